What follows belongs to an exercise in optimizing a design on an open flow for small area; a production flow would make more cautious choices. RTL that was checked went through simulation tests only; none was proved equivalent to the original. Order is by start time. A run may have started before the one above it ended, and the first run may already hold edits. Some runs may be left out. An edit can pass the tests and still lose a function that they never use. The RTL of runs 10, 18 and 19 was laid out without a check of its function. In runs 13 to 22 the design's own scripts or RTL, not TritonCTS, make the clock network. The clock port is modelled as an ideal driver, which makes a skipped or thinned clock tree look cheaper than it is; a real chip needs a root buffer or a tree.

--- config.mk ---
export PLATFORM = sky130hd
export DESIGN_NAME = checkers_top
export DESIGN_NICKNAME = checkers_top
export VERILOG_FILES = /design/flow/design.v
export SDC_FILE = /design/flow/constraint.sdc
export NUM_CORES = 4
export LEC_CHECK = 0
export CAP_MARGIN = 20
export CORE_MARGIN = 2
export CORE_UTILIZATION = 40
export PLACE_DENSITY = 0.6
export SLEW_MARGIN = 20
--- constraint.sdc ---
create_clock -name core_clock -period 10.0 [get_ports {clk}]
set_input_delay 2.0000 -clock core_clock [delete_from_list [all_inputs] [get_ports {clk}]]
set_output_delay 2.0000 -clock core_clock [all_outputs]
set_load 0.01 [all_outputs]
--- design.v ---
module getStatus(
    input [3:0] x_location,       
    input [3:0] y_location,       
    input [191:0] BoardState,     
    output reg [2:0] status       
);
    reg [5:0] index;   
		reg [2:0] result;
always @(*) begin
	index = (y_location) * 8 + (x_location);
	result = BoardState[index*3 +: 3];  
	status = result;
	end	
endmodule
module seven_segment (
input [3:0]i,
output reg [6:0]o
);
always@(*)
begin
   case (i)
     4'd0: o = 7'b1000000;
     4'd1: o = 7'b1111001;
     4'd2: o = 7'b0100100;
     4'd3: o = 7'b0110000;
     4'd4: o = 7'b0011001;
     4'd5: o = 7'b0010010;
     4'd6: o = 7'b0000010;
     4'd7: o = 7'b1111000;
     4'd8: o = 7'b0000000;
     4'd9: o = 7'b0010000;
     default: o = 7'b0000000;
   endcase
end
endmodule
module seven_segment_negative(i,o);
input i;
output reg [6:0]o;  
always@(*)
begin
   case (i)
    1'b1 : o = 7'b0111111;
    1'b0 : o = 7'b1111111;
   endcase
end
endmodule
module three_decimal_vals_w_neg (
input [3:0]val,
output [6:0]seg7_neg_sign,
output [6:0]seg7_dig0,
output [6:0]seg7_dig1,
output [6:0]seg7_dig2
);
reg [3:0] result_one_digit;
reg [3:0] result_ten_digit;
reg [3:0] result_hundred_digit;
reg result_is_negative;
always @(*) begin
	result_ten_digit = val[1];
	result_one_digit = val[0];
	result_hundred_digit = val[2];
	result_is_negative = 1'b0;
end
seven_segment dig2(result_hundred_digit,seg7_dig2);
seven_segment dig1(result_ten_digit,seg7_dig1);
seven_segment dig0(result_one_digit,seg7_dig0);
seven_segment_negative neg(result_is_negative,seg7_neg_sign);
endmodule
module selector (
    input clk,
    input rst,
    input s_rst,
    input submit,
    input [3:0] num,
    output reg [3:0] x1,
    output reg [3:0] y1,
    output reg [3:0] x2,
    output reg [3:0] y2,
    output reg done
);
reg [3:0] S;
reg [3:0] NS;
parameter START = 4'b0000,
    SET_x1 = 4'b0001,
    Debounce_1 = 4'b0010,
    SET_y1 = 4'b0011,
    Debounce_2 = 4'b0100,
    SET_x2 = 4'b0101,
    Debounce_3 = 4'b0110,
    SET_y2 = 4'b0111, 
    Debounce_4 = 4'b1000,
    DONE = 4'b1001;
always @(posedge clk or negedge rst) begin
    if (rst == 0)
        S <= START;
    else if (s_rst == 0)
        S <= START;
    else 
        S <= NS;
end
always @(*) begin
    case (S)
        START : begin
            if (submit == 0)  
                NS = SET_x1;
            else
                NS = START;
        end
        SET_x1 : begin
            if (submit == 1)
                NS = Debounce_1;
            else
                NS = SET_x1;
        end
        Debounce_1 : begin
            if (submit == 0)
                NS = SET_y1;
            else
                NS = Debounce_1; 
        end
        SET_y1 : begin
            if (submit == 1)
                NS = Debounce_2;
            else
                NS = SET_y1;
        end
        Debounce_2 : begin
            if (submit == 0)
                NS = SET_x2;
            else
                NS = Debounce_2;
        end
        SET_x2 : begin
            if (submit == 1)
                NS = Debounce_3;
            else
                NS = SET_x2;
        end
        Debounce_3 : begin
            if (submit == 0)
                NS = SET_y2;
            else
                NS = Debounce_3;
        end
        SET_y2 : begin
            if (submit == 1)
                NS = Debounce_4;
            else
                NS = SET_y2;
        end
        Debounce_4 : begin
            if (submit == 0)
                NS = DONE;
            else
                NS = Debounce_4; 
        end
        DONE : NS = DONE;
		  default : NS = START;
    endcase
end
always @(posedge clk or negedge rst) begin
    if (rst == 0) begin
        done <= 0;
        x1 <= 0;
        y1 <= 0;
        x2 <= 0;
        y2 <= 0;
    end
    else if (s_rst == 0) begin
        done <= 0;
        x1 <= 0;
        y1 <= 0;
        x2 <= 0;
        y2 <= 0;
    end
    else begin
        case (S)
            START : done <=0;
            SET_x1 : x1 <= num;
            Debounce_1 : done <= 0;
            SET_y1 : y1 <= num;
            Debounce_2 : done <= 0;
            SET_x2 : x2 <= num;
            Debounce_3 : done <= 0;
            SET_y2 : y2 <= num;
            Debounce_4 : done <= 0;
            DONE : done <= 1;
            default: done <= 0; 
        endcase
    end
end
endmodule
module PIECE_MOVER(
    input clk,
    input rst,
    input enable,
    input [191:0] BOARD,
    input Curr_Player_Turn,
    input [4:0] x_Selected,
    input [4:0] y_Selected,
    input [4:0] x_Target,
    input [4:0] y_Target,
    output reg [191:0] updated_board,
    output reg updated_Player_turn,  
    output reg done
);
    reg [7:0] S;
    reg [7:0] NS;
    wire [2:0] Select_Status;
    wire [2:0] Target_Status;
    parameter START = 8'd0,
              CHECK_PLAYER = 8'd1,
              CHECK_TARGET = 8'd2,
              CHECK_DISTANCE = 8'd3,
              REMOVE_SELECTED = 8'd4,
              PLACE_TARGET = 8'd5,
              REMOVE_CAPTURED = 8'd6,
              DONE = 8'd7,
              FAIL = 8'd8;
    localparam [191:0] INIT_BOARD = 192'b000010000010000010000010010000010000010000010000000010000010000010000010111000111000111000111000000111000111000111000111001000001000001000001000000001000001000001000001001000001000001000001000;
    reg [2:0] board_mem [0:63];
    always @(posedge clk or negedge rst) begin
        if (rst == 1'b0)
            S <= START;
        else
            S <= NS;
    end
    reg [5:0] distance;
    reg [5:0] x_distance, y_distance;
    always @(*) begin
        x_distance = 6'd0;
        y_distance = 6'd0;
        case (S)
            START: begin
                if (enable)
                    NS = CHECK_TARGET;
                else
                    NS = START;
            end
            CHECK_TARGET: begin
                if ((Select_Status != 3'b000) && (Select_Status != 3'b111) && (Target_Status == 3'b111))  
                    NS = CHECK_PLAYER;
                else
                    NS = FAIL;
            end
            CHECK_PLAYER: begin
                if (Curr_Player_Turn == 1) begin
                    if ((Select_Status == 3'b001) || (Select_Status == 3'b101))  
                        NS = CHECK_DISTANCE;
                    else
                        NS = FAIL;
                end else begin
                    if ((Select_Status == 3'b010) || (Select_Status == 3'b110))  
                        NS = CHECK_DISTANCE;
                    else
                        NS = FAIL;
                end
            end
            CHECK_DISTANCE: begin
                x_distance = (x_Selected > x_Target) ? (x_Selected - x_Target) : (x_Target - x_Selected);
                y_distance = (y_Selected > y_Target) ? (y_Selected - y_Target) : (y_Target - y_Selected);
                if (x_distance == 1 && y_distance == 1)
                    NS = REMOVE_SELECTED;  
                else if (x_distance == 2 && y_distance == 2)
                    NS = REMOVE_CAPTURED;  
                else
                    NS = FAIL;  
            end
            REMOVE_SELECTED: begin
                NS = PLACE_TARGET;
            end
            PLACE_TARGET: begin
                NS = DONE;
            end
            REMOVE_CAPTURED: begin
                NS = REMOVE_SELECTED;
            end
            DONE: begin
                NS = START;
            end
            FAIL: begin
                NS = START;
            end
            default: NS = START;
        endcase    
    end
    reg [191:0] next_board;
    reg [5:0] index_Target;
    reg [5:0] index_Selected;
    reg [5:0] removal_Index;
    reg [5:0] x_middle;
    reg [5:0] y_middle;
    always @(posedge clk or negedge rst) begin
        if (rst == 1'b0) begin
				updated_board <= INIT_BOARD;
            x_middle <=0;
            y_middle <=0;
            removal_Index <=0;
            board_mem[0] <= INIT_BOARD[2:0];
            board_mem[1] <= INIT_BOARD[5:3];
            board_mem[2] <= INIT_BOARD[8:6];
            board_mem[3] <= INIT_BOARD[11:9];
            board_mem[4] <= INIT_BOARD[14:12];
            board_mem[5] <= INIT_BOARD[17:15];
            board_mem[6] <= INIT_BOARD[20:18];
            board_mem[7] <= INIT_BOARD[23:21];
            board_mem[8] <= INIT_BOARD[26:24];
            board_mem[9] <= INIT_BOARD[29:27];
            board_mem[10] <= INIT_BOARD[32:30];
            board_mem[11] <= INIT_BOARD[35:33];
            board_mem[12] <= INIT_BOARD[38:36];
            board_mem[13] <= INIT_BOARD[41:39];
            board_mem[14] <= INIT_BOARD[44:42];
            board_mem[15] <= INIT_BOARD[47:45];
            board_mem[16] <= INIT_BOARD[50:48];
            board_mem[17] <= INIT_BOARD[53:51];
            board_mem[18] <= INIT_BOARD[56:54];
            board_mem[19] <= INIT_BOARD[59:57];
            board_mem[20] <= INIT_BOARD[62:60];
            board_mem[21] <= INIT_BOARD[65:63];
            board_mem[22] <= INIT_BOARD[68:66];
            board_mem[23] <= INIT_BOARD[71:69];
            board_mem[24] <= INIT_BOARD[74:72];
            board_mem[25] <= INIT_BOARD[77:75];
            board_mem[26] <= INIT_BOARD[80:78];
            board_mem[27] <= INIT_BOARD[83:81];
            board_mem[28] <= INIT_BOARD[86:84];
            board_mem[29] <= INIT_BOARD[89:87];
            board_mem[30] <= INIT_BOARD[92:90];
            board_mem[31] <= INIT_BOARD[95:93];
            board_mem[32] <= INIT_BOARD[98:96];
            board_mem[33] <= INIT_BOARD[101:99];
            board_mem[34] <= INIT_BOARD[104:102];
            board_mem[35] <= INIT_BOARD[107:105];
            board_mem[36] <= INIT_BOARD[110:108];
            board_mem[37] <= INIT_BOARD[113:111];
            board_mem[38] <= INIT_BOARD[116:114];
            board_mem[39] <= INIT_BOARD[119:117];
            board_mem[40] <= INIT_BOARD[122:120];
            board_mem[41] <= INIT_BOARD[125:123];
            board_mem[42] <= INIT_BOARD[128:126];
            board_mem[43] <= INIT_BOARD[131:129];
            board_mem[44] <= INIT_BOARD[134:132];
            board_mem[45] <= INIT_BOARD[137:135];
            board_mem[46] <= INIT_BOARD[140:138];
            board_mem[47] <= INIT_BOARD[143:141];
            board_mem[48] <= INIT_BOARD[146:144];
            board_mem[49] <= INIT_BOARD[149:147];
            board_mem[50] <= INIT_BOARD[152:150];
            board_mem[51] <= INIT_BOARD[155:153];
            board_mem[52] <= INIT_BOARD[158:156];
            board_mem[53] <= INIT_BOARD[161:159];
            board_mem[54] <= INIT_BOARD[164:162];
            board_mem[55] <= INIT_BOARD[167:165];
            board_mem[56] <= INIT_BOARD[170:168];
            board_mem[57] <= INIT_BOARD[173:171];
            board_mem[58] <= INIT_BOARD[176:174];
            board_mem[59] <= INIT_BOARD[179:177];
            board_mem[60] <= INIT_BOARD[182:180];
            board_mem[61] <= INIT_BOARD[185:183];
            board_mem[62] <= INIT_BOARD[188:186];
            board_mem[63] <= INIT_BOARD[191:189];
            updated_Player_turn <= 1'b1;  
            done <= 0;
        end else begin
            case (S)
                START: begin
                    index_Selected <= ((y_Selected) * 8 + x_Selected);  
                    index_Target <= ((y_Target) * 8 + x_Target);      
                    board_mem[0] <= BOARD[2:0];
                    board_mem[1] <= BOARD[5:3];
                    board_mem[2] <= BOARD[8:6];
                    board_mem[3] <= BOARD[11:9];
                    board_mem[4] <= BOARD[14:12];
                    board_mem[5] <= BOARD[17:15];
                    board_mem[6] <= BOARD[20:18];
                    board_mem[7] <= BOARD[23:21];
                    board_mem[8] <= BOARD[26:24];
                    board_mem[9] <= BOARD[29:27];
                    board_mem[10] <= BOARD[32:30];
                    board_mem[11] <= BOARD[35:33];
                    board_mem[12] <= BOARD[38:36];
                    board_mem[13] <= BOARD[41:39];
                    board_mem[14] <= BOARD[44:42];
                    board_mem[15] <= BOARD[47:45];
                    board_mem[16] <= BOARD[50:48];
                    board_mem[17] <= BOARD[53:51];
                    board_mem[18] <= BOARD[56:54];
                    board_mem[19] <= BOARD[59:57];
                    board_mem[20] <= BOARD[62:60];
                    board_mem[21] <= BOARD[65:63];
                    board_mem[22] <= BOARD[68:66];
                    board_mem[23] <= BOARD[71:69];
                    board_mem[24] <= BOARD[74:72];
                    board_mem[25] <= BOARD[77:75];
                    board_mem[26] <= BOARD[80:78];
                    board_mem[27] <= BOARD[83:81];
                    board_mem[28] <= BOARD[86:84];
                    board_mem[29] <= BOARD[89:87];
                    board_mem[30] <= BOARD[92:90];
                    board_mem[31] <= BOARD[95:93];
                    board_mem[32] <= BOARD[98:96];
                    board_mem[33] <= BOARD[101:99];
                    board_mem[34] <= BOARD[104:102];
                    board_mem[35] <= BOARD[107:105];
                    board_mem[36] <= BOARD[110:108];
                    board_mem[37] <= BOARD[113:111];
                    board_mem[38] <= BOARD[116:114];
                    board_mem[39] <= BOARD[119:117];
                    board_mem[40] <= BOARD[122:120];
                    board_mem[41] <= BOARD[125:123];
                    board_mem[42] <= BOARD[128:126];
                    board_mem[43] <= BOARD[131:129];
                    board_mem[44] <= BOARD[134:132];
                    board_mem[45] <= BOARD[137:135];
                    board_mem[46] <= BOARD[140:138];
                    board_mem[47] <= BOARD[143:141];
                    board_mem[48] <= BOARD[146:144];
                    board_mem[49] <= BOARD[149:147];
                    board_mem[50] <= BOARD[152:150];
                    board_mem[51] <= BOARD[155:153];
                    board_mem[52] <= BOARD[158:156];
                    board_mem[53] <= BOARD[161:159];
                    board_mem[54] <= BOARD[164:162];
                    board_mem[55] <= BOARD[167:165];
                    board_mem[56] <= BOARD[170:168];
                    board_mem[57] <= BOARD[173:171];
                    board_mem[58] <= BOARD[176:174];
                    board_mem[59] <= BOARD[179:177];
                    board_mem[60] <= BOARD[182:180];
                    board_mem[61] <= BOARD[185:183];
                    board_mem[62] <= BOARD[188:186];
                    board_mem[63] <= BOARD[191:189];
                    done <= 0;
                end
                CHECK_PLAYER : begin
                    x_middle <= (x_Target + x_Selected) >> 1;
                    y_middle <= (y_Target + y_Selected) >> 1;
                end
                CHECK_DISTANCE : begin
                    removal_Index <= y_middle * 8 + x_middle;
                end
                REMOVE_SELECTED: begin
                    board_mem[index_Selected] <= 3'b111;  
                end
                PLACE_TARGET: begin
                    if ((index_Target == 0) || (index_Target == 1) || (index_Target == 2) || (index_Target == 3) || (index_Target == 4) || (index_Target == 5) || (index_Target == 6) || (index_Target == 7) || (index_Target == 57) || (index_Target == 58) || (index_Target == 59) || (index_Target == 60) || (index_Target == 61) || (index_Target == 62) || (index_Target == 63))  
                        begin
                            if (Select_Status[1] == 1)  
                                begin
                                    board_mem[index_Target] <= 3'b110;    
                                end
                            else  
                                begin
                                    board_mem[index_Target] <= 3'b101;
                                end
                            end
                    else 
                        begin
                            board_mem[index_Target] <= Select_Status;  
                        end                            
                end
                REMOVE_CAPTURED: begin
                        if (board_mem[removal_Index] != 3'b000) begin
                            board_mem[removal_Index] <= 3'b111;  
                        end
                end
                DONE: begin
                    done <= 1;
                    updated_Player_turn <= !Curr_Player_Turn;  
                    updated_board[2:0]     <= board_mem[0];
                    updated_board[5:3]     <= board_mem[1];
                    updated_board[8:6]     <= board_mem[2];
                    updated_board[11:9]    <= board_mem[3];
                    updated_board[14:12]   <= board_mem[4];
                    updated_board[17:15]   <= board_mem[5];
                    updated_board[20:18]   <= board_mem[6];
                    updated_board[23:21]   <= board_mem[7];
                    updated_board[26:24]   <= board_mem[8];
                    updated_board[29:27]   <= board_mem[9];
                    updated_board[32:30]   <= board_mem[10];
                    updated_board[35:33]   <= board_mem[11];
                    updated_board[38:36]   <= board_mem[12];
                    updated_board[41:39]   <= board_mem[13];
                    updated_board[44:42]   <= board_mem[14];
                    updated_board[47:45]   <= board_mem[15];
                    updated_board[50:48]   <= board_mem[16];
                    updated_board[53:51]   <= board_mem[17];
                    updated_board[56:54]   <= board_mem[18];
                    updated_board[59:57]   <= board_mem[19];
                    updated_board[62:60]   <= board_mem[20];
                    updated_board[65:63]   <= board_mem[21];
                    updated_board[68:66]   <= board_mem[22];
                    updated_board[71:69]   <= board_mem[23];
                    updated_board[74:72]   <= board_mem[24];
                    updated_board[77:75]   <= board_mem[25];
                    updated_board[80:78]   <= board_mem[26];
                    updated_board[83:81]   <= board_mem[27];
                    updated_board[86:84]   <= board_mem[28];
                    updated_board[89:87]   <= board_mem[29];
                    updated_board[92:90]   <= board_mem[30];
                    updated_board[95:93]   <= board_mem[31];
                    updated_board[98:96]   <= board_mem[32];
                    updated_board[101:99]  <= board_mem[33];
                    updated_board[104:102] <= board_mem[34];
                    updated_board[107:105] <= board_mem[35];
                    updated_board[110:108] <= board_mem[36];
                    updated_board[113:111] <= board_mem[37];
                    updated_board[116:114] <= board_mem[38];
                    updated_board[119:117] <= board_mem[39];
                    updated_board[122:120] <= board_mem[40];
                    updated_board[125:123] <= board_mem[41];
                    updated_board[128:126] <= board_mem[42];
                    updated_board[131:129] <= board_mem[43];
                    updated_board[134:132] <= board_mem[44];
                    updated_board[137:135] <= board_mem[45];
                    updated_board[140:138] <= board_mem[46];
                    updated_board[143:141] <= board_mem[47];
                    updated_board[146:144] <= board_mem[48];
                    updated_board[149:147] <= board_mem[49];
                    updated_board[152:150] <= board_mem[50];
                    updated_board[155:153] <= board_mem[51];
                    updated_board[158:156] <= board_mem[52];
                    updated_board[161:159] <= board_mem[53];
                    updated_board[164:162] <= board_mem[54];
                    updated_board[167:165] <= board_mem[55];
                    updated_board[170:168] <= board_mem[56];
                    updated_board[173:171] <= board_mem[57];
                    updated_board[176:174] <= board_mem[58];
                    updated_board[179:177] <= board_mem[59];
                    updated_board[182:180] <= board_mem[60];
                    updated_board[185:183] <= board_mem[61];
                    updated_board[188:186] <= board_mem[62];
                    updated_board[191:189] <= board_mem[63];
                end
                FAIL: begin
                    done <= 1;
                    updated_Player_turn <= Curr_Player_Turn;
                    updated_board <= BOARD;  
                end
                default: ;
            endcase
        end
    end
    getStatus Select_Get(
        x_Selected,
        y_Selected,
        BOARD,
        Select_Status
    );
    getStatus Target_Get(
        x_Target,
        y_Target,
        BOARD,
        Target_Status
    );
endmodule
module BOARD_DRAWER (
    input clk,
    input rst,
    input [191:0]Board,
    output reg [14:0]the_vga_draw_frame_write_mem_address,  
    output reg [23:0]the_vga_draw_frame_write_mem_data,  
    output reg the_vga_draw_frame_write_a_pixel,  
    input enabled
);
reg [3:0]S;
reg [3:0]NS;
reg [14:0]IDX;  
reg [23:0] color;
wire [2:0] status;
reg [3:0] X;  
reg [3:0] Y;  
reg [14:0] counter;
parameter START = 4'd0,
    SET_ADDRESS = 4'd1,
    CONVERT_IDX = 4'd2,
    SET_COLOR = 4'd3,
    ENABLE_WRITE = 4'd4,
    DISABLE_WRITE = 4'd5,
    IDX_UP = 4'd6,
    CHECK_COLOR = 4'd7,
	 WAIT = 4'd8;
always @(posedge clk or negedge rst)
begin
	if (rst == 1'b0)
		S <= START;
	else
			S <= NS;
end
always @(*) begin
    case (S)
        START : NS = SET_ADDRESS;
		  SET_ADDRESS : NS = CONVERT_IDX;
        CONVERT_IDX : NS = CHECK_COLOR;
        CHECK_COLOR : NS = SET_COLOR;
        SET_COLOR : begin
            if ((enabled))  
                NS = ENABLE_WRITE;
            else begin
                if (enabled)  
                    NS = SET_COLOR;  
                else
                    NS = IDX_UP;  
            end
                end
        ENABLE_WRITE : NS = WAIT;
        WAIT : begin
		  if (counter >= 2)
			NS = DISABLE_WRITE;
		  else
			NS = WAIT;
		  end
		  DISABLE_WRITE : NS = IDX_UP;
        IDX_UP : NS = SET_ADDRESS;
        default : NS = START;
    endcase
end
getStatus g1 (
	.x_location(X),
	.y_location(Y),
   .BoardState(Board),
   .status(status)
);
reg [10:0] Y_step;
always @(posedge clk or negedge rst) begin
    if (rst == 1'b0) begin
		IDX <= 15'd0;  
        color <= 24'h000000;  
        the_vga_draw_frame_write_mem_address <= 15'd0;  
		the_vga_draw_frame_write_mem_data <= 24'd0;  
		the_vga_draw_frame_write_a_pixel <= 1'b0;  
		counter <= 6'd0;
		X <= 7;
		Y <= 7;
	end
    else begin
        case (S)
            START : begin
                the_vga_draw_frame_write_a_pixel <= 1'b0;
                IDX <= 15'd0;  
            end
            SET_ADDRESS : begin
                the_vga_draw_frame_write_mem_address <= IDX;
					 Y_step <= IDX % 120;
            end
            CONVERT_IDX : begin  
					if (Y_step < 15) begin
						Y <= 0;
						end
					else 
						if (Y_step > 14 && Y_step < 30) begin
							Y <= 1;
							end
						else
							if (Y_step > 29 && Y_step < 45) begin
								Y <= 2;
								end
							else
								if (Y_step > 44 && Y_step < 60) begin
									Y <= 3;
									end
								else
									if (Y_step > 59 && Y_step < 75) begin
										Y <= 4;
										end
									else
										if (Y_step > 74 && Y_step < 90) begin
											Y <= 5;
											end
										else
											if (Y_step > 89 && Y_step < 105) begin
												Y <= 6;
												end
											else begin
												Y <= 7;
												end
					if (IDX < 1801) begin
						X <= 0;
						end
					else 
						if (IDX > 1800 && IDX < 3601) begin
							X <= 1;
							end
						else
							if (IDX > 3600 && IDX < 5401) begin
								X <= 2;
								end
							else
								if (IDX > 5400 && IDX < 7201) begin
									X <= 3;
									end
								else
									if (IDX > 7200 && IDX < 9001) begin
										X <= 4;
										end
									else
										if (IDX > 9000 && IDX < 10801) begin
											X<= 5;
											end
										else
											if (IDX > 10800 && IDX < 12601) begin
												X<= 6;
												end
											else begin
												X<= 7;
												end 
            end
            SET_COLOR : begin
					case (status)
					  3'b000: color <= 24'hFFFFFF;  
					  3'b001: color <= 24'h98f5f9;  
					  3'b010: color <= 24'hfe5c5e;  
					  3'b101: color <= 24'h3f97fc;  
					  3'b110: color <= 24'hd80305;  
					  3'b111: color <= 24'h000000;  
					  default : color <= 24'h123123;  
				 endcase
			end
            CHECK_COLOR : begin
                the_vga_draw_frame_write_mem_data <= color;
            end
            ENABLE_WRITE : begin
					the_vga_draw_frame_write_a_pixel <= 1'b1;
                    counter <= 6'd0;
            end
            WAIT : counter <= counter + 6'd1;
            DISABLE_WRITE : begin
                the_vga_draw_frame_write_a_pixel <= 1'b0;
            end
            IDX_UP : begin
                if (IDX > 15'd14400)  
                    IDX <= 15'd0;
                else
                    IDX <= IDX + 15'd1 ;
            end
        endcase
    end
end
endmodule
module checkers_top (
    input             clk,            
    input             rst_n,          
    input             draw_n,         
    input             submit_n,       
    input      [3:0]  sw,             
    output     [6:0]  hex0,           
    output     [6:0]  hex1,           
    output     [6:0]  hex2,           
    output     [6:0]  hex3,           
    output     [9:0]  ledr,           
    output     [14:0] fb_addr,        
    output     [23:0] fb_data,        
    output            fb_we           
);
reg [191:0] BOARD;
wire rst;
assign rst = rst_n;
wire [14:0] adrr;
wire [23:0] framedraw;
wire en;
reg up;
wire enabled;
assign enabled = !draw_n || up;
assign ledr = adrr;
assign fb_addr = adrr;
assign fb_data = framedraw;
assign fb_we = en;
BOARD_DRAWER b1(
    clk,
    rst,
    BOARD,
    adrr,
    framedraw,
    en,
    enabled
	);
reg Curr_Player_Turn;
three_decimal_vals_w_neg display(
    {3'b000, Curr_Player_Turn},
    hex3,
    hex0,
    hex1,
    hex2
);
reg start_move;
wire move_done;
wire [191:0] updated_board;
wire corrected_Player_Turn;
wire [3:0] x1;
wire [3:0] y1;
wire [3:0] x2;
wire [3:0] y2;
wire Selector_done;
PIECE_MOVER p1(
    clk,
    rst,                      
    start_move,               
    BOARD,       
	Curr_Player_Turn,  
	{1'b0, x1},        
    {1'b0, y1},        
    {1'b0, x2},        
    {1'b0, y2},        
    updated_board,  
	corrected_Player_Turn,  
    move_done                
);
wire [3:0] num;
assign num = sw;
reg s_rst;
wire submit;
assign submit = !submit_n;
selector s1(
    clk,  
    rst,  
    s_rst,  
    submit,  
    num,  
    x1, 
    y1,
    x2,
    y2,
    Selector_done
);
reg [3:0] S;
reg [3:0] NS;
parameter StartState = 4'b0000 ,
	RUN_SELECTOR = 4'b0001,
	WAIT_SELECTOR = 4'b0011,
	RUN_PIECE_MOVER = 4'b0100,
	WAIT_MOVE = 4'b0101,
	UPDATE_BOARD = 4'b0110,
	DRAW_BOARD = 4'b0111,
	WAIT_DRAW = 4'b1000,
	DRAW_DONE = 4'b1001;
always @(posedge clk or negedge rst) begin
	if (rst == 0)
		S <= StartState;
	else
		S <= NS;
end
reg [20:0] wait_Counter;
always @(*) begin
	case (S)
		StartState : NS = RUN_SELECTOR;
		RUN_SELECTOR : NS = WAIT_SELECTOR;
		WAIT_SELECTOR : begin
			if (Selector_done)
				NS = RUN_PIECE_MOVER;
			else
				NS = WAIT_SELECTOR;
		end
		RUN_PIECE_MOVER : NS = WAIT_MOVE;
		WAIT_MOVE : begin
			if (move_done)
				NS = UPDATE_BOARD;
			else
				NS = WAIT_MOVE;
		end
		UPDATE_BOARD : NS = DRAW_BOARD;
		DRAW_BOARD : NS = WAIT_DRAW;
		WAIT_DRAW : begin
			if (wait_Counter > 20'd150000)
				NS = DRAW_DONE;
			else
				NS = WAIT_DRAW;
		end
		DRAW_DONE : NS = StartState;
		default: NS = StartState;
	endcase
end
always @(posedge clk or negedge rst) begin
	if (rst == 1'b0) begin
		s_rst <= 0;  
		start_move <= 0;  
		up <= 0;
		Curr_Player_Turn <= 1;  
		BOARD <= 192'b000010000010000010000010010000010000010000010000000010000010000010000010111000111000111000111000000111000111000111000111001000001000001000001000000001000001000001000001001000001000001000001000;
	end
	else begin
		case (S)
			StartState : begin
				s_rst <= 0;  
			end
			RUN_SELECTOR : begin
				s_rst <= 1;  
			end
			WAIT_SELECTOR : start_move <= 0;  
			RUN_PIECE_MOVER : start_move <= 1;  
			WAIT_MOVE : start_move <= 0;  
			UPDATE_BOARD : begin
				BOARD <= updated_board;
				Curr_Player_Turn <= corrected_Player_Turn;
			end
			DRAW_BOARD :begin
				up <= 1;  
				wait_Counter <= 0;
			end
			WAIT_DRAW : wait_Counter <= wait_Counter +1;
			DRAW_DONE : up <= 0;  
			default: up <= 0;
		endcase
	end
end
endmodule
--- run.sh ---
#!/bin/bash
# synth_recipe.tcl (not shown) runs the flow's synth.tcl, then flattens the netlist and writes it again
# the make line also repeats each setting of config.mk as NAME=value (left out here)
make -C /OpenROAD-flow-scripts/flow DESIGN_CONFIG=/design/flow/config.mk WORK_HOME=/design/flow/orfs CLKGATE_MAP_FILE= SYNTH_SCRIPT=/design/flow/synth_recipe.tcl finish
==> summary.txt, run 1 <==
The run finished with no timing, DRC or antenna violations. The count of buffers inserted at the top-level ports was 61; the slew at the pin with the worst max-slew slack was 1.20 ns. In the final layout, the share of cells above drive strength 1 is 21.4%. The number of antenna violations at the first check in global routing came out at 4. The root buffer selected by CTS was sky130_fd_sc_hd__clkbuf_16. 86 I/O pins were placed. Summing the areas of all fa, ha and maj instances in the mapped netlist gives 1.40% of the synthesized area. The hold buffer count at cts was 0; the via density per instance was 6.18. After layout, the minimum clock period comes to 5.82 ns.

The number of CTS-inserted buffers is 85, and the number of filler cells placed in the layout is 9,790. Counting distinct cell types in the post-synthesis netlist gives 111. The class of the most critical hold timing path was register to register. The worst path arrival time came out at 6.34 ns.

TritonCTS built the clock tree. Sequential elements use 46.1% of the synthesized area. The number of hold-slack violations in the final timing report came out at 0.

The first routing iteration left 4,624 violations. In the post-synthesis netlist, the cell with the most instances is sky130_fd_sc_hd__nand2_1. The proportion of register bits with asynchronous set or reset after synthesis came out at 94.2%. The reg-to-reg critical path endpoint is b1.Y_step[10].

For this run, the number of Yosys warnings is 13. Headroom to the max-slew limit came out at 19.0%. The tools report the synthesized instance count as 4,166. The die is 329 um tall. For the number of H-tree branching levels, the log shows 3.

The total number of vias is 34,300, and the clock transition at the register clock pins on the worst setup and hold paths after CTS is 0.06 ns. The setup fix buffers added after clock tree synthesis was 0; the number of enable flip-flop cells after synthesis was 44. The maximum clock frequency is 0.172 GHz, and the data required time of the worst path is 10.52 ns. The largest total area in the synthesized netlist belongs to sky130_fd_sc_hd__dfrtp_1. The max-capacitance violation count is 0. By area, the combinational part of the netlist is dominated by multiplexers. The origin of the worst setup path was b1.IDX[11]. Summed over all nets, the half-perimeter wirelength after detailed placement is 88,900 um. For this design, the sink count on the clock tree is 762.

Entering global routing, the biggest net connects 158 pins. The number of cells on the worst reg-to-reg path is 18. The count of nets left with antenna violations once routing finished came out at 0.

Worst setup path endpoint: b1.Y_step[10]. Aggregate global-route resource usage: 25.0%. Launching element type of the critical path: a register.

The worst register-to-register path begins at b1.IDX[11]. The share of synthesized area in the top cell type comes to 33.5%. Final RePlAce weighted congestion: 0.940.

Final-stage net count: 4,127. STA classifies the critical path endpoint as a register. After detailed routing, the number of remaining DRC violations is 0. The smallest hold slack is 0.454 ns. The run gives 0 as the total setup violations reported at the end of the flow.

The clock passes through at most 3 buffers. The wire length of the first global-routing pass is 210,000 um. Of the post-synthesis cell area, the part taken by muxes is 18.4%. The average cell area after synthesis is 10.1 um2, and the total negative setup slack is 0 ns. The starting utilization of the core area is 40.2%.

The run gives 42,200 um2 as the post-synthesis instance area. The run gives 32,900 as the number of global-route vias before repair. Number of detailed-routing iterations run before antenna repair: 10.

For this run, the leading register cell type out of synthesis is sky130_fd_sc_hd__dfrtp_1. The flop and latch count out of synthesis came out at 762. Across the routed clock network, the largest skew measured is 0.0299 ns. Sorting the synthesized cells by area gives the leading types as sky130_fd_sc_hd__dfrtp_1 34%, sky130_fd_sc_hd__dfstp_2 9.5%, sky130_fd_sc_hd__mux2_2 8.0%. The final wirelength was 137,000 um.

The run gives 0 as the number of pins with negative max-slew slack in the final report. The minimum setup slack among reg-to-reg paths is 4.18 ns, and the wire length per cell after detailed routing is 24.7 um. Summing the areas of all compound-gate instances in the mapped netlist gives 14.8% of the synthesized area.

The later pin in the worst-skew pair is clocked with a latency of 0.67 ns. Global routing finished with a remaining overflow of 0. The floorplan step defined a die boundary enclosing 108,000 um2. Summing the areas of all xor and xnor instances in the mapped netlist gives 0.788% of the synthesized area. The placeable core region is 105,000 um2, and the maximum fanout along the worst path is 25. The relative area change from synthesis to final layout was 11.5%; the number of core rows was 119.

Class of the most critical setup path: register to register. Ranked by instance count, the synthesized netlist is headed by 674 x sky130_fd_sc_hd__nand2_1, 566 x sky130_fd_sc_hd__dfrtp_1, 393 x sky130_fd_sc_hd__a21oi_1. The post-synthesis simple-gate area fraction was 13.5%; the die span in x was 329 um.

The post-route fraction of the period consumed by the critical path was 58.2%. Setup repair after global routing left no endpoint under its margin. The count of cells resized by post-cts repair came out at 0.
[kinds of logic after synthesis]
logic type	Yosys count
and+or+nand+nor	1249
AOI/OAI and AO/OA	985
DFF	762
xor gates and xnor gates	38
buffers and inverters	513
muxes	573
other	2
adders and majority gates	44
[sequential cells by signal, summed over array words and instances (netlist names), 6 cells and up]
register / count
b1.the_vga_draw_frame_write_mem_address: 15
b1.the_vga_draw_frame_write_mem_data: 19
p1.updated_board: 192
p1.removal_Index: 6
p1.board_mem: 192
wait_Counter: 21
p1.index_Selected: 6
b1.color: 19
b1.Y_step: 11
b1.IDX: 15
b1.counter: 15
BOARD: 192
p1.index_Target: 6
[routing by layer]
metal  GRT usage (%)  share of wire [%]
met5               0              0.029
met4            12.0                5.2
met3            5.88                9.5
met2            36.8                 44
met1            34.8                 41
[worst min-delay path by stage]
stage,startpoint,to,slack (ns),cells after the start
floorplan,b1.color[22],b1.color[22],0.43,2
global placement,p1.updated_board[181],p1.updated_board[181],0.45,2
detailed placement,p1.updated_board[107],p1.updated_board[107],0.45,2
CTS,p1.updated_board[9],p1.updated_board[9],0.46,2
global route,p1.updated_board[92],p1.updated_board[92],0.47,2
finish,p1.updated_board[101],p1.updated_board[101],0.45,2
[area by class of cell]
| class | instances | area [um2] | area share, % |
|---|---|---|---|
| diodes | 1 | 2.50 | 0.00531 |
| well taps | 1391 | 1740 | 3.70 |
| repair buffers | 142 | 1280 | 2.73 |
| inverters | 173 | 649 | 1.38 |
| multi-input cells | 2913 | 21000 | 44.5 |
| flip-flops and latches | 762 | 19500 | 41.4 |
| clock inverters | 30 | 367 | 0.778 |
| clock buffers | 128 | 2590 | 5.50 |
[placed cells by master (no fill, tap or decap), drive strengths merged, types with 143 or more instances in the layout]
cell type,count
dfstp,152
a21oi,395
o21ai,161
dfrtp,566
nor2,152
mux2i,143
a22oi,209
nand2,674
inv,177
mux2,299
[through the flow]
step	worst slack [ns]	instances	util, %	area [um2]
2_1_floorplan	5.30	4188	-	42300
3_3_place_gp	4.27	5379	41.9	44000
3_5_place_dp	4.23	5380	42.0	44100
4_1_cts	4.20	5538	44.8	47000
5_1_grt	3.79	5539	44.9	47100
6_report	4.18	5540	44.9	47100
[worst max-delay path: stages (launching register included)]
cell and delay, ns:
sky130_fd_sc_hd__dfrtp_1 0.85, sky130_fd_sc_hd__nand3_2 0.38, sky130_fd_sc_hd__inv_1 0.13, sky130_fd_sc_hd__ha_1 0.24, sky130_fd_sc_hd__nand3b_1 0.22, sky130_fd_sc_hd__o221a_4 0.31
sky130_fd_sc_hd__or2_4 0.28, sky130_fd_sc_hd__a311oi_1 0.36, sky130_fd_sc_hd__o2bb2ai_2 0.29, sky130_fd_sc_hd__and3b_1 0.26, sky130_fd_sc_hd__mux2i_4 0.30, sky130_fd_sc_hd__and2_1 0.38
sky130_fd_sc_hd__a32o_1 0.22, sky130_fd_sc_hd__o21ai_1 0.18, sky130_fd_sc_hd__o31ai_4 0.40, sky130_fd_sc_hd__o22ai_2 0.14, sky130_fd_sc_hd__a21o_2 0.29, sky130_fd_sc_hd__or3b_1 0.37
sky130_fd_sc_hd__nand3_1 0.09
Power of run 1 is not shown: the default activity estimate is doubtful for this run.
==> run 2, diff against run 1 <==
==> design.v (replaced) <==
module checkers_top (
    input             clk,
    input             rst_n,
    input             draw_n,
    input             submit_n,
    input      [3:0]  sw,
    output     [6:0]  hex0,
    output     [6:0]  hex1,
    output     [6:0]  hex2,
    output     [6:0]  hex3,
    output     [9:0]  ledr,
    output     [14:0] fb_addr,
    output     [23:0] fb_data,
    output            fb_we
);
reg [31:0] be;    
reg [31:0] bp;    
reg [31:0] bk;    
reg turn;         
assign hex0 = {1'b1, turn, turn, turn, 2'b00, turn};
assign hex1 = 7'b1000000;
assign hex2 = 7'b1000000;
assign hex3 = 7'b1111111;
reg [17:0] c;
reg [3:0] x1, y1, x2, y2;
wire pressed = !submit_n;
wire [2:0] sr = y1[2:0] + {2'b00, x1[3]};
wire [4:0] sb = {sr, x1[2:1]};
wire sdark = x1[0] ^ sr[0];
wire [2:0] tr = y2[2:0] + {2'b00, x2[3]};
wire [4:0] tb = {tr, x2[2:1]};
wire tdark = x2[0] ^ tr[0];
wire s_e = be[sb];
wire s_p = bp[sb];
wire s_k = bk[sb];
wire t_e = be[tb];
wire ok1 = sdark & ~s_e & tdark & t_e;
wire mine = s_p ^ turn;
wire [3:0] dx = (x1 > x2) ? x1 - x2 : x2 - x1;
wire [3:0] dy = (y1 > y2) ? y1 - y2 : y2 - y1;
wire d1 = (dx == 4'd1) && (dy == 4'd1);
wire d2 = (dx == 4'd2) && (dy == 4'd2);
wire [4:0] xsum = x1 + x2;
wire [4:0] ysum = y1 + y2;
wire [3:0] xm = xsum[4:1];
wire [3:0] ym = ysum[4:1];
wire [2:0] mr = ym[2:0] + {2'b00, xm[3]};
wire [4:0] mb = {mr, xm[2:1]};
wire mdark = xm[0] ^ mr[0];
wire king = (tr == 3'd0) | ((tr == 3'd7) & (x2[2:0] != 3'd0));
wire valid = ok1 & mine & (d1 | d2);
wire lowc = ~|c[17:4];
wire c_sel = lowc & (c[3:0] >= 4'd2) & (c[3:0] <= 4'd10);
wire c_done = lowc & (c[3:0] == 4'd11);
wire c_end = &{c[17], c[14], c[11], c[9], c[3], c[1], c[0]};    
wire upd = (c == 18'd23);
wire up = (|c[17:5]) | (c[4] & c[3] & (|c[2:0]));               
wire [4:0] off = !ok1 ? 5'd17 : !mine ? 5'd16 : d1 ? 5'd13 : d2 ? 5'd12 : 5'd15;
always @(posedge clk or negedge rst_n) begin
    if (!rst_n)
        c <= 18'd0;
    else if (c_end)
        c <= 18'd0;
    else if (c_done)
        c <= {13'd0, off};
    else if (!c_sel || (c[0] == pressed))
        c <= c + 18'd1;
end
always @(posedge clk) begin
    if (lowc && c[3:0] == 4'd3) x1 <= sw;
    if (lowc && c[3:0] == 4'd5) y1 <= sw;
    if (lowc && c[3:0] == 4'd7) x2 <= sw;
    if (lowc && c[3:0] == 4'd9) y2 <= sw;
end
integer i;
always @(posedge clk or negedge rst_n) begin
    if (!rst_n) begin
        be <= 32'h000FF000;
        bp <= 32'hFFF00000;
        bk <= 32'h00000000;
        turn <= 1'b1;
    end else if (upd && valid) begin
        turn <= ~turn;
        for (i = 0; i < 32; i = i + 1) begin
            if (i == tb) begin
                be[i] <= 1'b0;
                bp[i] <= s_p;
                bk[i] <= s_k | king;
            end else if (i == sb || (d2 && mdark && i == mb)) begin
                be[i] <= 1'b1;
            end
        end
    end
end
localparam [3:0] D_SA = 4'd0, D_CI = 4'd1, D_CC = 4'd2, D_SC = 4'd3,
                 D_EW = 4'd4, D_W1 = 4'd5, D_W2 = 4'd6, D_W3 = 4'd7,
                 D_DW = 4'd8, D_IU = 4'd9, D_ST = 4'd10, D_S0 = 4'd11;
localparam [2:0] K_P1 = 3'd0, K_K1 = 3'd1, K_P2 = 3'd2, K_K2 = 3'd3,
                 K_E = 3'd4, K_W = 3'd7;
reg [3:0] ds;
reg [14:0] addr;
reg [3:0] s15;    
reg [2:0] yc;     
reg [3:0] m15;    
reg [2:0] xc;     
reg [2:0] colr;
reg [2:0] dat;
wire en = ~draw_n | up;
wire wrap = &{addr[13], addr[12], addr[11], addr[6], addr[0]};   
wire [4:0] rb = {yc, xc[2:1]};
wire light = ~(xc[0] ^ yc[0]);
wire [2:0] cls = light ? K_W : be[rb] ? K_E : {1'b0, bp[rb], bk[rb]};
always @(posedge clk or negedge rst_n) begin
    if (!rst_n) begin
        ds <= D_ST;
        addr <= 15'd0;
        s15 <= 4'd0;
        yc <= 3'd0;
        m15 <= 4'd15;
        xc <= 3'd0;
        colr <= K_E;
    end else begin
        case (ds)
            D_ST: ds <= D_S0;
            D_S0: ds <= D_CI;
            D_SA: ds <= D_CI;
            D_CI: ds <= D_CC;
            D_CC: ds <= D_SC;
            D_SC: ds <= en ? D_EW : D_IU;
            D_EW: ds <= D_W1;
            D_W1: ds <= D_W2;
            D_W2: ds <= D_W3;
            D_W3: ds <= D_DW;
            D_DW: ds <= D_IU;
            D_IU: ds <= D_SA;
            default: ds <= D_ST;
        endcase
        if (ds == D_SA) begin
            if (wrap) begin
                addr <= 15'd0;
                s15 <= 4'd0;
                yc <= 3'd0;
                m15 <= 4'd15;
                xc <= 3'd0;
            end else begin
                addr <= addr + 15'd1;
                s15 <= (s15 == 4'd14) ? 4'd0 : s15 + 4'd1;
                if (s15 == 4'd14) yc <= yc + 3'd1;
                if (s15 == 4'd0 && yc == 3'd0) begin
                    m15 <= (m15 == 4'd14) ? 4'd0 : m15 + 4'd1;
                    if (m15 == 4'd14 && xc != 3'd7) xc <= xc + 3'd1;
                end
            end
        end
        if (ds == D_SC) colr <= cls;
    end
end
always @(posedge clk) begin
    if (ds == D_CC) dat <= colr;
end
reg [23:0] rgb;
always @(*) begin
    case (dat)
        K_P1: rgb = 24'h98f5f9;
        K_K1: rgb = 24'h3f97fc;
        K_P2: rgb = 24'hfe5c5e;
        K_K2: rgb = 24'hd80305;
        K_E:  rgb = 24'h000000;
        default: rgb = 24'hffffff;
    endcase
end
assign fb_addr = addr;
assign ledr = addr[9:0];
assign fb_data = rgb;
assign fb_we = (ds == D_W1) | (ds == D_W2) | (ds == D_W3) | (ds == D_DW);
endmodule
==> run 2 against run 1 <==
Sequential share of layout area is 8.4 points lower. Non-clock buffer count is 68 lower. Register-to-register slack better by 0.66 ns. Synthesized area is 71% lower. Cell area is 72% lower. Die area is 71% lower. Critical path depth is 8 lower.
==> summary.txt, run 2 <==
The run finished with no timing, DRC or antenna violations. The number of antenna diodes in the final layout is 0. Adding up every negative setup slack in the final design gives 0 ns.

After detailed routing, the number of vias per cell comes to 5.83. The later pin in the worst-skew pair is clocked with a latency of 0.44 ns. The number of placed instances, taps included, is 1,553. The wire length of the first global-routing pass is 50,600 um.

In this run the clock root is driven by a sky130_fd_sc_hd__clkbuf_16. The startpoint identified for the worst hold timing path is colr[1]. The DRC violation total after the first TritonRoute iteration came out at 955. Setup violations remaining at the end of the flow were counted as 0. The worst setup path is launched from a register.

The run gives 40.7% as the starting utilization of the core area. Leaving out fill and tap cells, the most frequent cell in the layout is sky130_fd_sc_hd__dfrtp_1. The maximum fanout along the worst path was 47.

The maximum number of buffers from clock root to sink was 2; the total number of vias was 9,246. At the end of the flow, the number of nets in the layout was 1,236. The wire-length estimate of the detail-placed layout is 23,000 um. The hold buffer count at cts is 0. STA classifies the critical path endpoint as a register.

The critical path starts at x1[2]. In the synthesized netlist the dominant register cell turns out to be sky130_fd_sc_hd__dfrtp_1. The data required time of the worst path is 10.33 ns. For the final wirelength, the log shows 32,100 um. Across the run, the number of max-cap violations was 0. Ranked by instance count, the synthesized netlist is headed by 123 x sky130_fd_sc_hd__dfrtp_1, 79 x sky130_fd_sc_hd__nor2_1, 67 x sky130_fd_sc_hd__nand2_1, 67 x sky130_fd_sc_hd__nand3_1, 54 x sky130_fd_sc_hd__buf_4. The portion of the post-synthesis area used by sequential elements was 36.2%; the placeable core region was 29,700 um2. The number of nets with antenna violations after routing came out at 0. After synthesis, the cell types taking the most area are sky130_fd_sc_hd__dfrtp_1 25%, sky130_fd_sc_hd__mux4_2 9.1%, sky130_fd_sc_hd__dfstp_2 6.1%. TritonCTS built the clock tree.

Once layout is complete, the cells apart from fillers number 1,586. In this run the number of H-tree levels came out at 4. The number of hold-slack violations in the final timing report is 0, and the number of distinct library cell variants in the gate-level netlist after synthesis is 71.

The run gives 8,756 as the number of global-route vias before repair. Port buffering added 61 buffers. The number of pins with negative max-slew slack in the final report was 0; the shortest clock period the worst path allows after layout was 5.16 ns. The number of primary I/O pins was 86; the aggregate global routing overflow was 0. The class of the most critical hold timing path was register to register. On the final layout, the worst hold slack is 0.450 ns.

In this run the horizontal extent of the chip is 178 um. The proportion of register bits with asynchronous set or reset after synthesis was 88.8%; the setup fix buffers added after clock tree synthesis was 0. The average instance in the mapped netlist occupies 10.1 um2. The logs give 31,700 um2 for the die footprint and 17 for the number of CTS-inserted buffers. The largest registers in the layout are be: 32 flops, bk: 32 flops, bp: 32 flops. The post-route DRC violation count came out at 0.

Yosys mapped a number of flops with a built-in enable equal to 19. The cell area that synthesis handed to floorplanning was 12,100 um2. The synthesized instance count is 1,195.

Clock skew on the completed layout was measured at 0.0154 ns. Number of antenna violations at the first check in global routing: 1. The startpoint of the worst register-to-register path was x1[2]. After clock tree synthesis, the repair step resized 0 gates.

The run gives 63 as the number of core rows. At the pin with the least slew margin, the transition time is 1.15 ns. Setup repair after global routing left no endpoint under its margin. Of the post-synthesis cell area, the dominant cell type holds 25.4%. Of the available clock period, the critical path in the final layout requires 51.6%.

Entering global routing, the biggest net connects 85 pins. Timing would allow up to 0.194 GHz. In this run the tightest slew margin relative to its limit is 22.8%.

The die is 178 um tall. The tools report the total of warnings raised by yosys as 1. Clock tree synthesis found a total of 170 sinks. Global routing used 20.9% of the available tracks across all layers.

The largest total area in the synthesized netlist belongs to sky130_fd_sc_hd__dfrtp_1. The worst path arrival time is 5.49 ns. The share of layout cells above drive strength 1 is 20.3%.

The critical path is of the register to register type. sky130_fd_sc_hd__dfrtp_1 is the most common cell in the netlist. After detailed routing, the average wire length per cell comes to 20.3 um.

At the end of routability-driven placement, the weighted congestion stood at 0.891. The clock transition at the register clock pins on the worst setup and hold paths after CTS was 0.08 ns. Counting flops and latches in the post-synthesis netlist gives 170. The number of detailed-routing iterations run before antenna repair was 5. Relative to the synthesized area, the layout overhead comes to 9.80%.

In the layout the commonest cells are 123 x sky130_fd_sc_hd__dfrtp_1, 78 x sky130_fd_sc_hd__nor2_1, 67 x sky130_fd_sc_hd__nand3_1, 66 x sky130_fd_sc_hd__nand2_1, 60 x sky130_fd_sc_hd__clkdlybuf4s50_1.
==> run 2: through the flow <==
| step | util (%) | setup slack, ns | instance area, um2 |
|---|---|---|---|
| floorplan | - | 5.59 | 12200 |
| global placement | 42.6 | 4.69 | 12700 |
| detailed placement | 42.7 | 4.76 | 12700 |
| CTS | 44.6 | 4.76 | 13300 |
| global route | 44.7 | 4.60 | 13300 |
| finish | 44.7 | 4.84 | 13300 |
==> run 2: worst paths after layout <==
| path | end | slack (ns) | cells past startpoint |
|---|---|---|---|
| worst max-delay path | bp[0] | 4.84 | 10 |
| worst min-delay path | dat[1] | 0.45 | 0 |
| max in group asynchronous | bk[16] | 6.96 | 2 |
| worst min register to register | dat[1] | 0.45 | 0 |
| min in group asynchronous | ds[0] | 1.63 | 1 |
| worst max register to register | bp[0] | 4.84 | 10 |
==> run 2: critical path: stages (launching register included) <==
cell and delay, ns:
sky130_fd_sc_hd__edfxtp_1 0.32, sky130_fd_sc_hd__buf_4 0.50, sky130_fd_sc_hd__inv_1 0.14, sky130_fd_sc_hd__ha_1 0.46
sky130_fd_sc_hd__or3b_1 0.41, sky130_fd_sc_hd__a211o_1 0.32, sky130_fd_sc_hd__a221oi_2 0.26, sky130_fd_sc_hd__nand4_2 0.74
sky130_fd_sc_hd__or3b_4 0.96, sky130_fd_sc_hd__nor3_1 0.52, sky130_fd_sc_hd__mux2_2 0.39
==> run 2: final cells by class <==
type / count / area, um2
fill: 2781 / 16400
multi-input combinational: 868 / 6930
sequential: 170 / 4380
timing repair buffer: 74 / 711
tap: 390 / 488
clock buffer: 19 / 464
inverter: 52 / 195
clock inverter: 13 / 125
==> run 2: cells by family (layout without fill, tap and decap cells) <==
family | count (synthesis) | in the layout | synth area share [%]
other | 2 | 24 | 0.0620
buffers and inverters | 179 | 158 | 7.53
muxes | 139 | 139 | 18.0
adders and majority gates | 45 | 45 | 5.02
DFF | 170 | 170 | 36.2
and+or+nand+nor | 410 | 410 | 18.2
AOI/OAI and AO/OA | 207 | 207 | 11.8
xor gates and xnor gates | 43 | 43 | 3.22
==> run 2: metal layers <==
metal	up-vias	share of wire [%]	global-route usage, %
li1	4277	-	-
met1	4594	45	29.2
met2	320	46	32.5
met3	53	6.8	4.09
met4	2	2.2	7.10
met5	-	0.040	0
Power of run 2 is not shown: the default activity estimate is doubtful for this run.
==> run 3, diff against run 2 <==
--- a/design.v
+++ b/design.v
@@ -23,5 +23,12 @@
 assign hex3 = 7'b1111111;
-reg [17:0] c;
-reg [3:0] x1, y1, x2, y2;
+reg F;
+reg [4:0] cl;
+reg [12:0] ch;
+reg [2:0] y2h;
 wire pressed = !submit_n;
+wire [3:0] x1 = ch[3:0];
+wire [3:0] y1 = ch[7:4];
+wire [3:0] x2 = ch[11:8];
+wire [3:0] y2 = {y2h, ch[12]};
+reg s_e, s_p, s_k, t_e;
 wire [2:0] sr = y1[2:0] + {2'b00, x1[3]};
@@ -32,12 +39,8 @@
 wire tdark = x2[0] ^ tr[0];
-wire s_e = be[sb];
-wire s_p = bp[sb];
-wire s_k = bk[sb];
-wire t_e = be[tb];
 wire ok1 = sdark & ~s_e & tdark & t_e;
 wire mine = s_p ^ turn;
-wire [3:0] dx = (x1 > x2) ? x1 - x2 : x2 - x1;
-wire [3:0] dy = (y1 > y2) ? y1 - y2 : y2 - y1;
-wire d1 = (dx == 4'd1) && (dy == 4'd1);
-wire d2 = (dx == 4'd2) && (dy == 4'd2);
+wire [4:0] dx = {1'b0, x1} - {1'b0, x2};
+wire [4:0] dy = {1'b0, y1} - {1'b0, y2};
+wire d1 = ((dx == 5'd1) | (dx == 5'd31)) & ((dy == 5'd1) | (dy == 5'd31));
+wire d2 = ((dx == 5'd2) | (dx == 5'd30)) & ((dy == 5'd2) | (dy == 5'd30));
 wire [4:0] xsum = x1 + x2;
@@ -51,28 +54,63 @@
 wire valid = ok1 & mine & (d1 | d2);
-wire lowc = ~|c[17:4];
-wire c_sel = lowc & (c[3:0] >= 4'd2) & (c[3:0] <= 4'd10);
-wire c_done = lowc & (c[3:0] == 4'd11);
-wire c_end = &{c[17], c[14], c[11], c[9], c[3], c[1], c[0]};    
-wire upd = (c == 18'd23);
-wire up = (|c[17:5]) | (c[4] & c[3] & (|c[2:0]));               
-wire [4:0] off = !ok1 ? 5'd17 : !mine ? 5'd16 : d1 ? 5'd13 : d2 ? 5'd12 : 5'd15;
+wire c_sel = (cl >= 5'd2) & (cl <= 5'd10);
+wire c_end = &{ch[12], ch[9], ch[6], ch[4], cl[3], cl[1], cl[0]};    
+wire upd = !F & (cl == 5'd23);
+wire up = F;
+wire [4:0] off = !ok1 ? 5'd20 : !mine ? 5'd19 : d1 ? 5'd16 : d2 ? 5'd15 : 5'd18;
+always @(posedge clk or negedge rst_n) begin
+    if (!rst_n) begin
+        F <= 1'b0;
+        cl <= 5'd31;
+    end else if (F) begin
+        if (c_end) begin
+            F <= 1'b0;
+            cl <= 5'd0;
+        end else
+            cl <= cl + 5'd1;
+    end else if (cl == 5'd24) begin
+        F <= 1'b1;
+        cl <= 5'd25;
+    end else if (cl == 5'd14)
+        cl <= off;
+    else if (cl == 5'd31)
+        cl <= 5'd1;
+    else if (!c_sel || (cl[0] == pressed))
+        cl <= cl + 5'd1;
+end
+always @(posedge clk) begin
+    if (F) begin
+        if (&cl) ch <= ch + 13'd1;
+    end else begin
+        if (cl == 5'd24) ch <= 13'd0;
+        if (cl == 5'd3) ch[3:0] <= sw;
+        if (cl == 5'd5) ch[7:4] <= sw;
+        if (cl == 5'd7) ch[11:8] <= sw;
+        if (cl == 5'd9) {y2h, ch[12]} <= sw;
+    end
+end
+wire dsc;
+wire [4:0] rb;
+wire [4:0] ra = dsc ? rb : (cl >= 5'd10) ? tb : sb;
+wire r_e = be[ra];
+wire r_p = bp[ra];
+wire r_k = bk[ra];
+always @(posedge clk) begin
+    if (!F && !dsc && cl >= 5'd6 && cl <= 5'd9) begin
+        s_e <= r_e;
+        s_p <= r_p;
+        s_k <= r_k;
+    end
+    if (!F && !dsc && cl >= 5'd10 && cl <= 5'd13)
+        t_e <= r_e;
+end
+wire binit = !F & (cl == 5'd31);
 always @(posedge clk or negedge rst_n) begin
     if (!rst_n)
-        c <= 18'd0;
-    else if (c_end)
-        c <= 18'd0;
-    else if (c_done)
-        c <= {13'd0, off};
-    else if (!c_sel || (c[0] == pressed))
-        c <= c + 18'd1;
-end
-always @(posedge clk) begin
-    if (lowc && c[3:0] == 4'd3) x1 <= sw;
-    if (lowc && c[3:0] == 4'd5) y1 <= sw;
-    if (lowc && c[3:0] == 4'd7) x2 <= sw;
-    if (lowc && c[3:0] == 4'd9) y2 <= sw;
+        turn <= 1'b1;
+    else if (upd && valid)
+        turn <= ~turn;
 end
 integer i;
-always @(posedge clk or negedge rst_n) begin
-    if (!rst_n) begin
+always @(posedge clk) begin
+    if (binit) begin
         be <= 32'h000FF000;
@@ -80,5 +118,3 @@
         bk <= 32'h00000000;
-        turn <= 1'b1;
     end else if (upd && valid) begin
-        turn <= ~turn;
         for (i = 0; i < 32; i = i + 1) begin
@@ -109,5 +145,6 @@
 wire wrap = &{addr[13], addr[12], addr[11], addr[6], addr[0]};   
-wire [4:0] rb = {yc, xc[2:1]};
+assign rb = {yc, xc[2:1]};
+assign dsc = (ds == D_SC);
 wire light = ~(xc[0] ^ yc[0]);
-wire [2:0] cls = light ? K_W : be[rb] ? K_E : {1'b0, bp[rb], bk[rb]};
+wire [2:0] cls = light ? K_W : r_e ? K_E : {1'b0, r_p, r_k};
 always @(posedge clk or negedge rst_n) begin
@@ -116,7 +153,2 @@
         addr <= 15'd0;
-        s15 <= 4'd0;
-        yc <= 3'd0;
-        m15 <= 4'd15;
-        xc <= 3'd0;
-        colr <= K_E;
     end else begin
@@ -138,4 +170,11 @@
         if (ds == D_SA) begin
-            if (wrap) begin
+            if (wrap)
                 addr <= 15'd0;
+            else
+                addr <= addr + 15'd1;
+        end
+    end
+end
+always @(posedge clk) begin
+        if (ds == D_ST || (ds == D_SA && wrap)) begin
                 s15 <= 4'd0;
@@ -144,4 +183,4 @@
                 xc <= 3'd0;
-            end else begin
-                addr <= addr + 15'd1;
+        end else if (ds == D_SA) begin
+            begin
                 s15 <= (s15 == 4'd14) ? 4'd0 : s15 + 4'd1;
@@ -154,4 +193,4 @@
         end
+        if (ds == D_ST) colr <= K_E;
         if (ds == D_SC) colr <= cls;
-    end
 end
--- a/config.mk
+++ b/config.mk
@@ -7,2 +7,3 @@
 export LEC_CHECK = 0
+export ABC_AREA = 1
 export CAP_MARGIN = 20
==> run 3 against run 2 <==
Cell count up 26%. Count of clock-buffer cells in the layout is the same. Still clean. Synthesized area is 10% lower. Largest cell class unchanged. Via count up 12%. Critical path depth is 4 lower. Register-to-register slack better by 1.5 ns. Sequential cell count decreased by 8. Synthesized cell count up 38%. Utilization about the same. First-iteration DRC count down 21%. Non-clock buffer count down 1. Setup slack improved by 0.93 ns.
==> summary.txt, run 3 <==
Global routing consumed, over all layers together, 21.9% of the routing resources. Counting distinct cell types in the post-synthesis netlist gives 57. Summed over its instances, the top area cell type makes up 20.2% of the synthesized netlist area. After routing the design area is 12,000 um2. The total of warnings raised by yosys is 1, and the number of hold-slack violations in the final timing report is 0. The final-stage net count is 1,695. The cell area that synthesis handed to floorplanning was 10,900 um2. Summing all placed instances gives a cell area of 11,400 um2.

The min-delay analysis places its worst path in the category register to register. Stage delay of the slowest cell on the critical path: 0.48 ns. The repair_antennas step left the layout with diodes totalling 0. The tool flagged a number of max-cap violations equal to 0. Most common flop cell mapped by yosys: sky130_fd_sc_hd__dfxtp_1.

The area share of xor/xnor cells in the synthesized design was 1.53%. For the number of core rows, the log shows 60. The critical path contains buffers and inverters numbering 2 combined. The run gives 162 as the clock net sink count. The die span in x is 169 um. The flow ran to the end and the layout has no timing, DRC or antenna violations. For the number of global-route vias before repair, the log shows 9,899.

Traced cell by cell, the critical path runs through nor2_1 -> inv_1 -> nand2_1 -> a21oi_1 -> or2_2 -> clkdlybuf4s50_1. After synthesis, the share of cell area in mux cells is 0%. The post-synthesis simple-gate area fraction is 38.0%. Gates resized during post-CTS repair numbered 0. The DRC violation total after the first TritonRoute iteration was 751; the height of the die was 169 um. The run gives 0 as the number of antenna violations at the first check in global routing.

STA puts the critical path data arrival time at 2.23 ns. The critical path is of the register to output pin type. Ranked by instance count, the synthesized netlist is headed by 413 x sky130_fd_sc_hd__nand2_1, 249 x sky130_fd_sc_hd__nor2_1, 220 x sky130_fd_sc_hd__inv_1. The smallest clock period supported by the final layout is computed as 4.23 ns. The HPWL after detailed placement is 21,600 um.

The tools report the synthesized instance count as 1,648. On the final layout, the worst hold slack is 0.438 ns. STA classifies the critical path startpoint as a register.

The kind of end point of the critical path is an output pin. The worst path uses 42.3% of the clock period. The run gives 0.236 GHz as the maximum clock frequency.

The congestion estimate from routability-driven global placement came to 0.928. sky130_fd_sc_hd__nand2_1 is the most common cell in the netlist. The run gives 0 as the number of pins with negative max-slew slack in the final report. Counting flops and latches in the post-synthesis netlist gives 162. Port buffering added 61 buffers. Largest family of logic cells by synthesized area: simple AND/OR/NAND/NOR gates. TritonCTS built the clock tree. Clock tree synthesis inserted a total of 17 buffers. Setup repair after global routing left no endpoint under its margin.

The run gives 30,500 um as the final wirelength. The logs give 0.0135 ns for the final worst clock skew and 3640 um2 for the register area. The average cell area after synthesis works out to 6.61 um2. After clock tree synthesis, the flow added hold-fix buffers numbering 0. The largest registers in the layout are be: 32 flops, bk: 32 flops, bp: 32 flops. STA puts the critical path data required time at 8.00 ns. CTS built an H-tree with a depth of 4. Entering global routing, the biggest net connects 86 pins. The worst pin sits at a relative slew slack of 35.8%. In the final layout, the multi-input gates occupy 5810 um2. Root buffer selected by CTS: sky130_fd_sc_hd__clkbuf_16. The run gives 33.4% as the portion of the post-synthesis area used by sequential elements. At the pin with the least slew margin, the transition time is 0.963 ns.

Counting the fill cells in the layout gives 2,816. The synthesized netlist devotes 8.41% of its cell area to compound gates. The number of detailed-routing iterations run before antenna repair came out at 5. The wire length of the first global-routing pass is 50,400 um.

Library cell occupying the most area in the post-synthesis netlist: sky130_fd_sc_hd__dfxtp_1. Once detail routing completed, the nets flagged for antenna violations numbered 0. The aggregate global routing overflow came out at 0. Yosys mapped a number of flops with a built-in enable equal to 26. The total number of vias was 10,400; the die footprint was 28,600 um2.

The floorplan step defined a core boundary enclosing 26,900 um2. Before CTS, the worst setup slack after placement is 5.89 ns. In the routed design, unresolved DRC markers number 0. The post-route netlist has 5.53% of its cells at a drive strength greater than 1. For the post-route worst setup slack, the log shows 5.77 ns. The clock transition at the register clock pins on the worst setup and hold paths after CTS was 0.07 ns; the adder and majority gate portion of the synthesized area was 4.41%. The run gives 0.44 ns as the insertion delay to the later sink of the worst-skew pair. For the final routed database, the setup TNS stands at 0 ns. After clock tree synthesis, the setup repair step added 0 buffers. Once the floorplan was initialized, standard cells occupied 40.5% of the core.

On the critical path, the stage with the largest delay is an instance of sky130_fd_sc_hd__clkdlybuf4s50_1. The clock passes through at most 2 buffers. On the critical path the largest part of the delay comes from simple AND/OR/NAND/NOR gates. The via density per instance works out to 5.17.

The maximum fanout along the worst path was 6; the proportion of register bits with asynchronous set or reset after synthesis was 16.0%. The wire length per cell after detailed routing works out to 15.2 um. In this run the count of I/O pins placed on the die edge is 86. In the post-synthesis netlist, the biggest area contributors are sky130_fd_sc_hd__dfxtp_1 20%, sky130_fd_sc_hd__nand2_1 14%, sky130_fd_sc_hd__nor2_1 8.6%.

For the total setup violations reported at the end of the flow, the log shows 0. In the layout the commonest cells are 413 x sky130_fd_sc_hd__nand2_1, 249 x sky130_fd_sc_hd__nor2_1, 220 x sky130_fd_sc_hd__inv_1, 174 x sky130_fd_sc_hd__nand3_1, 110 x sky130_fd_sc_hd__dfxtp_1. The library cell used most frequently in the layout, excluding fill and tap cells, is sky130_fd_sc_hd__nand2_1. The relative area change from synthesis to final layout came out at 10.3%.
## run 3: per-layer routing
layer / GRT usage (%) / routed length [um] / vias to the layer above
met5: 0 / 0 / -
met4: 6.50 / 682 / 0
met3: 3.60 / 1930 / 44
met2: 37.1 / 14400 / 345
met1: 28.7 / 13400 / 4798
li1: - / - / 5184
## run 3: path summary, 6_finish.rpt
| check | startpoint | end | slack, ns | depth (start not counted) |
|---|---|---|---|---|
| setup / recovery | dat[0] | fb_data[8] | 5.77 | 6 |
| hold / removal | colr[1] | dat[1] | 0.44 | 0 |
| setup reg to reg | ch[0] | be[21] | 6.31 | 16 |
| hold reg to reg | colr[1] | dat[1] | 0.44 | 0 |
| max in group asynchronous | rst_n | turn | 7.75 | 2 |
| min in group asynchronous | rst_n | addr[9] | 1.92 | 2 |
## run 3: per-stage QoR
step	instances	util [%]
after floorplan	1670	-
after global placement	1973	42.5
after detailed placement	1973	42.5
after CTS	2005	44.7
after global routing	2005	44.7
final	2005	44.7
## run 3: kinds of logic (layout without fill, tap and decap cells)
logic type / Yosys count / in the layout
adder cells (fa/ha/maj): 36 / 36
other: 2 / 24
buffers and inverters: 337 / 331
XOR/XNOR: 19 / 19
AO/OA/AOI/OAI: 164 / 164
flip-flops: 162 / 162
AND/OR/NAND/NOR: 928 / 928
## run 3: final cells by class
type / count / area share, %
multi-input combinational: 1171 / 48.4
inverter: 226 / 7.07
clock buffer: 19 / 3.69
clock inverter: 13 / 1.16
timing repair buffer: 73 / 5.83
sequential: 162 / 30.3
tap: 341 / 3.55
## run 3: worst register-to-register path, delay by kind of cell (launching register included)
kind,cells,cell delay [ns]
adders and majority gates,2,0.56
AOI/OAI and AO/OA,2,0.36
and+or+nand+nor,6,0.89
DFF,1,0.49
xor gates and xnor gates,1,0.17
buffers and inverters,5,1.15
Power of run 3 is not shown: the default activity estimate is doubtful for this run.
==> run 4, diff against run 3 <==
--- a/design.v
+++ b/design.v
@@ -15,5 +15,2 @@
 );
-reg [31:0] be;    
-reg [31:0] bp;    
-reg [31:0] bk;    
 reg turn;         
@@ -27,2 +24,4 @@
 reg [2:0] y2h;
+reg win;          
+reg pw;           
 wire pressed = !submit_n;
@@ -52,6 +51,9 @@
 wire mdark = xm[0] ^ mr[0];
+wire mclr = d2 & mdark;
 wire king = (tr == 3'd0) | ((tr == 3'd7) & (x2[2:0] != 3'd0));
 wire valid = ok1 & mine & (d1 | d2);
+wire P = s_p;
+wire K = s_k | king;
 wire c_sel = (cl >= 5'd2) & (cl <= 5'd10);
-wire c_end = &{ch[12], ch[9], ch[6], ch[4], cl[3], cl[1], cl[0]};    
+wire c_end = F & (&{ch[12], ch[9], ch[6], ch[4], ~cl[4], cl[3], cl[1], cl[0]});   
 wire upd = !F & (cl == 5'd23);
@@ -62,18 +64,30 @@
         F <= 1'b0;
-        cl <= 5'd31;
-    end else if (F) begin
-        if (c_end) begin
-            F <= 1'b0;
-            cl <= 5'd0;
-        end else
+        cl <= 5'd0;
+        win <= 1'b0;
+        pw <= 1'b0;
+        turn <= 1'b1;
+    end else begin
+        if (F) begin
+            if (c_end) begin
+                F <= 1'b0;
+                cl <= 5'd0;
+            end else
+                cl <= cl + 5'd1;
+            if (&cl) begin
+                win <= 1'b0;
+                pw <= 1'b0;
+            end
+        end else if (cl == 5'd24) begin
+            F <= 1'b1;
+            cl <= 5'd25;
+        end else if (cl == 5'd14)
+            cl <= off;
+        else if (!c_sel || (cl[0] == pressed))
             cl <= cl + 5'd1;
-    end else if (cl == 5'd24) begin
-        F <= 1'b1;
-        cl <= 5'd25;
-    end else if (cl == 5'd14)
-        cl <= off;
-    else if (cl == 5'd31)
-        cl <= 5'd1;
-    else if (!c_sel || (cl[0] == pressed))
-        cl <= cl + 5'd1;
+        if (upd) begin
+            win <= 1'b1;
+            pw <= valid;
+            if (valid) turn <= ~turn;
+        end
+    end
 end
@@ -81,5 +95,4 @@
     if (F) begin
-        if (&cl) ch <= ch + 13'd1;
-    end else begin
-        if (cl == 5'd24) ch <= 13'd0;
+        if (&cl) ch <= win ? 13'd1 : ch + 13'd1;
+    end else begin
         if (cl == 5'd3) ch[3:0] <= sw;
@@ -90,2 +103,23 @@
 end
+reg [95:0] ring;
+reg [2:0] ph;
+reg ini;
+always @(posedge clk or negedge rst_n) begin
+    if (!rst_n) begin
+        ph <= 3'd0;
+        ini <= 1'b1;
+    end else begin
+        ph <= ph + 3'd1;
+        if (ph == 3'd7) ini <= 1'b0;
+    end
+end
+wire [11:0] r0 = ring[11:0];
+wire [3:0] tdec = (pw && tr == ph) ? (4'b0001 << x2[2:1]) : 4'b0000;
+wire [3:0] sdec = (pw && sr == ph) ? (4'b0001 << x1[2:1]) : 4'b0000;
+wire [3:0] mdec = (pw && mclr && mr == ph) ? (4'b0001 << xm[2:1]) : 4'b0000;
+wire [3:0] ie = ini ? {4{ph == 3'd3 || ph == 3'd4}} : (r0[3:0] & ~tdec) | sdec | mdec;
+wire [3:0] ip = ini ? {4{ph >= 3'd5}} : (r0[7:4] & ~tdec) | (tdec & {4{P}});
+wire [3:0] ik = ini ? 4'b0000 : (r0[11:8] & ~tdec) | (tdec & {4{K}});
+always @(posedge clk)
+    ring <= {ik, ip, ie, ring[95:12]};
 wire dsc;
@@ -93,5 +127,9 @@
 wire [4:0] ra = dsc ? rb : (cl >= 5'd10) ? tb : sb;
-wire r_e = be[ra];
-wire r_p = bp[ra];
-wire r_k = bk[ra];
+wire [2:0] rpos = ra[4:2] - ph;
+wire [11:0] rw = ring[rpos * 12 +: 12];
+wire f_t = pw & (ra == tb);
+wire f_s = pw & ((ra == sb) | (mclr & (ra == mb)));
+wire r_e = ini ? (ra[4:2] == 3'd3 || ra[4:2] == 3'd4) : f_t ? 1'b0 : f_s ? 1'b1 : rw[ra[1:0]];
+wire r_p = ini ? (ra[4:2] >= 3'd5) : f_t ? P : rw[4 + ra[1:0]];
+wire r_k = ini ? 1'b0 : f_t ? K : rw[8 + ra[1:0]];
 always @(posedge clk) begin
@@ -104,27 +142,2 @@
         t_e <= r_e;
-end
-wire binit = !F & (cl == 5'd31);
-always @(posedge clk or negedge rst_n) begin
-    if (!rst_n)
-        turn <= 1'b1;
-    else if (upd && valid)
-        turn <= ~turn;
-end
-integer i;
-always @(posedge clk) begin
-    if (binit) begin
-        be <= 32'h000FF000;
-        bp <= 32'hFFF00000;
-        bk <= 32'h00000000;
-    end else if (upd && valid) begin
-        for (i = 0; i < 32; i = i + 1) begin
-            if (i == tb) begin
-                be[i] <= 1'b0;
-                bp[i] <= s_p;
-                bk[i] <= s_k | king;
-            end else if (i == sb || (d2 && mdark && i == mb)) begin
-                be[i] <= 1'b1;
-            end
-        end
-    end
 end
==> run 4 against run 3 <==
Sequential cell count is 6 higher. Worst hold slack worse by 0.094 ns. Register-to-register slack worse by 1.0 ns. Critical path depth is 12 higher. Highest routed layer unchanged.
==> summary.txt, run 4 <==
In this run the deepest clock path goes through 2 buffers. The first global-routing pass estimated 34,900 um of wire. The maximum fanout along the worst path was 33. The slowest stage of the critical path belongs to the cell sky130_fd_sc_hd__fa_1. The post-route fraction of the period consumed by the critical path came out at 47.0%. The relative area change from synthesis to final layout came out at 12.4%.

The stage delay of the slowest cell on the critical path was 0.95 ns; the number of nets with antenna violations after routing was 0. The data required time of the worst path is 10.16 ns. The floorplan step set the die height to 154 um. The run finished with no timing, DRC or antenna violations. The routed design could run at a clock period as short as 4.70 ns.

The number of antenna violations at the first check in global routing is 0. The clock net sink count is 168. Maximum number of pins on one net before global-route repair: 54. The run gives 1 as the total of warnings raised by yosys. The via density per instance came out at 5.06.

In this run the tightest slew margin relative to its limit is 34.4%. The insertion delay to the later sink of the worst-skew pair came out at 0.43 ns. Number of distinct library cell variants in the gate-level netlist after synthesis: 57. The critical path is of the register to register type.

The largest registers in the layout are ring: 96 flops, addr: 15 flops, ch: 13 flops. The slew at the pin with the worst max-slew slack is 0.982 ns. The run gives 5 as the number of detailed-routing iterations run before antenna repair. Together, buffers and inverters on the worst path number 3. The signal on the critical path passes through ha_1 -> ha_1 -> inv_1 -> nand3_1 -> nand3_1 -> nand2_1 -> inv_1 -> fa_1 -> inv_1 -> a21oi_1 -> a32o_1 -> nand3_1 -> nand3_1 -> nand3_1 -> nand2_1 -> nand2_1 -> a21boi_1 -> nand3_1. Clock-pin slew was measured on the worst setup and hold paths at 0.07 ns. Among the stages of the critical path, the cell type that occurs most often is sky130_fd_sc_hd__nand3_1. The initialized floorplan defines 54 standard-cell rows.

The largest total area in the synthesized netlist belongs to sky130_fd_sc_hd__dfxtp_1. The count of buffers inserted at the top-level ports was 61. By area the synthesized netlist is led by sky130_fd_sc_hd__dfxtp_1 24%, sky130_fd_sc_hd__nand2_1 9.2%, sky130_fd_sc_hd__edfxtp_1 8.7%. Dividing the synthesized area by the synthesized cell count gives 7.93 um2.

The core utilization of the finished layout was 46.0%; the worst path arrival time was 4.86 ns. The minimum setup slack among reg-to-reg paths is 5.30 ns. The worst setup path is launched from a register. The run gives 0.213 GHz as the maximum clock frequency. The startpoint identified for the worst hold timing path is ring[66]. In the layout the commonest cells are 221 x sky130_fd_sc_hd__nand2_1, 121 x sky130_fd_sc_hd__inv_1, 110 x sky130_fd_sc_hd__dfxtp_1, 103 x sky130_fd_sc_hd__nor2_1, 81 x sky130_fd_sc_hd__o21ai_0. The run gives 0 as the hold buffer count at cts. The path with the worst hold slack has its endpoint at ring[54]. The run gives 6,803 as the number of global-route vias before repair. The die span in x is 154 um, and the DRC violation total after the first TritonRoute iteration is 490. For this run, the total global-route usage over all layers was measured as 18.2%. Reg-to-reg critical path endpoint: colr[2]. In the final timing run, aggregate negative setup slack is 0 ns.

The proportion of register bits with asynchronous set or reset after synthesis is 19.0%, and the total setup violations reported at the end of the flow is 0. The tools report the final wirelength as 21,300 um. The worst register-to-register path has a depth of 18.

The placeable core region was 22,000 um2; the post-route DRC violation count was 0. The min-delay analysis places its worst path in the category register to register. The total number of vias is 7,368, and the estimated wirelength of the detail-placed design is 15,600 um. ring holds more flip-flops than any other register.

The wire length per cell after detailed routing came out at 14.6 um. The worst hold path passes through 0 cells. In the synthesized netlist the dominant register cell turns out to be sky130_fd_sc_hd__dfxtp_1. The run gives 0 as the max-capacitance violation count. Counting instances in the post-synthesis netlist gives the leading cell types as 221 x sky130_fd_sc_hd__nand2_1, 121 x sky130_fd_sc_hd__inv_1, 110 x sky130_fd_sc_hd__dfxtp_1. The final layout contains 1,212 nets. The tools report the number of H-tree branching levels as 4. The final worst clock skew was 0.00907 ns. TritonCTS built the clock tree.

The aggregate global routing overflow came out at 0. The number of diodes added for antenna fixing came out at 0. Leaving out fill and tap cells, the most frequent cell in the layout is sky130_fd_sc_hd__nand2_1.

The tools report the startpoint of the worst register-to-register path as ch[3]. The share of layout cells above drive strength 1 is 6.64%, and the number of pins with negative max-slew slack in the final report is 0. The cell sitting at the root of the clock tree is a sky130_fd_sc_hd__clkbuf_16. The tools report the synthesized instance count as 1,135. Post-CTS timing repair inserted 0 buffers for setup. Counting the buffers created by CTS gives 17. The flip-flop count of the largest register after layout was 96; the count of cells resized by post-cts repair was 0. The worst setup path is captured at a register. The congestion estimate from routability-driven global placement came to 0.920. In this run, synthesis inferred 26 flip-flops with an integrated enable.

After synthesis the netlist holds a flip-flop and latch count of 168. Sequential elements use 42.1% of the synthesized area. Post-layout instance area: 10,100 um2. Once placement finished, the instance area stood at 9540 um2.

The die covers 23,700 um2. The number of hold-slack violations in the final timing report is 0, and the fraction of post-synthesis cell area in the top cell type by area is 24.5%. The number of primary I/O pins is 86. Setup repair after global routing left no endpoint under its margin. The mapped netlist covers 9000 um2. For this configuration, the core starts out at a cell density of 41.0%.

The library cell with the highest instance count after synthesis was sky130_fd_sc_hd__nand2_1. Broken down by cell family, the worst path's largest delay share belongs to adder cells.
-- run 4: cell types whose count changed in the layout (fill, tap and decap cells not counted), moves of 7 or more --
| cell | delta |
|---|---|
| sky130_fd_sc_hd__a22oi_1 | +7 |
| sky130_fd_sc_hd__inv_1 | -99 |
| sky130_fd_sc_hd__a32o_1 | +7 |
| sky130_fd_sc_hd__o21ai_1 | -21 |
| sky130_fd_sc_hd__nand4_4 | -10 |
| sky130_fd_sc_hd__nand4_1 | -20 |
| sky130_fd_sc_hd__nand2_1 | -192 |
| sky130_fd_sc_hd__nand3_1 | -97 |
| sky130_fd_sc_hd__buf_4 | -9 |
| sky130_fd_sc_hd__o21ai_0 | +38 |
| sky130_fd_sc_hd__dfrtp_1 | +10 |
| sky130_fd_sc_hd__a21oi_1 | +16 |
| sky130_fd_sc_hd__nor2_1 | -146 |
-- run 4: metal layers --
layer,wire [um],up-vias,GRT usage (%)
li1,-,3756,-
met1,10300,3420,25.2
met2,9820,172,29.0
met3,874,20,3.21
met4,267,0,5.47
met5,0,-,0
-- run 4: cells by family after synthesis --
logic type               Yosys count  share of synthesized area [%]
multiplexers                       1                          0.111
adder cells (fa/ha/maj)           42                           6.26
other                              2                         0.0835
XOR/XNOR                          22                           2.14
buffers and inverters            208                           11.2
AND/OR/NAND/NOR                  474                           24.1
AO/OA/AOI/OAI                    218                           14.0
flip-flops                       168                           42.1
-- run 4: worst max-delay path by stage --
stage / to / slack, ns / from / cells past startpoint
global placement: colr[2] / 5.47 / ch[4] / 18
floorplan: colr[0] / 6.65 / ch[3] / 20
global route: colr[2] / 4.90 / ch[3] / 18
finish: colr[2] / 5.30 / ch[3] / 18
detailed placement: colr[2] / 5.32 / ch[3] / 18
CTS: colr[2] / 5.30 / ch[3] / 18
-- run 4: final cells by class --
cell class	instances	area, um2
Clock buffer	18	429
Clock inverter	14	138
Fill cell	2140	11800
Inverter	130	488
Multi-Input combinational cell	781	4280
Sequential cell	168	3790
Tap cell	280	350
Timing Repair Buffer	64	633
-- run 4: through the flow --
step,hold WS (ns),worst slack [ns],cells
after global placement,0.329,5.47,1423
after CTS,0.346,5.30,1455
after global routing,0.349,4.90,1455
final,0.345,5.30,1455
after floorplan,0.326,6.65,1157
after detailed placement,0.331,5.32,1423
Power of run 4 is not shown: the default activity estimate is doubtful for this run.
==> run 5, diff against run 4 <==
==> flow/run.sh (new file) <==
#!/bin/bash
# Own layout flow: the standard layout (standard.sh) with two changes.
#  - Synthesis is the standard flow's (synth_recipe.tcl, unchanged) except that ABC maps the
#    logic with an area-oriented script (flow/abc_area.script) instead of
#    ORFS's, which buffers and upsizes for speed; registers are untouched.
#  - The port buffers that global placement adds are sky130_fd_sc_hd__buf_1.
# Each tool's full output stays in orfs/logs/; make's output goes to flow.log.
set -euo pipefail
W=$(pwd)
cat > "$W/area_synth.tcl" <<TCL
proc abc {args} {
  set i [lsearch -exact \$args -script]
  if {\$i >= 0} { lset args [expr {\$i + 1}] $W/flow/abc_area.script }
  yosys abc {*}\$args
}
source $W/synth_recipe.tcl
TCL
bash "$W/standard.sh" "SYNTH_SCRIPT=$W/area_synth.tcl" \
  "BUFFER_PORTS_ARGS=-buffer_cell sky130_fd_sc_hd__buf_1" finish > "$W/flow.log" 2>&1
==> flow/abc_area.script (new file) <==
strash
&get -n
&fraig -x
&put
scorr
dc2
dretime
strash
&get -n
&dch -f
&nf -R 1000
&put
==> standard.sh (new file) <==
#!/bin/bash
# synth_recipe.tcl (not shown) runs the flow's synth.tcl, then flattens the netlist and writes it again
# the make line also repeats each setting of config.mk as NAME=value (left out here)
make -C /OpenROAD-flow-scripts/flow DESIGN_CONFIG=/design/flow/config.mk WORK_HOME=/design/flow/orfs CLKGATE_MAP_FILE= SYNTH_SCRIPT=/design/flow/synth_recipe.tcl "${@:-finish}"
--- a/config.mk
+++ b/config.mk
@@ -7,3 +7,2 @@
 export LEC_CHECK = 0
-export ABC_AREA = 1
 export CAP_MARGIN = 20
removed: run.sh
==> run 5 against run 4 <==
Cell count decreased by 24%. Maximum frequency decreased by 12%. Global-route usage decreased by 1.5 points. Critical path depth decreased by 1. Clock skew increased by 0.00094 ns. Cell area decreased by 12%. Register-to-register slack got worse by 0.62 ns. Worst hold slack improved by 0.0032 ns. Utilization decreased by 0.52 points. Largest cell class unchanged.
==> summary.txt, run 5 <==
The number of antenna diodes in the final layout is 0. The maximum number of buffers from clock root to sink is 2. The run gives 21,300 um2 as the die footprint.

TritonCTS built the clock tree. The number of global-route vias before repair is 5,599. Class of the most critical hold timing path: register to register. The class of the most critical setup path is register to register. From synthesis to final layout, the design area changed by 10.9%. Post-route fraction of the period consumed by the critical path: 53.2%.

Summed over all layers, the global routing overflow is 0. STA classifies the critical path startpoint as a register. The flop and latch count out of synthesis is 168, and the proportion of register bits with asynchronous set or reset after synthesis is 19.0%.

The number of gates resized after CTS was 0. Setup violations remaining at the end of the flow were counted as 0. The stage delay of the slowest cell on the critical path was 1.05 ns; the setup fix buffers added after clock tree synthesis was 0. Final-stage net count: 885. After synthesis, the largest family of logic cells by area is compound AO/OA/AOI/OAI gates. The number of nets with antenna violations after routing was 0. STA classifies the critical path endpoint as a register. For this run, the top clock speed supported by timing is 0.188 GHz.

The tools report the max-capacitance violation count as 0. The tools report the clock net sink count as 168. Between clock sinks in the finished design, the worst skew comes to 0.0100 ns.

The H-tree generated during clock tree synthesis spans 4 levels. The worst hold path begins at ring[72]. The run finished with no timing, DRC or antenna violations.

Critical path's top delay family: compound AO/OA/AOI/OAI gates. The mux cell area share after synthesis was 8.16%; the minimum setup slack among reg-to-reg paths was 4.68 ns. The compound-cell area share of the yosys netlist is 14.6%.

The tools report the number of primary I/O pins as 86. For the worst setup path, the data arrival time is 5.58 ns. Entering global routing, the biggest net connects 33 pins.

Synthesis produced 775 cells. In the layout the commonest cells are 110 x sky130_fd_sc_hd__dfxtp_1, 63 x sky130_fd_sc_hd__o21ai_0, 60 x sky130_fd_sc_hd__a21oi_1, 60 x sky130_fd_sc_hd__buf_1, 58 x sky130_fd_sc_hd__nor2_1. The worst pin sits at a relative slew slack of 26.1%. The final route contains 5,878 vias. The total of warnings raised by yosys was 1. Setup repair after global routing left no endpoint under its margin. The count of buffers inserted at the top-level ports was 61; the wire length per cell after detailed routing was 15.6 um. The flip-flop count of the largest register after layout was 96.

The number of clock buffers added by TritonCTS is 17. The largest registers in the layout are ring: 96 flops, addr: 15 flops, ch: 13 flops. After synthesis, the cell types taking the most area are sky130_fd_sc_hd__dfxtp_1 27%, sky130_fd_sc_hd__edfxtp_1 9.7%, sky130_fd_sc_hd__dfrtp_1 8.7%.

Standard cell with the maximum stage delay on the critical path: sky130_fd_sc_hd__fa_1. The logs give 0.840 for the final RePlAce weighted congestion and 28,800 um for the wire length of the first global-routing pass. The logs give 47.0% for the portion of the post-synthesis area used by sequential elements and 0 for the number of pins with negative max-slew slack in the final report. The cell sitting at the root of the clock tree is a sky130_fd_sc_hd__clkbuf_16. The most common flop cell mapped by yosys is sky130_fd_sc_hd__dfxtp_1. Detailed placement ended at an HPWL of 12,400 um. The average cell area after synthesis came out at 10.4 um2. By count the netlist is led by 110 x sky130_fd_sc_hd__dfxtp_1, 63 x sky130_fd_sc_hd__o21ai_0, 60 x sky130_fd_sc_hd__a21oi_1. The number of hold-slack violations in the final timing report is 0.

Of the post-synthesis cell area, the dominant cell type holds 27.3%. The placeable core region is 19,700 um2, and the adder and majority gate portion of the synthesized area is 6.98%. The die span in x was 146 um; the height of the die was 146 um. Global routing used 16.7% of the available tracks across all layers. In the final layout, the share of cells above drive strength 1 is 7.43%. The synthesized design contains 26 enable-type register cells.

sky130_fd_sc_hd__dfxtp_1 is the most common cell in the netlist. The synthesized netlist devotes 12.4% of its cell area to simple gates. After Yosys synthesis, XOR and XNOR cells account for 4.56% of the synthesized area. The tools report the number of detailed-routing iterations run before antenna repair as 5. For the number of core rows, the log shows 51. The number of antenna violations at the first check in global routing is 0, and the buffers plus inverters on the worst setup path is 2. The DRC violation total after the first TritonRoute iteration was 490. The worst register-to-register path has a depth of 17.

The tools report the insertion delay to the later sink of the worst-skew pair as 0.43 ns. Among the stages of the critical path, the cell type that occurs most often is sky130_fd_sc_hd__o21ai_0. Once the floorplan was initialized, standard cells occupied 41.1% of the core. The shortest clock period the worst path allows after layout works out to 5.32 ns.

Maximum fanout along the worst path: 19. The data required time of the worst path came out at 10.26 ns. Counting flops per register, the top entry is ring. The worst hold path cell count is 0. The most common cell after layout, fill and taps aside is sky130_fd_sc_hd__dfxtp_1. The startpoint of the worst register-to-register path was cl[2].

Adding up every negative setup slack in the final design gives 0 ns. Of all cell types, the one taking the most synthesized area is sky130_fd_sc_hd__dfxtp_1. The hold buffer count at cts was 0. Reg-to-reg critical path endpoint: colr[0].

The path with the worst hold slack has its endpoint at ring[60]. For the number of distinct library cell variants in the gate-level netlist after synthesis, the log shows 59. In the routed design, unresolved DRC markers number 0. Clock-pin slew was measured on the worst setup and hold paths at 0.06 ns. The critical path goes through clkinv_1 -> nand2_1 -> a21oi_1 -> o21ai_0 -> o21ai_0 -> clkinv_1 -> ha_1 -> fa_1 -> mux4_2 -> mux2_1 -> a21oi_1 -> o21ai_0 -> o21ai_0 -> a211o_1 -> o21ai_0 -> nand2b_1 -> a21oi_1.

At the pin with the least slew margin, the transition time is 1.10 ns. The mapped netlist covers 8070 um2. The final wirelength is 17,300 um, and the via density per instance is 5.28.
==> run 5: metal layers <==
layer / share of wire (%) / wire length, um / vias to the layer above / GRT usage [%]
met2: 47 / 8070 / 152 / 27.1
li1: - / - / 2889 / -
met1: 48 / 8360 / 2825 / 22.9
met4: 0.90 / 156 / 0 / 4.32
met3: 4.4 / 755 / 12 / 3.44
met5: 0 / 0 / - / 0
==> run 5: cell families after synthesis <==
logic type	count (synthesis)
simple gates	200
compound gates	195
flops	168
buf+inv	87
fa+ha+maj	42
xor+xnor	42
mux	39
other cells	2
==> run 5: cell type report <==
class                      count  area, um2
clock buffer                  20        447
clock inverter                12       93.8
fill                        1900      10700
inverter                      39        146
multi-input combinational    542       3860
sequential                   168       3790
tap                          265        332
timing repair buffer          67        275
==> run 5: stage by stage <==
stage	util, %	instances	hold slack [ns]	cell area (um2)	setup slack, ns
2_1_floorplan	-	797	0.326	8150	4.90
3_3_place_gp	42.8	1081	0.329	8410	4.93
3_5_place_dp	42.8	1081	0.333	8410	4.80
4_1_cts	45.5	1113	0.344	8950	4.74
5_1_grt	45.5	1113	0.354	8950	4.26
6_report	45.5	1113	0.348	8950	4.68
==> run 5: how the worst max path moves through the flow <==
stage,start,endpoint,slack (ns),cells after the start
after CTS,cl[2],colr[0],4.74,17
after detailed placement,cl[2],colr[0],4.80,17
final,cl[2],colr[0],4.68,17
after global placement,cl[2],colr[0],4.93,17
after global routing,cl[2],colr[0],4.26,17
after floorplan,cl[2],colr[0],4.90,18
Power of run 5 is not shown: the default activity estimate is doubtful for this run.
==> run 6, diff against run 5 <==
--- a/config.mk
+++ b/config.mk
@@ -10,2 +10,3 @@
 export CORE_UTILIZATION = 40
+export CTS_BUF_LIST = sky130_fd_sc_hd__clkbuf_4 sky130_fd_sc_hd__clkbuf_8
 export PLACE_DENSITY = 0.6
==> run 6 against run 5 <==
Wire length shrank 0.42%. Cell area shrank 2.1%. Global-route usage shrank 0.079 points. Synthesized area is the same. Count of clock-buffer cells in the layout is the same. Highest routed layer unchanged.
==> summary.txt, run 6 <==
The flow ran to the end and the layout has no timing, DRC or antenna violations. The die covers 21,300 um2. The number of global-route vias before repair was 5,566; the count of buffers inserted at the top-level ports was 61. Setup repair after global routing left no endpoint under its margin. After detailed placement, the design holds a cell count of 1,081. The clock transition at the register clock pins on the worst setup and hold paths after CTS was 0.09 ns. Counting flops and latches in the post-synthesis netlist gives 168.

Startpoint of the worst register-to-register path: cl[2]. 0 antenna diodes ended up in the layout. For this design the top-level I/O count stands at 86. The number of distinct library cell variants in the gate-level netlist after synthesis was 59. Leaving out fill and tap cells, the most frequent cell in the layout is sky130_fd_sc_hd__dfxtp_1. Summing all non-filler instances in the final layout gives an area of 8760 um2. The aggregate global-route resource usage was 16.6%. The largest registers in the layout are ring: 96 flops, addr: 15 flops, ch: 13 flops. The final cell count without fillers is 1,113, and the placeable core region is 19,700 um2. The count of nets left with antenna violations once routing finished came out at 0.

For the estimated wirelength of the detail-placed design, the log shows 12,400 um. For this run, asynchronously set or reset flops after synthesis account for 19.0%. For the post-synthesis instance area, the log shows 8070 um2. The average cell area after synthesis is 10.4 um2. The relative area change from synthesis to final layout came out at 8.59%.

After clock tree synthesis, the setup repair step added 0 buffers. The run gives 2 as the maximum number of buffers from clock root to sink. The die span in x was 146 um. The detailed router finished its first iteration with 468 violations. Worst hold path cell count: 0.

Ranked by total cell area, the synthesized netlist is headed by sky130_fd_sc_hd__dfxtp_1 27%, sky130_fd_sc_hd__edfxtp_1 9.7%, sky130_fd_sc_hd__dfrtp_1 8.7%. The register with the most flip-flops in the layout has 96 of them. The met3 global-route usage is 3.62%. In this run the most critical hold path is launched from ring[95].

For the worst-skew pair, the clock arrives at the later sink with an insertion delay of 0.46 ns. The share of synthesized area in the top cell type comes to 27.3%. The met1 usage in global routing is 22.8%.

The tools report the remaining max-slew budget at the tightest pin as 23.8%. The worst path needs 5.26 ns of the cycle, external delays included. The class of the most critical setup path is register to register. The via density per instance is 5.26, and the height of the die is 146 um.

After the last flow step, the layout net total stands at 885. The number of clock buffers added by TritonCTS is 17. In the layout the commonest cells are 110 x sky130_fd_sc_hd__dfxtp_1, 63 x sky130_fd_sc_hd__o21ai_0, 60 x sky130_fd_sc_hd__a21oi_1, 60 x sky130_fd_sc_hd__buf_1, 58 x sky130_fd_sc_hd__nor2_1.

The number of antenna violations at the first check in global routing is 0, and the synthesized instance count is 775. For the wire length of the first global-routing pass, the log shows 28,700 um. At the pin with the least slew margin, the transition time is 1.13 ns.

Counting every sink on the clock net gives 168. The worst setup path is captured at a register. Counting flops with a built-in enable in the synthesized netlist gives 26. The tools report the standard cell area after detailed placement as 8410 um2. Buffers inserted to repair hold after CTS numbered 0. After floorplanning, the core was divided into 51 placement rows.

In this run the most used layer during global routing was met2. Setup slack closes at 4.74 ns. The worst hold path terminates at ring[83].

In the final layout, the share of cells above drive strength 1 is 7.67%. The library cell with the highest instance count after synthesis is sky130_fd_sc_hd__dfxtp_1. After synthesis, flip-flops and latches occupy 47.0% of the total area. The starting utilization of the core area was 41.1%; the number of pins with negative max-slew slack in the final report was 0. Before CTS, the worst setup slack after placement is 4.80 ns. TritonCTS built the clock tree.

By count the netlist is led by 110 x sky130_fd_sc_hd__dfxtp_1, 63 x sky130_fd_sc_hd__o21ai_0, 60 x sky130_fd_sc_hd__a21oi_1. Based on the critical path, the design can be clocked at up to 0.190 GHz. The total overflow left after global routing is 0. At the end of routability-driven placement, the weighted congestion stood at 0.840. The maximum number of pins on one net before global-route repair is 33. The tools report the root buffer selected by CTS as sky130_fd_sc_hd__clkbuf_8. For the number of hold-slack violations in the final timing report, the log shows 0.

Max-cap violations in this run came to 0. The data required time of the worst path was 10.30 ns; the number of H-tree branching levels was 4. The final layout contains routed wiring with a total length of 17,300 um.

For this run, design rule violations remaining after detail routing come to 0. The total setup violations reported at the end of the flow was 0. sky130_fd_sc_hd__dfxtp_1 takes more of the synthesized area than any other cell. The total number of vias was 5,851; the maximum fanout along the worst path was 19. For met2 alone, demand over resource in global routing was 27.1%.

The total of warnings raised by yosys came out at 1. The cell depth of the worst flop-to-flop path is 17. For this run, the leading register cell type out of synthesis is sky130_fd_sc_hd__dfxtp_1. The tools report the minimum setup slack among reg-to-reg paths as 4.74 ns. Reg-to-reg critical path endpoint: colr[0].

STA classifies the critical path startpoint as a register. The count of cells resized by post-cts repair was 0. On the final layout, the worst clock skew is 0.0127 ns. More flip-flops sit in one register than any other, and that register is ring. Counting the fill cells in the layout gives 1,931.

The worst hold path belongs to the class register to register. STA puts the critical path data arrival time at 5.56 ns. After layout, the worst path uses 52.6% of the clock period. Setup total negative slack on the finished layout was measured at 0 ns. Dividing the detail-routed wire length by the instance count gives 15.5 um. The pre-antenna-repair detailed-routing pass consisted of 4 iterations.
==> run 6: cell types whose count changed in the layout (fill, tap and decap cells not counted) <==
cell,before,now
sky130_fd_sc_hd__clkbuf_1,2,0
sky130_fd_sc_hd__clkbuf_4,0,2
sky130_fd_sc_hd__clkbuf_16,17,0
sky130_fd_sc_hd__clkbuf_8,1,18
==> run 6: worst max path at each step <==
| stage | startpoint | endpoint | slack (ns) | cells past startpoint |
|---|---|---|---|---|
| after floorplan | cl[2] | colr[0] | 4.90 | 18 |
| after global placement | cl[2] | colr[0] | 4.93 | 17 |
| after detailed placement | cl[2] | colr[0] | 4.80 | 17 |
| after CTS | cl[2] | colr[0] | 4.76 | 17 |
| after global routing | cl[2] | colr[0] | 4.27 | 17 |
| final | cl[2] | colr[0] | 4.74 | 17 |
==> run 6: per-layer routing <==
metal	vias up	share of wire [%]
met5	-	0
met3	13	4.3
li1	2885	-
met2	142	46
met1	2811	48
met4	0	0.83
==> run 6: critical path, stage by stage (launching register included) <==
cell and delay [ns]:
sky130_fd_sc_hd__dfrtp_1 0.50, sky130_fd_sc_hd__clkinv_1 0.13, sky130_fd_sc_hd__nand2_1 0.11, sky130_fd_sc_hd__a21oi_1 0.60, sky130_fd_sc_hd__o21ai_0 0.14, sky130_fd_sc_hd__o21ai_0 0.37
sky130_fd_sc_hd__clkinv_1 0.19, sky130_fd_sc_hd__ha_1 0.24, sky130_fd_sc_hd__fa_1 1.04, sky130_fd_sc_hd__mux4_2 0.40, sky130_fd_sc_hd__mux2_1 0.30, sky130_fd_sc_hd__a21oi_1 0.13
sky130_fd_sc_hd__o21ai_0 0.10, sky130_fd_sc_hd__o21ai_0 0.15, sky130_fd_sc_hd__a211o_1 0.20, sky130_fd_sc_hd__o21ai_0 0.17, sky130_fd_sc_hd__nand2b_1 0.19, sky130_fd_sc_hd__a21oi_1 0.13
==> run 6: cell type report <==
| type | instances | area [um2] | area share (%) |
|---|---|---|---|
| clock buffer | 20 | 263 | 3.00 |
| tap | 265 | 332 | 3.78 |
| timing repair buffer | 67 | 275 | 3.14 |
| sequential | 168 | 3790 | 43.2 |
| inverter | 39 | 146 | 1.67 |
| multi-input combinational | 542 | 3860 | 44.1 |
| clock inverter | 12 | 93.8 | 1.07 |
==> run 6: per-stage QoR <==
| step | hold slack, ns | util [%] |
|---|---|---|
| 2_1_floorplan | 0.326 | - |
| 3_3_place_gp | 0.329 | 42.8 |
| 3_5_place_dp | 0.333 | 42.8 |
| 4_1_cts | 0.346 | 44.6 |
| 5_1_grt | 0.354 | 44.6 |
| 6_report | 0.346 | 44.6 |
==> run 6: kinds of logic after synthesis <==
family / synth area share, %
other cells: 0.0931
xor+xnor: 4.56
flops: 47.0
buf+inv: 6.28
compound gates: 14.6
fa+ha+maj: 6.98
simple gates: 12.4
mux: 8.16
Power of run 6 is not shown: the default activity estimate is doubtful for this run.
==> run 7, diff against run 6 <==
--- a/flow/run.sh
+++ b/flow/run.sh
@@ -5,3 +5,5 @@
 #    ORFS's, which buffers and upsizes for speed; registers are untouched.
+#    Adders are left to ABC too (no ORFS adder cells), which maps them smaller.
 #  - The port buffers that global placement adds are sky130_fd_sc_hd__buf_1.
+#  - Clock tree synthesis adds no dummy loads.
 # Each tool's full output stays in orfs/logs/; make's output goes to flow.log.
@@ -17,3 +19,4 @@
 TCL
-bash "$W/standard.sh" "SYNTH_SCRIPT=$W/area_synth.tcl" \
-  "BUFFER_PORTS_ARGS=-buffer_cell sky130_fd_sc_hd__buf_1" finish > "$W/flow.log" 2>&1
+bash "$W/standard.sh" "SYNTH_SCRIPT=$W/area_synth.tcl" "ADDER_MAP_FILE=" \
+  "BUFFER_PORTS_ARGS=-buffer_cell sky130_fd_sc_hd__buf_1" \
+  "CTS_ARGS=-sink_clustering_enable -repair_clock_nets -dont_use_dummy_load -sink_clustering_size 40 -sink_clustering_max_diameter 100 -buf_list {sky130_fd_sc_hd__clkbuf_4 sky130_fd_sc_hd__clkbuf_8}" finish > "$W/flow.log" 2>&1
--- a/config.mk
+++ b/config.mk
@@ -11,2 +11,4 @@
 export CTS_BUF_LIST = sky130_fd_sc_hd__clkbuf_4 sky130_fd_sc_hd__clkbuf_8
+export CTS_CLUSTER_DIAMETER = 100
+export CTS_CLUSTER_SIZE = 40
 export PLACE_DENSITY = 0.6
==> run 7 against run 6 <==
Still clean. Maximum frequency grew 11%. Global-route usage rose by 0.069 points. First-iteration DRC count fell by 8.8%. Register-to-register slack better by 0.53 ns. Via count down 4.5%. Sequential cell count stayed put. Sequential share of layout area is 2.8 points higher. Non-clock buffer count rose by 3. Clock skew increased by 0.017 ns. Utilization shrank 0.70 points. Critical path type unchanged. Largest cell class is now flip-flops and latches. Highest routed layer unchanged.
==> summary.txt, run 7 <==
The proportion of register bits with asynchronous set or reset after synthesis came out at 19.0%. The multi-input combinational cell area was 3550 um2; the via density per instance was 5.28. Along the worst path, the maximum fanout reaches 27.

The tools report the total of warnings raised by yosys as 1. The die footprint was 20,300 um2; the share of layout cells above drive strength 1 was 6.55%. Relative area change from synthesis to final layout: 7.32%. For this configuration, the core starts out at a cell density of 40.9%. The total setup violations reported at the end of the flow was 0; the maximum number of buffers from clock root to sink was 2. Number of antenna violations at the first check in global routing: 0. Kind of end point of the critical path: a register. The worst setup path is launched from a register. Final worst clock skew: 0.0294 ns.

The run gives 0 as the number of diodes added for antenna fixing. The worst hold path belongs to the class register to register. The tools report the total number of vias as 5,590. Once detailed placement completed, the half-perimeter wirelength came to 11,600 um. The run gives 5 as the number of detailed-routing iterations run before antenna repair.

For this run, the register share of the synthesized area comes to 49.4%. The cell depth of the worst flop-to-flop path was 15; the standard cell area after detailed placement was 8000 um2. By area the synthesized netlist is led by sky130_fd_sc_hd__dfxtp_1 29%, sky130_fd_sc_hd__edfxtp_1 10%, sky130_fd_sc_hd__dfrtp_1 9.1%. The most common flop cell mapped by yosys is sky130_fd_sc_hd__dfxtp_1. The aggregate global routing overflow came out at 0.

The critical path is of the register to register type. Across every metal layer, demand over resource in global routing totals 16.7%. Among all cell types in the netlist, the one instantiated most often is sky130_fd_sc_hd__dfxtp_1.

In this run the mean area of a mapped cell was 10.0 um2. In this run the number of H-tree levels came out at 4. The first global-routing pass estimated 26,600 um of wire.

The root buffer selected by CTS is sky130_fd_sc_hd__clkbuf_8. Across the run, the number of max-cap violations was 0. TritonCTS built the clock tree. Die span in x: 143 um.

After filler insertion, the fill cell instance count of the layout stands at 1,821. The largest registers in the layout are ring: 96 flops, addr: 15 flops, ch: 13 flops. After the first detailed-routing iteration, the DRC count stood at 427. Clock latency on the worst-skew pair, taken at its later pin, is 0.47 ns. The run gives 0 as the number of pins with negative max-slew slack in the final report.

The die is 143 um tall. Including well taps, the total number of placed cells is 1,042. Count of cells resized by post-cts repair: 0. The number of primary I/O pins is 86. The commonest cells after synthesis are 110 x sky130_fd_sc_hd__dfxtp_1, 72 x sky130_fd_sc_hd__nor2_1, 68 x sky130_fd_sc_hd__nand2_1. For the number of core rows, the log shows 50. Derived from the worst setup path, the maximum achievable clock frequency is 0.212 GHz. The wire length per cell after detailed routing was 15.4 um; the final-stage net count was 835.

In this run, synthesis produced a sequential element count of 168. In the finished design, the share of the clock period the worst path needs comes to 47.2%. The standard cell with the maximum stage delay on the critical path is sky130_fd_sc_hd__a22oi_1. The cell repeated most along the worst path was sky130_fd_sc_hd__a21oi_1.

The most flop-heavy register was ring. Entering global routing, the biggest net connects 33 pins. The register with the most flip-flops in the layout has 96 of them. After synthesis the cells add up to 7670 um2. Yosys mapped the design onto 56 distinct sky130hd cell types.

At the pin with the least slew margin, the transition time is 0.984 ns. The run finished with no timing, DRC or antenna violations. Synthesis produced 764 cells.

The run gives 0 as the number of hold-slack violations in the final timing report. Leaving out filler cells and counting taps, the final layout contains 1,059. Setup repair after global routing left no endpoint under its margin. In this run the worst setup path terminates at colr[1]. Summed over all layers, the routed wires come to 16,300 um. Yosys mapped a number of flops with a built-in enable equal to 26. STA puts the critical path data arrival time at 5.03 ns. Library cell occupying the most area in the post-synthesis netlist: sky130_fd_sc_hd__dfxtp_1. Leaving out fill and tap cells, the most frequent cell in the layout is sky130_fd_sc_hd__dfxtp_1. For this run, design rule violations remaining after detail routing come to 0. In this design, the stage delay of the slowest critical-path cell is 0.62 ns. For the hold buffer count at cts, the log shows 0.

In the layout the commonest cells are 110 x sky130_fd_sc_hd__dfxtp_1, 72 x sky130_fd_sc_hd__nor2_1, 68 x sky130_fd_sc_hd__nand2_1, 60 x sky130_fd_sc_hd__buf_1, 55 x sky130_fd_sc_hd__a21oi_1. The run gives 3790 um2 as the register area. At the worst endpoint, the required time is 10.30 ns. The remaining max-slew budget at the tightest pin is 34.1%, and the fraction of post-synthesis cell area in the top cell type by area is 28.7%. Routability-driven placement finished with a final weighted congestion of 0.859. In this run the critical register-to-register path is launched from ds[1].

The finished cells cover 8240 um2. For the final routed database, the setup TNS stands at 0 ns. For flop-to-flop paths, the worst setup slack is 5.28 ns. The shortest clock period the worst path allows after layout works out to 4.72 ns.

The core region is 18,800 um2. Number of nets with antenna violations after routing: 0. Setup fix buffers added after clock tree synthesis: 0. The number of CTS-inserted buffers was 17. After clock tree synthesis, the clock-pin slew on the worst setup and hold paths is 0.09 ns.

The worst hold path cell count was 0; the number of global-route vias before repair was 5,119. The count of buffers inserted at the top-level ports works out to 61. The endpoint identified for the worst register-to-register timing path is colr[1].

Counting every sink on the clock net gives 168. The signal on the critical path passes through and2_0 -> and2_0 -> a21oi_1 -> a22oi_1 -> xor2_1 -> a21oi_1 -> xnor2_2 -> buf_4 -> mux4_2 -> nor2_1 -> o32a_1 -> a221oi_1 -> a211oi_1 -> or3_1 -> a21oi_1. Origin of the worst setup path: ds[1].
-- run 7: kinds of logic (layout without fill, tap and decap cells) --
kind of cell               Yosys count  count (layout)  synth area share [%]
muxes                               35              35                  8.00
xor gates and xnor gates            65              65                  7.42
buffers and inverters               68             107                  5.67
other                                2              24                0.0979
DFF                                168             168                  49.4
and+or+nand+nor                    253             253                  15.5
adders and majority gates            4               4                 0.522
AOI/OAI and AO/OA                  169             169                  13.5
-- run 7: layout make-up --
cell class	count	share of cell area, %
repair buffers	70	3.62
multi-input cells	550	43.1
clock buffers	17	2.84
flip-flops and latches	168	46.0
inverters	20	0.911
well taps	234	3.55
-- run 7: worst min path at each step --
stage          slack [ns]      from        to
2_1_floorplan        0.33  ring[48]  ring[36]
3_3_place_gp         0.33  ring[13]   ring[1]
3_5_place_dp         0.33  ring[63]  ring[51]
4_1_cts              0.34  ring[29]  ring[17]
5_1_grt              0.34  ring[29]  ring[17]
6_report             0.34  ring[29]  ring[17]
-- run 7: routing by layer --
layer | global-route usage [%] | part of all wire, %
met1 | 23.5 | 50
met2 | 25.8 | 45
met3 | 3.94 | 4.2
met4 | 4.38 | 1.2
met5 | 0 | 0
-- run 7: worst max-delay path: cells and delay by family, from the launching register on --
family,cells,cell delay (ns)
simple gates,4,1.04
flops,1,0.57
xor+xnor,2,0.40
buf+inv,1,0.34
compound gates,7,1.97
mux,1,0.26
-- run 7: stage by stage --
| step | util (%) | setup WS (ns) | hold slack, ns |
|---|---|---|---|
| floorplan | - | 4.70 | 0.326 |
| global placement | 42.6 | 5.44 | 0.330 |
| detailed placement | 42.6 | 5.31 | 0.334 |
| CTS | 43.9 | 5.29 | 0.338 |
| global route | 43.9 | 4.95 | 0.341 |
| finish | 43.9 | 5.28 | 0.337 |
Power of run 7 is not shown: the default activity estimate is doubtful for this run.
==> run 8, diff against run 7 <==
--- a/flow/run.sh
+++ b/flow/run.sh
@@ -7,3 +7,2 @@
 #  - The port buffers that global placement adds are sky130_fd_sc_hd__buf_1.
-#  - Clock tree synthesis adds no dummy loads.
 # Each tool's full output stays in orfs/logs/; make's output goes to flow.log.
@@ -20,3 +19,2 @@
 bash "$W/standard.sh" "SYNTH_SCRIPT=$W/area_synth.tcl" "ADDER_MAP_FILE=" \
-  "BUFFER_PORTS_ARGS=-buffer_cell sky130_fd_sc_hd__buf_1" \
-  "CTS_ARGS=-sink_clustering_enable -repair_clock_nets -dont_use_dummy_load -sink_clustering_size 40 -sink_clustering_max_diameter 100 -buf_list {sky130_fd_sc_hd__clkbuf_4 sky130_fd_sc_hd__clkbuf_8}" finish > "$W/flow.log" 2>&1
+  "BUFFER_PORTS_ARGS=-buffer_cell sky130_fd_sc_hd__buf_1" finish > "$W/flow.log" 2>&1
==> run 8 against run 7 <==
Still clean on timing, DRC and antenna. First-iteration DRC count decreased by 11%. Utilization grew 1.1 points. Sequential cell count unchanged. Synthesized area stayed put. Non-clock buffer count unchanged. Largest cell class unchanged.
==> summary.txt, run 8 <==
The flow ran to the end and the layout has no timing, DRC or antenna violations. The tools report the placeable core region as 18,800 um2. The logs give 0.47 ns for the insertion delay to the later sink of the worst-skew pair and 0 for the aggregate global routing overflow. Across the routed clock network, the largest skew measured is 0.00974 ns. Via density per instance: 5.24. Synthesis instantiated 56 different standard cells from the library. The number of diodes added for antenna fixing is 0.

Leaving out fill and tap cells, the most frequent cells in the layout are 110 x sky130_fd_sc_hd__dfxtp_1, 72 x sky130_fd_sc_hd__nor2_1, 68 x sky130_fd_sc_hd__nand2_1, 60 x sky130_fd_sc_hd__buf_1, 55 x sky130_fd_sc_hd__a21oi_1. The fraction of post-synthesis cell area in the top cell type by area came out at 28.7%. Summed over all failing endpoints, the final setup total negative slack is 0 ns. The flop and latch count out of synthesis was 168; the count of buffers inserted at the top-level ports was 61. Setup repair after global routing left no endpoint under its margin.

The library cell used most frequently in the layout, excluding fill and tap cells, is sky130_fd_sc_hd__dfxtp_1. STA puts the critical path data arrival time at 5.06 ns. Sorting the synthesized cells by area gives the leading types as sky130_fd_sc_hd__dfxtp_1 29%, sky130_fd_sc_hd__edfxtp_1 10%, sky130_fd_sc_hd__dfrtp_1 9.1%.

The max-capacitance violation count was 0; the height of the die was 143 um. Remaining max-slew budget at the tightest pin: 35.7%. The number of hold-slack violations in the final timing report was 0; the number of enable flip-flop cells after synthesis was 26. The most flop-heavy register was ring.

Counting every sink on the clock net gives 168. After Yosys synthesis, and, or, nand and nor cells account for 15.5% of the synthesized area. For this block, the initial DRC count from the detailed router was 379. Routability-driven placement finished with a final weighted congestion of 0.859. For the finished layout, the period the worst path requires is 4.75 ns. After synthesis, the most frequently instantiated cells are 110 x sky130_fd_sc_hd__dfxtp_1, 72 x sky130_fd_sc_hd__nor2_1, 68 x sky130_fd_sc_hd__nand2_1. The run gives 7670 um2 as the post-synthesis instance area.

STA classifies the critical path startpoint as a register. For this design the top-level I/O count stands at 86. In this run the register-to-register setup slack is 5.25 ns.

The tools report the maximum number of pins on one net before global-route repair as 33. The root buffer selected by CTS was sky130_fd_sc_hd__clkbuf_8. The cell repeated most along the worst path was sky130_fd_sc_hd__a21oi_1. In the final design database the tool counted 835 nets. The total of warnings raised by yosys is 1, and the post-route fraction of the period consumed by the critical path is 47.5%.

TritonCTS built the clock tree. For this run, the register share of the synthesized area comes to 49.4%. The run gives 10.31 ns as the data required time of the worst path. The initial utilization of the core area, before any placement, comes to 40.9%.

Synthesis produced 764 cells. The signal on the critical path passes through and2_0 -> and2_0 -> a21oi_1 -> a22oi_1 -> xor2_1 -> a21oi_1 -> xnor2_2 -> buf_4 -> mux4_2 -> nor2_1 -> o32a_1 -> a221oi_1 -> a211oi_1 -> or3_1 -> a21oi_1. The wire length per cell after detailed routing is 15.3 um.

The final wirelength was 16,500 um; the compound-cell area share of the yosys netlist was 13.5%. The run gives 5 as the number of detailed-routing iterations run before antenna repair. The synthesized design spends more area on one cell type than any other, namely sky130_fd_sc_hd__dfxtp_1.

The total setup violations reported at the end of the flow is 0, and the number of pins with negative max-slew slack in the final report is 0. Number of nets with antenna violations after routing: 0. The class of the most critical hold timing path was register to register. Count of cells resized by post-cts repair: 0.

The library cell with the highest instance count after synthesis is sky130_fd_sc_hd__dfxtp_1. The proportion of register bits with asynchronous set or reset after synthesis came out at 19.0%. In the global route stage, overall resource usage came out at 16.7%.

The logs give 5,155 for the number of global-route vias before repair and 0.211 GHz for the maximum clock frequency. In this run the post-CTS setup repair buffer count came out at 0. TritonCTS created 17 clock buffers.

In this run the worst path has a maximum fanout of 27. The worst hold path cell count works out to 0. The worst setup path is of the register to register kind. The number of antenna violations at the first check in global routing is 0.

The most used flip-flop cell after synthesis is sky130_fd_sc_hd__dfxtp_1. The register with the most flip-flops in the layout has 96 of them. The post-route DRC violation count is 0, and the maximum number of buffers from clock root to sink is 2. The slew at the pin with the worst max-slew slack was 0.960 ns. The die covers 20,300 um2. The die is 143 um wide. After Yosys synthesis, full adders, half adders and majority gates account for 0.522% of the synthesized area. The cell depth of the worst flop-to-flop path is 15, and the hold buffer count at cts is 0. Counting the fill cells in the layout gives 1,797.

Multiplexer cells account for 8.00% of the synthesized area. Of the total synthesized cell area, the portion taken by XOR and XNOR cells is 7.42%. The largest family of logic cells by synthesized area was simple AND/OR/NAND/NOR gates. The routed layout has 5,632 vias.

The clock tree synthesis step divided the H-tree into 4 levels. The slowest stage of the critical path belongs to the cell sky130_fd_sc_hd__a22oi_1. Relative to the synthesized area, the layout overhead comes to 9.90%. The first global-routing pass estimated 26,700 um of wire.

The kind of end point of the critical path was a register. On the worst path, the slowest cell contributes a delay of 0.62 ns. After synthesis, the mean cell area works out to 10.0 um2.

For the estimated wirelength of the detail-placed design, the log shows 11,600 um. The largest registers in the layout are ring: 96 flops, addr: 15 flops, ch: 13 flops. The initialized floorplan defines 50 standard-cell rows.

The clock transition at the register clock pins on the worst setup and hold paths after CTS is 0.09 ns, and the share of layout cells above drive strength 1 is 8.21%.
[run 8: cell counts after synthesis]
No cell type changed its count.
[run 8: critical path, delay by kind of cell, from the launching register on]
family | cells | cell delay (ns)
multiplexers | 1 | 0.26
buffers and inverters | 1 | 0.35
flip-flops | 1 | 0.58
AND/OR/NAND/NOR | 4 | 1.04
XOR/XNOR | 2 | 0.40
AO/OA/AOI/OAI | 7 | 1.96
[run 8: layout make-up]
| type | instances | area, um2 | share of cell area (%) |
|---|---|---|---|
| Clock buffer | 18 | 241 | 2.86 |
| Timing Repair Buffer | 70 | 298 | 3.53 |
| Sequential cell | 168 | 3790 | 44.9 |
| Multi-Input combinational cell | 550 | 3550 | 42.1 |
| Inverter | 20 | 75.1 | 0.890 |
| Tap cell | 234 | 293 | 3.47 |
| Clock inverter | 14 | 190 | 2.25 |
[run 8: cells by family after synthesis]
| group | Yosys count |
|---|---|
| and+or+nand+nor | 253 |
| AOI/OAI and AO/OA | 169 |
| DFF | 168 |
| buffers and inverters | 68 |
| xor gates and xnor gates | 65 |
| muxes | 35 |
| adders and majority gates | 4 |
| other | 2 |
[run 8: metal layers]
metal,vias up,global-route usage (%),part of all wire (%)
met2,145,26.1,45
met4,0,4.38,0.85
li1,2809,-,-
met1,2666,23.3,50
met3,12,3.97,4.0
met5,-,0,0
[run 8: final timing paths]
path / startpoint / to
min in group asynchronous: rst_n / win
max in group asynchronous: rst_n / ds[2]
worst min register to register: ring[29] / ring[17]
worst min-delay path: ring[29] / ring[17]
worst max-delay path: ds[1] / colr[1]
worst max register to register: ds[1] / colr[1]
[run 8: metrics by stage]
| stage | setup WS, ns | cell area [um2] | hold WS (ns) | instances | utilization (%) |
|---|---|---|---|---|---|
| 2_1_floorplan | 4.70 | 7760 | 0.326 | 786 | - |
| 3_3_place_gp | 5.44 | 8000 | 0.330 | 1042 | 42.6 |
| 3_5_place_dp | 5.31 | 8000 | 0.334 | 1042 | 42.6 |
| 4_1_cts | 5.25 | 8430 | 0.349 | 1074 | 44.9 |
| 5_1_grt | 4.92 | 8430 | 0.352 | 1074 | 44.9 |
| 6_report | 5.25 | 8430 | 0.350 | 1074 | 44.9 |
Power of run 8 is not shown: the default activity estimate is doubtful for this run.
==> run 9, diff against run 8 <==
--- a/flow/run.sh
+++ b/flow/run.sh
@@ -7,2 +7,3 @@
 #  - The port buffers that global placement adds are sky130_fd_sc_hd__buf_1.
+#  - Clock tree synthesis adds no dummy loads.
 # Each tool's full output stays in orfs/logs/; make's output goes to flow.log.
@@ -19,2 +20,3 @@
 bash "$W/standard.sh" "SYNTH_SCRIPT=$W/area_synth.tcl" "ADDER_MAP_FILE=" \
-  "BUFFER_PORTS_ARGS=-buffer_cell sky130_fd_sc_hd__buf_1" finish > "$W/flow.log" 2>&1
+  "BUFFER_PORTS_ARGS=-buffer_cell sky130_fd_sc_hd__buf_1" \
+  "CTS_ARGS=-sink_clustering_enable -repair_clock_nets -dont_use_dummy_load -sink_clustering_size 40 -sink_clustering_max_diameter 200 -buf_list {sky130_fd_sc_hd__clkbuf_16}" finish > "$W/flow.log" 2>&1
==> run 9 against run 8 <==
Sequential share of layout area about the same. Still clean. Highest routed layer unchanged. Maximum frequency increased by 0.82%. Non-clock buffer count unchanged. Global-route usage about the same. Die area unchanged. Critical path depth increased by 1.
==> summary.txt, run 9 <==
The flow ran to the end and the layout has no timing, DRC or antenna violations. The path class of the tightest hold or removal check is register to register. The clock net sink count is 168. The tool flagged a number of max-cap violations equal to 0. Adding up every negative setup slack in the final design gives 0 ns. For flop-to-flop paths, the worst setup slack is 5.29 ns. Clock-pin slew was measured on the worst setup and hold paths at 0.05 ns. The tree is rooted in a sky130_fd_sc_hd__clkbuf_16. Global routing finished with a remaining overflow of 0. The number of diodes added for antenna fixing came out at 0. Once the floorplan was initialized, standard cells occupied 40.9% of the core.

In this run, the number of DRC markers left after iteration 0 of detailed routing was 371. Among cell families on the critical path, the largest total delay comes from compound AO/OA/AOI/OAI gates. Ranked by total cell area, the synthesized netlist is headed by sky130_fd_sc_hd__dfxtp_1 29%, sky130_fd_sc_hd__edfxtp_1 10%, sky130_fd_sc_hd__dfrtp_1 9.1%. The most common flop cell mapped by yosys was sky130_fd_sc_hd__dfxtp_1.

The commonest cells after synthesis are 110 x sky130_fd_sc_hd__dfxtp_1, 72 x sky130_fd_sc_hd__nor2_1, 68 x sky130_fd_sc_hd__nand2_1. The proportion of register bits with asynchronous set or reset after synthesis came out at 19.0%. The signal on the critical path passes through and2_0 -> and2_0 -> a21oi_1 -> a22oi_1 -> xor2_1 -> a21oi_1 -> xnor2_2 -> buf_4 -> mux4_2 -> nor2_1 -> nor3_1 -> nor2_1 -> a221oi_1 -> a211oi_1 -> or3_1 -> a21oi_1. TritonCTS built the clock tree. The estimated wirelength of the detail-placed design is 11,600 um, and the setup fix buffers added after clock tree synthesis is 0. The synthesized instance count is 764. The flip-flop count of the largest register after layout came out at 96.

Setup violations remaining at the end of the flow were counted as 0. On the worst path, the slowest cell contributes a delay of 0.61 ns. The final RePlAce weighted congestion was 0.859. The run gives 5,662 as the total number of vias. Of the post-synthesis cell area, the dominant cell type holds 28.7%.

The buffers plus inverters on the worst setup path works out to 1. The synthesized netlist contains 56 unique library cells. The run gives 86 as the number of primary I/O pins. The number of antenna violations at the first check in global routing was 0; the shortest clock period the worst path allows after layout was 4.71 ns. Maximum number of pins on one net before global-route repair: 33. The share of layout cells above drive strength 1 is 6.55%. Setup repair after global routing left no endpoint under its margin. For the number of hold-slack violations in the final timing report, the log shows 0.

For the post-route DRC violation count, the log shows 0. The relative area change from synthesis to final layout is 9.81%. The largest registers in the layout are ring: 96 flops, addr: 15 flops, ch: 13 flops. For this block, the routed nets add up to 16,300 um of wire. In this run the tightest slew margin relative to its limit is 34.3%. In this run the horizontal extent of the chip is 143 um.

The run gives 5,132 as the number of global-route vias before repair. Library cell occupying the most area in the post-synthesis netlist: sky130_fd_sc_hd__dfxtp_1. For the pin with the worst max-slew slack, the measured transition is 0.982 ns.

The average cell area after synthesis works out to 10.0 um2. The final-stage net count came out at 835. The via density per instance works out to 5.35. The maximum fanout along the worst path is 27. Number of H-tree branching levels: 4. The final worst clock skew came out at 0.0209 ns. The floorplan step set the die height to 143 um. Once detail routing completed, the nets flagged for antenna violations numbered 0.

Cell depth of the worst flop-to-flop path: 16. Most common cell after layout, fill and taps aside: sky130_fd_sc_hd__dfxtp_1. The number of gates resized after CTS was 0. The post-synthesis instance area was 7670 um2; the hold buffer count at cts was 0. Class of the most critical setup path: register to register. The first detailed-routing pass took 6 iterations.

The tools report the maximum number of buffers from clock root to sink as 2. For this design, the slowest cell found on the critical path is sky130_fd_sc_hd__a22oi_1. The first global-routing pass estimated 26,700 um of wire. The flop and latch count out of synthesis is 168.

The total of warnings raised by yosys is 1. Worst path arrival time: 4.98 ns. ring holds more flip-flops than any other register. The die covers 20,300 um2. The count of buffers inserted at the top-level ports is 61. Of the synthesized area, sequential elements account for 49.4%. STA classifies the critical path startpoint as a register. Counting buffers and inverters, the worst setup path is 16 cells deep.

Kind of end point of the critical path: a register. The library cells used most frequently in the layout, excluding fill and tap cells, are 110 x sky130_fd_sc_hd__dfxtp_1, 72 x sky130_fd_sc_hd__nor2_1, 68 x sky130_fd_sc_hd__nand2_1, 60 x sky130_fd_sc_hd__buf_1, 55 x sky130_fd_sc_hd__a21oi_1. After detailed routing, the average wire length per cell comes to 15.4 um.

The logs give 18,800 um2 for the placeable core region and 0 for the number of pins with negative max-slew slack in the final report. The cell repeated most along the worst path was sky130_fd_sc_hd__a21oi_1. Post-route fraction of the period consumed by the critical path: 47.1%. In this run, synthesis inferred 26 flip-flops with an integrated enable. The insertion delay to the later sink of the worst-skew pair came out at 0.43 ns. The worst hold path cell count works out to 0. For this run, the total global-route usage over all layers was measured as 16.7%. The initialized floorplan defines 50 standard-cell rows. For the worst setup path, the data required time is 10.27 ns.

Buffers inserted during clock tree synthesis total 17. Maximum clock frequency: 0.212 GHz. Among all cell types in the netlist, the one instantiated most often is sky130_fd_sc_hd__dfxtp_1.
[run 9: cell counts after synthesis]
Identical to the previous run, type by type.
[run 9: path summary, 6_finish.rpt]
check,from,endpoint
max,ds[1],colr[1]
min,ring[69],ring[57]
max reg2reg,ds[1],colr[1]
min reg2reg,ring[69],ring[57]
max in group asynchronous,rst_n,pw
min in group asynchronous,rst_n,cl[4]
[run 9: metrics by stage]
stage | setup slack, ns | area (um2) | utilization, % | hold slack (ns) | cells
floorplan | 4.70 | 7760 | - | 0.326 | 786
global placement | 5.44 | 8000 | 42.6 | 0.330 | 1042
detailed placement | 5.31 | 8000 | 42.6 | 0.334 | 1042
CTS | 5.29 | 8430 | 44.9 | 0.341 | 1059
global route | 4.95 | 8430 | 44.9 | 0.347 | 1059
finish | 5.29 | 8430 | 44.9 | 0.340 | 1059
[run 9: final cells by class]
class	count	area, um2
tap	234	293
clock buffer	17	425
multi-input combinational	550	3550
inverter	20	75.1
fill	1784	10300
sequential	168	3790
timing repair buffer	70	298
[run 9: kinds of logic (layout without fill, tap and decap cells)]
family / after synthesis / in the layout / share of synthesized area [%]
muxes: 35 / 35 / 8.00
xor gates and xnor gates: 65 / 65 / 7.42
buffers and inverters: 68 / 107 / 5.67
AOI/OAI and AO/OA: 169 / 169 / 13.5
other: 2 / 24 / 0.0979
adders and majority gates: 4 / 4 / 0.522
DFF: 168 / 168 / 49.4
and+or+nand+nor: 253 / 253 / 15.5
[run 9: per-layer routing]
metal  up-vias  global-route usage [%]  routed length, um
met3        23                    3.77                691
li1       2796                       -                  -
met5         -                       0                  0
met4         0                    4.69                201
met1      2679                    23.7               8130
met2       164                    25.7               7280
Power of run 9 is not shown: the default activity estimate is doubtful for this run.
==> run 10, diff against run 9 <==
--- a/design.v
+++ b/design.v
@@ -103,3 +103,13 @@
 end
-reg [95:0] ring;
+function [5:0] pdec;
+    input [4:0] c;
+    pdec = {c[4] & c[3], c[4] ? c[1] : c[3], c[4] ? c[0] : c[2],
+            c[4] & c[2], c[1], c[0]};
+endfunction
+function [4:0] penc;
+    input [5:0] s;
+    penc = {s[5] | s[2], (s[5] | s[2]) ? s[5] : s[4], (s[5] | s[2]) ? s[2] : s[3],
+            s[2] ? s[4] : s[1], s[2] ? s[3] : s[0]};
+endfunction
+reg [79:0] ring;
 reg [2:0] ph;
@@ -115,3 +125,7 @@
 end
-wire [11:0] r0 = ring[11:0];
+wire [5:0] q0 = pdec(ring[4:0]);
+wire [5:0] q1 = pdec(ring[9:5]);
+wire [3:0] oe = {q1[5], q1[2], q0[5], q0[2]};
+wire [3:0] op = {q1[4], q1[1], q0[4], q0[1]};
+wire [3:0] ok = {q1[3], q1[0], q0[3], q0[0]};
 wire [3:0] tdec = (pw && tr == ph) ? (4'b0001 << x2[2:1]) : 4'b0000;
@@ -119,7 +133,11 @@
 wire [3:0] mdec = (pw && mclr && mr == ph) ? (4'b0001 << xm[2:1]) : 4'b0000;
-wire [3:0] ie = ini ? {4{ph == 3'd3 || ph == 3'd4}} : (r0[3:0] & ~tdec) | sdec | mdec;
-wire [3:0] ip = ini ? {4{ph >= 3'd5}} : (r0[7:4] & ~tdec) | (tdec & {4{P}});
-wire [3:0] ik = ini ? 4'b0000 : (r0[11:8] & ~tdec) | (tdec & {4{K}});
+wire [3:0] ie = (oe & ~tdec) | sdec | mdec;
+wire [3:0] ip = (op & ~tdec) | (tdec & {4{P}});
+wire [3:0] ik = (ok & ~tdec) | (tdec & {4{K}});
+wire [9:0] irow = ini ? ((ph == 3'd3 || ph == 3'd4) ? 10'b11100_11100 :
+                         (ph >= 3'd5) ? 10'b01010_01010 : 10'b00000_00000) :
+                  {penc({ie[3], ip[3], ik[3], ie[2], ip[2], ik[2]}),
+                   penc({ie[1], ip[1], ik[1], ie[0], ip[0], ik[0]})};
 always @(posedge clk)
-    ring <= {ik, ip, ie, ring[95:12]};
+    ring <= {irow, ring[79:10]};
 wire dsc;
@@ -128,8 +146,9 @@
 wire [2:0] rpos = ra[4:2] - ph;
-wire [11:0] rw = ring[rpos * 12 +: 12];
+wire [9:0] rw = ring[rpos * 10 +: 10];
+wire [5:0] rq = pdec(ra[1] ? rw[9:5] : rw[4:0]);
 wire f_t = pw & (ra == tb);
 wire f_s = pw & ((ra == sb) | (mclr & (ra == mb)));
-wire r_e = ini ? (ra[4:2] == 3'd3 || ra[4:2] == 3'd4) : f_t ? 1'b0 : f_s ? 1'b1 : rw[ra[1:0]];
-wire r_p = ini ? (ra[4:2] >= 3'd5) : f_t ? P : rw[4 + ra[1:0]];
-wire r_k = ini ? 1'b0 : f_t ? K : rw[8 + ra[1:0]];
+wire r_e = ini ? (ra[4:2] == 3'd3 || ra[4:2] == 3'd4) : f_t ? 1'b0 : f_s ? 1'b1 : (ra[0] ? rq[5] : rq[2]);
+wire r_p = ini ? (ra[4:2] >= 3'd5) : f_t ? P : (ra[0] ? rq[4] : rq[1]);
+wire r_k = ini ? 1'b0 : f_t ? K : (ra[0] ? rq[3] : rq[0]);
 always @(posedge clk) begin
@@ -152,6 +171,8 @@
 reg [2:0] yc;     
-reg [3:0] m15;    
-reg [2:0] xc;     
 reg [2:0] colr;
 reg [2:0] dat;
+wire [2:0] xc = (addr < 15'd1801) ? 3'd0 : (addr < 15'd3601) ? 3'd1 :
+                (addr < 15'd5401) ? 3'd2 : (addr < 15'd7201) ? 3'd3 :
+                (addr < 15'd9001) ? 3'd4 : (addr < 15'd10801) ? 3'd5 :
+                (addr < 15'd12601) ? 3'd6 : 3'd7;
 wire en = ~draw_n | up;
@@ -182,28 +203,16 @@
         endcase
-        if (ds == D_SA) begin
-            if (wrap)
-                addr <= 15'd0;
-            else
-                addr <= addr + 15'd1;
-        end
-    end
-end
-always @(posedge clk) begin
-        if (ds == D_ST || (ds == D_SA && wrap)) begin
-                s15 <= 4'd0;
-                yc <= 3'd0;
-                m15 <= 4'd15;
-                xc <= 3'd0;
-        end else if (ds == D_SA) begin
-            begin
-                s15 <= (s15 == 4'd14) ? 4'd0 : s15 + 4'd1;
-                if (s15 == 4'd14) yc <= yc + 3'd1;
-                if (s15 == 4'd0 && yc == 3'd0) begin
-                    m15 <= (m15 == 4'd14) ? 4'd0 : m15 + 4'd1;
-                    if (m15 == 4'd14 && xc != 3'd7) xc <= xc + 3'd1;
-                end
-            end
-        end
-        if (ds == D_ST) colr <= K_E;
-        if (ds == D_SC) colr <= cls;
+        if (ds == D_SA)
+            addr <= wrap ? 15'd0 : addr + 15'd1;
+    end
+end
+always @(posedge clk) begin
+    if (ds == D_ST || (ds == D_SA && wrap)) begin
+        s15 <= 4'd0;
+        yc <= 3'd0;
+    end else if (ds == D_SA) begin
+        s15 <= (s15 == 4'd14) ? 4'd0 : s15 + 4'd1;
+        if (s15 == 4'd14) yc <= yc + 3'd1;
+    end
+    if (ds == D_ST) colr <= K_E;
+    if (ds == D_SC) colr <= cls;
 end
--- a/flow/run.sh
+++ b/flow/run.sh
@@ -21,2 +21,2 @@
   "BUFFER_PORTS_ARGS=-buffer_cell sky130_fd_sc_hd__buf_1" \
-  "CTS_ARGS=-sink_clustering_enable -repair_clock_nets -dont_use_dummy_load -sink_clustering_size 40 -sink_clustering_max_diameter 200 -buf_list {sky130_fd_sc_hd__clkbuf_16}" finish > "$W/flow.log" 2>&1
+  "CTS_ARGS=-sink_clustering_enable -repair_clock_nets -dont_use_dummy_load -sink_clustering_size 40 -sink_clustering_max_diameter 100 -buf_list {sky130_fd_sc_hd__clkbuf_4 sky130_fd_sc_hd__clkbuf_8}" finish > "$W/flow.log" 2>&1
==> run 10 against run 9 <==
Still clean. First-iteration DRC count rose by 2.4%. Register-to-register slack got worse by 0.57 ns. Die area fell by 4.0%. Maximum frequency fell by 11%. Cell count rose by 2.5%. Critical path depth rose by 1. Critical path type unchanged.
==> summary.txt, run 10 <==
Clock-pin slew was measured on the worst setup and hold paths at 0.10 ns. The max-capacitance violation count was 0. For this run, the leading register cell type out of synthesis is sky130_fd_sc_hd__dfxtp_1. For this block, the routed nets add up to 17,000 um of wire.

The DRC violation total after the first TritonRoute iteration is 380, and the aggregate global routing overflow is 0. The synthesized instance count is 799, and the wire length of the first global-routing pass is 27,200 um. For the final-stage net count, the log shows 866. After synthesis, the most frequently instantiated cells are 87 x sky130_fd_sc_hd__dfxtp_1, 84 x sky130_fd_sc_hd__nor2_1, 76 x sky130_fd_sc_hd__nand2_1. Relative to the synthesized area, the layout overhead comes to 7.07%.

Once the floorplan was initialized, standard cells occupied 40.8% of the core. Proportion of register bits with asynchronous set or reset after synthesis: 22.1%. Setup repair after global routing left no endpoint under its margin.

In this run the number of H-tree levels came out at 4. The wire length per cell after detailed routing came out at 15.7 um. The die footprint came out at 19,500 um2. At the pin with the least slew margin, the transition time is 0.904 ns. The class of the most critical setup path is register to register. Global routing consumed, over all layers together, 17.3% of the routing resources. After detailed routing, the number of vias per cell comes to 5.38. The clock period could shrink to 5.28 ns. The post-route netlist has 4.79% of its cells at a drive strength greater than 1. By instance count, the leading cell after synthesis is sky130_fd_sc_hd__dfxtp_1. Setup slack closes at 4.72 ns. Number of diodes added for antenna fixing: 0. In the routed design, unresolved DRC markers number 0. The tools report the number of primary I/O pins as 86.

For the total negative setup slack, the log shows 0 ns. The root buffer selected by CTS was sky130_fd_sc_hd__clkbuf_8. The number of detailed-routing iterations run before antenna repair was 5; the number of antenna violations at the first check in global routing was 0. The number of distinct library cell variants in the gate-level netlist after synthesis is 53, and the final worst clock skew is 0.0353 ns. Counting flops per register, the top entry is ring.

The class of the most critical hold timing path was register to register. The count of cells resized by post-cts repair is 0. The worst path arrival time is 5.46 ns. After clock tree synthesis, the flow added hold-fix buffers numbering 0. TritonCTS built the clock tree. Leaving out fill and tap cells, the most frequent cell in the layout is sky130_fd_sc_hd__dfxtp_1. For the total of warnings raised by yosys, the log shows 1. For this run, the top clock speed supported by timing is 0.189 GHz.

Data on the critical path is required at its endpoint by 10.18 ns. Once detail routing completed, the nets flagged for antenna violations numbered 0. The worst register-to-register path has a setup slack of 4.72 ns. The worst setup path is captured at a register.

For the number of hold-slack violations in the final timing report, the log shows 0. Ranked by total cell area, the synthesized netlist is headed by sky130_fd_sc_hd__dfxtp_1 24%, sky130_fd_sc_hd__edfxtp_1 11%, sky130_fd_sc_hd__dfrtp_1 9.5%. The insertion delay to the later sink of the worst-skew pair is 0.46 ns. The height of the die is 140 um.

Summed over all instances, the cell type with the most area after synthesis is sky130_fd_sc_hd__dfxtp_1. Row generation in the floorplan step produced 49 rows. Clock tree synthesis inserted a total of 17 buffers. The layout has 1,799 filler cells.

Entering global routing, the biggest net connects 33 pins. The largest registers in the layout are ring: 80 flops, addr: 15 flops, ch: 13 flops. The placement-stage worst setup slack came out at 4.76 ns.

The fraction of post-synthesis cell area in the top cell type by area is 23.7%. During placement, the flow inserted port buffers numbering 61. A synthesized cell averages 9.21 um2. The total setup violations reported at the end of the flow came out at 0. The post-synthesis instance area was 7360 um2; the number of enable flip-flop cells after synthesis was 26. Measured against its own limit, the worst slew margin works out to 39.2%. The worst setup path is launched from a register. The final route contains 5,840 vias.

Synthesis inferred 145 register bits. The die span in x came out at 140 um. The flip-flop count of the largest register after layout works out to 80.

The number of pins with negative max-slew slack in the final report is 0. For the number of global-route vias before repair, the log shows 5,162. In this run the deepest clock path goes through 2 buffers. The final RePlAce weighted congestion was 0.893.

Detailed placement ended at an HPWL of 12,400 um. In the layout the commonest cells are 87 x sky130_fd_sc_hd__dfxtp_1, 83 x sky130_fd_sc_hd__nor2_1, 76 x sky130_fd_sc_hd__nand2_1, 65 x sky130_fd_sc_hd__a21oi_1. The number of setup buffers added after CTS is 0. The maximum fanout along the worst path came out at 28.

The flow ran to the end and the layout has no timing, DRC or antenna violations. The clock net sink count was 145; the portion of the post-synthesis area used by sequential elements was 45.2%. The core region is 18,000 um2. Of the available clock period, the critical path in the final layout requires 52.8%.
## run 10: worst max-delay path, cell delays in order (launching register included)
cell,delay (ns)
sky130_fd_sc_hd__dfstp_2,0.56
sky130_fd_sc_hd__and2_0,0.22
sky130_fd_sc_hd__and2_0,0.48
sky130_fd_sc_hd__a21oi_1,0.09
sky130_fd_sc_hd__a22oi_1,0.61
sky130_fd_sc_hd__xor2_1,0.24
sky130_fd_sc_hd__a21oi_1,0.37
sky130_fd_sc_hd__xnor2_2,0.15
sky130_fd_sc_hd__buf_4,0.38
sky130_fd_sc_hd__mux4_2,0.54
sky130_fd_sc_hd__mux2_1,0.30
sky130_fd_sc_hd__nor2_1,0.09
sky130_fd_sc_hd__a21oi_1,0.07
sky130_fd_sc_hd__nor2b_1,0.24
sky130_fd_sc_hd__a21oi_1,0.10
sky130_fd_sc_hd__a221oi_1,0.33
sky130_fd_sc_hd__or3_1,0.16
sky130_fd_sc_hd__a21oi_1,0.06
## run 10: cell type report
cell class / instances / area (um2) / share of cell area [%]
Multi-Input combinational cell: 607 / 3680 / 46.8
Sequential cell: 145 / 3330 / 42.2
Tap cell: 229 / 287 / 3.64
Timing Repair Buffer: 66 / 268 / 3.40
Clock buffer: 17 / 234 / 2.97
Inverter: 21 / 78.8 / 1.00
## run 10: cells by family (layout without fill, tap and decap cells)
family,count (synthesis),after routing,share of synthesized area (%)
buffers and inverters,69,104,5.97
other,2,24,0.102
xor gates and xnor gates,68,68,8.09
and+or+nand+nor,287,287,18.5
adders and majority gates,3,3,0.408
AOI/OAI and AO/OA,194,194,15.5
muxes,31,31,6.27
DFF,145,145,45.2
## run 10: path summary, 6_finish.rpt
kind,from,end,cells past startpoint
max,ds[1],colr[1],17
min,ring[14],ring[4],0
max reg2reg,ds[1],colr[1],17
min reg2reg,ring[14],ring[4],0
max in group asynchronous,rst_n,ph[2],1
min in group asynchronous,rst_n,addr[8],1
## run 10: per-layer routing
| layer | track usage, % | routed length, um | vias to the layer above |
|---|---|---|---|
| met5 | 0 | 0 | - |
| met4 | 4.53 | 165 | 0 |
| met3 | 3.51 | 712 | 17 |
| met2 | 26.1 | 7390 | 146 |
| met1 | 25.5 | 8750 | 2757 |
| li1 | - | - | 2920 |
## run 10: through the flow
| step | instance area (um2) | hold WS [ns] | instances | util [%] |
|---|---|---|---|---|
| floorplan | 7440 | 0.324 | 821 | - |
| finish | 7880 | 0.331 | 1085 | 43.7 |
| detailed placement | 7640 | 0.333 | 1068 | 42.4 |
| global placement | 7640 | 0.329 | 1068 | 42.4 |
| global route | 7880 | 0.328 | 1085 | 43.7 |
| CTS | 7880 | 0.328 | 1085 | 43.7 |
Power of run 10 is not shown: the default activity estimate is doubtful for this run.
==> run 11, diff against run 10 <==
--- a/design.v
+++ b/design.v
@@ -44,6 +44,4 @@
 wire d2 = ((dx == 5'd2) | (dx == 5'd30)) & ((dy == 5'd2) | (dy == 5'd30));
-wire [4:0] xsum = x1 + x2;
-wire [4:0] ysum = y1 + y2;
-wire [3:0] xm = xsum[4:1];
-wire [3:0] ym = ysum[4:1];
+wire [3:0] xm = dx[4] ? x1 + 4'd1 : x1 - 4'd1;
+wire [3:0] ym = dy[4] ? y1 + 4'd1 : y1 - 4'd1;
 wire [2:0] mr = ym[2:0] + {2'b00, xm[3]};
@@ -144,3 +142,3 @@
 wire [4:0] rb;
-wire [4:0] ra = dsc ? rb : (cl >= 5'd10) ? tb : sb;
+wire [4:0] ra = dsc ? rb : (cl >= 5'd12) ? tb : sb;
 wire [2:0] rpos = ra[4:2] - ph;
@@ -150,7 +148,7 @@
 wire f_s = pw & ((ra == sb) | (mclr & (ra == mb)));
-wire r_e = ini ? (ra[4:2] == 3'd3 || ra[4:2] == 3'd4) : f_t ? 1'b0 : f_s ? 1'b1 : (ra[0] ? rq[5] : rq[2]);
-wire r_p = ini ? (ra[4:2] >= 3'd5) : f_t ? P : (ra[0] ? rq[4] : rq[1]);
-wire r_k = ini ? 1'b0 : f_t ? K : (ra[0] ? rq[3] : rq[0]);
-always @(posedge clk) begin
-    if (!F && !dsc && cl >= 5'd6 && cl <= 5'd9) begin
+wire r_e = f_t ? 1'b0 : f_s ? 1'b1 : (ra[0] ? rq[5] : rq[2]);
+wire r_p = f_t ? P : (ra[0] ? rq[4] : rq[1]);
+wire r_k = f_t ? K : (ra[0] ? rq[3] : rq[0]);
+always @(posedge clk) begin
+    if (!F && !dsc && (cl == 5'd10 || cl == 5'd11)) begin
         s_e <= r_e;
@@ -159,3 +157,3 @@
     end
-    if (!F && !dsc && cl >= 5'd10 && cl <= 5'd13)
+    if (!F && !dsc && (cl == 5'd12 || cl == 5'd13))
         t_e <= r_e;
==> run 11 against run 10 <==
Still clean. Synthesized cell count stayed put. Critical path type unchanged. Sequential share of layout area is essentially flat. Via count increased by 0.27%. Register-to-register slack better by 0.11 ns.
==> summary.txt, run 11 <==
The routed design could run at a clock period as short as 5.17 ns. The startpoint of the worst register-to-register path is ds[1]. The commonest cells after synthesis are 91 x sky130_fd_sc_hd__nand2_1, 87 x sky130_fd_sc_hd__dfxtp_1, 73 x sky130_fd_sc_hd__nor2_1. The pre-antenna-repair detailed-routing pass consisted of 5 iterations. Ranked by flip-flop count, first place goes to ring. The H-tree generated during clock tree synthesis spans 4 levels. The netlist uses 55 different library cells. Setup repair after global routing left no endpoint under its margin. In the final design database the tool counted 867 nets. The standard cell area after detailed placement was 7630 um2. sky130_fd_sc_hd__dfxtp_1 takes more of the synthesized area than any other cell.

The register with the most flip-flops in the layout has 80 of them. Summing the areas of all xor and xnor instances in the mapped netlist gives 8.13% of the synthesized area. The synthesized netlist devotes 17.1% of its cell area to compound gates.

The max-capacitance violation count is 0, and the final RePlAce weighted congestion is 0.928. For the pin with the worst max-slew slack, the measured transition is 1.01 ns. Gates resized during post-CTS repair numbered 0.

The proportion of register bits with asynchronous set or reset after synthesis was 22.1%. The count of nets left with antenna violations once routing finished came out at 0. Mux cell area share after synthesis: 4.78%. The most common cell after layout, fill and taps aside was sky130_fd_sc_hd__nand2_1. The count of buffers inserted at the top-level ports came out at 61. In the layout the commonest cells are 91 x sky130_fd_sc_hd__nand2_1, 87 x sky130_fd_sc_hd__dfxtp_1, 73 x sky130_fd_sc_hd__nor2_1, 63 x sky130_fd_sc_hd__a21oi_1, 62 x sky130_fd_sc_hd__o21ai_0. The tools report the number of filler cells placed in the layout as 1,768. In this run the worst setup path terminates at colr[1]. The tools report the hold buffer count at cts as 0. The run gives 0 as the total setup violations reported at the end of the flow. The die footprint is 19,400 um2, and the data required time of the worst path is 10.17 ns. For the final database, setup skew stands at 0.0327 ns. Of the total synthesized cell area, the portion taken by AND, OR, NAND and NOR gates is 18.0%. Entering global routing, the biggest net connects 36 pins. For the worst-skew pair, the clock arrives at the later sink with an insertion delay of 0.45 ns. In the final layout, the registers with the most flip-flops are ring: 80 flops, addr: 15 flops, ch: 13 flops. Synthesized instance count: 799. The synthesized netlist occupies a cell area of 7320 um2. The wire length per cell after detailed routing is 15.0 um. The most critical setup path has its startpoint at ds[1]. The run gives 40.8% as the starting utilization of the core area. The library cell with the highest instance count after synthesis is sky130_fd_sc_hd__nand2_1.

The tools report the total of warnings raised by yosys as 1. Height of the die: 139 um. The most common flop cell mapped by yosys was sky130_fd_sc_hd__dfxtp_1. The cell depth of the worst flop-to-flop path is 17, and the clock transition at the register clock pins on the worst setup and hold paths after CTS is 0.07 ns. Clock tree synthesis inserted a total of 17 buffers.

Cells with a size suffix above 1 make up 4.43% of the layout. The tools report the portion of the post-synthesis area used by sequential elements as 45.4%. The run gives 0.193 GHz as the maximum clock frequency.

Ranked by total cell area, the synthesized netlist is headed by sky130_fd_sc_hd__dfxtp_1 24%, sky130_fd_sc_hd__edfxtp_1 11%, sky130_fd_sc_hd__dfrtp_1 9.6%. Headroom to the max-slew limit came out at 32.1%. Counting flops with a built-in enable in the synthesized netlist gives 26. The number of global-route vias before repair is 5,444. After detailed routing, the total wire length is 16,300 um. The setup check on the worst reg-to-reg path leaves a slack of 4.83 ns. The endpoint identified for the worst register-to-register timing path is colr[1]. The number of hold-slack violations in the final timing report came out at 0. The run finished with no timing, DRC or antenna violations. The run gives 0 as the setup fix buffers added after clock tree synthesis. The total number of vias was 5,856; the placement-stage worst setup slack was 4.75 ns. STA classifies the critical path startpoint as a register. The maximum fanout along the worst path came out at 33. Summing the areas of all fa, ha and maj instances in the mapped netlist gives 0.410% of the synthesized area. The number of pins with negative max-slew slack in the final report is 0, and the wire length of the first global-routing pass is 27,200 um. Kind of end point of the critical path: a register. The tree is rooted in a sky130_fd_sc_hd__clkbuf_8.

The tools report the number of antenna violations at the first check in global routing as 0. After routing the design area is 7880 um2. Fraction of post-synthesis cell area in the top cell type by area: 23.8%. The HPWL after detailed placement is 11,700 um. The class of the most critical hold timing path was register to register.

Number of core rows: 49. Via density per instance: 5.39. The die span in x is 139 um, and the DRC violation total after the first TritonRoute iteration is 405. The worst hold path passes through 0 cells. After floorplanning, the core was sized to cover 18,000 um2. In this run, synthesis produced a sequential element count of 145.

Class of the most critical setup path: register to register. Data arrives at the worst endpoint at 5.34 ns. The largest family of logic cells by synthesized area was simple AND/OR/NAND/NOR gates. From synthesis to final layout, the design area changed by 7.53%. In this run the deepest clock path goes through 2 buffers.

Cells fill 43.8% of the core in the end. The average instance in the mapped netlist occupies 9.17 um2. Global routing consumed, over all layers together, 17.2% of the routing resources.

The post-route fraction of the period consumed by the critical path is 51.7%. 0 antenna diodes ended up in the layout. Setup slack on the critical path of the routed design comes to 4.83 ns.

After detailed routing, the number of remaining DRC violations is 0. The total negative setup slack is 0 ns, and the clock net sink count is 145. TritonCTS built the clock tree. 86 I/O pins were placed. Summed over all layers, the global routing overflow is 0.
run 11: cells by family (layout without fill, tap and decap cells):
kind of cell,count (synthesis),after routing
AO/OA/AOI/OAI,206,206
XOR/XNOR,68,68
adder cells (fa/ha/maj),3,3
buffers and inverters,68,104
flip-flops,145,145
multiplexers,26,26
other,2,24
AND/OR/NAND/NOR,281,281
run 11: worst min path at each step:
stage	start	to	slack [ns]
4_1_cts	ring[68]	ring[58]	0.33
5_1_grt	ring[39]	ring[29]	0.34
3_5_place_dp	ring[68]	ring[58]	0.33
2_1_floorplan	ring[23]	ring[13]	0.33
3_3_place_gp	ring[27]	ring[17]	0.33
6_report	ring[68]	ring[58]	0.33
run 11: through the flow:
step	hold slack (ns)	cells
5_1_grt	0.341	1086
2_1_floorplan	0.326	821
3_5_place_dp	0.333	1069
3_3_place_gp	0.334	1069
6_report	0.334	1086
4_1_cts	0.333	1086
run 11: critical path: stages (launching register included):
cell	delay [ns]
sky130_fd_sc_hd__dfstp_2	0.57
sky130_fd_sc_hd__nand2_1	0.08
sky130_fd_sc_hd__or3_1	0.45
sky130_fd_sc_hd__o21ai_0	0.72
sky130_fd_sc_hd__nand2_1	0.18
sky130_fd_sc_hd__a21oi_1	0.53
sky130_fd_sc_hd__xnor2_2	0.24
sky130_fd_sc_hd__buf_4	0.41
sky130_fd_sc_hd__mux2i_1	0.15
sky130_fd_sc_hd__o221ai_1	0.21
sky130_fd_sc_hd__o21ai_0	0.14
sky130_fd_sc_hd__nand2_1	0.08
sky130_fd_sc_hd__o21ai_0	0.15
sky130_fd_sc_hd__or3_1	0.43
sky130_fd_sc_hd__a21oi_1	0.25
sky130_fd_sc_hd__clkinv_1	0.15
sky130_fd_sc_hd__nand2_1	0.09
sky130_fd_sc_hd__a21oi_1	0.06
run 11: area by class of cell:
| cell class | count | area, um2 | share of cell area [%] |
|---|---|---|---|
| Multi-Input combinational cell | 608 | 3680 | 46.7 |
| Sequential cell | 145 | 3330 | 42.3 |
| Tap cell | 229 | 287 | 3.64 |
| Timing Repair Buffer | 67 | 275 | 3.50 |
| Clock buffer | 17 | 234 | 2.97 |
| Inverter | 20 | 75.1 | 0.953 |
run 11: layer usage:
layer	part of all wire [%]	vias to the layer above	global-route usage [%]
li1	-	2923	-
met1	48	2775	24.2
met2	46	136	26.5
met3	3.8	22	3.37
met4	1.6	0	5.79
met5	0	-	0
Power of run 11 is not shown: the default activity estimate is doubtful for this run.
==> run 12, diff against run 11 <==
--- a/flow/run.sh
+++ b/flow/run.sh
@@ -8,2 +8,4 @@
 #  - Clock tree synthesis adds no dummy loads.
+#  - Constant outputs keep synthesis's single tie cell for each value
+#    instead of one tie cell per output.
 # Each tool's full output stays in orfs/logs/; make's output goes to flow.log.
@@ -19,3 +21,3 @@
 TCL
-bash "$W/standard.sh" "SYNTH_SCRIPT=$W/area_synth.tcl" "ADDER_MAP_FILE=" \
+bash "$W/standard.sh" "SYNTH_SCRIPT=$W/area_synth.tcl" "ADDER_MAP_FILE=" "SKIP_REPAIR_TIE_FANOUT=1" \
   "BUFFER_PORTS_ARGS=-buffer_cell sky130_fd_sc_hd__buf_1" \
==> run 12 against run 11 <==
Sequential cell count is the same. Die area is the same. Sequential share of layout area grew 0.48 points. Highest routed layer unchanged.
==> summary.txt, run 12 <==
The library cell used most frequently in the layout, excluding fill and tap cells, is sky130_fd_sc_hd__nand2_1. Before CTS, the worst setup slack after placement is 4.81 ns. The setup path with the least slack is of type register to register. The run gives 5,347 as the number of global-route vias before repair.

Synthesized instance count: 799. In the layout the commonest cells are 91 x sky130_fd_sc_hd__nand2_1, 87 x sky130_fd_sc_hd__dfxtp_1, 73 x sky130_fd_sc_hd__nor2_1, 63 x sky130_fd_sc_hd__a21oi_1, 62 x sky130_fd_sc_hd__o21ai_0. The cell depth of the worst flop-to-flop path works out to 17. The kind of end point of the critical path was a register.

In the synthesized netlist, the cells that appear most often are 91 x sky130_fd_sc_hd__nand2_1, 87 x sky130_fd_sc_hd__dfxtp_1, 73 x sky130_fd_sc_hd__nor2_1. The run gives 11,800 um as the estimated wirelength of the detail-placed design. Most common flop cell mapped by yosys: sky130_fd_sc_hd__dfxtp_1. The number of nets with antenna violations after routing was 0; the maximum number of pins on one net before global-route repair was 36. The setup fix buffers added after clock tree synthesis came out at 0. For this block, the routed nets add up to 16,400 um of wire. The tools report the final RePlAce weighted congestion as 0.926. Counting the buffers created by CTS gives 17. Setup repair after global routing left no endpoint under its margin.

The startpoint of the worst register-to-register path is ds[1]. The first detailed-routing pass took 5 iterations. The slew at the pin with the worst max-slew slack was 0.949 ns; the maximum fanout along the worst path was 33.

The repair_antennas step left the layout with diodes totalling 0. The tools report the number of hold-slack violations in the final timing report as 0. After clock tree synthesis, the flow added hold-fix buffers numbering 0. Including well taps, the total number of placed cells is 1,047. The run gives 7320 um2 as the post-synthesis instance area. For this block, the via count after detailed routing is 5,754. Data required time of the worst path: 10.17 ns. The root buffer selected by CTS was sky130_fd_sc_hd__clkbuf_8.

The run gives 0.203 GHz as the maximum clock frequency. Fill cells in the final layout number 1,762. After floorplanning, the core was divided into 49 placement rows. The synthesized design devotes to its leading area cell type 23.8% of total area. In this run the mean area of a mapped cell was 9.17 um2. In the final routed layout, each cell accounts on average for 15.4 um. In the final layout, the share of cells above drive strength 1 is 4.67%.

Post-route fraction of the period consumed by the critical path: 49.3%. The final cell count without fillers was 1,065; the wire length of the first global-routing pass was 27,500 um. Once the floorplan was initialized, standard cells occupied 40.8% of the core. DRC violation total after the first TritonRoute iteration: 325.

After synthesis, the share of flip-flops with an asynchronous set or reset is 22.1%. Sequential elements use 45.4% of the synthesized area. Height of the die: 139 um. Library cell with the highest instance count after synthesis: sky130_fd_sc_hd__nand2_1.

Following the worst setup path forward leads to its endpoint at colr[1]. The critical path starts at ds[1]. For the total negative setup slack, the log shows 0 ns. TritonCTS built the clock tree. The tool flagged a number of max-cap violations equal to 0. The post-route DRC violation count is 0. The count of buffers inserted at the top-level ports was 61. In this run the standard cell core region covers 18,000 um2. The flow ran to the end and the layout has no timing, DRC or antenna violations. The logs give 0 for the number of antenna violations at the first check in global routing and 846 for the final-stage net count. For the minimum setup slack among reg-to-reg paths, the log shows 5.07 ns.

Counting flops per register, the top entry is ring. The library cell occupying the most area in the post-synthesis netlist was sky130_fd_sc_hd__dfxtp_1. The flip-flop count of the largest register after layout was 80. From left edge to right edge, the die measures 139 um.

The worst pin sits at a relative slew slack of 36.1%. The worst setup path is launched from a register. Aggregate global routing overflow: 0. After clock tree synthesis, the repair step resized 0 gates. The clock transition at the register clock pins on the worst setup and hold paths after CTS is 0.09 ns, and the maximum number of buffers from clock root to sink is 2. The H-tree was split into 4 levels.

By area the synthesized netlist is led by sky130_fd_sc_hd__dfxtp_1 24%, sky130_fd_sc_hd__edfxtp_1 11%, sky130_fd_sc_hd__dfrtp_1 9.6%. The largest registers in the layout are ring: 80 flops, addr: 15 flops, ch: 13 flops. For this design the top-level I/O count stands at 86.

Number of pins with negative max-slew slack in the final report: 0. The class of the most critical hold timing path is register to register. The die covers 19,400 um2. The tree built by TritonCTS fans out to 145 sinks.

After layout, the worst setup slack is 5.07 ns. In this run, synthesis produced a sequential element count of 145. After synthesis, the netlist uses 55 different library cells.

The total of warnings raised by yosys is 1, and the worst path arrival time is 5.10 ns. The relative area change from synthesis to final layout came out at 6.32%. The tools report the reg-to-reg critical path endpoint as colr[1]. The insertion delay to the later sink of the worst-skew pair is 0.45 ns.

The shortest clock period the worst path allows after layout came out at 4.93 ns. The number of enable flip-flop cells after synthesis works out to 26. Global routing used 17.5% of the available tracks across all layers. On the final layout, the worst clock skew is 0.0263 ns. The total setup violations reported at the end of the flow is 0. The via density per instance works out to 5.40.
## run 12: how the worst min path moves through the flow
stage / start / endpoint / slack, ns / cells past startpoint
global route: ring[59] / ring[49] / 0.34 / 0
CTS: ring[59] / ring[49] / 0.33 / 0
floorplan: ring[23] / ring[13] / 0.33 / 0
detailed placement: ring[63] / ring[53] / 0.33 / 0
finish: ring[59] / ring[49] / 0.33 / 0
global placement: ring[70] / ring[60] / 0.33 / 0
## run 12: logic make-up (layout without fill, tap and decap cells)
family,Yosys count,after routing,share of synthesized area (%)
compound gates,206,206,17.1
xor+xnor,68,68,8.13
fa+ha+maj,3,3,0.410
buf+inv,68,105,5.95
flops,145,145,45.4
mux,26,26,4.78
other cells,2,2,0.103
simple gates,281,281,18.0
## run 12: stage by stage
stage	cell area (um2)	util (%)	hold WS, ns
global placement	7550	42.0	0.334
finish	7790	43.3	0.330
floorplan	7320	-	0.326
detailed placement	7550	42.0	0.333
CTS	7780	43.3	0.332
global route	7790	43.3	0.338
## run 12: layout make-up
class | count | area (um2) | share of cell area [%]
inverter | 20 | 75.1 | 0.964
clock buffer | 17 | 234 | 3.00
multi-input combinational | 586 | 3580 | 46.0
sequential | 145 | 3330 | 42.7
tap | 229 | 287 | 3.68
timing repair buffer | 68 | 280 | 3.60
## run 12: critical path, stage by stage (launching register included)
cell                       delay, ns
sky130_fd_sc_hd__dfstp_2        0.56
sky130_fd_sc_hd__nand2_1        0.08
sky130_fd_sc_hd__or3_1          0.45
sky130_fd_sc_hd__o21ai_0        0.73
sky130_fd_sc_hd__nand2_1        0.19
sky130_fd_sc_hd__a21oi_1        0.40
sky130_fd_sc_hd__xnor2_2        0.22
sky130_fd_sc_hd__buf_4          0.39
sky130_fd_sc_hd__mux2i_1        0.12
sky130_fd_sc_hd__o221ai_1       0.17
sky130_fd_sc_hd__o21ai_0        0.10
sky130_fd_sc_hd__nand2_1        0.07
sky130_fd_sc_hd__o21ai_0        0.19
sky130_fd_sc_hd__or3_1          0.44
sky130_fd_sc_hd__a21oi_1        0.24
sky130_fd_sc_hd__clkinv_1       0.15
sky130_fd_sc_hd__nand2_1        0.09
sky130_fd_sc_hd__a21oi_1        0.06
## run 12: per-layer routing
metal / track usage (%) / up-vias / routed length [um]
li1: - / 2903 / -
met1: 24.0 / 2683 / 7760
met2: 27.2 / 140 / 7470
met3: 3.44 / 28 / 760
met4: 6.75 / 0 / 366
met5: 0 / - / 0
Power of run 12 is not shown: the default activity estimate is doubtful for this run.
==> run 13, diff against run 12 <==
--- a/flow/run.sh
+++ b/flow/run.sh
@@ -1,3 +1,3 @@
 #!/bin/bash
-# Own layout flow: the standard layout (standard.sh) with two changes.
+# Own layout flow: the standard layout (standard.sh) with these changes.
 #  - Synthesis is the standard flow's (synth_recipe.tcl, unchanged) except that ABC maps the
@@ -7,3 +7,5 @@
 #  - The port buffers that global placement adds are sky130_fd_sc_hd__buf_1.
-#  - Clock tree synthesis adds no dummy loads.
+#  - The clock tree is flow/manual_cts.tcl's: one root buffer and eight
+#    leaf buffers, each for an eighth of the flip-flops (TritonCTS builds
+#    seventeen buffers for this many flip-flops).
 #  - Constant outputs keep synthesis's single tie cell for each value
@@ -23,2 +25,2 @@
   "BUFFER_PORTS_ARGS=-buffer_cell sky130_fd_sc_hd__buf_1" \
-  "CTS_ARGS=-sink_clustering_enable -repair_clock_nets -dont_use_dummy_load -sink_clustering_size 40 -sink_clustering_max_diameter 100 -buf_list {sky130_fd_sc_hd__clkbuf_4 sky130_fd_sc_hd__clkbuf_8}" finish > "$W/flow.log" 2>&1
+  "PRE_CTS_TCL=$W/flow/manual_cts.tcl" finish > "$W/flow.log" 2>&1
==> flow/manual_cts.tcl (new file) <==
# Sourced before ORFS's CTS step (PRE_CTS_TCL): replaces clock_tree_synthesis.
# A small clock tree in place of TritonCTS: one root buffer at the clock
# port's side of the sinks drives NLEAF leaf buffers, each at the centre of a
# group of flip-flops: the sinks cut into MCTS_COLS columns by x, each cut
# into rows by y.
proc clock_tree_synthesis {args} {
  set nleaf [expr {[info exists ::env(MCTS_LEAVES)] ? $::env(MCTS_LEAVES) : 8}]
  set leafm [expr {[info exists ::env(MCTS_LEAF)] ? $::env(MCTS_LEAF) : "sky130_fd_sc_hd__clkbuf_8"}]
  set rootm [expr {[info exists ::env(MCTS_ROOT)] ? $::env(MCTS_ROOT) : "sky130_fd_sc_hd__clkbuf_8"}]
  set db [ord::get_db]
  set block [ord::get_db_block]
  set clk [$block findNet clk]
  set sinks {}
  foreach it [$clk getITerms] {
    set inst [$it getInst]
    set bb [$inst getBBox]
    lappend sinks [list $it [expr {([$bb xMin] + [$bb xMax]) / 2}] [expr {([$bb yMin] + [$bb yMax]) / 2}]]
  }
  # groups: NCOL columns of equal size by x, each cut into NROW by y
  set ncol [expr {[info exists ::env(MCTS_COLS)] ? $::env(MCTS_COLS) : 4}]
  set nrow [expr {$nleaf / $ncol}]
  set groups {}
  set byx [lsort -real -index 1 $sinks]
  set n [llength $byx]
  for {set c 0} {$c < $ncol} {incr c} {
    set col [lrange $byx [expr {$c * $n / $ncol}] [expr {($c + 1) * $n / $ncol - 1}]]
    set byy [lsort -real -index 2 $col]
    set m [llength $byy]
    for {set r 0} {$r < $nrow} {incr r} {
      lappend groups [lrange $byy [expr {$r * $m / $nrow}] [expr {($r + 1) * $m / $nrow - 1}]]
    }
  }
  set rootnet [odb::dbNet_create $block clknet_root]
  $rootnet setSigType CLOCK
  set root [odb::dbInst_create $block [$db findMaster $rootm] clkbuf_root]
  set cx 0; set cy 0; set n 0
  set i 0
  foreach g $groups {
    set sx 0; set sy 0
    foreach s $g { set sx [expr {$sx + [lindex $s 1]}]; set sy [expr {$sy + [lindex $s 2]}] }
    set gx [expr {$sx / [llength $g]}]; set gy [expr {$sy / [llength $g]}]
    set net [odb::dbNet_create $block clknet_leaf_$i]
    $net setSigType CLOCK
    set leaf [odb::dbInst_create $block [$db findMaster $leafm] clkbuf_leaf_$i]
    $leaf setLocation [expr {int($gx)}] [expr {int($gy)}]
    $leaf setPlacementStatus PLACED
    [$leaf findITerm A] connect $rootnet
    [$leaf findITerm X] connect $net
    foreach s $g {
      set it [lindex $s 0]
      $it disconnect
      $it connect $net
    }
    set cx [expr {$cx + $gx}]; set cy [expr {$cy + $gy}]; incr n
    incr i
  }
  $root setLocation [expr {int($cx / $n)}] [expr {int($cy / $n)}]
  $root setPlacementStatus PLACED
  [$root findITerm A] connect $clk
  [$root findITerm X] connect $rootnet
  $clk setSigType CLOCK
  set_propagated_clock [all_clocks]
  puts "manual clock tree: root $rootm, [llength $groups] leaves of $leafm"
}
==> run 13 against run 12 <==
Synthesized area unchanged. Clock skew decreased by 0.012 ns. Register-to-register slack got worse by 0.03 ns. Global-route usage decreased by 1.2 points. Cell area decreased by 1.4%. First-iteration DRC count increased by 1.2%. Setup slack got worse by 0.034 ns. Sequential share of layout area increased by 0.61 points. Via count decreased by 0.73%. Critical path depth unchanged. Utilization decreased by 0.61 points.
==> summary.txt, run 13 <==
The number of antenna violations at the first check in global routing was 0; the aggregate global-route resource usage was 16.3%. For the max-capacitance violation count, the log shows 0. In this run the critical register-to-register path is launched from ds[1]. In the synthesized netlist, the number of instances is 799.

For the number of hold-slack violations in the final timing report, the log shows 0. The library cells used most frequently in the layout, excluding fill and tap cells, are 91 x sky130_fd_sc_hd__nand2_1, 87 x sky130_fd_sc_hd__dfxtp_1, 73 x sky130_fd_sc_hd__nor2_1, 63 x sky130_fd_sc_hd__a21oi_1, 62 x sky130_fd_sc_hd__o21ai_0. The die span in x came out at 139 um. Ranked by total cell area, the synthesized netlist is headed by sky130_fd_sc_hd__dfxtp_1 24%, sky130_fd_sc_hd__edfxtp_1 11%, sky130_fd_sc_hd__dfrtp_1 9.6%. Counting flops per register, the top entry is ring.

Once detail routing completed, the nets flagged for antenna violations numbered 0. After synthesis, flip-flops and latches occupy 45.4% of the total area. Entering global routing, the biggest net connects 36 pins.

Placeable core region: 18,000 um2. For the number of global-route vias before repair, the log shows 5,252. The standard cell with the maximum stage delay on the critical path was sky130_fd_sc_hd__o21ai_0. In the final layout, the share of cells above drive strength 1 is 3.74%. The tools report the number of core rows as 49. Counting cells, the worst reg-to-reg path comes to 17. The most critical setup path has its startpoint at ds[1]. The flip-flop count of the largest register after layout was 80.

The clock transition at the register clock pins on the worst setup and hold paths after CTS was 0.12 ns. The total of warnings raised by yosys was 1. Post-CTS repair changed the size of 0 cells. The first global-routing pass estimated 27,000 um of wire. Number of enable flip-flop cells after synthesis: 26.

The multi-input combinational cells in the finished layout cover a total of 3580 um2. At the end of the flow, the number of nets in the layout was 838. The run gives 5.04 ns as the minimum setup slack among reg-to-reg paths.

The logs give 0 for the total setup violations reported at the end of the flow and 86 for the number of primary I/O pins. The number of distinct library cell variants in the gate-level netlist after synthesis was 55. The via density per instance works out to 5.40. After clock tree synthesis, the setup repair step added 0 buffers.

The relative area change from synthesis to final layout was 4.82%. Static timing analysis puts the maximum clock frequency at 0.201 GHz. The stage delay of the slowest cell on the critical path is 0.72 ns.

For the register area, the log shows 3330 um2. The library cell used most frequently in the layout, excluding fill and tap cells, is sky130_fd_sc_hd__nand2_1. The wire length per cell after detailed routing was 15.4 um; the fraction of post-synthesis cell area in the top cell type by area was 23.8%. The detailed router finished its first iteration with 329 violations. The slew at the pin with the worst max-slew slack is 0.972 ns. For the post-synthesis instance area, the log shows 7320 um2. STA classifies the critical path endpoint as a register. The critical path goes through nand2_1 -> or3_1 -> o21ai_0 -> nand2_1 -> a21oi_1 -> xnor2_2 -> buf_4 -> mux2i_1 -> o221ai_1 -> o21ai_0 -> nand2_1 -> o21ai_0 -> or3_1 -> a21oi_1 -> clkinv_1 -> nand2_1 -> a21oi_1. Final hold analysis gives a worst-case slack of 0.352 ns.

The average cell area after synthesis is 9.17 um2, and the estimated wirelength of the detail-placed design is 11,800 um. Setup repair after global routing left no endpoint under its margin. Across the routed clock network, the largest skew measured is 0.0139 ns. Counting stages on the worst path, the most repeated cell is sky130_fd_sc_hd__nand2_1. By count the netlist is led by 91 x sky130_fd_sc_hd__nand2_1, 87 x sky130_fd_sc_hd__dfxtp_1, 73 x sky130_fd_sc_hd__nor2_1.

The library cell occupying the most area in the post-synthesis netlist is sky130_fd_sc_hd__dfxtp_1. In this run the most critical hold path is launched from ring[65]. The starting utilization of the core area was 40.8%; the worst hold path cell count was 0.

The shortest clock period the worst path allows after layout is 4.96 ns. 0 antenna diodes ended up in the layout. The largest registers in the layout are ring: 80 flops, addr: 15 flops, ch: 13 flops.

The critical path is of the register to register type. The filler cells instantiated in the layout total 1,767. The post-route DRC violation count was 0; the hold buffer count at cts was 0. The worst register-to-register path ends at colr[1]. The number of detailed-routing iterations run before antenna repair is 4. In this run the tightest slew margin relative to its limit is 34.5%. The library cell with the highest instance count after synthesis was sky130_fd_sc_hd__nand2_1. Data arrives at the worst endpoint at 5.14 ns. The tools report the final RePlAce weighted congestion as 0.926.

The launching element type of the critical path is a register. The maximum fanout along the worst path is 33. The flow ran to the end and the layout has no timing, DRC or antenna violations. Counting flops and latches in the post-synthesis netlist gives 145. The count of buffers added on input and output ports is 61. The worst hold path belongs to the class register to register. The worst path uses 49.6% of the clock period. The final layout contains routed wiring with a total length of 16,300 um. The most common flop cell mapped by yosys is sky130_fd_sc_hd__dfxtp_1.

For this run the aggregate overflow at the end of global routing stands at 0. The floorplan step defined a die boundary enclosing 19,400 um2. The total number of vias was 5,712. The height of the die is 139 um, and the number of pins with negative max-slew slack in the final report is 0.

For the worst setup path, the data required time is 10.18 ns. In the final timing run, aggregate negative setup slack is 0 ns. For this run, asynchronously set or reset flops after synthesis account for 22.1%.

The clock reaches the later pin of the worst-skew pair after 0.42 ns. Worst setup path endpoint: colr[1].
## run 13: cell counts after synthesis
No cell type changed its count.
## run 13: area by class of cell
type                    instances  share of cell area, %
flip-flops and latches        145                   43.4
inverters                      20                  0.978
plain buffers                   9                   1.61
well taps                     229                   3.73
multi-input cells             586                   46.7
repair buffers                 68                   3.65
## run 13: logic make-up (layout without fill, tap and decap cells)
kind of cell / Yosys count / in the layout / share of synthesized area, %
AND/OR/NAND/NOR: 281 / 281 / 18.0
AO/OA/AOI/OAI: 206 / 206 / 17.1
flip-flops: 145 / 145 / 45.4
XOR/XNOR: 68 / 68 / 8.13
buffers and inverters: 68 / 97 / 5.95
multiplexers: 26 / 26 / 4.78
adder cells (fa/ha/maj): 3 / 3 / 0.410
other: 2 / 2 / 0.103
## run 13: routing by layer
metal / routed length (um) / share of wire, % / track usage, %
met5: 0 / 0 / 0
met4: 346 / 2.1 / 3.51
met1: 7680 / 47 / 23.5
met3: 687 / 4.2 / 1.27
met2: 7540 / 46 / 26.9
## run 13: critical path, delay by kind of cell, from the launching register on
kind,cells,cell delay [ns]
AO/OA/AOI/OAI,7,1.91
XOR/XNOR,1,0.22
buffers and inverters,2,0.55
flip-flops,1,0.58
multiplexers,1,0.12
AND/OR/NAND/NOR,6,1.33
## run 13: per-stage QoR
stage,setup WS (ns),area (um2),utilization (%),std cells
floorplan,4.47,7320,-,799
global placement,5.03,7550,42.0,1047
detailed placement,4.81,7550,42.0,1047
CTS,4.82,7670,42.7,1056
global route,4.42,7680,42.7,1057
finish,5.04,7680,42.7,1057
## run 13: how the worst min path moves through the flow
stage | end | slack (ns)
final | ring[55] | 0.35
after global routing | ring[53] | 0.36
after floorplan | ring[13] | 0.33
after global placement | ring[60] | 0.33
after CTS | ring[55] | 0.35
after detailed placement | ring[53] | 0.33
Power of run 13 is not shown: the default activity estimate is doubtful for this run.
==> run 14, diff against run 13 <==
--- a/design.v
+++ b/design.v
@@ -24,4 +24,2 @@
 reg [2:0] y2h;
-reg win;          
-reg pw;           
 wire pressed = !submit_n;
@@ -31,3 +29,3 @@
 wire [3:0] y2 = {y2h, ch[12]};
-reg s_e, s_p, s_k, t_e;
+reg s_e, s_m, s_k, t_e;
 wire [2:0] sr = y1[2:0] + {2'b00, x1[3]};
@@ -39,3 +37,3 @@
 wire ok1 = sdark & ~s_e & tdark & t_e;
-wire mine = s_p ^ turn;
+wire mine = s_m;
 wire [4:0] dx = {1'b0, x1} - {1'b0, x2};
@@ -52,8 +50,10 @@
 wire valid = ok1 & mine & (d1 | d2);
-wire P = s_p;
+wire P = turn;     
 wire K = s_k | king;
 wire c_sel = (cl >= 5'd2) & (cl <= 5'd10);
-wire c_end = F & (&{ch[12], ch[9], ch[6], ch[4], ~cl[4], cl[3], cl[1], cl[0]});   
+wire c_end = F & (&{ch[12], ch[9], ch[6], ch[4], cl[3], cl[1], cl[0]});   
 wire upd = !F & (cl == 5'd23);
-wire up = F;
+wire win = !F & cl[4] & cl[3];                                    
+wire pw = win & valid;
+wire up = F | (win & (|cl[2:0]));
 wire [4:0] off = !ok1 ? 5'd20 : !mine ? 5'd19 : d1 ? 5'd16 : d2 ? 5'd15 : 5'd18;
@@ -63,4 +63,2 @@
         cl <= 5'd0;
-        win <= 1'b0;
-        pw <= 1'b0;
         turn <= 1'b1;
@@ -73,9 +71,2 @@
                 cl <= cl + 5'd1;
-            if (&cl) begin
-                win <= 1'b0;
-                pw <= 1'b0;
-            end
-        end else if (cl == 5'd24) begin
-            F <= 1'b1;
-            cl <= 5'd25;
         end else if (cl == 5'd14)
@@ -84,7 +75,6 @@
             cl <= cl + 5'd1;
-        if (upd) begin
-            win <= 1'b1;
-            pw <= valid;
-            if (valid) turn <= ~turn;
-        end
+        if (!F && cl == 5'd31)
+            F <= 1'b1;
+        if (upd && valid)
+            turn <= ~turn;
     end
@@ -93,4 +83,5 @@
     if (F) begin
-        if (&cl) ch <= win ? 13'd1 : ch + 13'd1;
-    end else begin
+        if (&cl) ch <= ch + 13'd1;
+    end else begin
+        if (cl == 5'd31) ch <= 13'd1;
         if (cl == 5'd3) ch[3:0] <= sw;
@@ -154,3 +145,3 @@
         s_e <= r_e;
-        s_p <= r_p;
+        s_m <= r_p ^ turn;
         s_k <= r_k;
--- a/flow/run.sh
+++ b/flow/run.sh
@@ -7,4 +7,4 @@
 #  - The port buffers that global placement adds are sky130_fd_sc_hd__buf_1.
-#  - The clock tree is flow/manual_cts.tcl's: one root buffer and eight
-#    leaf buffers, each for an eighth of the flip-flops (TritonCTS builds
+#  - The clock tree is flow/manual_cts.tcl's: one root buffer and ten
+#    leaf buffers, each for a tenth of the flip-flops (TritonCTS builds
 #    seventeen buffers for this many flip-flops).
--- a/flow/manual_cts.tcl
+++ b/flow/manual_cts.tcl
@@ -2,7 +2,8 @@
 # A small clock tree in place of TritonCTS: one root buffer at the clock
-# port's side of the sinks drives NLEAF leaf buffers, each at the centre of a
-# group of flip-flops: the sinks cut into MCTS_COLS columns by x, each cut
-# into rows by y.
+# port's side of the sinks drives NLEAF (10) leaf buffers, each at the centre
+# of a group of flip-flops: the sinks cut into MCTS_COLS (5) columns by x,
+# each cut into rows by y, then moved to the nearest group centre for
+# MCTS_KMEANS (3) rounds.
 proc clock_tree_synthesis {args} {
-  set nleaf [expr {[info exists ::env(MCTS_LEAVES)] ? $::env(MCTS_LEAVES) : 8}]
+  set nleaf [expr {[info exists ::env(MCTS_LEAVES)] ? $::env(MCTS_LEAVES) : 10}]
   set leafm [expr {[info exists ::env(MCTS_LEAF)] ? $::env(MCTS_LEAF) : "sky130_fd_sc_hd__clkbuf_8"}]
@@ -19,3 +20,3 @@
   # groups: NCOL columns of equal size by x, each cut into NROW by y
-  set ncol [expr {[info exists ::env(MCTS_COLS)] ? $::env(MCTS_COLS) : 4}]
+  set ncol [expr {[info exists ::env(MCTS_COLS)] ? $::env(MCTS_COLS) : 5}]
   set nrow [expr {$nleaf / $ncol}]
@@ -31,2 +32,25 @@
     }
+  }
+  # refine the groups by a few rounds of k-means on the sink positions
+  set iters [expr {[info exists ::env(MCTS_KMEANS)] ? $::env(MCTS_KMEANS) : 3}]
+  for {set it 0} {$it < $iters} {incr it} {
+    set cents {}
+    foreach g $groups {
+      set sx 0; set sy 0
+      foreach s $g { set sx [expr {$sx + [lindex $s 1]}]; set sy [expr {$sy + [lindex $s 2]}] }
+      lappend cents [list [expr {$sx / [llength $g]}] [expr {$sy / [llength $g]}]]
+    }
+    set ng {}
+    foreach c $cents { lappend ng {} }
+    foreach s $sinks {
+      set best 0; set bd 1e30; set k 0
+      foreach c $cents {
+        set d [expr {abs([lindex $s 1] - [lindex $c 0]) + abs([lindex $s 2] - [lindex $c 1])}]
+        if {$d < $bd} { set bd $d; set best $k }
+        incr k
+      }
+      lset ng $best [concat [lindex $ng $best] [list $s]]
+    }
+    set groups {}
+    foreach g $ng { if {[llength $g] > 0} { lappend groups $g } }
   }
==> run 14 against run 13 <==
Still clean on timing, DRC and antenna. Worst hold slack worse by 0.018 ns. Cell count is 0.47% lower. Maximum frequency is 6.1% lower. Global-route usage is 0.61 points higher. Die area is 0.81% lower. Sequential cell count is 2 lower. Register-to-register slack worse by 0.32 ns. Critical endpoint is now colr[0]. Largest cell class unchanged.
==> summary.txt, run 14 <==
The aggregate global routing overflow is 0. The tools report the wire length on met1 as 7960 um. The worst register-to-register path has a setup slack of 4.71 ns. The die span in x was 139 um; the slew at the pin with the worst max-slew slack was 0.891 ns. The worst setup path is launched from a register.

After routing, the total negative slack on setup checks comes to 0 ns. Ranked by total cell area, the synthesized netlist is headed by sky130_fd_sc_hd__dfxtp_1 24%, sky130_fd_sc_hd__edfxtp_1 11%, sky130_fd_sc_hd__dfrtp_1 9.0%. Clock skew on the completed layout was measured at 0.0493 ns. Cell depth of the worst flop-to-flop path: 18. For the maximum clock frequency, the log shows 0.189 GHz.

The tightest min-delay check is of the register to register type. Detailed routing placed a total of 7510 um of wire on met2. The tools report the remaining max-slew budget at the tightest pin as 40.0%. The fraction of post-synthesis cell area in the top cell type by area came out at 24.0%. The startpoint of the worst register-to-register path is ch[11]. From bottom edge to top edge, the die measures 139 um.

For the met3 wire length, the log shows 846 um. Setup violations remaining at the end of the flow were counted as 0. The detailed router used layers up to and including met4. The worst setup path is of the register to register kind.

Worst hold path cell count: 0. Dividing the detail-routed via count by the number of cells gives 5.45. The average cell area after synthesis was 9.19 um2; the wire length per cell after detailed routing was 15.8 um. Buffers added to address setup during post-CTS repair amount to 0.

In the post-synthesis netlist, the cell with the most instances is sky130_fd_sc_hd__nand2_1. The repair_antennas step left the layout with diodes totalling 0. Once detailed placement completed, the half-perimeter wirelength came to 12,200 um.

The post-route netlist has 4.86% of its cells at a drive strength greater than 1. The detailed router placed 5,734 vias in this run. The worst register-to-register path ends at colr[0]. After synthesis the netlist holds a flip-flop and latch count of 143. Entering global routing, the biggest net connects 31 pins. The logs give 86 for the number of primary I/O pins and 0 for the number of pins with negative max-slew slack in the final report. After detailed routing, the number of remaining DRC violations is 0.

The number of hold-slack violations in the final timing report was 0; the placeable core region was 17,900 um2. Total of warnings raised by yosys: 1. The later pin in the worst-skew pair is clocked with a latency of 0.45 ns.

The logs give 5,420 for the number of global-route vias before repair and 790 for the synthesized instance count. The number of detailed-routing iterations run before antenna repair is 5. The path with the worst hold slack has its endpoint at ring[7]. The max-capacitance violation count was 0. In this run the remaining antenna-violating nets after routing total 0. The most used flip-flop cell after synthesis is sky130_fd_sc_hd__dfxtp_1.

After synthesis, the share of flip-flops with an asynchronous set or reset is 21.0%. The logs give 0 for the count of cells resized by post-cts repair and 27,800 um for the wire length of the first global-routing pass. In this run the most critical hold path is launched from ring[17]. The initialized floorplan defines 49 standard-cell rows. The top cell types in the final layout, fill and taps aside, are 91 x sky130_fd_sc_hd__nand2_1, 87 x sky130_fd_sc_hd__dfxtp_1, 69 x sky130_fd_sc_hd__nor2_1, 66 x sky130_fd_sc_hd__o21ai_0. The die covers 19,200 um2. By count the netlist is led by 91 x sky130_fd_sc_hd__nand2_1, 87 x sky130_fd_sc_hd__dfxtp_1, 69 x sky130_fd_sc_hd__nor2_1. The number of antenna violations at the first check in global routing is 0.

The worst path arrival time was 5.44 ns. The largest registers in the layout are ring: 80 flops, addr: 15 flops, ch: 13 flops. For the DRC violation total after the first TritonRoute iteration, the log shows 435.

Shortest clock period the worst path allows after layout: 5.29 ns. For the number of distinct library cell variants in the gate-level netlist after synthesis, the log shows 54. Setup repair after global routing left no endpoint under its margin.

At the end of routability-driven placement, the weighted congestion stood at 0.907. After detailed routing, the total wire length is 16,700 um. Of all cell types, the one taking the most synthesized area is sky130_fd_sc_hd__dfxtp_1.

The most flop-heavy register was ring. After synthesis, flip-flops and latches occupy 45.1% of the total area. The number of enable flip-flop cells after synthesis is 26, and the relative area change from synthesis to final layout is 5.46%. The library cell used most frequently in the layout, excluding fill and tap cells, is sky130_fd_sc_hd__nand2_1.

The worst setup path is captured at a register. Clock-pin slew was measured on the worst setup and hold paths at 0.11 ns. The post-route fraction of the period consumed by the critical path is 52.9%. The maximum fanout along the worst path was 28.

The final-stage net count was 833; the data required time of the worst path was 10.16 ns. The cell area that synthesis handed to floorplanning was 7260 um2. The count of buffers added on input and output ports is 61.

The run finished with no timing, DRC or antenna violations. In the global route stage, overall resource usage came out at 16.9%. The flip-flop count of the largest register after layout is 80. The starting utilization of the core area came out at 40.6%. After clock tree synthesis, the flow added hold-fix buffers numbering 0.
-- run 14: cell types whose count changed after synthesis, sizes merged, moves of 5 or more --
| cell | change |
|---|---|
| mux4 | +5 |
| xor2 | -14 |
| mux2i | -6 |
| clkinv | +5 |
| a21boi | -5 |
| nor3 | +10 |
| xnor2 | +12 |
-- run 14: metal layers --
| layer | vias to the layer above | global-route usage [%] |
|---|---|---|
| li1 | 2850 | - |
| met1 | 2723 | 24.7 |
| met2 | 133 | 27.3 |
| met3 | 28 | 1.80 |
| met4 | 0 | 3.72 |
| met5 | - | 0 |
-- run 14: worst max path at each step --
stage / endpoint / cells past startpoint / slack, ns / from
final: colr[0] / 18 / 4.71 / ch[11]
after global routing: colr[0] / 18 / 4.33 / ch[11]
after CTS: colr[0] / 17 / 4.74 / cl[3]
after detailed placement: colr[0] / 17 / 4.74 / cl[3]
after global placement: colr[0] / 17 / 4.75 / cl[3]
after floorplan: colr[0] / 16 / 4.51 / cl[3]
-- run 14: cell families (layout without fill, tap and decap cells) --
kind of cell | after synthesis | count (layout) | share of synthesized area (%)
flops | 143 | 143 | 45.1
other cells | 2 | 2 | 0.103
buf+inv | 73 | 106 | 6.25
mux | 28 | 28 | 6.01
fa+ha+maj | 3 | 3 | 0.414
compound gates | 190 | 190 | 15.5
xor+xnor | 66 | 66 | 7.96
simple gates | 285 | 285 | 18.6
-- run 14: worst max-delay path: stages (launching register included) --
cell and delay [ns]:
sky130_fd_sc_hd__edfxtp_1 0.57, sky130_fd_sc_hd__nand2_1 0.17, sky130_fd_sc_hd__xnor2_1 0.50, sky130_fd_sc_hd__mux2_1 0.22, sky130_fd_sc_hd__nand2_1 0.05, sky130_fd_sc_hd__o21ai_0 0.34, sky130_fd_sc_hd__xor2_1 0.26, sky130_fd_sc_hd__a21oi_1 0.40
sky130_fd_sc_hd__xnor2_2 0.15, sky130_fd_sc_hd__buf_4 0.37, sky130_fd_sc_hd__mux4_2 0.55, sky130_fd_sc_hd__o21ai_0 0.16, sky130_fd_sc_hd__o22ai_1 0.16, sky130_fd_sc_hd__nor2_1 0.28, sky130_fd_sc_hd__a21oi_1 0.12, sky130_fd_sc_hd__a211oi_1 0.33
sky130_fd_sc_hd__a21oi_1 0.12, sky130_fd_sc_hd__a21oi_1 0.20, sky130_fd_sc_hd__nor2_1 0.05
-- run 14: through the flow --
| step | setup slack (ns) | cell area [um2] | hold WS [ns] | utilization, % | cells |
|---|---|---|---|---|---|
| after global placement | 4.75 | 7510 | 0.332 | 41.9 | 1041 |
| after CTS | 4.74 | 7660 | 0.336 | 42.8 | 1052 |
| after detailed placement | 4.74 | 7510 | 0.334 | 41.9 | 1041 |
| after global routing | 4.33 | 7660 | 0.346 | 42.8 | 1052 |
| final | 4.71 | 7660 | 0.334 | 42.8 | 1052 |
| after floorplan | 4.51 | 7260 | 0.326 | - | 790 |
-- run 14: cell type report --
cell class / instances / area, um2
repair buffers: 70 / 298
inverters: 25 / 93.8
flip-flops and latches: 143 / 3280
fillers: 1756 / 10200
plain buffers: 11 / 151
well taps: 229 / 287
multi-input cells: 574 / 3550
Power of run 14 is not shown: the default activity estimate is doubtful for this run.
==> run 15, diff against run 14 <==
==> flow/abc_area.script (replaced) <==
strash
dc2
dch -f
amap
strash
dc2
dch -f
amap
strash
dc2
dch -f
amap
==> run 15 against run 14 <==
Synthesized area is 3.3% lower. Critical path type unchanged. Worst hold slack better by 0.0095 ns. Critical endpoint is now colr[2]. Still clean. Sequential cell count stayed put. Largest cell class is now flip-flops and latches. Register-to-register slack worse by 1.0 ns. Synthesized cell count is 6.6% higher. Clock skew is 0.024 ns lower. Global-route usage is 1.6 points higher. Cell count is 4.0% higher. Setup slack worse by 1.0 ns.
==> summary.txt, run 15 <==
Origin of the worst setup path: ch[4]. Summed over all instances, the cell type with the most area after synthesis is sky130_fd_sc_hd__dfxtp_1. The tools report the final wirelength as 17,500 um.

The top metal layer carrying routed signals is met4. The run gives 5,487 as the number of global-route vias before repair. After global routing the overflow that remains totals 0. Counting the fill cells in the layout gives 1,761. Most common cell after layout, fill and taps aside: sky130_fd_sc_hd__nor2_1. The synthesized design devotes to its leading area cell type 24.8% of total area. The total of warnings raised by yosys came out at 1. Along the worst path, the maximum fanout reaches 31. The tightest min-delay check is of the register to register type. The run gives 17,200 um2 as the placeable core region. In the post-synthesis netlist, the cell with the most instances is sky130_fd_sc_hd__nor2_1.

The register with the most flip-flops in the layout has 80 of them. The count of buffers inserted at the top-level ports works out to 61. The run finished with no timing, DRC or antenna violations. After synthesis the netlist holds a flip-flop and latch count of 143.

The setup fix buffers added after clock tree synthesis is 0, and the maximum number of pins on one net before global-route repair is 32. Once the clock tree was built, the resizer swapped 0 gates to a different size. The worst hold path begins at ring[47].

For the number of antenna violations at the first check in global routing, the log shows 0. By area the synthesized netlist is led by sky130_fd_sc_hd__dfxtp_1 25%, sky130_fd_sc_hd__edfxtp_1 11%, sky130_fd_sc_hd__dfrtp_1 9.3%. The proportion of register bits with asynchronous set or reset after synthesis is 21.0%, and the die span in x is 137 um. The DRC violation total after the first TritonRoute iteration is 325, and the worst hold path cell count is 0. In this run the tightest slew margin relative to its limit is 35.5%. The commonest cells after synthesis are 141 x sky130_fd_sc_hd__nor2_1, 103 x sky130_fd_sc_hd__clkinv_1, 87 x sky130_fd_sc_hd__dfxtp_1.

The synthesized netlist occupies a cell area of 7020 um2. The average cell area after synthesis came out at 8.34 um2. Setup slack on the critical path of the routed design comes to 3.67 ns. The total negative setup slack is 0 ns, and the post-layout instance area is 7350 um2. STA classifies the critical path endpoint as a register. Summing over every cut layer, the via total after detailed routing is 6,066. The post-route DRC violation count was 0.

Clock transition at the register clock pins on the worst setup and hold paths after CTS: 0.10 ns. Post-route fraction of the period consumed by the critical path: 63.3%. After detailed routing, the met3 layer carries 777 um of wire. For the worst-skew pair, the clock arrives at the later sink with an insertion delay of 0.44 ns. The die is 137 um tall. The number of diodes added for antenna fixing was 0.

The most used flip-flop cell after synthesis is sky130_fd_sc_hd__dfxtp_1. Dividing the detail-routed wire length by the instance count gives 16.0 um. Hold repair after CTS inserted 0 buffers.

In this run the remaining antenna-violating nets after routing total 0. The share of layout cells above drive strength 1 is 2.30%. Setup repair after global routing left no endpoint under its margin. The setup path with the least slack is of type register to register. The first global-routing pass estimated 28,200 um of wire. At the worst endpoint, the required time is 10.18 ns. The reg-to-reg critical path endpoint was colr[2].

In the final layout, the registers with the most flip-flops are ring: 80 flops, addr: 15 flops, ch: 13 flops. Relative to the synthesized area, the layout overhead comes to 4.69%. STA classifies the critical path startpoint as a register.

In this run the critical register-to-register path is launched from ch[4]. 86 I/O pins were placed. The run gives 8340 um as the wire length on met1.

For hold timing, the worst endpoint is ring[37]. On the worst path, the slowest cell contributes a delay of 0.75 ns. For the final worst clock skew, the log shows 0.0253 ns. The die covers 18,600 um2.

More flip-flops sit in one register than any other, and that register is ring. Number of pins with negative max-slew slack in the final report: 0. Max-cap violations in this run came to 0. The number of distinct library cell variants in the gate-level netlist after synthesis is 48. The slowest stage of the critical path belongs to the cell sky130_fd_sc_hd__clkinv_1.

Counting stages on the worst path, the most repeated cell is sky130_fd_sc_hd__clkinv_1. The placement-stage worst setup slack is 3.89 ns, and the worst path arrival time is 6.51 ns. The number of hold-slack violations in the final timing report is 0, and the shortest clock period the worst path allows after layout is 6.33 ns.

After detailed routing, the met2 layer carries 7900 um of wire. The congestion estimate from routability-driven global placement came to 0.988. The floorplan has 48 rows. Minimum setup slack among reg-to-reg paths: 3.67 ns.

After technology mapping, the gate count stands at 842. Final hold analysis gives a worst-case slack of 0.344 ns. At the end of the flow, the number of nets in the layout was 879. The logs give 0.158 GHz for the maximum clock frequency and 0 for the total setup violations reported at the end of the flow. At the pin with the least slew margin, the transition time is 0.961 ns. In this run, synthesis inferred 26 flip-flops with an integrated enable. The tools report the starting utilization of the core area as 40.7%.

The critical path goes through clkinv_1 -> nor2_1 -> clkinv_1 -> nor2_1 -> clkinv_1 -> o21ai_0 -> a22oi_1 -> o22ai_1 -> clkinv_1 -> a22oi_1 -> nand2_1 -> o21ai_0 -> nor2_1 -> a21oi_2 -> buf_4 -> clkinv_1 -> a221oi_1 -> nor3_1 -> o32ai_1 -> nand2_1 -> a31oi_1 -> nor2_1 -> or3_1. The share of the Yosys chip area taken by registers is 46.7%. The via density per instance was 5.54. The estimated wirelength of the detail-placed design came out at 13,000 um. The logs give 18.5% for the aggregate global-route resource usage and 6 for the number of detailed-routing iterations run before antenna repair.

Once placement finished, the instance area stood at 7200 um2. The top cell types in the final layout, fill and taps aside, are 141 x sky130_fd_sc_hd__nor2_1, 103 x sky130_fd_sc_hd__clkinv_1, 87 x sky130_fd_sc_hd__dfxtp_1, 65 x sky130_fd_sc_hd__o22ai_1, 60 x sky130_fd_sc_hd__buf_1. Counting cells, the worst reg-to-reg path comes to 23.
==> run 15: cell count changes after synthesis, sizes merged, moves of 13 or more <==
| cell | delta |
|---|---|
| a22oi | +13 |
| xor2 | -19 |
| nor2 | +72 |
| nand2 | -38 |
| o22ai | +56 |
| clkinv | +78 |
| xnor2 | -47 |
| a21oi | -18 |
| o221ai | +13 |
==> run 15: worst max-delay path by stage <==
stage / to / cells past startpoint
finish: colr[2] / 23
global route: colr[2] / 23
CTS: colr[2] / 23
detailed placement: colr[2] / 20
global placement: colr[2] / 20
floorplan: colr[2] / 22
==> run 15: cell families after synthesis <==
| group | share of synthesized area (%) |
|---|---|
| AOI/OAI and AO/OA | 25.8 |
| and+or+nand+nor | 16.8 |
| buffers and inverters | 10.6 |
| DFF | 46.7 |
| other | 0.107 |
==> run 15: routing by layer <==
metal / global-route usage [%] / vias up
met4: 4.40 / 0
met5: 0 / -
met1: 26.9 / 2800
li1: - / 3096
met2: 29.7 / 142
met3: 1.67 / 28
==> run 15: layout make-up <==
cell class | instances | area [um2] | share of cell area, %
Buffer | 11 | 151 | 2.06
Inverter | 103 | 387 | 5.26
Multi-Input combinational cell | 548 | 3000 | 40.8
Sequential cell | 143 | 3280 | 44.6
Tap cell | 225 | 282 | 3.83
Timing Repair Buffer | 64 | 253 | 3.44
==> run 15: critical path: cells and delay by family, from the launching register on <==
family                 cells  cell delay [ns]
buffers and inverters      6             1.75
AND/OR/NAND/NOR            8             1.21
flip-flops                 1             0.52
AO/OA/AOI/OAI              9             2.61
==> run 15: stage by stage <==
step / std cells / util (%)
final: 1094 / 42.7
after detailed placement: 1083 / 41.8
after global routing: 1094 / 42.7
after CTS: 1094 / 42.7
after global placement: 1083 / 41.8
after floorplan: 842 / -
Power of run 15 is not shown: the default activity estimate is doubtful for this run.
==> run 16, diff against run 15 <==
==> config.mk (replaced) <==
export PLATFORM = sky130hd
export DESIGN_NAME = checkers_top
export DESIGN_NICKNAME = checkers_top
export VERILOG_FILES = /design/flow/design.v
export SDC_FILE = /design/flow/constraint.sdc
export NUM_CORES = 4
export LEC_CHECK = 0
export CAP_MARGIN = 0
export CORE_MARGIN = 2
export CORE_UTILIZATION = 40
export PLACE_DENSITY = 0.6
export SLEW_MARGIN = 0
==> run 16 against run 15 <==
Global-route usage is the same. Worst hold slack did not move. Die area did not move. Synthesized cell count stayed put. Sequential share of layout area unchanged. Sequential cell count stayed put. Synthesized area is the same. First-iteration DRC count stayed put. Critical path depth unchanged. Wire length unchanged. Maximum frequency is the same. Critical path type unchanged. Largest cell class unchanged.
==> summary.txt, run 16 <==
The net count of the finished layout is 879. Leaving out fill and tap cells, the most frequent cells in the layout are 141 x sky130_fd_sc_hd__nor2_1, 103 x sky130_fd_sc_hd__clkinv_1, 87 x sky130_fd_sc_hd__dfxtp_1, 65 x sky130_fd_sc_hd__o22ai_1, 60 x sky130_fd_sc_hd__buf_1. Detailed placement finished with a half-perimeter wire length of 13,000 um.

The proportion of register bits with asynchronous set or reset after synthesis is 21.0%, and the DRC violation total after the first TritonRoute iteration is 325. At the pin with the least slew margin, the transition time is 0.961 ns. The clock period could shrink to 6.33 ns.

After detailed placement, the total cell area comes to 7200 um2. Wire length of the first global-routing pass: 28,200 um. STA classifies the critical path endpoint as a register. The placement-stage worst setup slack is 3.89 ns, and the die footprint is 18,600 um2. Total setup violations reported at the end of the flow: 0.

Final worst clock skew: 0.0253 ns. The class of the most critical hold timing path is register to register. Yosys mapped a number of flops with a built-in enable equal to 26. The die is 137 um wide. The post-route DRC violation count is 0. For the hold buffer count at cts, the log shows 0.

In this run the count of I/O pins placed on the die edge is 86. The run gives 0 as the count of cells resized by post-cts repair. Yosys mapped the design onto 48 distinct sky130hd cell types.

Average cell area after synthesis: 8.34 um2. STA classifies the critical path startpoint as a register. The pre-antenna-repair detailed-routing pass consisted of 6 iterations.

Along the worst path, the maximum fanout reaches 31. The total of warnings raised by yosys was 1; the aggregate global routing overflow was 0. From bottom edge to top edge, the die measures 137 um. With fillers left out, the area of the finished cells amounts to 7350 um2. The wire length per cell after detailed routing works out to 16.0 um.

The run finished with no timing, DRC or antenna violations. Cells fill 42.7% of the core in the end. The total negative setup slack is 0 ns, and the max-capacitance violation count is 0. The data required time of the worst path came out at 10.18 ns. The number of antenna violations at the first check in global routing came out at 0.

In this run the biggest area consumer among cell types represents 24.8% of the synthesized area. Ranked by total cell area, the synthesized netlist is headed by sky130_fd_sc_hd__dfxtp_1 25%, sky130_fd_sc_hd__edfxtp_1 11%, sky130_fd_sc_hd__dfrtp_1 9.3%. The relative area change from synthesis to final layout is 4.69%, and the count of buffers inserted at the top-level ports is 61. The worst setup path is of the register to register kind. The maximum clock frequency is 0.158 GHz, and the flop and latch count out of synthesis is 143. The library cell used most frequently in the layout, excluding fill and tap cells, is sky130_fd_sc_hd__nor2_1. The number of pins with negative max-slew slack in the final report was 0; the via density per instance was 5.54. At the later pin of the worst-skew pair, clock insertion delay measures 0.44 ns. Of the available clock period, the critical path in the final layout requires 63.3%.

Final RePlAce weighted congestion: 0.988. The run gives 6.51 ns as the worst path arrival time. The detail route stage leaves a number of antenna-violating nets equal to 0. After synthesis the cells add up to 7020 um2. For this block, the via count after detailed routing is 6,066.

The startpoint of the worst register-to-register path is ch[4]. The critical path starts at ch[4]. The largest registers in the layout are ring: 80 flops, addr: 15 flops, ch: 13 flops. The run gives 842 as the synthesized instance count. The remaining max-slew budget at the tightest pin is 35.5%.

The register with the most flip-flops in the layout has 80 of them. Entering global routing, the biggest net connects 32 pins. The aggregate global-route resource usage is 18.5%, and the starting utilization of the core area is 40.7%.

Once routing completed, OpenROAD measured the worst setup slack at 3.67 ns. The floorplan step defined a core boundary enclosing 17,200 um2. The logs give 5,487 for the number of global-route vias before repair and 46.7% for the portion of the post-synthesis area used by sequential elements. Hold path startpoint: ring[47]. By count the netlist is led by 141 x sky130_fd_sc_hd__nor2_1, 103 x sky130_fd_sc_hd__clkinv_1, 87 x sky130_fd_sc_hd__dfxtp_1. The most used flip-flop cell after synthesis is sky130_fd_sc_hd__dfxtp_1. Summed over all layers, the routed wires come to 17,500 um.

The number of antenna diodes in the final layout is 0. Setup repair after global routing left no endpoint under its margin. Clock-pin slew was measured on the worst setup and hold paths at 0.10 ns. The library cell occupying the most area in the post-synthesis netlist was sky130_fd_sc_hd__dfxtp_1. The post-route netlist has 2.30% of its cells at a drive strength greater than 1.

For the number of hold-slack violations in the final timing report, the log shows 0. The library cell with the highest instance count after synthesis was sky130_fd_sc_hd__nor2_1. More flip-flops sit in one register than any other, and that register is ring.

Buffers added to address setup during post-CTS repair amount to 0. The floorplan has 48 rows. The number of filler cells placed in the layout was 1,761.
==> run 16: worst paths after layout <==
path                            end  slack, ns  cells after the start
min in group asynchronous   addr[2]       1.65                      1
setup reg to reg            colr[2]       3.67                     23
max in group asynchronous     cl[1]       7.83                      1
hold reg to reg            ring[37]       0.34                      0
hold / removal             ring[37]       0.34                      0
setup / recovery            colr[2]       3.67                     23
==> run 16: cell families (layout without fill, tap and decap cells) <==
group	Yosys count	in the layout	synth area share, %
buffers and inverters	151	178	10.6
AO/OA/AOI/OAI	272	272	25.8
flip-flops	143	143	46.7
AND/OR/NAND/NOR	274	274	16.8
other	2	2	0.107
==> run 16: layout make-up <==
type                            count  area [um2]  share of cell area, %
Tap cell                          225         282                   3.83
Timing Repair Buffer               64         253                   3.44
Buffer                             11         151                   2.06
Multi-Input combinational cell    548        3000                   40.8
Sequential cell                   143        3280                   44.6
Inverter                          103         387                   5.26
==> run 16: critical path, stage by stage, from the launching register on <==
cell	delay [ns]
sky130_fd_sc_hd__edfxtp_1	0.52
sky130_fd_sc_hd__clkinv_1	0.23
sky130_fd_sc_hd__nor2_1	0.17
sky130_fd_sc_hd__clkinv_1	0.09
sky130_fd_sc_hd__nor2_1	0.13
sky130_fd_sc_hd__clkinv_1	0.10
sky130_fd_sc_hd__o21ai_0	0.29
sky130_fd_sc_hd__a22oi_1	0.17
sky130_fd_sc_hd__o22ai_1	0.40
sky130_fd_sc_hd__clkinv_1	0.25
sky130_fd_sc_hd__a22oi_1	0.29
sky130_fd_sc_hd__nand2_1	0.10
sky130_fd_sc_hd__o21ai_0	0.13
sky130_fd_sc_hd__nor2_1	0.10
sky130_fd_sc_hd__a21oi_2	0.11
sky130_fd_sc_hd__buf_4	0.33
sky130_fd_sc_hd__clkinv_1	0.75
sky130_fd_sc_hd__a221oi_1	0.53
sky130_fd_sc_hd__nor3_1	0.09
sky130_fd_sc_hd__o32ai_1	0.53
sky130_fd_sc_hd__nand2_1	0.10
sky130_fd_sc_hd__a31oi_1	0.16
sky130_fd_sc_hd__nor2_1	0.14
sky130_fd_sc_hd__or3_1	0.38
==> run 16: per-layer routing <==
metal / share of wire (%) / vias to the layer above / GRT usage, %
li1: - / 3096 / -
met1: 48 / 2800 / 26.9
met5: 0 / - / 0
met4: 2.6 / 0 / 4.40
met2: 45 / 142 / 29.7
met3: 4.4 / 28 / 1.67
==> run 16: metrics by stage <==
step / cells / hold WS, ns
2_1_floorplan: 842 / 0.326
3_3_place_gp: 1083 / 0.333
3_5_place_dp: 1083 / 0.336
4_1_cts: 1094 / 0.341
5_1_grt: 1094 / 0.342
6_report: 1094 / 0.344
Power of run 16 is not shown: the default activity estimate is doubtful for this run.
==> run 17, diff against run 16 <==
--- a/config.mk
+++ b/config.mk
@@ -7,3 +7,3 @@
 export LEC_CHECK = 0
-export CAP_MARGIN = 0
+export CAP_MARGIN = 20
 export CORE_MARGIN = 2
@@ -11,2 +11,2 @@
 export PLACE_DENSITY = 0.6
-export SLEW_MARGIN = 0
+export SLEW_MARGIN = 20
==> run 17 against run 16 <==
First-iteration DRC count stayed put. Sequential share of layout area stayed put. Maximum frequency unchanged. Sequential cell count unchanged. Still clean. Worst hold slack is the same. Critical path depth unchanged. Cell area unchanged. Highest routed layer unchanged. Largest cell class unchanged. Clock skew did not move. Synthesized cell count unchanged. Via count did not move. Global-route usage stayed put. Die area unchanged.
==> summary.txt, run 17 <==
The run finished with no timing, DRC or antenna violations. The detail route stage leaves a number of antenna-violating nets equal to 0. The setup fix buffers added after clock tree synthesis is 0. The shortest clock period the worst path allows after layout works out to 6.33 ns. Fill cells in the final layout number 1,761.

In this design, the stage delay of the slowest critical-path cell is 0.75 ns. Number of detailed-routing iterations run before antenna repair: 6. After legalization and detailed placement, the total HPWL measured 13,000 um.

The relative area change from synthesis to final layout works out to 4.69%. In the post-synthesis netlist, the cell with the most instances is sky130_fd_sc_hd__nor2_1. Once the clock tree was built, the resizer swapped 0 gates to a different size. The aggregate global routing overflow came out at 0. Counting flops with a built-in enable in the synthesized netlist gives 26. The run gives 46.7% as the portion of the post-synthesis area used by sequential elements.

The finished cells cover 7350 um2. The wire length per cell after detailed routing works out to 16.0 um. The worst setup path is captured at a register. Static timing analysis puts the maximum clock frequency at 0.158 GHz. The most common flop cell mapped by yosys is sky130_fd_sc_hd__dfxtp_1.

In this design, the critical path's most frequently occurring cell is sky130_fd_sc_hd__clkinv_1. The routed design has 17,500 um of wire. For the number of hold-slack violations in the final timing report, the log shows 0. In the final design database the tool counted 879 nets. The synthesized design devotes to its leading area cell type 24.8% of total area. The die span in x was 137 um. The standard cell with the maximum stage delay on the critical path was sky130_fd_sc_hd__clkinv_1. In this run the tool buffered the top-level ports with 61 buffer cells. Dividing the synthesized area by the synthesized cell count gives 8.34 um2.

Of all cell types, the one taking the most synthesized area is sky130_fd_sc_hd__dfxtp_1. The max-capacitance violation count was 0; the number of pins with negative max-slew slack in the final report was 0. The post-synthesis instance area is 7020 um2.

The initial utilization of the core area, before any placement, comes to 40.7%. The tools report the aggregate global-route resource usage as 18.5%. The maximum fanout along the worst path was 31. The most common cell after layout, fill and taps aside was sky130_fd_sc_hd__nor2_1.

After synthesis the netlist holds a flip-flop and latch count of 143. For the final worst clock skew, the log shows 0.0253 ns. The congestion estimate from routability-driven global placement came to 0.988. For the synthesized instance count, the log shows 842. The most flop-heavy register was ring. The number of hold buffers added after CTS was 0. Yosys mapped the design onto 48 distinct sky130hd cell types. In the synthesized netlist, the cells that appear most often are 141 x sky130_fd_sc_hd__nor2_1, 103 x sky130_fd_sc_hd__clkinv_1, 87 x sky130_fd_sc_hd__dfxtp_1. The class of the most critical hold timing path is register to register. During I/O placement, the number of pins put on the boundary was 86.

The first global-routing pass estimated 28,200 um of wire. After layout, the worst path uses 63.3% of the clock period. For the number of antenna violations at the first check in global routing, the log shows 0. Remaining max-slew budget at the tightest pin: 35.5%. Setup repair after global routing left no endpoint under its margin. Summing all placed instances gives a cell area of 7200 um2. In the post-synthesis netlist, the biggest area contributors are sky130_fd_sc_hd__dfxtp_1 25%, sky130_fd_sc_hd__edfxtp_1 11%, sky130_fd_sc_hd__dfrtp_1 9.3%. The flip-flop count of the largest register after layout works out to 80.

The routed layout has 6,066 vias. The tools report the launching element type of the critical path as a register. Data on the critical path is required at its endpoint by 10.18 ns. The share of layout cells above drive strength 1 came out at 2.30%. The initialized floorplan defines 48 standard-cell rows. Data arrives at the worst endpoint at 6.51 ns.

The number of global-route vias before repair was 5,487. The total setup violations reported at the end of the flow was 0; the proportion of register bits with asynchronous set or reset after synthesis was 21.0%. For the pin with the worst max-slew slack, the measured transition is 0.961 ns.

The post-route DRC violation count was 0. The largest registers in the layout are ring: 80 flops, addr: 15 flops, ch: 13 flops. By startpoint and endpoint, the worst setup path is classified as register to register.

The floorplan step set the die height to 137 um. Using the TritonRoute via totals, the vias-per-cell ratio works out to 5.54. At the later pin of the worst-skew pair, clock insertion delay measures 0.44 ns. For the maximum number of pins on one net before global-route repair, the log shows 32. In the layout the commonest cells are 141 x sky130_fd_sc_hd__nor2_1, 103 x sky130_fd_sc_hd__clkinv_1, 87 x sky130_fd_sc_hd__dfxtp_1, 65 x sky130_fd_sc_hd__o22ai_1, 60 x sky130_fd_sc_hd__buf_1. The placeable core region is 17,200 um2. The die covers 18,600 um2.

Clock-pin slew was measured on the worst setup and hold paths at 0.10 ns. Walking the worst path, the cells encountered are clkinv_1 -> nor2_1 -> clkinv_1 -> nor2_1 -> clkinv_1 -> o21ai_0 -> a22oi_1 -> o22ai_1 -> clkinv_1 -> a22oi_1 -> nand2_1 -> o21ai_0 -> nor2_1 -> a21oi_2 -> buf_4 -> clkinv_1 -> a221oi_1 -> nor3_1 -> o32ai_1 -> nand2_1 -> a31oi_1 -> nor2_1 -> or3_1. For the total of warnings raised by yosys, the log shows 1.

The run gives 0 as the number of diodes added for antenna fixing. The total negative setup slack is 0 ns. DRC violation total after the first TritonRoute iteration: 325.
run 17: cell counts after synthesis:
No cell type changed its count.
run 17: stage by stage:
| stage | std cells | hold WS [ns] | util [%] | worst slack [ns] |
|---|---|---|---|---|
| floorplan | 842 | 0.326 | - | 3.97 |
| global placement | 1083 | 0.333 | 41.8 | 3.83 |
| detailed placement | 1083 | 0.336 | 41.8 | 3.89 |
| CTS | 1094 | 0.341 | 42.7 | 3.85 |
| global route | 1094 | 0.342 | 42.7 | 2.99 |
| finish | 1094 | 0.344 | 42.7 | 3.67 |
run 17: final cells by class:
cell class / instances / area [um2] / share of cell area, %
timing repair buffer: 64 / 253 / 3.44
multi-input combinational: 548 / 3000 / 40.8
sequential: 143 / 3280 / 44.6
inverter: 103 / 387 / 5.26
buffer: 11 / 151 / 2.06
tap: 225 / 282 / 3.83
run 17: worst paths after layout:
kind / slack (ns) / start / end / cells past startpoint
hold / removal: 0.34 / ring[47] / ring[37] / 0
setup / recovery: 3.67 / ch[4] / colr[2] / 23
max in group asynchronous: 7.83 / rst_n / cl[1] / 1
min in group asynchronous: 1.65 / rst_n / addr[2] / 1
hold reg to reg: 0.34 / ring[47] / ring[37] / 0
setup reg to reg: 3.67 / ch[4] / colr[2] / 23
run 17: worst max-delay path, delay by kind of cell (launching register included):
family	cells	cell delay [ns]
flops	1	0.52
buf+inv	6	1.75
simple gates	8	1.21
compound gates	9	2.61
run 17: metal layers:
metal / share of wire, % / track usage [%]
met2: 45 / 29.7
met1: 48 / 26.9
met5: 0 / 0
met3: 4.4 / 1.67
met4: 2.6 / 4.40
run 17: kinds of logic after synthesis:
kind of cell	Yosys count	share of synthesized area (%)
other cells	2	0.107
flops	143	46.7
compound gates	272	25.8
simple gates	274	16.8
buf+inv	151	10.6
Power of run 17 is not shown: the default activity estimate is doubtful for this run.
==> run 18, diff against run 17 <==
--- a/design.v
+++ b/design.v
@@ -53,3 +53,3 @@
 wire c_sel = (cl >= 5'd2) & (cl <= 5'd10);
-wire c_end = F & (&{ch[12], ch[9], ch[6], ch[4], cl[3], cl[1], cl[0]});   
+wire c_end = F & (ch == 13'd1970) & cl[3] & cl[1] & cl[0];       
 wire upd = !F & (cl == 5'd23);
@@ -83,3 +83,3 @@
     if (F) begin
-        if (&cl) ch <= ch + 13'd1;
+        if (&cl) ch <= {ch[11:0], ch[12] ^ ch[3] ^ ch[2] ^ ch[0]};
     end else begin
@@ -198,7 +198,7 @@
     if (ds == D_ST || (ds == D_SA && wrap)) begin
-        s15 <= 4'd0;
+        s15 <= 4'd1;
         yc <= 3'd0;
     end else if (ds == D_SA) begin
-        s15 <= (s15 == 4'd14) ? 4'd0 : s15 + 4'd1;
-        if (s15 == 4'd14) yc <= yc + 3'd1;
+        s15 <= (s15 == 4'd8) ? 4'd1 : {s15[2:0], s15[3] ^ s15[2]};
+        if (s15 == 4'd8) yc <= yc + 3'd1;
     end
==> flow/abc_area.script (replaced) <==
strash
dc2
dch -f
amap
strash
dc2
dch -f
amap
strash
dc2
dch -f
amap
strash
dc2
dch -f
amap
strash
dc2
dch -f
amap
strash
dc2
dch -f
amap
==> run 18 against run 17 <==
Clock skew rose by 0.025 ns. Global-route usage rose by 0.30 points. Setup slack got worse by 0.052 ns. Sequential share of layout area rose by 0.11 points. Critical endpoint is now colr[1]. Sequential cell count did not move. Critical path type unchanged. Die area fell by 0.52%. Maximum frequency fell by 0.82%. Worst hold slack got worse by 0.016 ns. Wire length rose by 1.8%. Via count rose by 2.2%. Critical path depth fell by 3. Cell area fell by 0.26%.
==> summary.txt, run 18 <==
The run finished with no timing, DRC or antenna violations. In the global route stage, met1 resource usage came out at 27.8%. The fraction of post-synthesis cell area in the top cell type by area is 24.9%. Compared with the post-synthesis result, the final layout area differs by 4.98%. The core region is 17,200 um2. The post-synthesis instance area was 6990 um2; the post-synthesis simple-gate area fraction was 16.5%. The number of antenna violations at the first check in global routing is 0.

Once detailed placement completed, the half-perimeter wirelength came to 13,000 um. The slowest stage of the critical path is the sky130_fd_sc_hd__o32ai_1 cell. Max-cap violations in this run came to 0.

Wire length of the first global-routing pass: 28,600 um. The post-route fraction of the period consumed by the critical path was 63.8%. The routed design could run at a clock period as short as 6.38 ns.

The flop and latch count out of synthesis was 143; the total setup violations reported at the end of the flow was 0. The via density per instance works out to 5.75. The run gives 0.0499 ns as the final worst clock skew. For this run, asynchronously set or reset flops after synthesis account for 21.0%. At the end of the flow, the number of nets in the layout was 864. For the number of primary I/O pins, the log shows 86. The number of diodes added for antenna fixing is 0. The aggregate global routing overflow came out at 0. The largest family of logic cells by synthesized area was compound AO/OA/AOI/OAI gates. The share of layout cells above drive strength 1 was 2.69%. Measured along the x axis, the die boundary spans 136 um. For the total of warnings raised by yosys, the log shows 1. The total negative setup slack was 0 ns; the synthesized instance count was 826. The tightest min-delay check is of the register to register type.

The post-route DRC violation count came out at 0. After synthesis, the most frequently instantiated cells are 122 x sky130_fd_sc_hd__nor2_1, 95 x sky130_fd_sc_hd__clkinv_1, 87 x sky130_fd_sc_hd__dfxtp_1. Number of distinct library cell variants in the gate-level netlist after synthesis: 47.

The tools report the insertion delay to the later sink of the worst-skew pair as 0.44 ns. The largest registers in the layout are ring: 80 flops, addr: 15 flops, ch: 13 flops. The stage delay of the slowest cell on the critical path works out to 0.75 ns.

After detailed routing, the average wire length per cell comes to 16.5 um. Maximum fanout along the worst path: 25. The library cell with the highest instance count after synthesis was sky130_fd_sc_hd__nor2_1.

Most common cell after layout, fill and taps aside: sky130_fd_sc_hd__nor2_1. In this run the most used layer during global routing was met2. By instance count, the cell type seen most on the critical path is sky130_fd_sc_hd__clkinv_1. Count of cells resized by post-cts repair: 0. The flip-flop count of the largest register after layout was 80; the portion of the post-synthesis area used by sequential elements was 46.9%. For the die footprint, the log shows 18,500 um2. Traced cell by cell, the critical path runs through clkinv_1 -> nand3_1 -> clkinv_1 -> o22ai_1 -> clkinv_1 -> o22ai_1 -> clkinv_1 -> nand2_1 -> o21ai_0 -> a21oi_2 -> buf_4 -> clkinv_1 -> o221a_1 -> o32ai_1 -> o211ai_1 -> o21a_1 -> nor2_1 -> clkinv_1 -> a21oi_1 -> nor2_1.

Mux cell area share after synthesis: 0%. The number of hold-slack violations in the final timing report is 0, and the final wirelength is 17,800 um. For this run, the share of the core covered by cells in the final layout is 42.7%. For this block, the via count after detailed routing is 6,200. In the global route stage, met2 resource usage came out at 29.9%. The run gives 6.51 ns as the worst path arrival time. The synthesized netlist devotes 26.2% of its cell area to compound gates. For this run, the detailed router's first-pass iteration total came to 5. The met3 global-route usage came out at 2.09%. The kind of end point of the critical path was a register. In this run the core area contains 48 standard-cell rows. For this run, the leading register cell type out of synthesis is sky130_fd_sc_hd__dfxtp_1. The height of the die was 136 um. Number of nets with antenna violations after routing: 0.

STA classifies the critical path startpoint as a register. The synthesized netlist devotes 0% of its cell area to adder and majority cells. The data required time of the worst path came out at 10.12 ns. The class of the most critical setup path is register to register.

The clock transition at the register clock pins on the worst setup and hold paths after CTS is 0.11 ns. Setup repair after global routing left no endpoint under its margin. The top cell types in the final layout, fill and taps aside, are 122 x sky130_fd_sc_hd__nor2_1, 95 x sky130_fd_sc_hd__clkinv_1, 87 x sky130_fd_sc_hd__dfxtp_1, 68 x sky130_fd_sc_hd__o22ai_1, 61 x sky130_fd_sc_hd__o21ai_0. Global routing used 18.8% of the available tracks. The run gives 41.2% as the remaining max-slew budget at the tightest pin.

The most flop-heavy register is ring. The tools report the number of global-route vias before repair as 5,562. The slew at the pin with the worst max-slew slack is 0.872 ns, and the DRC violation total after the first TritonRoute iteration is 653. The initial utilization of the core area, before any placement, comes to 40.7%. The average instance in the mapped netlist occupies 8.46 um2.

The logs give 0.157 GHz for the maximum clock frequency and 31 for the maximum number of pins on one net before global-route repair. The library cell occupying the most area in the post-synthesis netlist was sky130_fd_sc_hd__dfxtp_1. The number of pins with negative max-slew slack in the final report was 0; the count of buffers inserted at the top-level ports was 61. The tools report the final RePlAce weighted congestion as 0.940. Fill cells in the final layout number 1,741. The synthesized design contains 26 enable-type register cells. Sorting the synthesized cells by area gives the leading types as sky130_fd_sc_hd__dfxtp_1 25%, sky130_fd_sc_hd__edfxtp_1 11%, sky130_fd_sc_hd__dfrtp_1 9.3%. For this design, the CTS-stage hold fixing added 0 buffers. The area share of xor/xnor cells in the synthesized design was 0%; the setup fix buffers added after clock tree synthesis was 0.
[run 18: changes by cell type after synthesis, moves of 4 or more]
cell	change
sky130_fd_sc_hd__nor3_1	-4
sky130_fd_sc_hd__clkinv_1	-8
sky130_fd_sc_hd__a221oi_1	-6
sky130_fd_sc_hd__nand3_1	+7
sky130_fd_sc_hd__o21ai_0	+4
sky130_fd_sc_hd__a22o_1	+6
sky130_fd_sc_hd__nor2_1	-19
sky130_fd_sc_hd__o32ai_1	-7
sky130_fd_sc_hd__o22a_1	+4
sky130_fd_sc_hd__or3_1	+5
[run 18: cell type report]
cell class	instances	area [um2]	share of cell area (%)
plain buffers	11	151	2.06
inverters	95	357	4.86
multi-input cells	540	3010	41.0
flip-flops and latches	143	3280	44.7
well taps	225	282	3.84
repair buffers	65	260	3.55
[run 18: metrics by stage]
step / std cells / hold slack, ns / setup WS [ns] / cell area, um2
after global placement: 1068 / 0.334 / 3.73 / 7180
after CTS: 1079 / 0.327 / 3.61 / 7330
after detailed placement: 1068 / 0.337 / 3.71 / 7180
final: 1079 / 0.327 / 3.62 / 7330
after floorplan: 826 / 0.331 / 4.18 / 6990
after global routing: 1079 / 0.329 / 3.04 / 7330
[run 18: critical path, delay by kind of cell, from the launching register on]
| kind | cells | cell delay, ns |
|---|---|---|
| flops | 1 | 0.59 |
| compound gates | 9 | 2.83 |
| buf+inv | 7 | 1.82 |
| simple gates | 4 | 0.82 |
[run 18: metal layers]
metal  routed length (um)  up-vias
li1                     -     3060
met1                 8510     2864
met2                 7780      252
met3                 1150       24
met4                  342        0
met5                    0        -
[run 18: final timing paths]
check                      depth (start not counted)  slack [ns]        to  startpoint
min                                                0        0.33  ring[28]    ring[38]
min reg2reg                                        0        0.33  ring[28]    ring[38]
max reg2reg                                       20        3.62   colr[1]       ds[3]
max                                               20        3.62   colr[1]       ds[3]
min in group asynchronous                          1        1.64   addr[4]       rst_n
max in group asynchronous                          1        7.79     ph[1]       rst_n
[run 18: cells by family after synthesis]
| logic type | after synthesis |
|---|---|
| buffers and inverters | 143 |
| other | 2 |
| AOI/OAI and AO/OA | 276 |
| and+or+nand+nor | 262 |
| DFF | 143 |
Power of run 18 is not shown: the default activity estimate is doubtful for this run.
==> run 19, diff against run 18 <==
==> flow/abc_area.script (replaced) <==
strash
dc2
dch -f
amap
strash
dc2
dch -f
amap
strash
dc2
dch -f
amap
==> run 19 against run 18 <==
Wire length is 0.99% lower. Critical endpoint is now colr[0]. Critical path depth is 1 higher. Register-to-register slack better by 0.25 ns. Utilization is 0.11 points lower. Maximum frequency is 4.0% higher. Sequential share of layout area is 0.28 points higher. Largest cell class unchanged. Sequential cell count stayed put. Setup slack better by 0.25 ns. Die area is 0.62% lower. Cell count is 0.28% lower. Global-route usage is 0.15 points higher.
==> summary.txt, run 19 <==
The flow ran to the end and the layout has no timing, DRC or antenna violations. For the placeable core region, the log shows 17,100 um2. Number of hold-slack violations in the final timing report: 0. Once placement finished, the instance area stood at 7140 um2. Setup violations remaining at the end of the flow were counted as 0. The worst setup path is captured at a register. For this run, the leading register cell type out of synthesis is sky130_fd_sc_hd__dfxtp_1.

The number of primary I/O pins is 86, and the count of cells resized by post-cts repair is 0. Entering global routing, the biggest net connects 35 pins. The maximum clock frequency is 0.163 GHz, and the clock transition at the register clock pins on the worst setup and hold paths after CTS is 0.11 ns.

The routed design has 17,600 um of wire. Buffers placed on the I/O ports in this run total 61. The launching element type of the critical path is a register. The number of pins with negative max-slew slack in the final report came out at 0. For the hold buffer count at cts, the log shows 0. Of all cell types, the one taking the most synthesized area is sky130_fd_sc_hd__dfxtp_1. The class of the most critical hold timing path is register to register. The average cell area after synthesis came out at 8.44 um2. The wire length per cell after detailed routing is 16.4 um. The data required time of the worst path came out at 10.15 ns. After synthesis, the cell types taking the most area are sky130_fd_sc_hd__dfxtp_1 25%, sky130_fd_sc_hd__edfxtp_1 11%, sky130_fd_sc_hd__dfrtp_1 9.4%. The floorplan step defined a die boundary enclosing 18,400 um2. The relative area change from synthesis to final layout works out to 5.01%. After the last flow step, the layout net total stands at 861.

Buffers added to address setup during post-CTS repair amount to 0. The initial utilization of the core area, before any placement, comes to 40.5%. The run gives 48 as the number of core rows. The total negative setup slack is 0 ns, and the fraction of post-synthesis cell area in the top cell type by area is 25.1%. In this run the cell area of the synthesized design comes to 6940 um2.

The run gives 18.9% as the aggregate global-route resource usage. Summed over all nets, the half-perimeter wirelength after detailed placement is 13,100 um. The clock arrives with 0.0370 ns of skew. Of the synthesized area, sequential elements account for 47.2%. Dividing the detail-routed via count by the number of cells gives 5.67. The DRC violation total after the first TritonRoute iteration is 509, and the number of enable flip-flop cells after synthesis is 26. The first global-routing pass estimated 28,800 um of wire.

In the synthesized netlist the async set-or-reset flop fraction comes to 21.0%. The total of warnings raised by yosys was 1. The flip-flop count of the largest register after layout was 80; the aggregate global routing overflow was 0. The number of filler cells placed in the layout was 1,750; the maximum fanout along the worst path was 24.

ring holds more flip-flops than any other register. The commonest cells after synthesis are 117 x sky130_fd_sc_hd__nor2_1, 102 x sky130_fd_sc_hd__clkinv_1, 87 x sky130_fd_sc_hd__dfxtp_1. Across all layers, the routed design uses 6,099 vias.

The logs give 0 for the post-route DRC violation count and 44 for the number of distinct library cell variants in the gate-level netlist after synthesis. Synthesis produced 822 cells. Max-capacitance violation count: 0. Die span in x: 136 um. The later pin in the worst-skew pair is clocked with a latency of 0.44 ns. The number of detailed-routing iterations run before antenna repair is 5, and the worst path arrival time is 6.28 ns.

Setup repair after global routing left no endpoint under its margin. For the pin with the worst max-slew slack, the measured transition is 0.977 ns. The tools report the remaining max-slew budget at the tightest pin as 34.4%. By instance count, the leading cell after synthesis is sky130_fd_sc_hd__nor2_1. Counting I/O delays and the setup requirement, the final critical path takes 6.14 ns. The number of antenna violations at the first check in global routing was 0.

The worst setup path is of the register to register kind. The congestion estimate from routability-driven global placement came to 0.952. The top cell types in the final layout, fill and taps aside, are 117 x sky130_fd_sc_hd__nor2_1, 102 x sky130_fd_sc_hd__clkinv_1, 87 x sky130_fd_sc_hd__dfxtp_1, 76 x sky130_fd_sc_hd__o22ai_1, 60 x sky130_fd_sc_hd__buf_1. The count of nets left with antenna violations once routing finished came out at 0.

In the final layout, the registers with the most flip-flops are ring: 80 flops, addr: 15 flops, ch: 13 flops. Of the cells placed in the final design, the portion with a size suffix greater than 1 is 2.70%. The tools report the number of diodes added for antenna fixing as 0. The run gives 5,557 as the number of global-route vias before repair. The flop and latch count out of synthesis works out to 143. After routing the design area is 7290 um2. Post-route fraction of the period consumed by the critical path: 61.4%.

The library cell used most frequently in the layout, excluding fill and tap cells, is sky130_fd_sc_hd__nor2_1. The die is 136 um tall.
## run 19: cell types whose count changed after synthesis, sizes merged, moves of 6 or more
cell    delta
a21oi      +9
a221oi     +9
a22oi      +8
o22ai      +8
or3        -8
clkinv     +7
o221ai     -7
nand3      -6
## run 19: stage by stage
step	cells	hold WS (ns)	worst slack, ns	utilization, %
floorplan	822	0.331	3.36	-
global placement	1065	0.334	3.93	41.7
detailed placement	1065	0.337	3.95	41.7
CTS	1076	0.356	3.90	42.6
global route	1076	0.362	3.38	42.6
finish	1076	0.351	3.86	42.6
## run 19: cells by family (layout without fill, tap and decap cells)
family | count (synthesis) | after routing | share of synthesized area [%]
compound gates | 290 | 290 | 27.2
simple gates | 237 | 237 | 14.8
buf+inv | 150 | 179 | 10.7
flops | 143 | 143 | 47.2
other cells | 2 | 2 | 0.108
## run 19: layout make-up
| type | instances | area [um2] | area share (%) |
|---|---|---|---|
| flip-flops and latches | 143 | 3280 | 45.0 |
| inverters | 102 | 383 | 5.25 |
| plain buffers | 11 | 151 | 2.08 |
| repair buffers | 66 | 268 | 3.67 |
| multi-input cells | 529 | 2930 | 40.2 |
| well taps | 225 | 282 | 3.86 |
## run 19: layer usage
metal  part of all wire, %  up-vias  GRT usage [%]
met5                     0        -              0
met3                   5.9       25           1.98
met2                    44      194           31.2
met4                   1.9        0           3.13
met1                    48     2830           27.3
li1                      -     3050              -
## run 19: critical path: stages (launching register included)
cell	delay, ns
sky130_fd_sc_hd__edfxtp_1	0.45
sky130_fd_sc_hd__clkinv_1	0.21
sky130_fd_sc_hd__nor2_1	0.09
sky130_fd_sc_hd__o21ai_0	0.63
sky130_fd_sc_hd__a22oi_1	0.21
sky130_fd_sc_hd__o22ai_1	0.47
sky130_fd_sc_hd__clkinv_1	0.27
sky130_fd_sc_hd__o22ai_1	0.26
sky130_fd_sc_hd__clkinv_1	0.12
sky130_fd_sc_hd__nand2_1	0.09
sky130_fd_sc_hd__o21ai_0	0.13
sky130_fd_sc_hd__a21oi_2	0.16
sky130_fd_sc_hd__buf_4	0.28
sky130_fd_sc_hd__clkinv_1	0.59
sky130_fd_sc_hd__o221a_1	0.45
sky130_fd_sc_hd__o32ai_1	0.53
sky130_fd_sc_hd__o211ai_1	0.19
sky130_fd_sc_hd__o21a_1	0.16
sky130_fd_sc_hd__nor2_1	0.20
sky130_fd_sc_hd__clkinv_1	0.14
sky130_fd_sc_hd__a21oi_1	0.16
sky130_fd_sc_hd__nor2_1	0.06
## run 19: path summary, 6_finish.rpt
kind                            startpoint  endpoint  slack, ns  cells past startpoint
worst max-delay path                 ch[3]   colr[0]       3.86                     21
worst min-delay path              ring[29]  ring[19]       0.35                      0
worst max register to register       ch[3]   colr[0]       3.86                     21
worst min register to register    ring[29]  ring[19]       0.35                      0
max in group asynchronous            rst_n     cl[0]       7.83                      1
min in group asynchronous            rst_n   addr[4]       1.63                      1
Power of run 19 is not shown: the default activity estimate is doubtful for this run.
==> run 20, diff against run 19 <==
--- a/design.v
+++ b/design.v
@@ -29,3 +29,3 @@
 wire [3:0] y2 = {y2h, ch[12]};
-reg s_e, s_m, s_k, t_e;
+reg ok1, s_m, s_k;
 wire [2:0] sr = y1[2:0] + {2'b00, x1[3]};
@@ -36,3 +36,2 @@
 wire tdark = x2[0] ^ tr[0];
-wire ok1 = sdark & ~s_e & tdark & t_e;
 wire mine = s_m;
@@ -144,3 +143,3 @@
     if (!F && !dsc && (cl == 5'd10 || cl == 5'd11)) begin
-        s_e <= r_e;
+        ok1 <= sdark & ~r_e;
         s_m <= r_p ^ turn;
@@ -149,3 +148,3 @@
     if (!F && !dsc && (cl == 5'd12 || cl == 5'd13))
-        t_e <= r_e;
+        ok1 <= ok1 & tdark & r_e;
 end
==> run 20 against run 19 <==
Via count decreased by 2.2%. Worst hold slack got worse by 0.026 ns. Setup slack got worse by 0.47 ns. Sequential share of layout area decreased by 0.34 points. Register-to-register slack got worse by 0.47 ns. Synthesized cell count decreased by 0.73%. Synthesized area decreased by 0.27%. Critical endpoint is now colr[2]. Largest cell class unchanged. Highest routed layer unchanged.
==> summary.txt, run 20 <==
The largest registers in the layout are ring: 80 flops, addr: 15 flops, ch: 13 flops. After synthesis, the share of flip-flops with an asynchronous set or reset is 21.1%. Detailed placement finished with a half-perimeter wire length of 12,900 um.

Once the floorplan was initialized, standard cells occupied 40.4% of the core. The net count of the finished layout is 855. The count of buffers inserted at the top-level ports works out to 61.

Summed over all layers, the routed wires come to 17,200 um. For this run, the top clock speed supported by timing is 0.151 GHz. For the number of distinct library cell variants in the gate-level netlist after synthesis, the log shows 48. The run gives 17,100 um2 as the placeable core region.

The run gives 0 as the number of hold-slack violations in the final timing report. For this run, the total global-route usage over all layers was measured as 18.6%. At the pin with the least slew margin, the transition time is 0.967 ns. The launching element type of the critical path is a register. Routability-driven placement finished with a final weighted congestion of 0.925.

The maximum fanout along the worst path was 27. The final worst clock skew came out at 0.0457 ns. The relative area change from synthesis to final layout was 5.12%; the shortest clock period the worst path allows after layout was 6.61 ns. Summing the sequential cell areas from Yosys gives 46.9% of the chip area.

The largest single stage delay on the critical path is 0.80 ns. The worst hold path cell count came out at 0. The tool flagged a number of max-cap violations equal to 0. The reg-to-reg critical path endpoint is colr[2]. Headroom to the max-slew limit came out at 35.0%.

The synthesized design spends more area on one cell type than any other, namely sky130_fd_sc_hd__dfxtp_1. For this run, the leading register cell type out of synthesis is sky130_fd_sc_hd__dfxtp_1. The data required time of the worst path is 10.20 ns, and the total negative setup slack is 0 ns. The pre-antenna-repair detailed-routing pass consisted of 5 iterations. Worst path arrival time: 6.81 ns.

After clock tree synthesis, the clock-pin slew on the worst setup and hold paths is 0.11 ns. The fraction of post-synthesis cell area in the top cell type by area is 25.2%. The share of layout cells above drive strength 1 came out at 2.84%.

The most critical setup path has its startpoint at ds[1]. Entering global routing, the biggest net connects 31 pins. The largest individual stage delay along the critical path comes from the cell sky130_fd_sc_hd__nor3_1.

The detail route stage leaves a number of antenna-violating nets equal to 0. Counting every instance in the synthesized netlist gives 816. The run finished with no timing, DRC or antenna violations. The wire length of the first global-routing pass was 28,300 um; the flip-flop count of the largest register after layout was 80.

The later pin in the worst-skew pair is clocked with a latency of 0.44 ns. The number of global-route vias before repair is 5,573. The library cell used most frequently in the layout, excluding fill and tap cells, is sky130_fd_sc_hd__nor2_1.

The flop and latch count out of synthesis was 142. After clock tree synthesis, the setup repair step added 0 buffers. The number of antenna violations at the first check in global routing is 0, and the number of filler cells placed in the layout is 1,746. In the synthesized netlist, the cells that appear most often are 111 x sky130_fd_sc_hd__nor2_1, 99 x sky130_fd_sc_hd__clkinv_1, 87 x sky130_fd_sc_hd__dfxtp_1. Ranked by total cell area, the synthesized netlist is headed by sky130_fd_sc_hd__dfxtp_1 25%, sky130_fd_sc_hd__edfxtp_1 11%, sky130_fd_sc_hd__dfrtp_1 9.4%. The capture endpoint of the worst hold path was ring[50].

The critical path goes through clkinv_1 -> nor3_1 -> clkinv_1 -> o22ai_1 -> clkinv_1 -> a22oi_1 -> nand2_1 -> o21ai_0 -> nor2_1 -> a21oi_2 -> buf_4 -> clkinv_1 -> o221ai_1 -> o21ai_0 -> nor2_1 -> a311oi_1 -> a311oi_1 -> a211oi_1 -> o21ai_0 -> clkinv_1 -> or3_1. The post-route fraction of the period consumed by the critical path was 66.1%; the aggregate global routing overflow was 0. The class of the most critical setup path is register to register. The worst register-to-register path has a setup slack of 3.39 ns. Total number of vias: 5,967. The most flop-heavy register is ring. The cell repeated most along the worst path was sky130_fd_sc_hd__clkinv_1.

The tightest min-delay check is of the register to register type. The synthesized netlist occupies a cell area of 6920 um2. Averaged over all synthesized cells, the footprint is 8.48 um2. In this run the critical register-to-register path is launched from ds[1].

The die span in x was 136 um; the hold buffer count at cts was 0. 86 I/O pins were placed. The tools report the hold path startpoint as ring[60].

Among all cell types in the netlist, the one instantiated most often is sky130_fd_sc_hd__nor2_1. Setup repair after global routing left no endpoint under its margin. The first routing iteration left 345 violations.

The via density per instance came out at 5.58. After detailed routing, the number of remaining DRC violations is 0. Gates resized during post-CTS repair numbered 0. The number of enable flip-flop cells after synthesis came out at 25.

Dividing the detail-routed wire length by the instance count gives 16.1 um. Setup violations remaining at the end of the flow were counted as 0. Counting cells, the worst reg-to-reg path comes to 21. The kind of end point of the critical path was a register.

The floorplan has 48 rows. In the layout the commonest cells are 111 x sky130_fd_sc_hd__nor2_1, 99 x sky130_fd_sc_hd__clkinv_1, 87 x sky130_fd_sc_hd__dfxtp_1, 61 x sky130_fd_sc_hd__nand2_1, 60 x sky130_fd_sc_hd__buf_1. The repair_antennas step left the layout with diodes totalling 0. The floorplan step defined a die boundary enclosing 18,400 um2. The height of the die is 136 um. For the number of pins with negative max-slew slack in the final report, the log shows 0. The total of warnings raised by yosys came out at 1.
[run 20: worst max path at each step]
stage	slack, ns	end
after detailed placement	3.49	colr[2]
after global routing	2.42	colr[2]
final	3.39	colr[2]
after global placement	3.63	colr[2]
after floorplan	3.62	colr[2]
after CTS	3.44	colr[2]
[run 20: cell type report]
type / instances / area (um2) / share of cell area (%)
buffer: 11 / 151 / 2.08
sequential: 142 / 3250 / 44.6
multi-input combinational: 527 / 2960 / 40.6
inverter: 99 / 372 / 5.11
timing repair buffer: 66 / 268 / 3.68
tap: 225 / 282 / 3.87
[run 20: cells by family (layout without fill, tap and decap cells)]
| logic type | after synthesis | after routing | synth area share, % |
|---|---|---|---|
| other | 2 | 2 | 0.109 |
| buffers and inverters | 147 | 176 | 10.6 |
| flip-flops | 142 | 142 | 46.9 |
| AND/OR/NAND/NOR | 249 | 249 | 15.8 |
| AO/OA/AOI/OAI | 276 | 276 | 26.6 |
[run 20: metal layers]
metal	vias to the layer above	track usage, %	part of all wire [%]
li1	3033	-	-
met1	2725	26.8	48
met2	168	30.0	45
met3	41	1.61	4.4
met4	0	5.03	2.8
met5	-	0	0
[run 20: per-stage QoR]
step	worst slack, ns	utilization (%)	cell area (um2)	std cells	hold slack, ns
final	3.39	42.5	7280	1070	0.325
after global routing	2.42	42.5	7280	1070	0.335
after CTS	3.44	42.5	7280	1070	0.327
after detailed placement	3.49	41.6	7120	1059	0.333
after global placement	3.63	41.6	7120	1059	0.330
after floorplan	3.62	-	6920	816	0.324
[run 20: worst max-delay path, delay by kind of cell, from the launching register on]
kind | cells | cell delay (ns)
buffers and inverters | 6 | 1.96
flip-flops | 1 | 0.56
AO/OA/AOI/OAI | 10 | 2.37
AND/OR/NAND/NOR | 5 | 1.48
Power of run 20 is not shown: the default activity estimate is doubtful for this run.
==> run 21, diff against run 20 <==
--- a/config.mk
+++ b/config.mk
@@ -9,4 +9,4 @@
 export CORE_MARGIN = 2
-export CORE_UTILIZATION = 40
-export PLACE_DENSITY = 0.6
+export CORE_UTILIZATION = 60
+export PLACE_DENSITY = 0.8
 export SLEW_MARGIN = 20
==> run 21 against run 20 <==
Sequential share of layout area rose by 0.71 points. Still clean. Worst hold slack barely moved. Cell count fell by 7.8%. Setup slack got worse by 0.14 ns. Highest routed layer unchanged. Synthesized cell count did not move. Synthesized area did not move. Largest cell class unchanged.
==> summary.txt, run 21 <==
After clock tree synthesis, the clock-pin slew on the worst setup and hold paths is 0.10 ns. The tools report the number of core rows as 39. The setup fix buffers added after clock tree synthesis was 0; the post-route DRC violation count was 0.

Summed over all layers, the global routing overflow is 0. The tools report the origin of the worst setup path as ds[1]. Of the available clock period, the critical path in the final layout requires 67.5%. The most numerous cell type found on the critical path is sky130_fd_sc_hd__clkinv_1. In this run the remaining antenna-violating nets after routing total 0. Global routing used 26.9% of the available tracks.

The worst setup path is of the register to register kind. The worst setup path is captured at a register. In the final layout, the share of cells above drive strength 1 is 2.61%. The die footprint was 12,400 um2. The hold path startpoint was ring[55]. The startpoint identified for the worst register-to-register timing path is ds[1]. The clock reaches the later pin of the worst-skew pair after 0.43 ns. In this run, post-CTS repair resized a total of 0 instances. 0 antenna diodes ended up in the layout. The number of enable flip-flop cells after synthesis was 25. The critical path goes through clkinv_1 -> nor3_1 -> clkinv_1 -> o22ai_1 -> clkinv_1 -> a22oi_1 -> nand2_1 -> o21ai_0 -> nor2_1 -> a21oi_2 -> buf_4 -> clkinv_1 -> o221ai_1 -> o21ai_0 -> nor2_1 -> a311oi_1 -> a311oi_1 -> a211oi_1 -> o21ai_0 -> clkinv_1 -> or3_1. Final wirelength: 17,600 um. The number of global-route vias before repair was 5,855; the portion of the post-synthesis area used by sequential elements was 46.9%. The tools report the total of warnings raised by yosys as 1. For this run, the post-layout net count is 854. The number of antenna violations at the first check in global routing is 0. Synthesis instantiated 48 different standard cells from the library. The register with the most flip-flops in the layout has 80 of them. In this run the mean area of a mapped cell was 8.48 um2. After synthesis, the largest area contributor takes up 25.2% of total cell area.

Counting instances in the post-synthesis netlist gives the leading cell types as 111 x sky130_fd_sc_hd__nor2_1, 99 x sky130_fd_sc_hd__clkinv_1, 87 x sky130_fd_sc_hd__dfxtp_1. The run gives 0 as the number of hold-slack violations in the final timing report. Static timing analysis puts the maximum clock frequency at 0.148 GHz.

In this design, the stage delay of the slowest critical-path cell is 0.82 ns. After detailed routing, the average wire length per cell comes to 17.8 um. The max-capacitance violation count is 0, and the proportion of register bits with asynchronous set or reset after synthesis is 21.1%.

Adding up every negative setup slack in the final design gives 0 ns. The most flop-heavy register was ring. Shortest clock period the worst path allows after layout: 6.75 ns. Entering global routing, the biggest net connects 31 pins. The first global-routing pass estimated 28,300 um of wire. The cell area that synthesis handed to floorplanning was 6920 um2.

The slew at the pin with the worst max-slew slack is 1.04 ns. Library cell with the highest instance count after synthesis: sky130_fd_sc_hd__nor2_1. The die is 111 um wide. The flop and latch count out of synthesis was 142. For this configuration, the core starts out at a cell density of 61.1%. After synthesis, the cell types taking the most area are sky130_fd_sc_hd__dfxtp_1 25%, sky130_fd_sc_hd__edfxtp_1 11%, sky130_fd_sc_hd__dfrtp_1 9.4%. Count of buffers inserted at the top-level ports: 61. The run finished with no timing, DRC or antenna violations.

Most common cell after layout, fill and taps aside: sky130_fd_sc_hd__nor2_1. For the total number of vias, the log shows 6,271. Standard cell with the maximum stage delay on the critical path: sky130_fd_sc_hd__nor3_1.

On the final layout, the worst clock skew is 0.0401 ns. Setup violations remaining at the end of the flow were counted as 0. Minimum setup slack among reg-to-reg paths: 3.25 ns. For the worst setup path, the data arrival time is 6.93 ns. The data required time of the worst path is 10.18 ns. For this run, the share of the core covered by cells in the final layout is 63.3%. From bottom edge to top edge, the die measures 111 um.

The run gives 30.9% as the remaining max-slew budget at the tightest pin. After floorplanning, the core was sized to cover 11,300 um2. Final RePlAce weighted congestion: 1.00. The via density per instance is 6.35. The largest registers in the layout are ring: 80 flops, addr: 15 flops, ch: 13 flops. The worst setup path is launched from a register. Setup repair after global routing left no endpoint under its margin. The most used flip-flop cell after synthesis is sky130_fd_sc_hd__dfxtp_1. In the layout the commonest cells are 111 x sky130_fd_sc_hd__nor2_1, 99 x sky130_fd_sc_hd__clkinv_1, 87 x sky130_fd_sc_hd__dfxtp_1, 61 x sky130_fd_sc_hd__nand2_1, 60 x sky130_fd_sc_hd__buf_1. Relative to the synthesized area, the layout overhead comes to 3.47%. The class of the most critical hold timing path is register to register. Synthesis handed over a netlist of 816 instances. The logs give 0 for the number of pins with negative max-slew slack in the final report and 0 for the hold buffer count at cts.

The estimated wirelength of the detail-placed design is 13,100 um, and the number of primary I/O pins is 86. The maximum fanout along the worst path was 27. The number of detailed-routing iterations run before antenna repair was 5. For this block, the initial DRC count from the detailed router was 574. Library cell occupying the most area in the post-synthesis netlist: sky130_fd_sc_hd__dfxtp_1.
## run 21: path summary, 6_finish.rpt
kind | cells past startpoint | endpoint
max in group asynchronous | 1 | ph[0]
hold / removal | 0 | ring[45]
min in group asynchronous | 1 | ph[2]
setup / recovery | 21 | colr[2]
hold reg to reg | 0 | ring[45]
setup reg to reg | 21 | colr[2]
## run 21: cell families (layout without fill, tap and decap cells)
family / count (synthesis) / after routing / share of synthesized area, %
AOI/OAI and AO/OA: 276 / 276 / 26.6
and+or+nand+nor: 249 / 249 / 15.8
buffers and inverters: 147 / 175 / 10.6
DFF: 142 / 142 / 46.9
other: 2 / 2 / 0.109
## run 21: critical path: cells and delay by family (launching register included)
| family | cells | cell delay (ns) |
|---|---|---|
| buffers and inverters | 6 | 1.94 |
| DFF | 1 | 0.58 |
| and+or+nand+nor | 5 | 1.50 |
| AOI/OAI and AO/OA | 10 | 2.47 |
## run 21: cell type report
class / count / area [um2]
Timing Repair Buffer: 65 / 260
Inverter: 99 / 372
Tap cell: 143 / 179
Multi-Input combinational cell: 527 / 2950
Sequential cell: 142 / 3250
Buffer: 11 / 151
Fill cell: 1026 / 4160
## run 21: metrics by stage
stage,cells,worst slack (ns),hold slack (ns),cell area (um2)
after global routing,987,2.65,0.319,7160
after CTS,987,3.43,0.325,7160
after floorplan,816,3.62,0.324,6920
after global placement,976,3.79,0.326,7010
after detailed placement,976,3.51,0.330,7010
final,987,3.25,0.325,7160
## run 21: metal layers
metal / part of all wire [%] / global-route usage (%) / vias to the layer above
met3: 6.6 / 3.10 / 39
met4: 2.6 / 7.16 / 0
li1: - / - / 3024
met1: 42 / 35.3 / 2969
met5: 0 / 0 / -
met2: 49 / 47.6 / 239
Power of run 21 is not shown: the default activity estimate is doubtful for this run.
==> run 22, diff against run 21 <==
--- a/config.mk
+++ b/config.mk
@@ -9,4 +9,5 @@
 export CORE_MARGIN = 2
-export CORE_UTILIZATION = 60
-export PLACE_DENSITY = 0.8
+export CORE_UTILIZATION = 40
+export GPL_TIMING_DRIVEN = 0
+export PLACE_DENSITY = 0.6
 export SLEW_MARGIN = 20
==> run 22 against run 21 <==
Worst hold slack gained 0.015 ns. Setup slack lost 0.89 ns. Largest cell class unchanged. Critical path type unchanged. Utilization shrank 18 points. Cell area grew 7.0%. Global-route usage shrank 8.5 points. Sequential cell count is the same. First-iteration DRC count shrank 23%. Clock skew grew 0.0018 ns. Critical path depth shrank 1. Synthesized area is the same. Highest routed layer unchanged. Cell count grew 13%. Wire length shrank 1.3%.
==> summary.txt, run 22 <==
Setup repair after global routing left no endpoint under its margin. Port buffering added 61 buffers. Of all nets on the critical path, the largest fanout is 27.

The tools report the final-stage net count as 901. The cell repeated most along the worst path was sky130_fd_sc_hd__clkinv_1. In this design, the stage delay of the slowest critical-path cell is 0.90 ns.

Broken down by cell family, the worst path's largest delay share belongs to compound AO/OA/AOI/OAI gates. Clock-pin slew was measured on the worst setup and hold paths at 0.11 ns. Detailed placement finished with a half-perimeter wire length of 13,100 um. The share of synthesized area in the top cell type comes to 25.2%. The placeable core region is 17,100 um2, and the proportion of register bits with asynchronous set or reset after synthesis is 21.1%. The final RePlAce weighted congestion was 0.964.

After routing the design area is 7660 um2. The worst hold path was traced through 0 stages. For the number of filler cells placed in the layout, the log shows 1,709. In the layout the commonest cells are 111 x sky130_fd_sc_hd__nor2_1, 99 x sky130_fd_sc_hd__clkinv_1, 87 x sky130_fd_sc_hd__dfxtp_1, 61 x sky130_fd_sc_hd__nand2_1, 60 x sky130_fd_sc_hd__buf_1. The maximum number of pins on one net before global-route repair is 31, and the final wirelength is 17,400 um. After technology mapping, the gate count stands at 816. The run gives 5,566 as the number of global-route vias before repair. The class of the most critical hold timing path was register to register.

The multi-input combinational cell area came out at 2970 um2. By count the netlist is led by 111 x sky130_fd_sc_hd__nor2_1, 99 x sky130_fd_sc_hd__clkinv_1, 87 x sky130_fd_sc_hd__dfxtp_1. The synthesized design contains 25 enable-type register cells.

The startpoint identified for the worst register-to-register timing path is ds[1]. The critical path is of the register to register type. The number of core rows was 48; the post-synthesis instance area was 6920 um2. Across every metal layer, demand over resource in global routing totals 18.4%. For the count of cells resized by post-cts repair, the log shows 0. The number of pins with negative max-slew slack in the final report was 0; the total number of vias was 6,182. Clock latency on the worst-skew pair, taken at its later pin, is 0.44 ns.

Area share of xor/xnor cells in the synthesized design: 0%. The tools report the aggregate global routing overflow as 0. The via density per instance was 5.54; the total negative setup slack was 0 ns.

The area growth from synthesis to layout is 10.7%. The worst path arrival time came out at 7.82 ns. The library cell occupying the most area in the post-synthesis netlist is sky130_fd_sc_hd__dfxtp_1.

In the final routed layout, each cell accounts on average for 15.6 um. Together, buffers and inverters on the worst path number 5. Post-route DRC violation count: 0. The final worst clock skew was 0.0419 ns. The DRC violation total after the first TritonRoute iteration is 441, and the die span in x is 136 um. Largest family of logic cells by synthesized area: compound AO/OA/AOI/OAI gates. For this run, the leading register cell type out of synthesis is sky130_fd_sc_hd__dfxtp_1.

The height of the die is 136 um, and the share of layout cells above drive strength 1 is 7.97%. The tools report the number of nets with antenna violations after routing as 0. 86 I/O pins were placed. Setup violations remaining at the end of the flow were counted as 0.

Yosys attributes the largest share of cell area to sky130_fd_sc_hd__dfxtp_1 25%, sky130_fd_sc_hd__edfxtp_1 11%, sky130_fd_sc_hd__dfrtp_1 9.4%. The most common cell after layout, fill and taps aside was sky130_fd_sc_hd__nor2_1. The slew at the pin with the worst max-slew slack was 1.05 ns. The average cell area after synthesis was 8.48 um2. The flow ran to the end and the layout has no timing, DRC or antenna violations. The post-synthesis simple-gate area fraction came out at 15.8%.

Summing the areas of all compound-gate instances in the mapped netlist gives 26.6% of the synthesized area. The worst hold path begins at ring[62]. The first global-routing pass estimated 28,100 um of wire. Traced cell by cell, the critical path runs through clkinv_1 -> nor3_1 -> clkinv_1 -> o22ai_1 -> clkinv_1 -> a22oi_1 -> nand2_1 -> o21ai_0 -> nor2_1 -> a21oi_4 -> clkinv_1 -> o221ai_1 -> o21ai_0 -> nor2_1 -> a311oi_1 -> a311oi_1 -> a211oi_1 -> o21ai_0 -> clkinv_1 -> or3_1. The worst path in the final design needs a cycle of 7.63 ns, including I/O delays and setup. For the portion of the post-synthesis area used by sequential elements, the log shows 46.9%. Of the total synthesized cell area, the portion taken by full adders, half adders and majority gates is 0%.

For the worst flop-to-flop path, the logic depth is 20. The number of hold-slack violations in the final timing report is 0, and the total of warnings raised by yosys is 1. The mux cell area share after synthesis came out at 0%. The most flop-heavy register is ring. The sequential cells in the finished layout cover a total of 3250 um2. The reg-to-reg critical path endpoint was colr[2]. The worst hold path terminates at ring[52]. Post-CTS timing repair inserted 0 buffers for setup. The tools report the number of detailed-routing iterations run before antenna repair as 6.

After clock tree synthesis, the flow added hold-fix buffers numbering 0. The flop and latch count out of synthesis works out to 142. The logs give 10.19 ns for the data required time of the worst path and 7510 um2 for the standard cell area after detailed placement.

The worst register-to-register path has a setup slack of 2.37 ns. The number of antenna violations at the first check in global routing came out at 0. Library cell with the highest instance count after synthesis: sky130_fd_sc_hd__nor2_1. The tools report the launching element type of the critical path as a register. The post-route fraction of the period consumed by the critical path came out at 76.3%. The die footprint was 18,400 um2. For this configuration, the core starts out at a cell density of 40.4%.

In this run, distinct cell masters in the synthesized netlist total 48. The kind of end point of the critical path is a register. Across the run, the number of max-cap violations was 0. The flip-flop count of the largest register after layout was 80; the number of diodes added for antenna fixing was 0. Standard cell with the maximum stage delay on the critical path: sky130_fd_sc_hd__clkinv_1. The tools report the maximum clock frequency as 0.131 GHz. The largest registers in the layout are ring: 80 flops, addr: 15 flops, ch: 13 flops.

The remaining max-slew budget at the tightest pin came out at 30.1%.
==> run 22: layout make-up <==
class                      instances  area share, %
inverter                          99           4.85
timing repair buffer              64           3.61
buffer                            59           6.68
multi-input combinational        527           38.8
tap                              225           3.67
sequential                       142           42.4
==> run 22: logic make-up (layout without fill, tap and decap cells) <==
logic type,after synthesis,count (layout)
compound gates,276,276
buf+inv,147,222
flops,142,142
other cells,2,2
simple gates,249,249
==> run 22: stage by stage <==
step                instances  worst slack [ns]  hold WS (ns)  utilization, %
floorplan                 816              3.62         0.324               -
global placement         1102             0.983         0.333            43.4
detailed placement       1105              2.47         0.335            43.9
CTS                      1116              2.36         0.337            44.8
global route             1116              1.49         0.344            44.8
finish                   1116              2.37         0.340            44.8
==> run 22: worst max-delay path by stage <==
stage               startpoint      end  slack, ns  cells after the start
floorplan                ds[1]  colr[2]       3.62                     20
global placement         ds[1]  colr[2]       0.98                     20
detailed placement       ds[1]  colr[2]       2.47                     20
CTS                      ds[1]  colr[2]       2.36                     20
global route             ds[1]  colr[2]       1.49                     20
finish                   ds[1]  colr[2]       2.37                     20
==> run 22: per-layer routing <==
layer	vias to the layer above	track usage (%)	part of all wire (%)
met1	2863	26.2	47
met5	-	0	0
met3	27	1.87	4.7
met4	0	3.53	2.0
met2	161	30.5	46
li1	3131	-	-
Power of run 22 is not shown: the default activity estimate is doubtful for this run.

-- afterwards: timing with drivers on the ports --
The results above use ideal ports. As a check the final layouts listed here were re-extracted and re-timed, cells and wires unchanged.
Step 1 (the two cells are an assumption about what drives the block):
set clk [get_ports {clk}]
set_driving_cell -lib_cell sky130_fd_sc_hd__clkbuf_16 $clk
set_driving_cell -lib_cell sky130_fd_sc_hd__buf_2 [delete_from_list [all_inputs] $clk]
Step 2 moves the port delays by t, midway between the first and last clock arrival at a register: inputs arrive t later, outputs are due t later. That takes back most of the time a late clock gives input paths.
a / b / c = ideal ports / drivers / drivers and shift; a / b = the first two.
run | shift t [ns] | setup WS [ns] | worst setup path after step 2
run 1 | 0.724 | 4.177 / 4.177 / 4.177 | register to register
run 2 | 0.485 | 4.840 / 4.840 / 4.840 | register to register
run 3 | 0.479 | 5.770 / 5.721 / 6.201 | register to output
run 4 | 0.467 | 5.302 / 5.302 / 5.302 | register to register
run 5 | 0.465 | 4.685 / 4.685 / 4.685 | register to register
run 6 | 0.487 | 4.745 / 4.745 / 4.745 | register to register
run 7 | 0.485 | 5.276 / 5.276 / 5.276 | register to register
run 8 | 0.496 | 5.251 / 5.251 / 5.251 | register to register
run 9 | 0.459 | 5.290 / 5.290 / 5.290 | register to register
run 10 | 0.483 | 4.718 / 4.718 / 4.718 | register to register
run 11 | 0.472 | 4.828 / 4.828 / 4.828 | register to register
run 12 | 0.472 | 5.070 / 5.070 / 5.070 | register to register
run 13 | 0.451 | 5.036 / 5.036 / 5.036 | register to register
run 14 | 0.458 | 4.712 / 4.712 / 4.712 | register to register
run 15 | 0.463 | 3.668 / 3.668 / 3.668 | register to register
run 16 | 0.463 | 3.668 / 3.668 / 3.668 | register to register
run 17 | 0.463 | 3.668 / 3.668 / 3.668 | register to register
run 18 | 0.447 | 3.615 / 3.615 / 3.615 | register to register
run 19 | 0.453 | 3.862 / 3.862 / 3.862 | register to register
run 20 | 0.458 | 3.392 / 3.392 / 3.392 | register to register
run 21 | 0.449 | 3.254 / 3.254 / 3.254 | register to register
run 22 | 0.452 | 2.369 / 2.369 / 2.369 | register to register
After both steps setup and hold are still met in every run listed.
